From an optimization exercise on the open Yosys and OpenROAD flow, aimed at small area, a short achievable clock period and few clock cycles per item; shortcuts taken in it are not production practice. RTL that was checked went through simulation tests only; none was proved equivalent to the original. The runs stand in the order in which they began. Some may have run side by side, so a run need not build on the results above it, and the first need not be the original design. The series may have gaps, and a smaller design here may also do less where the tests do not look. The RTL of runs 6, 7 and 13 to 16 was laid out without a check of its function. Power figures rest on the tool's default switching activity, not on a simulated workload.

<file path="flow/config.mk">
export PLATFORM = sky130hd
export DESIGN_NAME = minisys_ex
export DESIGN_NICKNAME = minisys_ex
export VERILOG_FILES = /design/flow/design.v
export SDC_FILE = /design/flow/constraint.sdc
export NUM_CORES = 4
export LEC_CHECK = 0
export CAP_MARGIN = 40
export CORE_MARGIN = 2
export CORE_UTILIZATION = 40
export SLEW_MARGIN = 45
</file>
<file path="flow/run.sh">
#!/bin/bash
# synth_recipe.tcl (not shown) runs the flow's synth.tcl, then flattens the netlist and writes it again
# the make line also repeats each setting of config.mk as NAME=value (left out here)
make -C /OpenROAD-flow-scripts/flow DESIGN_CONFIG=/design/flow/config.mk WORK_HOME=/design/flow/orfs CLKGATE_MAP_FILE= SYNTH_SCRIPT=/design/flow/synth_recipe.tcl finish
</file>
<file path="flow/constraint.sdc">
create_clock -name core_clock -period 14.0 [get_ports {clock}]
set_input_delay 2.8000 -clock core_clock [delete_from_list [all_inputs] [get_ports {clock}]]
set_output_delay 2.8000 -clock core_clock [all_outputs]
set_load 0.01 [all_outputs]
</file>
<file path="flow/design.v">
`timescale 1ns / 1ps
module control32(
   input [31:0] Instruction,
   input [21:0] Alu_resultHigh,
   input clock, 
   input reset, 
   output Regdst, 
   output Alusrc, 
   output MemIOtoReg, 
   output RegWrite, 
   output MemWrite, 
   output MemRead, 
   output IORead, 
   output IOWrite, 
   output Wir, 
   output Waluresult, 
   output Jmp, 
   output Jal, 
   output Jalr, 
   output Jrn, 
   output Beq,
   output Bne,
   output Bgez,
   output Bgtz,
   output Blez,
   output Bltz,
   output Bgezal, 
   output Bltzal, 
   output Mfhi, 
   output Mflo, 
   output Mfc0, 
   output Mthi, 
   output Mtlo, 
   output Mtc0, 
   output I_format, 
   output S_format, 
   output L_format, 
   output Sftmd, 
   output Div, 
   output [1:0] ALUop, 
   output Mem_sign, 
   output [1:0] Mem_Dwidth, 
   output Break, 
   output Syscall, 
   output Eret, 
   output Rsvd 
 );
   reg[2:0] state;
   reg[2:0] next_state;
   parameter[2:0] sinit = 3'b000,
                    sif = 3'b001,
                    sid = 3'b010,
                    sex = 3'b011,
                    smem = 3'b100,
                    swb = 3'b101;
    wire R_format; 
    wire [5:0] op,func; 
    wire[4:0]   rs,rt;
    assign op = Instruction[31:26];
    assign func = Instruction[5:0];
    assign rs = Instruction[25:21];
    assign rt = Instruction[20:16];
    assign R_format = (op==6'b000000|| op==6'b010000); 
    assign Jrn = (op==6'b000000&&func==6'b001000);
    assign Jalr = (op==6'b000000&&func==6'b001001);
    assign Mfhi = (op==6'b000000&&func==6'b010000);
    assign Mflo = (op==6'b000000&&func==6'b010010);
    assign Mthi = (op==6'b000000&&func==6'b010001);
    assign Mtlo = (op==6'b000000&&func==6'b010011);
    assign Mfc0 = (op==6'b010000&&func[5:3]==3'b000);
    assign Mtc0 = (op==6'b010000&&func[5:3]==3'b000);
    assign Break = (op==6'b000000&&func==6'b001101);
    assign Syscall = (op==6'b000000&&func==6'b001100);
    assign Eret = (op==6'b010000&&func==6'b011000);
    assign I_format = (op[5:3]==3'b001); 
    assign L_format = (op[5:3]==3'b100); 
    assign S_format = (op[5:3]==3'b101); 
    assign Beq = (op==6'b000100);
    assign Bne = (op==6'b000101);
    assign Bgez = (op==6'b000001&&rt==5'b00001);
    assign Bgtz = (op==6'b000111&&rt==5'b00000);
    assign Blez = (op==6'b000110&&rt==5'b00000);
    assign Bltz = (op==6'b000001&&rt==5'b00000);
    assign Bgezal = (op==6'b000001&&rt==5'b10001);
    assign Bltzal = (op==6'b000001&&rt==5'b00000);
    assign Jmp = (op==6'b000010);
    assign Jal = (op==6'b000011);
     assign MemRead = L_format&&(Alu_resultHigh!=22'b1111111111111111111111);
     assign IORead = L_format&&(Alu_resultHigh==22'b1111111111111111111111);
     assign MemWrite = S_format&&(Alu_resultHigh!=22'b1111111111111111111111);
     assign IOWrite = S_format&&(Alu_resultHigh==22'b1111111111111111111111);
     assign MemIOtoReg = L_format;
     assign Sftmd = (op==6'b000000&&func[5:3]==3'b000);
     assign Div = (op==6'b000000&&func[5:1]==5'b01101);
     assign Mem_sign = !op[2]; 
     assign Mem_Dwidth = op[1:0]; 
     assign ALUop = {(R_format || I_format),(Beq || Bne || Bgez || Bgtz || Blez ||Bltz || Bgezal || Bltzal)}; 
     assign Alusrc = I_format||L_format||S_format;
     assign RegWrite = R_format? (func[5:3]==3'b100||func[5:1]==5'b10101||Jalr||Sftmd||Mfc0||Mfhi||Mflo):(I_format||L_format||Bgezal||Bltzal||Jal);
     assign Regdst = (R_format && !Mfc0);
     assign Rsvd = !(R_format||I_format||L_format||S_format||Beq || Bne || Bgez || Bgtz || Blez ||Bltz || Bgezal || Bltzal||Jmp||Jal);
endmodule
`timescale 1ns / 1ps
module executs32(
  input clock,
  input reset,
  input [31:0] EX_opcplus4,
  input [31:0] EX_A,
  input [31:0] EX_B,
  input [31:0] EX_IMM,
  input [5:0]  EX_func,
  input [5:0]  EX_op,
  input [4:0]  EX_shamt,
  input [4:0]  EX_write_address_0,
  input [4:0]  EX_write_address_1,
  input [1:0] EX_Aluop,
  input EX_Sftmd,
  input EX_Div,
  input EX_Alusrc,
  input [1:0] AluAsrc,
  input [1:0] AluBsrc,
  input EX_I_format,
  input EX_Jrn,
  input EX_Jalr,
  input EX_Jal,
  input EX_Regdst,
  input EX_Mfhi,
  input EX_Mflo,
  input EX_Mthi,
  input EX_Mtlo,
  input [31:0] EX_MEM_ALU_result,
  input [31:0] Wdata,
  output EX_stall,
  output Zero,
  output Overflow,
  output reg Div_0,
  output [4:0] Waddr,
  output reg [31:0] EX_ALU_result,
  output [31:0] EX_rt_data
);
  assign Waddr = EX_Regdst ? EX_write_address_1 :  EX_write_address_0;
  wire [31:0] A_input,B_input;
  assign A_input = (AluAsrc == 2'b00) ? EX_A : (AluAsrc == 2'b01) ? EX_MEM_ALU_result : Wdata;
  assign B_input = (EX_Alusrc == 1'b1) ? EX_IMM : (AluBsrc == 2'b00) ? EX_B : (AluBsrc == 2'b01) ? EX_MEM_ALU_result : Wdata;
  assign EX_rt_data = (AluBsrc == 2'b00) ? EX_B : (AluBsrc == 2'b01) ? EX_MEM_ALU_result : Wdata;
  reg [31:0] Sftmd_input;
  wire signed [31:0] S_A_input;
  wire signed [31:0] S_B_input;
  assign S_A_input = A_input;
  assign S_B_input = B_input;
  always @* begin
    if (EX_Sftmd)
      case (EX_func[2:0])
        3'b000: Sftmd_input = B_input << EX_shamt; 
        3'b010: Sftmd_input = B_input >> EX_shamt; 
        3'b011: Sftmd_input = S_B_input >>> EX_shamt; 
        3'b100: Sftmd_input = B_input << A_input; 
        3'b110: Sftmd_input = B_input >> A_input; 
        3'b111: Sftmd_input = S_B_input >>> A_input; 
        default: Sftmd_input = B_input;
       endcase
     else Sftmd_input = B_input;
  end
  wire[2:0] ALU_ctl;
  wire[5:0] Exe_code;
  assign Exe_code = (EX_I_format==0) ? EX_func:{3'b000,EX_op[2:0]};
  assign ALU_ctl = (EX_Aluop == 2'b10) ? Exe_code[2:0] : (EX_Aluop == 2'b01)? 3'b010 :3'b000;
  reg[32:0] Alu_output_mux;
  always @* begin
    case(ALU_ctl)
      3'b000: Alu_output_mux = S_A_input + S_B_input;
      3'b001: Alu_output_mux = A_input + B_input;
      3'b010: Alu_output_mux = S_A_input - S_B_input;
      3'b011: Alu_output_mux = A_input - B_input;
      3'b100: Alu_output_mux = A_input & B_input;
      3'b101: Alu_output_mux = A_input | B_input;
      3'b110: Alu_output_mux = A_input ^ B_input;
      3'b111: Alu_output_mux = ~(A_input | B_input);
      default: Alu_output_mux = 32'd0;
    endcase
  end
  assign Zero = (Alu_output_mux[31:0] == 32'd0) ? 1'b1 : 1'b0;
  assign Overflow = (ALU_ctl != 3'b000 && ALU_ctl != 3'b010) ? 1'b0 :
         (ALU_ctl == 3'b000) ? (S_A_input[31] == S_B_input[31] && S_A_input[31] != Alu_output_mux[31]):
         (S_A_input[31] != S_B_input[31] && S_B_input[31] != Alu_output_mux[31]);
  reg [31:0] HI;
  reg [31:0] LO;
  wire Mult,Multu,Div,Divu;
  assign Mult = (EX_op == 6'b000000 && EX_func == 6'b011000);
  assign Multu = (EX_op == 6'b000000 && EX_func == 6'b011001);
  assign Div = (EX_op == 6'b000000 && EX_func == 6'b011010);
  assign Divu = (EX_op == 6'b000000 && EX_func == 6'b011011);
  wire md_signed = Mult || Div;
  wire div_zero = (B_input == 32'd0);
  wire [31:0] md_a = (md_signed && A_input[31]) ? (~A_input + 32'd1) : A_input;
  wire [31:0] md_b = (md_signed && B_input[31]) ? (~B_input + 32'd1) : B_input;
  reg [31:0] md_hi;
  reg [31:0] md_lo;
  wire [35:0] mul_sum = {4'd0, md_hi} + md_a * md_lo[3:0];
  wire [32:0] div_trial = {md_hi, md_lo[31]} - {1'b0, md_b};
  wire [63:0] mul_p = {md_hi, md_lo};
  wire [63:0] Multi_result = (Mult && (A_input[31] ^ B_input[31])) ? (~mul_p + 64'd1) : mul_p;
  wire [31:0] div_qs = (Div && (A_input[31] ^ B_input[31])) ? (~md_lo + 32'd1) : md_lo;
  wire [31:0] div_rs = (Div && A_input[31]) ? (~md_hi + 32'd1) : md_hi;
  reg [5:0] md_count;
  wire md_op = Mult || Multu || Div || Divu;
  wire [5:0] md_last = (Div || Divu) ? 6'd33 : 6'd9;
  assign EX_stall = md_op && (md_count != md_last);
  always @(posedge clock) begin
    if (reset)
      md_count <= 6'd0;
    else if (EX_stall)
      md_count <= md_count + 6'd1;
    else
      md_count <= 6'd0;
  end
  always @(posedge clock) begin
    if (md_op && md_count == 6'd0) begin
      md_hi <= 32'd0;
      md_lo <= EX_Div ? md_a : md_b;
    end
    else if ((Mult || Multu) && md_count <= 6'd8) begin
      md_hi <= mul_sum[35:4];
      md_lo <= {mul_sum[3:0], md_lo[31:4]};
    end
    else if (EX_Div && md_count <= 6'd32) begin
      if (div_trial[32]) begin
        md_hi <= {md_hi[30:0], md_lo[31]};
        md_lo <= {md_lo[30:0], 1'b0};
      end
      else begin
        md_hi <= div_trial[31:0];
        md_lo <= {md_lo[30:0], 1'b1};
      end
    end
  end
  always @(posedge clock) begin
    if (reset)
      Div_0 <= 1'b0;
    else if (EX_Div)
      Div_0 <= div_zero;
  end
  always @(posedge clock) begin
    if (reset) begin
      HI <= 32'd0;
      LO <= 32'd0;
    end
    else if (EX_Mthi)
      HI <= A_input;
    else if (EX_Mtlo)
      LO <= A_input;
    else if (!EX_stall) begin
      if (Mult || Multu)
        {HI,LO} <= Multi_result;
      else if (EX_Div && !div_zero)
        {HI,LO} <= {div_qs, div_rs};
    end
  end
  always @* begin
    if (EX_Mfhi)
      EX_ALU_result = HI;
    else if (EX_Mflo)
      EX_ALU_result = LO;
    else if ((ALU_ctl == 3'b111) && (EX_I_format == 1'b1)) 
      EX_ALU_result = {B_input[15:0] , 16'd0};
    else if (EX_Sftmd)
      EX_ALU_result = Sftmd_input;
    else if ((ALU_ctl [2:1] == 2'b01) && (EX_Aluop[1] == 1'b1) && (Exe_code[5:3] != 3'b100)) 
      EX_ALU_result = {31'd0 , Alu_output_mux[32]};
    else if (EX_Jal || EX_Jalr)
      EX_ALU_result = EX_opcplus4;
    else
      EX_ALU_result = Alu_output_mux[31:0];
  end
endmodule
`timescale 1ns / 1ps
module minisys_ex(
  input clock,
  input reset,
  input [31:0] instr,           
  input [31:0] opcplus4,        
  input [31:0] rs_value,        
  input [31:0] rt_value,        
  input [1:0] fwd_a_sel,        
  input [1:0] fwd_b_sel,        
  input [31:0] mem_result,      
  input [31:0] wb_data,         
  output stall,
  output [31:0] alu_result,
  output zero,
  output overflow,
  output div_zero,
  output [4:0] waddr,
  output [31:0] rt_data
);
  wire [5:0] op = instr[31:26];
  wire [15:0] immediate = instr[15:0];
  wire [31:0] sign_extend = (op==6'b001100||op==6'b001101||op==6'b001110||op==6'b001011) ?
                            {16'd0,immediate} : {{16{immediate[15]}},immediate};
  wire Regdst, Alusrc, Jal, Jalr, Jrn, Mfhi, Mflo, Mthi, Mtlo, I_format, Sftmd, Div;
  wire [1:0] ALUop;
  control32 ctl(
    .Instruction(instr),
    .Alu_resultHigh(22'd0),
    .clock(clock),
    .reset(reset),
    .Regdst(Regdst),
    .Alusrc(Alusrc),
    .MemIOtoReg(),
    .RegWrite(),
    .MemWrite(),
    .MemRead(),
    .IORead(),
    .IOWrite(),
    .Wir(),
    .Waluresult(),
    .Jmp(),
    .Jal(Jal),
    .Jalr(Jalr),
    .Jrn(Jrn),
    .Beq(),
    .Bne(),
    .Bgez(),
    .Bgtz(),
    .Blez(),
    .Bltz(),
    .Bgezal(),
    .Bltzal(),
    .Mfhi(Mfhi),
    .Mflo(Mflo),
    .Mfc0(),
    .Mthi(Mthi),
    .Mtlo(Mtlo),
    .Mtc0(),
    .I_format(I_format),
    .S_format(),
    .L_format(),
    .Sftmd(Sftmd),
    .Div(Div),
    .ALUop(ALUop),
    .Mem_sign(),
    .Mem_Dwidth(),
    .Break(),
    .Syscall(),
    .Eret(),
    .Rsvd()
  );
  executs32 ex(
    .clock(clock),
    .reset(reset),
    .EX_opcplus4(opcplus4),
    .EX_A(rs_value),
    .EX_B(rt_value),
    .EX_IMM(sign_extend),
    .EX_func(instr[5:0]),
    .EX_op(op),
    .EX_shamt(instr[10:6]),
    .EX_write_address_0(instr[20:16]),
    .EX_write_address_1(instr[15:11]),
    .EX_Aluop(ALUop),
    .EX_Sftmd(Sftmd),
    .EX_Div(Div),
    .EX_Alusrc(Alusrc),
    .AluAsrc(fwd_a_sel),
    .AluBsrc(fwd_b_sel),
    .EX_I_format(I_format),
    .EX_Jrn(Jrn),
    .EX_Jalr(Jalr),
    .EX_Jal(Jal),
    .EX_Regdst(Regdst),
    .EX_Mfhi(Mfhi),
    .EX_Mflo(Mflo),
    .EX_Mthi(Mthi),
    .EX_Mtlo(Mtlo),
    .EX_MEM_ALU_result(mem_result),
    .Wdata(wb_data),
    .EX_stall(stall),
    .Zero(zero),
    .Overflow(overflow),
    .Div_0(div_zero),
    .Waddr(waddr),
    .EX_ALU_result(alu_result),
    .EX_rt_data(rt_data)
  );
endmodule
</file>
==> results of run 1 <==
## through the flow
step / instances / setup slack (ns) / power, W / hold WS (ns)
final: 6256 / 0.387 / 0.00347 / 0.461
after global routing: 6235 / 0.260 / 0.00355 / 0.481
after CTS: 6234 / 0.756 / 0.00332 / 0.460
after detailed placement: 6202 / 0.791 / 0.00284 / 0.448
after global placement: 6196 / 0.848 / 0.00283 / 0.440
after floorplan: 4892 / 2.59 / 0.00177 / 0.432
## final cells by class
| cell class | instances | area share, % |
|---|---|---|
| multi-input combinational | 4176 | 73.6 |
| clock buffer | 17 | 1.07 |
| timing repair buffer | 531 | 11.6 |
| antenna | 21 | 0.132 |
| clock inverter | 15 | 0.383 |
| sequential | 135 | 7.59 |
| inverter | 217 | 2.04 |
| tap | 1144 | 3.59 |
## routing by layer
metal  track usage [%]  share of wire [%]  vias to the layer above  wire length (um)
met3              18.2                 14                      838             30700
li1                  -                  -                    18300                 -
met5              2.05               0.15                        -               325
met2              68.0                 39                     3301             87000
met4              38.0                9.4                       18             21100
met1              61.7                 38                    20700             84300
## layout by cell type, fill, tap and decap left out, drive strengths merged, types with 69 or more instances in the layout
cell type / count
inv: 222
nand2: 553
nor3: 126
xnor2: 237
xor2: 89
and2: 90
ha: 210
clkdlybuf4s50: 260
a21o: 69
o21ai: 305
fa: 94
a21oi: 361
nor2: 515
a211oi: 225
nand3: 95
dfxtp: 103
mux2i: 250
buf: 271
## report_power, final
| group | internal [W] | total [W] | switching (W) |
|---|---|---|---|
| clock network | 0.000253 | 0.000474 | 0.000222 |
| registers | 0.000401 | 0.000418 | 0.0000164 |
| logic | 0.000885 | 0.00258 | 0.00169 |
| total | 0.00154 | 0.00347 | 0.00193 |
## worst max-delay path, delay by kind of cell
kind	cells	cell delay (ns)
AOI/OAI and AO/OA	6	1.92
xor gates and xnor gates	2	0.48
adders and majority gates	1	0.39
buffers and inverters	6	2.46
and+or+nand+nor	11	2.74
## state kept, by name (all words and copies together), names as in the netlist
register and count:
ex.HI 32, ex.md_count 6, ex.Div_0 1, ex.md_lo 32
ex.LO 32, ex.md_hi 32
## kinds of logic (layout without fill, tap and decap cells)
| logic type | count (synthesis) | in the layout | synth area share, % |
|---|---|---|---|
| compound gates | 1549 | 1549 | 30.1 |
| mux | 317 | 317 | 9.92 |
| buf+inv | 581 | 780 | 6.93 |
| flops | 135 | 135 | 8.83 |
| other cells | 0 | 21 | 0 |
| simple gates | 1680 | 1680 | 22.7 |
| fa+ha+maj | 304 | 304 | 13.2 |
| xor+xnor | 326 | 326 | 8.34 |
## worst min path at each step
stage          slack (ns)  cells past startpoint   endpoint      start
5_1_grt              0.48                      2  ex.HI[16]  ex.HI[16]
6_report             0.46                      2  ex.HI[16]  ex.HI[16]
4_1_cts              0.46                      2  ex.HI[28]  ex.HI[28]
2_1_floorplan        0.43                      2  ex.HI[26]  ex.HI[26]
3_3_place_gp         0.44                      2  ex.HI[26]  ex.HI[26]
3_5_place_dp         0.45                      2  ex.HI[26]  ex.HI[26]
==> results.toml, run 1 <==
[cells_and_area]
areaGrowthSynthToFinish_pct = 16.4
finish.utilization_pct = 46.9
finalInstanceArea_um2 = 39800
drive_gt1_share_pct = 10.6
finalNetCount = 5580
nFillCells = 8884
multi_input_area_um2 = 29300
seq_area_um2 = 3020

[run_status]
status = "no timing/DRC/antenna violations"

[logic_synthesis]
synthesis.nets = 5394
yosysUniqueCellTypes = 107
synth_top_flop_cell = "dfxtp_1"
synth.most_common_cell = "nand2_1"
yosysTopAreaCell = "ha_1"
synth_edf_count = 32
synth_top_area_share_pct = 7.68
ys_ff_latch = 135
ys_warn_count = 1
synth_area_leaders = "ha_1 (7.7%), mux2i_1 (7.3%), xnor2_1 (6.1%), nand2_1 (6.1%), dfxtp_1 (6.0%)"
syn_area_um2 = 34200
synth-seq-area-share_pct = 8.83
synthCells = 4892
post_synth.cell_area_avg_um2 = 7.00
async_reset_ff_share_pct = 0
yosys-top-cells-count = "nand2_1 (552), nor2_1 (515), a21oi_1 (359)"

[place]
gp_congestion = 1.12
dpl_cell_area_um2 = 39100
port_buffers = 265
dpl.hpwl_um = 174000

[clock_network]
cts_sinks = 135
h-tree-depth = 4
cts_setup_buffers = 0
root_buffer = "clkbuf_16"
cts_tree = "built"
clk_latency_ns = 0.46
path_clk_slew_ns = 0.06
ctsLongestPathBuffers = 2
cts_resized = 0
hold_buffers = 0
cts_buffers = 17

[timing]
min_period_ns = 13.61
fmax_ghz = 0.0735
finalHoldViolCount = 0
tns_ns = 0
max-slew-margin-rel_pct = 35.9
finalCritPeriodShare_pct = 97.2
final-setup-viol-count = 0
worst_pin_slew_ns = 0.955
report.final.slew_viol_count = 0
fin_skew_ns = 0.0218
rsz0062_at_grt = "no"

[global_routing]
grt.overflow.total = 0
grt_pass1_wl_um = 305000
antenna_found_initial = 23
grt_max_degree = 79
grt_pass1_vias = 38800
track_usage_pct = 49.4

[worst_setup_path]
r2r-start = "ex.md_lo[2]"
worstPathArrival_ns = 10.81
crit_type = "in2out"
reg2reg_to = "ex.md_hi[31]"
critPathMaxFanout = 20
cp-end-kind = "output port"
crit_path_start_kind = "primary input"
max_stage_delay_ns = 0.74
crit_start = "instr[29]"
cp_common_cell = "buf_4"
worstRegToRegCells = 18
crit_end = "zero"
crit_slowest_cell = "clkdlybuf4s50_1"
r2r_setup_slack_ns = 8.05
critPathRequiredTime_ns = 11.20

[routing]
wl_per_cell_um = 35.7
vias = 43100
drtPass1Iterations = 7
vias_per_cell = 6.89
drt_iter0_drc = 6881
ant_nets = 0
drc = 0
routed_wl_um = 223000

[die]
rows = 107
io-pin-count = 271
coreArea_um2 = 85000
fp.dieW_um = 297
dieHeight_um = 297
dieArea_um2 = 87900
initial_core_util_pct = 40.3

[job]
max_cap_violations = 0

[power]
power.density_nw_per_um2 = 87.0
peakVddDrop_mv = 0.0818
p_leak_nw = 16.4

[worst_hold_path]
hp-class = "reg2reg"
Testbench counts, summed over its fixed seeds: cycles 36,522, instructions 12,000.
==> inputs of run 2 (changes only) <==
==> flow/design.v (replaced) <==
module skadd #(parameter N = 32) (
  input [N-1:0] a,
  input [N-1:0] b,
  input ci,
  output [N-1:0] s,
  output co
);
  localparam M = N + 1;
  localparam LV = (M <= 2) ? 1 : (M <= 4) ? 2 : (M <= 8) ? 3 : (M <= 16) ? 4 : (M <= 32) ? 5 : (M <= 64) ? 6 : 7;
  wire [M-1:0] g [0:LV];
  wire [M-1:0] p [0:LV];
  assign g[0] = {a & b, ci};
  assign p[0] = {a ^ b, 1'b0};
  genvar l, i;
  generate
    for (l = 0; l < LV; l = l + 1) begin : lv
      for (i = 0; i < M; i = i + 1) begin : bt
        if ((i >> l) & 1) begin : nd
          localparam integer J = ((i >> l) << l) - 1;
          assign g[l+1][i] = g[l][i] | (p[l][i] & g[l][J]);
          assign p[l+1][i] = p[l][i] & p[l][J];
        end else begin : ps
          assign g[l+1][i] = g[l][i];
          assign p[l+1][i] = p[l][i];
        end
      end
    end
  endgenerate
  assign s = p[0][N:1] ^ g[LV][N-1:0];
  assign co = g[LV][N];
endmodule
module inc32(
  input [31:0] x,
  input ci,
  output [31:0] y
);
  wire [8:0] bc;
  assign bc[0] = ci;
  genvar k;
  generate
    for (k = 0; k < 8; k = k + 1) begin : blk
      wire [3:0] xs = x[4*k+3:4*k];
      assign bc[k+1] = bc[k] & (&xs);
      assign y[4*k]   = xs[0] ^ bc[k];
      assign y[4*k+1] = xs[1] ^ (bc[k] & xs[0]);
      assign y[4*k+2] = xs[2] ^ (bc[k] & xs[0] & xs[1]);
      assign y[4*k+3] = xs[3] ^ (bc[k] & xs[0] & xs[1] & xs[2]);
    end
  endgenerate
endmodule
`timescale 1ns / 1ps
module minisys_ex(
  input clock,
  input reset,
  input [31:0] instr,
  input [31:0] opcplus4,
  input [31:0] rs_value,
  input [31:0] rt_value,
  input [1:0] fwd_a_sel,
  input [1:0] fwd_b_sel,
  input [31:0] mem_result,
  input [31:0] wb_data,
  output stall,
  output [31:0] alu_result,
  output zero,
  output overflow,
  output div_zero,
  output [4:0] waddr,
  output [31:0] rt_data
);
  wire [5:0] op = instr[31:26];
  wire [5:0] fn = instr[5:0];
  wire [4:0] rt = instr[20:16];
  wire op0   = (op == 6'h00);
  wire rfmt  = op0 | (op == 6'h10);
  wire ifmt  = (op[5:3] == 3'b001);
  wire lfmt  = (op[5:3] == 3'b100);
  wire sfmt  = (op[5:3] == 3'b101);
  wire br    = (op == 6'h04) | (op == 6'h05) |
               ((op == 6'h01) & ((rt == 5'd0) | (rt == 5'd1) | (rt == 5'd17))) |
               (((op == 6'h07) | (op == 6'h06)) & (rt == 5'd0));
  wire aluop1 = rfmt | ifmt;
  wire alusrc = ifmt | lfmt | sfmt;
  wire jal   = (op == 6'h03);
  wire jalr  = op0 & (fn == 6'h09);
  wire mfhi  = op0 & (fn == 6'h10);
  wire mflo  = op0 & (fn == 6'h12);
  wire mthi  = op0 & (fn == 6'h11);
  wire mtlo  = op0 & (fn == 6'h13);
  wire mfc0  = (op == 6'h10) & (fn[5:3] == 3'b000);
  wire sft   = op0 & (fn[5:3] == 3'b000);
  wire mdop  = op0 & (fn[5:2] == 4'b0110);
  wire isdiv = fn[1];
  wire mdsgn = ~fn[0];
  wire usehl = op0 & (fn[5:4] == 2'b01) & ~fn[2];
  wire zext  = (op == 6'h0c) | (op == 6'h0d) | (op == 6'h0e) | (op == 6'h0b);
  assign waddr = (rfmt & ~mfc0) ? instr[15:11] : instr[20:16];
  wire [2:0] exe_lo = ifmt ? op[2:0] : fn[2:0];
  wire [2:0] ctl = aluop1 ? exe_lo : (br ? 3'b010 : 3'b000);
  wire [31:0] a = (fwd_a_sel == 2'b00) ? rs_value : (fwd_a_sel == 2'b01) ? mem_result : wb_data;
  wire [31:0] bf = (fwd_b_sel == 2'b00) ? rt_value : (fwd_b_sel == 2'b01) ? mem_result : wb_data;
  wire [31:0] imm = {{16{instr[15] & ~zext}}, instr[15:0]};
  wire [31:0] b = alusrc ? imm : bf;
  assign rt_data = bf;
  wire sub = ctl[1];
  wire sgn = ~ctl[0];
  wire [32:0] xa = {sgn & a[31], a};
  wire [32:0] xb = {sgn & b[31], b} ^ {33{sub}};
  wire [32:0] sum;
  wire sum_co;
  skadd #(33) alu_add(.a(xa), .b(xb), .ci(sub), .s(sum), .co(sum_co));
  reg [31:0] lg;
  always @* begin
    case (ctl[1:0])
      2'b00: lg = a & b;
      2'b01: lg = a | b;
      2'b10: lg = a ^ b;
      default: lg = ~(a | b);
    endcase
  end
  wire [31:0] res = ctl[2] ? lg : sum[31:0];
  wire [31:0] hs = xa[31:0] ^ xb[31:0];
  wire [31:0] need = {xa[30:0] | xb[30:0], sub};
  wire zero_as = (hs == need);
  assign zero = ctl[2] ? (lg == 32'd0) : zero_as;
  assign overflow = (ctl == 3'b000) ? ((a[31] == b[31]) & (a[31] != sum[31])) :
                    (ctl == 3'b010) ? ((a[31] != b[31]) & (b[31] != sum[31])) : 1'b0;
  wire v11 = (fn[1:0] == 2'b01);                  
  wire [4:0] amt = v11 ? 5'd0 : (fn[2] ? a[4:0] : instr[10:6]);
  wire big = fn[2] & ~v11 & (|a[31:5]);
  wire left = ~fn[1];
  wire fill = fn[1] & fn[0] & bf[31];
  reg [31:0] brev, srev;
  integer i;
  always @* for (i = 0; i < 32; i = i + 1) brev[i] = bf[31 - i];
  wire [31:0] s0 = left ? brev : bf;
  wire [31:0] s1 = amt[0] ? {fill, s0[31:1]} : s0;
  wire [31:0] s2 = amt[1] ? {{2{fill}}, s1[31:2]} : s1;
  wire [31:0] s3 = amt[2] ? {{4{fill}}, s2[31:4]} : s2;
  wire [31:0] s4 = amt[3] ? {{8{fill}}, s3[31:8]} : s3;
  wire [31:0] s5 = amt[4] ? {{16{fill}}, s4[31:16]} : s4;
  always @* for (i = 0; i < 32; i = i + 1) srev[i] = s5[31 - i];
  reg [31:0] hi, lo, m;
  reg [4:0] cnt;
  reg dtop, dv, msg, sbr, fq, fr, div0, bprev, mfix;
  wire stepping = (cnt != 5'd0);
  wire fixing = fq | fr;
  wire busy = stepping | fixing;
  wire bz = (bf == 32'd0);
  wire sa = mdsgn & a[31];
  wire sb = mdsgn & bf[31];
  wire issue = mdop & ~busy & ~(isdiv & bz);
  wire fixc = ~stepping & fixing;
  assign stall = busy & usehl;
  assign div_zero = (mdop & isdiv) ? bz : div0;
  wire [31:0] nx = fixc ? (fq ? hi : lo) : a;
  wire ns = fixc | (mdop & isdiv & sa);
  wire [31:0] nu;
  inc32 neg_inc(.x(nx ^ {32{ns}}), .ci(ns), .y(nu));
  wire corr = mfix & (cnt == 5'd1);
  wire [3:0] mb = lo[3:0] & {4{~corr}};
  wire [33:0] mx = {{2{msg & m[31]}}, m};
  wire [2:0] bd0 = {mb[1], mb[0], bprev};
  wire [2:0] bd1 = {mb[3], mb[2], mb[1]};
  wire one0 = bd0[1] ^ bd0[0];
  wire two0 = (bd0 == 3'b100) | (bd0 == 3'b011);
  wire one1 = bd1[1] ^ bd1[0];
  wire two1 = (bd1 == 3'b100) | (bd1 == 3'b011);
  wire [33:0] pp0 = (({34{one0}} & mx) | ({34{two0}} & {mx[32:0], 1'b0})) ^ {34{bd0[2]}};
  wire [33:0] pp1 = (({34{one1}} & mx) | ({34{two1}} & {mx[32:0], 1'b0})) ^ {34{bd1[2]}};
  wire [35:0] x0 = {{4{hi[31]}}, hi};
  wire [35:0] x1 = {{2{pp0[33]}}, pp0};
  wire [35:0] x2 = {pp1, bd1[2], bd1[2]};
  wire [35:0] sv = x0 ^ x1 ^ x2;
  wire [35:0] cv = (x0 & x1) | (x0 & x2) | (x1 & x2);
  wire [35:0] macc;
  wire macc_co;
  skadd #(36) m_add(.a(sv), .b({cv[34:0], bd1[2]}), .ci(bd0[2]), .s(macc), .co(macc_co));
  wire [31:0] mhi = corr ? macc[31:0] : macc[35:4];
  wire [31:0] mlo = corr ? lo : {macc[3:0], lo[31:4]};
  wire [32:0] me = sbr ? {1'b1, m} : ~{1'b0, m};
  wire [32:0] w1 = {lo, dtop};
  wire [32:0] t1;
  wire c1;
  skadd #(33) d1(.a(w1), .b(me), .ci(~sbr), .s(t1), .co(c1));
  wire [31:0] r1 = c1 ? t1[31:0] : w1[31:0];
  wire [32:0] w2 = {r1, hi[31]};
  wire [32:0] t2;
  wire c2;
  skadd #(33) d2(.a(w2), .b(me), .ci(~sbr), .s(t2), .co(c2));
  wire [31:0] r2 = c2 ? t2[31:0] : w2[31:0];
  wire [32:0] w3 = {r2, hi[30]};
  wire [32:0] t3;
  wire c3;
  skadd #(33) d3(.a(w3), .b(me), .ci(~sbr), .s(t3), .co(c3));
  wire [31:0] r3 = c3 ? t3[31:0] : w3[31:0];
  always @(posedge clock) begin
    if (reset) begin
      hi <= 32'd0; lo <= 32'd0; cnt <= 5'd0; fq <= 1'b0; fr <= 1'b0; div0 <= 1'b0;
    end else begin
      if (mdop & isdiv) div0 <= bz;
      if (stepping) begin
        cnt <= cnt - 5'd1;
        if (dv) begin
          dtop <= hi[29];
          hi <= {hi[28:0], c1, c2, c3};
          lo <= r3;
        end else begin
          hi <= mhi;
          lo <= mlo;
          bprev <= mb[3] | (bprev & corr);
        end
      end else if (fixing) begin
        if (fq) begin hi <= nu; fq <= 1'b0; end
        else begin lo <= nu; fr <= 1'b0; end
      end else if (issue) begin
        m <= bf;
        dv <= isdiv;
        msg <= ~isdiv & mdsgn;
        sbr <= isdiv & sb;
        bprev <= 1'b0;
        mfix <= ~isdiv & ~mdsgn & a[31];
        if (isdiv) begin
          cnt <= 5'd11;
          dtop <= 1'b0;
          hi <= nu;
          lo <= 32'd0;
          fq <= sa ^ sb;
          fr <= sa;
        end else begin
          cnt <= (~mdsgn & a[31]) ? 5'd9 : 5'd8;
          hi <= 32'd0;
          lo <= nu;
        end
      end else if (mthi) begin
        hi <= nu;
      end else if (mtlo) begin
        lo <= nu;
      end
    end
  end
  wire slt = (ctl[2:1] == 2'b01) & aluop1 & ~(~ifmt & (fn[5:3] == 3'b100));
  wire s_hi = mfhi;
  wire s_lo = mflo;
  wire s_lui = ifmt & (op[2:0] == 3'b111);
  wire s_shl = sft & left & ~big;
  wire s_shr = sft & ~left & ~big;
  wire s_fill = sft & ~left & big & fill;
  wire s_slt = slt & ~sft & ~mflo;
  wire s_pc = jal | jalr;
  wire s_res = ~(s_hi | s_lo | s_lui | sft | s_slt | s_pc);
  assign alu_result = ({32{s_hi}} & hi) | ({32{s_lo}} & lo) | ({32{s_lui}} & {instr[15:0], 16'd0}) |
                      ({32{s_shl}} & srev) | ({32{s_shr}} & s5) | {32{s_fill}} |
                      {31'd0, s_slt & sum[32]} | ({32{s_pc}} & opcplus4) | ({32{s_res}} & res);
endmodule
--- a/flow/config.mk
+++ b/flow/config.mk
@@ -9,3 +9,4 @@
 export CORE_MARGIN = 2
 export CORE_UTILIZATION = 40
+export SETUP_SLACK_MARGIN = 4
 export SLEW_MARGIN = 45
==> results.toml, run 2 <==
[worst_setup_path]
cp_common_cell = "a21o_1"
worstRegToRegCells = 36
r2r-start = "sbr"
critPathRequiredTime_ns = 11.20
crit_end = "overflow"
crit_start = "wb_data[4]"
reg2reg_to = "lo[24]"
crit_path_cell_trace = "dlygate4sd2_1, nand2_1, o21a_2, nor2_4, a21oi_4, xor2_2, ha_1, a21o_1, a21o_1, a21o_1, a21o_1, a21oi_2, o211ai_1, buf_4, o2111ai_4, a21o_1, o21ai_2, a21o_1, a21oi_2, fa_2, a2111oi_4, buf_2"
crit_slowest_cell = "dlygate4sd2_1"
crit_type = "in2out"
max_stage_delay_ns = 0.52
r2r_setup_slack_ns = 4.47
critPathMaxFanout = 6
cp-end-kind = "output port"
crit_path_start_kind = "primary input"
worstPathArrival_ns = 7.42

[power]
p_leak_nw = 13.5
power.density_nw_per_um2 = 232
peakVddDrop_mv = 0.132

[logic_synthesis]
synth_edf_count = 38
synth_top_area_share_pct = 13.6
yosys-top-cells-count = "ha_1 (285), nand2_1 (284), nor2_1 (251)"
post_synth.cell_area_avg_um2 = 7.78
syn_area_um2 = 26200
synth_area_leaders = "ha_1 (14%), xnor2_1 (7.5%), mux2i_1 (7.1%), dfxtp_1 (5.5%), fa_1 (4.4%)"
synth.most_common_cell = "ha_1"
yosysUniqueCellTypes = 84
synthCells = 3366
async_reset_ff_share_pct = 0
ys_ff_latch = 110
synth-seq-area-share_pct = 9.86
yosysTopAreaCell = "ha_1"
ys_warn_count = 3
synth_top_flop_cell = "dfxtp_1"
synthesis.nets = 3906

[routing]
drtPass1Iterations = 9
routed_wl_um = 125000
ant_nets = 0
drc = 0
vias_per_cell = 6.37
vias = 28400
wl_per_cell_um = 28.1
drt_iter0_drc = 3514

[timing]
max-slew-margin-rel_pct = 48.6
worst_pin_slew_ns = 0.749
fin_skew_ns = 0.0152
fmax_ghz = 0.0978
tns_ns = 0
rsz0062_at_grt = "yes"
finalHoldViolCount = 0
final-setup-viol-count = 0
hold_ws_ns = 0.490
min_period_ns = 10.22
report.final.slew_viol_count = 0
finalCritPeriodShare_pct = 73.0

[clock_network]
path_clk_slew_ns = 0.07
ctsLongestPathBuffers = 2
cts_buffers = 9
cts_sinks = 110
hold_buffers = 0
root_buffer = "clkbuf_16"
cts_tree = "built"
clk_latency_ns = 0.40
h-tree-depth = 3

[die]
rows = 93
dieArea_um2 = 67600
coreArea_um2 = 64600
fp.dieW_um = 260
initial_core_util_pct = 40.6
dieHeight_um = 260
io-pin-count = 271

[cells_and_area]
areaGrowthSynthToFinish_pct = 22.9
final_common_cell = "ha_1"
finalInstanceArea_um2 = 32200
finish.utilization_pct = 49.8
final_cell_mix = "ha_1 (279), nand2_1 (278), nor2_1 (233)"
reg_top3 = "hi (32), lo (32), m (32)"
nFillCells = 6353
drive_gt1_share_pct = 15.0
finalNetCount = 4137

[place]
dpl.hpwl_um = 99800
gp_congestion = 1.09
dpl_cell_area_um2 = 29900
port_buffers = 265

[global_routing]
grt_util_met3_pct = 8.27
grt_pass1_vias = 26800
grt.overflow.total = 0
grt_pass1_wl_um = 181000
grt_util_met2_pct = 56.9
track_usage_pct = 36.1
antenna_found_initial = 7
busiest_layer = "met2"
grtUsageMet1_pct = 42.7
grt_max_degree = 68

[worst_hold_path]
min_delay_path_depth = 2
hp-class = "reg2reg"

[run_status]
status = "no timing/DRC/antenna violations"

[job]
max_cap_violations = 0
## run 2: layout make-up
class                      count  area, um2  share of cell area [%]
clock inverter                 6       52.6                   0.163
inverter                     188        737                    2.29
clock buffer                  10        229                   0.711
timing repair buffer         432       4210                    13.1
multi-input combinational   2856      23300                    72.4
sequential                   110       2580                    8.03
antenna                        4       10.0                  0.0311
tap                          855       1070                    3.32
## run 2: report_power, final
group / switching [W] / internal [W] / total, W
clock network: 0.000143 / 0.000124 / 0.000267
logic: 0.00389 / 0.00272 / 0.00662
registers: 0.000180 / 0.000412 / 0.000592
total: 0.00422 / 0.00326 / 0.00748
## run 2: layer usage
layer	wire [um]	vias to the layer above	part of all wire [%]
met4	11400	4	9.1
met2	55000	1730	44
met1	46600	13400	37
met5	27	-	0.022
li1	-	12900	-
met3	12100	449	9.7
## run 2: worst max-delay path: cells and delay by family
family          cells  cell delay (ns)
compound gates     14             2.42
xor+xnor            1             0.21
fa+ha+maj           2             0.78
buf+inv             3             0.91
simple gates        2             0.25
## run 2: cells by family after synthesis
logic type               Yosys count  synth area share (%)
buffers and inverters            401                  6.03
adder cells (fa/ha/maj)          342                  18.0
AND/OR/NAND/NOR                  847                  14.9
XOR/XNOR                         339                  11.3
AO/OA/AOI/OAI                   1012                  26.0
flip-flops                       110                  9.86
multiplexers                     315                  13.9
## run 2: stage by stage
stage / total power (W) / cells / worst slack (ns)
floorplan: 0.00521 / 3366 / 3.88
global placement: 0.00687 / 4352 / 2.11
detailed placement: 0.00689 / 4356 / 2.10
CTS: 0.00729 / 4421 / 3.83
global route: 0.00810 / 4459 / 3.67
finish: 0.00748 / 4461 / 3.78
## run 2: worst min path at each step
stage / start / to / slack [ns]
final: cnt[4] / cnt[4] / 0.49
after global routing: cnt[4] / cnt[4] / 0.54
after CTS: cnt[4] / cnt[4] / 0.49
after detailed placement: cnt[4] / cnt[4] / 0.48
after global placement: cnt[4] / cnt[4] / 0.48
after floorplan: cnt[4] / cnt[4] / 0.44
## run 2: what timing repair did
| item | in CTS | in global routing |
|---|---|---|
| resized for setup | 224 | 126 |
| cloned | 3 | 0 |
| setup buffers | 46 | 35 |
| pin swaps | 28 | 40 |
| setup endpoints to repair | 67 | 64 |
Testbench counts for the RTL of run 2, summed over its fixed seeds: cycles 20,197, instructions 12,000.
==> inputs of run 3 (changes only) <==
--- a/flow/config.mk
+++ b/flow/config.mk
@@ -8,5 +8,6 @@
 export CAP_MARGIN = 40
 export CORE_MARGIN = 2
-export CORE_UTILIZATION = 40
-export SETUP_SLACK_MARGIN = 4
+export CORE_UTILIZATION = 60
+export SETUP_SLACK_MARGIN = 5
 export SLEW_MARGIN = 45
+export TNS_END_PERCENT = 100
==> results.toml, run 3 <==
[run_status]
status = "stopped before the end"
lastStage = "global routing"
error_line = "[ERROR GRT-0232] Routing congestion too high. Check the congestion heatmap in the GUI."

[place]
dpl.hpwl_um = 99300
gp_congestion = 1.14
port_buffers = 265
pre_cts_ws_ns = 1.90

[global_routing]
track_usage_pct = 72.0
grt_max_degree = 68
grt.overflow.total = 19

[clock_network]
cts_sinks = 110
hold_buffers = 0
cts_buffers = 9
h-tree-depth = 3
root_buffer = "clkbuf_16"
ctsLongestPathBuffers = 2

[logic_synthesis]
synth.most_common_cell = "ha_1"
yosysTopAreaCell = "ha_1"
post_synth.cell_area_avg_um2 = 7.78
yosysUniqueCellTypes = 84
synthesis.nets = 3906
synth_area_leaders = "ha_1 (14%), xnor2_1 (7.5%), mux2i_1 (7.1%), dfxtp_1 (5.5%), fa_1 (4.4%)"
synth_top_flop_cell = "dfxtp_1"
synth-seq-area-share_pct = 9.86
async_reset_ff_share_pct = 0
ys_warn_count = 3
synth_edf_count = 38
synthCells = 3366
yosys-top-cells-count = "ha_1 (285), nand2_1 (284), nor2_1 (251)"
ys_ff_latch = 110
synth_top_area_share_pct = 13.6
syn_area_um2 = 26200

[die]
io-pin-count = 271
fp.dieW_um = 213
dieHeight_um = 213
initial_core_util_pct = 60.8
rows = 76
-- run 3: cell counts after synthesis --
Identical to the previous run, type by type.
-- run 3: routing by layer --
layer	overflow	GRT usage, %
met1	0	71.8
met2	5	87.8
met3	0	59.5
met4	14	68.0
met5	0	29.7
-- run 3: kinds of logic after synthesis --
kind of cell	count (synthesis)	synth area share (%)
XOR/XNOR	339	11.3
AND/OR/NAND/NOR	847	14.9
multiplexers	315	13.9
flip-flops	110	9.86
AO/OA/AOI/OAI	1012	26.0
adder cells (fa/ha/maj)	342	18.0
buffers and inverters	401	6.03
-- run 3: power by group through the flow --
stage	Clock [W]	Sequential [W]	Combinational, W
2_1_floorplan	0	0.000497	0.00472
3_3_place_gp	0	0.000583	0.00614
3_5_place_dp	0	0.000589	0.00636
4_1_cts	0.000275	0.000583	0.00681
-- run 3: worst max-delay path by stage --
stage,start,end,slack (ns)
after floorplan,instr[28],overflow,3.88
after global placement,instr[31],alu_result[31],1.94
after detailed placement,instr[31],alu_result[31],1.90
after CTS,instr[28],overflow,3.86
-- run 3: timing repair --
action | CTS
buffers inserted | 132
gates resized for setup | 559
endpoints found under the setup margin | 67
gates cloned | 7
pin swaps | 107
-- run 3: stage by stage --
stage	cells	hold slack, ns	power (W)	cell area (um2)	utilization [%]
after detailed placement	4079	0.497	0.00695	29700	68.9
after global placement	4076	0.470	0.00672	29500	68.5
after floorplan	3366	0.442	0.00522	26400	-
after CTS	4234	0.509	0.00767	32700	75.9
==> inputs of run 4 (changes only) <==
--- a/flow/config.mk
+++ b/flow/config.mk
@@ -8,5 +8,5 @@
 export CAP_MARGIN = 40
 export CORE_MARGIN = 2
-export CORE_UTILIZATION = 60
+export CORE_UTILIZATION = 48
 export SETUP_SLACK_MARGIN = 5
 export SLEW_MARGIN = 45
==> results.toml, run 4 <==
[timing]
rsz0062_at_grt = "yes"
max-slew-margin-rel_pct = -4.73
hold_ws_ns = 0.509
fin_skew_ns = 0.0150
min_period_ns = 10.53
final-setup-viol-count = 0
worst_pin_slew_ns = 1.56
fmax_ghz = 0.0949
finalHoldViolCount = 0
report.final.slew_viol_count = 4
finalCritPeriodShare_pct = 75.2
tns_ns = 0

[die]
dieArea_um2 = 56500
fp.dieW_um = 238
rows = 85
io-pin-count = 271
coreArea_um2 = 53900
initial_core_util_pct = 48.6
dieHeight_um = 238

[routing]
ant_nets = 0
drt_iter0_drc = 4783
drtPass1Iterations = 8
vias = 31800
wl_per_cell_um = 33.2
vias_per_cell = 7.14
drc = 0
routed_wl_um = 148000

[logic_synthesis]
yosysTopAreaCell = "ha_1"
synthCells = 3366
synth-seq-area-share_pct = 9.86
post_synth.cell_area_avg_um2 = 7.78
synth.most_common_cell = "ha_1"
synth_edf_count = 38
synth_top_area_share_pct = 13.6
synth_area_leaders = "ha_1 (14%), xnor2_1 (7.5%), mux2i_1 (7.1%), dfxtp_1 (5.5%), fa_1 (4.4%)"
yosys-top-cells-count = "ha_1 (285), nand2_1 (284), nor2_1 (251)"
synthesis.nets = 3906
async_reset_ff_share_pct = 0
synth_top_flop_cell = "dfxtp_1"
yosysUniqueCellTypes = 84
syn_area_um2 = 26200
ys_ff_latch = 110
ys_warn_count = 3

[cells_and_area]
final_cell_mix = "nand2_1 (273), ha_1 (249), buf_4 (239)"
drive_gt1_share_pct = 25.6
final_common_cell = "nand2_1"
finalNetCount = 4291
reg_top3 = "hi (32), lo (32), m (32)"
areaGrowthSynthToFinish_pct = 34.5

[global_routing]
grt_max_degree = 68
grt_pass1_vias = 29200
antenna_found_initial = 8
grt_pass1_wl_um = 198000
grt.overflow.total = 0
track_usage_pct = 47.6

[worst_hold_path]
hp-class = "reg2reg"

[worst_setup_path]
critPathMaxFanout = 6
crit_type = "in2out"
r2r_setup_slack_ns = 4.20
crit_path_start_kind = "primary input"
cp-end-kind = "output port"
worstPathArrival_ns = 7.73
critPathRequiredTime_ns = 11.20

[power]
power.share.clock_pct = 3.0
p_seq_share_pct = 6.7
p_leak_nw = 14.7
share_comb_of_total_power_pct = 90.4
power.internal_w = 0.00407
switching_power_w = 0.00529
switching_share_pct = 56.5
peakVddDrop_mv = 0.206
power.density_nw_per_um2 = 266

[place]
gp_congestion = 1.10
dpl.hpwl_um = 107000
port_buffers = 265

[job]
max_cap_violations = 1

[clock_network]
path_clk_slew_ns = 0.08
hold_buffers = 0
clk_latency_ns = 0.39
cts_buffers = 9
cts_sinks = 110
h-tree-depth = 3
cts_tree = "built"
root_buffer = "clkbuf_16"
ctsLongestPathBuffers = 2

[run_status]
so_faults = "max-capacitance violations, max-slew violations"
status = "complete, but fails checks"
==> run 4: cell type report <==
class	instances	area (um2)
clock inverter	7	91.3
timing repair buffer	583	5610
multi-input combinational	2859	25100
antenna	3	7.51
sequential	110	2580
tap	696	871
fill	4348	18700
clock buffer	9	225
inverter	188	748
==> run 4: kinds of logic after synthesis <==
family	synth area share, %
XOR/XNOR	11.3
buffers and inverters	6.03
adder cells (fa/ha/maj)	18.0
flip-flops	9.86
AND/OR/NAND/NOR	14.9
multiplexers	13.9
AO/OA/AOI/OAI	26.0
==> run 4: power groups by stage <==
stage | sequential (W) | combinational [W] | clock, W
2_1_floorplan | 0.000497 | 0.00472 | 0
3_3_place_gp | 0.000596 | 0.00622 | 0
3_5_place_dp | 0.000598 | 0.00643 | 0
4_1_cts | 0.000592 | 0.00690 | 0.000275
5_1_grt | 0.000616 | 0.00885 | 0.000285
6_report | 0.000623 | 0.00846 | 0.000277
==> run 4: final timing paths <==
check	cells past startpoint	start	end
hold reg to reg	2	cnt[4]	cnt[4]
setup reg to reg	41	sbr	lo[7]
setup / recovery	26	instr[29]	alu_result[29]
hold / removal	2	cnt[4]	cnt[4]
==> run 4: per-stage QoR <==
stage | worst slack, ns | instances | utilization, % | total power (W) | instance area (um2)
3_5_place_dp | 1.60 | 4205 | 55.6 | 0.00703 | 30000
6_report | 3.47 | 4455 | 65.3 | 0.00936 | 35200
5_1_grt | 3.49 | 4452 | 65.3 | 0.00975 | 35200
4_1_cts | 3.49 | 4318 | 60.2 | 0.00776 | 32500
2_1_floorplan | 3.88 | 3366 | - | 0.00522 | 26400
3_3_place_gp | 1.67 | 4200 | 55.2 | 0.00681 | 29700
==> run 4: routing by layer <==
| metal | global-route usage (%) | vias up | share of wire, % | routed length (um) |
|---|---|---|---|---|
| li1 | - | 13200 | - | - |
| met1 | 55.2 | 14900 | 34 | 50200 |
| met2 | 72.9 | 2743 | 41 | 60600 |
| met3 | 12.5 | 956 | 13 | 19700 |
| met4 | 40.9 | 8 | 12 | 17500 |
| met5 | 0 | - | 0.036 | 54 |
==> run 4: worst max-delay path, cell delays in order <==
cell and delay (ns):
buf_12 0.11, nor4_4 0.29, nor2_2 0.08, o32a_4 0.43, buf_12 0.17, xor2_2 0.18, ha_1 0.33, a21o_1 0.17
a21o_1 0.13, a21o_1 0.10, a21o_1 0.12, a21oi_2 0.06, o211ai_1 0.47, o2111ai_2 0.22, a21o_4 0.30, buf_4 0.14
buf_6 0.10, buf_6 0.10, buf_6 0.10, buf_6 0.10, buf_6 0.10, buf_6 0.12, or2_4 0.21, mux2_4 0.30
o221ai_4 0.27, buf_2 0.20
==> run 4: what timing repair did <==
action	in CTS	in global routing
cloned	8	6
pin swaps	87	182
endpoints found under the setup margin	67	67
buffers inserted	89	126
resized for setup	436	388
==> inputs of run 5 (changes only) <==
==> flow/flow/run.sh (new file) <==
#!/bin/bash
set -euo pipefail
export BUFFER_PORTS_ARGS="-buffer_cell sky130_fd_sc_hd__buf_2"
bash standard.sh finish > standard_make.log 2>&1
==> flow/standard.sh (new file) <==
#!/bin/bash
# synth_recipe.tcl (not shown) runs the flow's synth.tcl, then flattens the netlist and writes it again
# the make line also repeats each setting of config.mk as NAME=value (left out here)
make -C /OpenROAD-flow-scripts/flow DESIGN_CONFIG=/design/flow/config.mk WORK_HOME=/design/flow/orfs CLKGATE_MAP_FILE= SYNTH_SCRIPT=/design/flow/synth_recipe.tcl "${@:-finish}"
--- a/flow/config.mk
+++ b/flow/config.mk
@@ -8,6 +8,5 @@
 export CAP_MARGIN = 40
 export CORE_MARGIN = 2
-export CORE_UTILIZATION = 48
-export SETUP_SLACK_MARGIN = 5
+export CORE_UTILIZATION = 40
+export SETUP_SLACK_MARGIN = 4
 export SLEW_MARGIN = 45
-export TNS_END_PERCENT = 100
removed: flow/run.sh
==> results.toml, run 5 <==
[logic_synthesis]
yosys.area_share.xor_xnor_pct = 11.3
synth_fa_ha_area_share_pct = 18.0
yosys-top-cells-count = "ha_1 (285), nand2_1 (284), nor2_1 (251)"
synthCells = 3366
yosysUniqueCellTypes = 84
synth_area_leaders = "ha_1 (14%), xnor2_1 (7.5%), mux2i_1 (7.1%), dfxtp_1 (5.5%), fa_1 (4.4%)"
synth_compound_area_share_pct = 26.0
synth_top_flop_cell = "dfxtp_1"
synth_top_area_share_pct = 13.6
post_synth.cell_area_avg_um2 = 7.78
yosys.area_share.simple_pct = 14.9
ys_warn_count = 3
yosysTopAreaCell = "ha_1"
ys_ff_latch = 110
synthesis.nets = 3906
synth_edf_count = 38
synth-seq-area-share_pct = 9.86
synth_top_family_by_area = "compound AO/OA/AOI/OAI gates"
synth_mux_area_share_pct = 13.9
synth.most_common_cell = "ha_1"
async_reset_ff_share_pct = 0
syn_area_um2 = 26200

[global_routing]
antenna_found_initial = 11
grt_pass1_wl_um = 181000
track_usage_pct = 36.1
grt_max_degree = 65
grt_pass1_vias = 26800
grt.overflow.total = 0

[run_status]
status = "no timing/DRC/antenna violations"

[clock_network]
h-tree-depth = 3
root_buffer = "clkbuf_16"
ctsLongestPathBuffers = 2
path_clk_slew_ns = 0.07
cts_tree = "built"
cts_buffers = 9
clk_latency_ns = 0.40
cts_sinks = 110

[timing]
hold_ws_ns = 0.489
fmax_ghz = 0.0974
fin_skew_ns = 0.0150
max-slew-margin-rel_pct = 41.6
rsz0062_at_grt = "yes"
min_period_ns = 10.27
finalCritPeriodShare_pct = 73.3
report.final.slew_viol_count = 0
worst_pin_slew_ns = 0.869
final-setup-viol-count = 0
tns_ns = 0
finalHoldViolCount = 0

[power]
power.density_nw_per_um2 = 246
peakVddDrop_mv = 0.135
p_leak_nw = 13.1

[cells_and_area]
final_common_cell = "ha_1"
drive_gt1_share_pct = 19.7
final_cell_mix = "ha_1 (283), nand2_1 (282), buf_2 (256)"
areaGrowthSynthToFinish_pct = 15.1
reg_top3 = "hi (32), lo (32), m (32)"
nFillCells = 6557
finalNetCount = 4116

[routing]
ant_nets = 0
drtPass1Iterations = 13
wl_per_cell_um = 28.2
drc = 0
vias = 28600
drt_iter0_drc = 3551
routed_wl_um = 125000
vias_per_cell = 6.43

[die]
io-pin-count = 271
dieArea_um2 = 67600
dieHeight_um = 260
fp.dieW_um = 260
coreArea_um2 = 64600
rows = 93
initial_core_util_pct = 40.6

[worst_setup_path]
worstPathArrival_ns = 7.47
cp-end-kind = "output port"
critPathMaxFanout = 37
critPathRequiredTime_ns = 11.20
crit_path_start_kind = "primary input"
crit_type = "in2out"

[job]
max_cap_violations = 0

[place]
gp_congestion = 1.11
dpl.hpwl_um = 100000
port_buffers = 265

[worst_hold_path]
hp-class = "reg2reg"
[run 5: kinds of logic (layout without fill, tap and decap cells)]
family / count (synthesis) / in the layout
simple gates: 847 / 848
fa+ha+maj: 342 / 342
compound gates: 1012 / 1012
other cells: 0 / 8
xor+xnor: 339 / 339
mux: 315 / 315
flops: 110 / 110
buf+inv: 401 / 615
[run 5: cell type report]
| type | count | area, um2 | area share (%) |
|---|---|---|---|
| diodes | 8 | 20.0 | 0.0664 |
| clock buffers | 11 | 233 | 0.772 |
| clock inverters | 5 | 41.3 | 0.137 |
| inverters | 188 | 727 | 2.41 |
| multi-input cells | 2856 | 22800 | 75.7 |
| flip-flops and latches | 110 | 2580 | 8.57 |
| well taps | 855 | 1070 | 3.55 |
| repair buffers | 411 | 2650 | 8.79 |
[run 5: worst paths after layout]
check / from / end / slack [ns] / depth (start not counted)
max: fwd_a_sel[1] / overflow / 3.73 / 19
min: cnt[4] / cnt[4] / 0.49 / 2
min reg2reg: cnt[4] / cnt[4] / 0.49 / 2
max reg2reg: sbr / hi[0] / 4.47 / 38
[run 5: routing by layer]
metal  GRT usage [%]  routed length [um]  up-vias
met3            7.78               12400      487
met4            29.6               12500        8
met1            42.7               46100    13600
met5               0                  52        -
met2            56.2               54200     1715
li1                -                   -    12800
[run 5: worst max-delay path: stages]
cell	delay (ns)
buf_2	0.09
buf_4	0.24
inv_4	0.37
mux2i_4	0.48
inv_1	0.22
ha_1	0.48
a21o_1	0.15
a21o_1	0.14
a21oi_1	0.11
o21ai_1	0.28
a21oi_1	0.16
a21o_4	0.28
o21ai_4	0.15
a21o_1	0.15
a21oi_2	0.07
fa_2	0.64
nor2_2	0.06
a2111oi_4	0.36
buf_2	0.20
[run 5: what timing repair did]
| item | in CTS | in global routing |
|---|---|---|
| setup buffers | 41 | 22 |
| endpoints found under the setup margin | 59 | 52 |
| gates resized for setup | 114 | 60 |
| pin swaps | 16 | 13 |
| hold buffers | 0 | 0 |
| cloned | 2 | 1 |
[run 5: report_power, final]
| part | internal [W] | total (W) | switching [W] |
|---|---|---|---|
| clock network | 0.000124 | 0.000266 | 0.000142 |
| logic | 0.00264 | 0.00657 | 0.00393 |
| registers | 0.000412 | 0.000592 | 0.000180 |
| total | 0.00318 | 0.00743 | 0.00425 |
[run 5: through the flow]
stage | worst slack (ns) | power [W] | utilization (%) | cell area [um2] | std cells
5_1_grt | 3.61 | 0.00804 | 46.7 | 30200 | 4441
3_3_place_gp | 2.26 | 0.00680 | 44.1 | 28500 | 4352
4_1_cts | 3.88 | 0.00721 | 46.0 | 29700 | 4413
3_5_place_dp | 2.73 | 0.00684 | 44.2 | 28600 | 4354
6_report | 3.73 | 0.00743 | 46.7 | 30200 | 4444
2_1_floorplan | 3.88 | 0.00521 | - | 26300 | 3366
==> inputs of run 6 (changes only) <==
--- a/flow/design.v
+++ b/flow/design.v
@@ -141,4 +141,26 @@
   wire [31:0] s5 = amt[4] ? {{16{fill}}, s4[31:16]} : s4;
   always @* for (i = 0; i < 32; i = i + 1) srev[i] = s5[31 - i];
+  function [36:0] skf;
+    input [35:0] x;
+    input [35:0] y;
+    input ci;
+    reg [36:0] g, p, gn, pn;
+    integer l, k, j;
+    begin
+      g = {x & y, ci};
+      p = {x ^ y, 1'b0};
+      for (l = 0; l < 6; l = l + 1) begin
+        gn = g; pn = p;
+        for (k = 0; k < 37; k = k + 1)
+          if ((k >> l) & 1) begin
+            j = ((k >> l) << l) - 1;
+            gn[k] = g[k] | (p[k] & g[j]);
+            pn[k] = p[k] & p[j];
+          end
+        g = gn; p = pn;
+      end
+      skf = {g[36], (x ^ y) ^ g[35:0]};
+    end
+  endfunction
   reg [31:0] hi, lo, m;
   reg [4:0] cnt;
@@ -174,24 +196,23 @@
   wire [35:0] sv = x0 ^ x1 ^ x2;
   wire [35:0] cv = (x0 & x1) | (x0 & x2) | (x1 & x2);
-  wire [35:0] macc;
-  wire macc_co;
-  skadd #(36) m_add(.a(sv), .b({cv[34:0], bd1[2]}), .ci(bd0[2]), .s(macc), .co(macc_co));
+  wire [36:0] maccf = skf(sv, {cv[34:0], bd1[2]}, bd0[2]);
+  wire [35:0] macc = maccf[35:0];
   wire [31:0] mhi = corr ? macc[31:0] : macc[35:4];
   wire [31:0] mlo = corr ? lo : {macc[3:0], lo[31:4]};
   wire [32:0] me = sbr ? {1'b1, m} : ~{1'b0, m};
   wire [32:0] w1 = {lo, dtop};
-  wire [32:0] t1;
-  wire c1;
-  skadd #(33) d1(.a(w1), .b(me), .ci(~sbr), .s(t1), .co(c1));
+  wire [36:0] f1 = skf({3'b000, w1}, {3'b000, me}, ~sbr);
+  wire [32:0] t1 = f1[32:0];
+  wire c1 = f1[33];
   wire [31:0] r1 = c1 ? t1[31:0] : w1[31:0];
   wire [32:0] w2 = {r1, hi[31]};
-  wire [32:0] t2;
-  wire c2;
-  skadd #(33) d2(.a(w2), .b(me), .ci(~sbr), .s(t2), .co(c2));
+  wire [36:0] f2 = skf({3'b000, w2}, {3'b000, me}, ~sbr);
+  wire [32:0] t2 = f2[32:0];
+  wire c2 = f2[33];
   wire [31:0] r2 = c2 ? t2[31:0] : w2[31:0];
   wire [32:0] w3 = {r2, hi[30]};
-  wire [32:0] t3;
-  wire c3;
-  skadd #(33) d3(.a(w3), .b(me), .ci(~sbr), .s(t3), .co(c3));
+  wire [36:0] f3 = skf({3'b000, w3}, {3'b000, me}, ~sbr);
+  wire [32:0] t3 = f3[32:0];
+  wire c3 = f3[33];
   wire [31:0] r3 = c3 ? t3[31:0] : w3[31:0];
   always @(posedge clock) begin
==> results.toml, run 6 <==
[worst_hold_path]
hp-class = "reg2reg"

[routing]
m1WireLength_um = 48800
vias = 28500
routed.top_layer = "met5"
vias_per_cell = 6.32
drt_iter0_drc = 3313
ant_nets = 0
drc = 0
drtPass1Iterations = 8
wl_per_cell_um = 28.7
routed_wl_um = 129000
wl_met3_um = 13200
wl_met2_um = 56200

[cells_and_area]
final_cell_mix = "nor2_1 (301), ha_1 (279), nand2_1 (278)"
finalInstanceArea_um2 = 30500
areaGrowthSynthToFinish_pct = 17.5
drive_gt1_share_pct = 19.4
final_common_cell = "nor2_1"
reg_top3 = "hi (32), lo (32), m (32)"
finalNetCount = 4186

[timing]
final-setup-viol-count = 0
rsz0062_at_grt = "yes"
finalCritPeriodShare_pct = 75.7
finalHoldViolCount = 0
fmax_ghz = 0.0943
tns_ns = 0
worst_pin_slew_ns = 0.850
setup_ws_ns = 3.40
report.final.slew_viol_count = 0
max-slew-margin-rel_pct = 42.8
fin_skew_ns = 0.0115
min_period_ns = 10.60

[clock_network]
ctsLongestPathBuffers = 2
path_clk_slew_ns = 0.09
clk_latency_ns = 0.39
cts_tree = "built"
cts_buffers = 9
cts_sinks = 110
root_buffer = "clkbuf_16"
h-tree-depth = 3

[place]
dpl_cell_area_um2 = 28700
pre_cts_ws_ns = 2.03
gp_congestion = 1.06
dpl.hpwl_um = 101000
port_buffers = 265

[logic_synthesis]
synth_edf_count = 38
async_reset_ff_share_pct = 0
synthCells = 3400
post_synth.cell_area_avg_um2 = 7.63
ys_warn_count = 2
yosysUniqueCellTypes = 96
yosys.area_share.simple_pct = 15.9
synth_compound_area_share_pct = 25.8
ys_ff_latch = 110
yosys-top-cells-count = "nor2_1 (311), ha_1 (285), nand2_1 (280)"
synth_area_leaders = "ha_1 (14%), mux2i_1 (7.9%), xnor2_1 (7.7%), dfxtp_1 (5.6%), a21oi_1 (4.9%)"
synth_top_flop_cell = "dfxtp_1"
yosysTopAreaCell = "ha_1"
synth_top_family_by_area = "compound AO/OA/AOI/OAI gates"
synth-seq-area-share_pct = 9.95
synth_fa_ha_area_share_pct = 18.1
yosys.area_share.xor_xnor_pct = 11.7
synth_top_area_share_pct = 13.7
synthesis.nets = 3940
syn_area_um2 = 26000
synth.most_common_cell = "nor2_1"
synth_mux_area_share_pct = 12.5

[worst_setup_path]
crit_path_start_kind = "primary input"
cp-end-kind = "output port"
max_stage_delay_ns = 0.58
crit_slowest_cell = "fa_2"
worstPathArrival_ns = 7.80
critPathTopFamily = "compound AO/OA/AOI/OAI gates"
crit_buf_inv = 4
crit_type = "in2out"
critPathRequiredTime_ns = 11.20
critPathMaxFanout = 5

[die]
rows = 93
coreArea_um2 = 64300
io-pin-count = 271
initial_core_util_pct = 40.3
dieHeight_um = 259
fp.dieW_um = 259
dieArea_um2 = 66900

[global_routing]
grt_pass1_vias = 27100
grt_max_degree = 79
track_usage_pct = 37.6
grt_pass1_wl_um = 185000
grt.overflow.total = 0
antenna_found_initial = 7

[run_status]
status = "no timing/DRC/antenna violations"

[job]
max_cap_violations = 0

[power]
peakVddDrop_mv = 0.146
power.density_nw_per_um2 = 230
p_leak_nw = 13.5
-- run 6: cell count changes in the layout (fill, tap and decap cells not counted), moves of 14 or more --
cell      change
nor2_1       +61
o21ai_0      +41
mux2i_1      +32
a21oi_1      +31
mux2_2       -24
buf_4        +21
o221ai_1     -17
xnor2_1      -16
a222oi_1     -14
nand3_1      -14
-- run 6: cell families after synthesis --
family                     after synthesis
xor gates and xnor gates               346
DFF                                    110
AOI/OAI and AO/OA                     1018
buffers and inverters                  390
and+or+nand+nor                        903
muxes                                  291
adders and majority gates              342
-- run 6: tightest hold or removal path, delay by kind of cell (launching register included) --
kind | cells | cell delay, ns
flops | 1 | 0.34
simple gates | 1 | 0.11
compound gates | 1 | 0.05
-- run 6: power by group --
group | switching (W) | total (W) | internal, W
Clock | 0.000150 | 0.000279 | 0.000129
Sequential | 0.000178 | 0.000582 | 0.000404
Combinational | 0.00366 | 0.00616 | 0.00249
-- run 6: repair_timing --
item,in CTS,in global routing
setup endpoints to repair,56,47
resized for setup,109,54
setup buffers,41,16
pin swaps,31,17
hold buffers,0,0
cloned,8,1
-- run 6: cell type report --
type | instances | area (um2)
fill | 6555 | 33900
tap | 855 | 1070
inverter | 182 | 691
clock buffer | 9 | 225
sequential | 110 | 2580
multi-input combinational | 2901 | 22800
timing repair buffer | 442 | 3050
antenna | 4 | 10.0
clock inverter | 7 | 80.1
-- run 6: path summary, 6_finish.rpt --
| path | start | slack (ns) | endpoint | depth (start not counted) |
|---|---|---|---|---|
| worst min-delay path | hi[1] | 0.55 | hi[1] | 2 |
| worst min register to register | hi[1] | 0.55 | hi[1] | 2 |
| worst max register to register | sbr | 4.34 | lo[28] | 37 |
| worst max-delay path | fwd_b_sel[0] | 3.40 | alu_result[31] | 26 |
-- run 6: through the flow --
step           instances  total power, W  util, %  hold slack [ns]
6_report            4510         0.00702     47.4            0.551
3_5_place_dp        4424         0.00641     44.5            0.536
4_1_cts             4489         0.00685     46.7            0.550
2_1_floorplan       3400         0.00479        -            0.503
5_1_grt             4508         0.00756     47.4            0.593
3_3_place_gp        4422         0.00636     44.4            0.522
-- run 6: per-layer routing --
metal / vias to the layer above / GRT usage [%]
met5: - / 0
met1: 13600 / 46.4
met2: 1663 / 58.8
met3: 418 / 6.84
met4: 6 / 27.6
li1: 12900 / -
==> inputs of run 7 (changes only) <==
--- a/flow/config.mk
+++ b/flow/config.mk
@@ -11,2 +11,3 @@
 export SETUP_SLACK_MARGIN = 4
 export SLEW_MARGIN = 45
+export SYNTH_HIERARCHICAL = 1
==> results.toml, run 7 <==
[die]
dieHeight_um = 259
dieArea_um2 = 66800
io-pin-count = 271
rows = 93
coreArea_um2 = 64200
initial_core_util_pct = 40.3
fp.dieW_um = 259

[worst_hold_path]
hp-class = "reg2reg"

[global_routing]
grt_max_degree = 69
grt_pass1_vias = 26300
track_usage_pct = 36.8
grt.overflow.total = 0
grt_pass1_wl_um = 182000
antenna_found_initial = 8

[cells_and_area]
finalNetCount = 4027
final_cell_mix = "ha_1 (273), buf_2 (263), xnor2_1 (255)"
seq_area_um2 = 2580
final_common_cell = "ha_1"
nFillCells = 6486
multi_input_area_um2 = 22800
reg_top3 = "hi (32), lo (32), m (32)"
areaGrowthSynthToFinish_pct = 15.9
drive_gt1_share_pct = 21.5

[clock_network]
root_buffer = "clkbuf_16"
hold_buffers = 0
clk_latency_ns = 0.39
ctsLongestPathBuffers = 2
cts_tree = "built"
h-tree-depth = 3
cts_sinks = 110
path_clk_slew_ns = 0.09
cts_buffers = 9

[worst_setup_path]
crit_type = "in2out"
crit_path_start_kind = "primary input"
crit_path_cell_trace = "buf_2, nor2_4, nand2_4, mux2i_4, a21oi_2, a31oi_4, buf_8, buf_12, buf_12, buf_8, xor2_2, ha_1, o211ai_1, a21o_4, a21o_1, a31oi_4, o21ai_4, o221ai_4, fa_2, mux2i_4, o2111ai_2, a221o_1, buf_2"
worstPathArrival_ns = 7.33
cp-end-kind = "output port"
critPathMaxFanout = 6
max_stage_delay_ns = 0.51
critPathRequiredTime_ns = 11.20
crit_slowest_cell = "fa_2"

[logic_synthesis]
synthesis.nets = 3825
post_synth.cell_area_avg_um2 = 7.89
syn_area_um2 = 25900
ys_warn_count = 8
synthCells = 3284

[routing]
drt_iter0_drc = 3506
ant_nets = 0
wl_per_cell_um = 29.3
vias = 27900
drtPass1Iterations = 9
routed_wl_um = 127000
vias_per_cell = 6.40
drc = 0

[place]
gp_congestion = 1.08
dpl.hpwl_um = 102000
port_buffers = 265

[timing]
min_period_ns = 10.13
rsz0062_at_grt = "yes"
tns_ns = 0
max-slew-margin-rel_pct = 39.9
worst_pin_slew_ns = 0.901
finalCritPeriodShare_pct = 72.4
final-setup-viol-count = 0
report.final.slew_viol_count = 0
finalHoldViolCount = 0
fin_skew_ns = 0.0182
fmax_ghz = 0.0987

[power]
total_power_w = 0.00797
peakVddDrop_mv = 0.209
power.density_nw_per_um2 = 266
p_leak_nw = 12.9

[run_status]
status = "no timing/DRC/antenna violations"

[job]
max_cap_violations = 0
run 7: report_power, final:
group	internal [W]	switching [W]
sequential	0.000419	0.000202
combinational	0.00283	0.00424
clock	0.000129	0.000156
total	0.00337	0.00460
run 7: path summary, 6_finish.rpt:
path,endpoint,slack [ns],start,cells after the start
max,alu_result[31],3.87,instr[30],23
min,cnt[1],0.50,cnt[1],2
max reg2reg,lo[5],4.45,sbr,36
min reg2reg,cnt[1],0.50,cnt[1],2
run 7: metal layers:
| metal | up-vias | global-route usage, % | share of wire [%] |
|---|---|---|---|
| li1 | 12500 | - | - |
| met1 | 13300 | 46.2 | 39 |
| met5 | - | 0 | 0.026 |
| met2 | 1748 | 56.7 | 43 |
| met3 | 363 | 7.96 | 10 |
| met4 | 6 | 24.7 | 8.1 |
run 7: critical path: cells and delay by family:
kind | cells | cell delay, ns
xor+xnor | 1 | 0.18
compound gates | 10 | 1.90
buf+inv | 6 | 0.87
fa+ha+maj | 2 | 0.82
mux | 2 | 0.49
simple gates | 2 | 0.25
run 7: timing repair:
item	CTS	global route
setup endpoints to repair	63	56
resized for setup	137	89
pin swaps	23	25
endpoints found under the hold margin	0	0
buffers inserted	31	10
cloned	1	0
run 7: layout make-up:
cell class,instances,share of cell area [%]
clock buffers,9,0.750
well taps,855,3.56
diodes,5,0.0417
flip-flops and latches,110,8.60
clock inverters,7,0.292
repair buffers,394,8.19
inverters,199,2.58
multi-input cells,2772,76.0
run 7: stage by stage:
stage / util, % / instances / hold slack, ns / cell area [um2] / setup WS, ns
after global routing: 46.7 / 4348 / 0.510 / 30000 / 3.86
after floorplan: - / 3284 / 0.457 / 25900 / 4.04
after detailed placement: 43.9 / 4281 / 0.483 / 28200 / 2.64
final: 46.8 / 4351 / 0.496 / 30000 / 3.87
after global placement: 43.7 / 4274 / 0.475 / 28100 / 2.33
after CTS: 45.8 / 4329 / 0.494 / 29400 / 3.85
==> inputs of run 8 (changes only) <==
--- a/flow/design.v
+++ b/flow/design.v
@@ -4,4 +4,5 @@
   input ci,
   output [N-1:0] s,
+  output [N-1:0] cy,
   output co
 );
@@ -28,4 +29,5 @@
   endgenerate
   assign s = p[0][N:1] ^ g[LV][N-1:0];
+  assign cy = g[LV][N-1:0];
   assign co = g[LV][N];
 endmodule
@@ -108,6 +110,7 @@
   wire [32:0] xb = {sgn & b[31], b} ^ {33{sub}};
   wire [32:0] sum;
+  wire [32:0] cy;
   wire sum_co;
-  skadd #(33) alu_add(.a(xa), .b(xb), .ci(sub), .s(sum), .co(sum_co));
+  skadd #(33) alu_add(.a(xa), .b(xb), .ci(sub), .s(sum), .cy(cy), .co(sum_co));
   reg [31:0] lg;
   always @* begin
@@ -124,6 +127,6 @@
   wire zero_as = (hs == need);
   assign zero = ctl[2] ? (lg == 32'd0) : zero_as;
-  assign overflow = (ctl == 3'b000) ? ((a[31] == b[31]) & (a[31] != sum[31])) :
-                    (ctl == 3'b010) ? ((a[31] != b[31]) & (b[31] != sum[31])) : 1'b0;
+  assign overflow = (ctl == 3'b000) ? ((a[31] == b[31]) & (a[31] != cy[31])) :
+                    (ctl == 3'b010) ? ((a[31] != b[31]) & (b[31] != cy[31])) : 1'b0;
   wire v11 = (fn[1:0] == 2'b01);                  
   wire [4:0] amt = v11 ? 5'd0 : (fn[2] ? a[4:0] : instr[10:6]);
==> results.toml, run 8 <==
[clock_network]
cts_tree = "built"
hold_buffers = 0
cts_buffers = 9
ctsLongestPathBuffers = 2
root_buffer = "clkbuf_16"
h-tree-depth = 3
path_clk_slew_ns = 0.10
clk_latency_ns = 0.41
cts_sinks = 110

[place]
dpl_cell_area_um2 = 28600
pre_cts_ws_ns = 2.34
dpl.hpwl_um = 102000
gp_congestion = 1.05
port_buffers = 265

[worst_setup_path]
critPathMaxFanout = 7
critPathRequiredTime_ns = 11.20
worstPathArrival_ns = 8.09
crit_slowest_cell = "or4_4"
crit_type = "in2out"
cp-end-kind = "output port"
max_stage_delay_ns = 0.53
critPathTopFamily = "compound AO/OA/AOI/OAI gates"
crit_buf_inv = 9
crit_path_start_kind = "primary input"

[global_routing]
grt.overflow.total = 0
grt_pass1_wl_um = 183000
track_usage_pct = 36.7
grt_pass1_vias = 26700
antenna_found_initial = 9
grt_max_degree = 88

[timing]
fin_skew_ns = 0.0277
fmax_ghz = 0.0918
report.final.slew_viol_count = 0
finalCritPeriodShare_pct = 77.8
worst_pin_slew_ns = 0.895
max-slew-margin-rel_pct = 40.3
tns_ns = 0
min_period_ns = 10.89
setup_ws_ns = 3.11
rsz0062_at_grt = "yes"
finalHoldViolCount = 0
final-setup-viol-count = 0

[routing]
vias_per_cell = 6.50
vias = 28500
drc = 0
drt_iter0_drc = 3328
ant_nets = 0
wl_per_cell_um = 29.3
drtPass1Iterations = 6
routed_wl_um = 128000

[die]
coreArea_um2 = 64600
rows = 93
dieHeight_um = 260
initial_core_util_pct = 40.5
fp.dieW_um = 260
io-pin-count = 271
dieArea_um2 = 67500

[power]
p_seq_share_pct = 7.8
peakVddDrop_mv = 0.143
switching_share_pct = 57.2
total_power_w = 0.00790
power.density_nw_per_um2 = 259
share_comb_of_total_power_pct = 88.6
p_leak_nw = 13.0
power.internal_w = 0.00338
power.share.clock_pct = 3.6
switching_power_w = 0.00452

[logic_synthesis]
ys_warn_count = 8
syn_area_um2 = 26200
synthCells = 3303
synthesis.nets = 3844
post_synth.cell_area_avg_um2 = 7.92

[cells_and_area]
nFillCells = 6514
areaGrowthSynthToFinish_pct = 16.6
final_cell_mix = "ha_1 (275), buf_2 (257), nand2_1 (233)"
reg_top3 = "hi (32), lo (32), m (32)"
finalNetCount = 4049
finish.utilization_pct = 47.2
drive_gt1_share_pct = 21.9
final_common_cell = "ha_1"
finalInstanceArea_um2 = 30500

[worst_hold_path]
hp-class = "reg2reg"

[job]
max_cap_violations = 0

[run_status]
status = "no timing/DRC/antenna violations"
## run 8: changes by cell type in the layout (fill, tap and decap cells not counted), moves of 14 or more
cell,previous run,this run
o211ai_1,40,55
mux2_2,70,92
buf_4,100,121
xnor2_1,255,214
a31oi_1,18,38
a22o_1,5,22
o21ai_0,145,172
a21oi_1,212,173
inv_1,189,203
mux2i_1,187,163
a21boi_0,3,27
nor2_1,242,203
## run 8: worst min-delay path, delay by kind of cell, from the launching register on
kind	cells	cell delay (ns)
AND/OR/NAND/NOR	1	0.07
AO/OA/AOI/OAI	1	0.04
flip-flops	1	0.36
## run 8: path summary, 6_finish.rpt
path	startpoint	to	slack [ns]	depth (start not counted)
max	instr[29]	overflow	3.11	26
max reg2reg	m[12]	lo[0]	4.41	32
min reg2reg	cnt[4]	cnt[4]	0.50	2
min	cnt[4]	cnt[4]	0.50	2
## run 8: cell type report
type	count	area, um2	area share, %
multi-input cells	2775	23200	75.9
flip-flops and latches	110	2580	8.47
repair buffers	404	2580	8.46
well taps	855	1070	3.51
inverters	208	791	2.59
clock buffers	9	225	0.738
clock inverters	7	76.3	0.250
diodes	7	17.5	0.0574
## run 8: what timing repair did
action	CTS	global route
endpoints found under the setup margin	65	57
pin swaps	57	53
cloned	2	0
hold endpoints to repair	0	0
buffers inserted	37	14
gates resized for setup	126	80
## run 8: power by group through the flow
stage	Combinational (W)	Sequential, W	Clock, W
after CTS	0.00679	0.000602	0.000288
after global routing	0.00755	0.000616	0.000297
after floorplan	0.00492	0.000502	0
final	0.00700	0.000613	0.000288
after detailed placement	0.00659	0.000608	0
after global placement	0.00658	0.000608	0
## run 8: metal layers
metal  GRT usage (%)  share of wire, %  routed length (um)  up-vias
met4            27.7               9.1               11700        6
met5               0             0.032                  41        -
met1            44.5                38               48700    13600
met2            58.0                44               56000     1691
met3            6.39               9.1               11600      442
li1                -                 -                   -    12700
## run 8: through the flow
stage          hold WS, ns  cells
2_1_floorplan        0.443   3303
3_3_place_gp         0.478   4295
3_5_place_dp         0.478   4298
4_1_cts              0.495   4353
5_1_grt              0.510   4370
6_report             0.496   4375
Testbench counts for the RTL of run 8, summed over its fixed seeds: cycles 20,197, instructions 12,000.
==> inputs of run 9 (changes only) <==
--- a/flow/config.mk
+++ b/flow/config.mk
@@ -9,5 +9,5 @@
 export CORE_MARGIN = 2
 export CORE_UTILIZATION = 40
-export SETUP_SLACK_MARGIN = 4
+export SETUP_SLACK_MARGIN = 3
 export SLEW_MARGIN = 45
 export SYNTH_HIERARCHICAL = 1
==> results.toml, run 9 <==
[die]
dieArea_um2 = 67500
rows = 93
initial_core_util_pct = 40.5
coreArea_um2 = 64600
io-pin-count = 271
fp.dieW_um = 260
dieHeight_um = 260

[routing]
vias_per_cell = 6.43
wl_per_cell_um = 29.0
drtPass1Iterations = 6
drt_iter0_drc = 3214
vias = 27800
ant_nets = 0
drc = 0
routed_wl_um = 126000

[worst_hold_path]
hp-class = "reg2reg"

[clock_network]
clk_latency_ns = 0.38
h-tree-depth = 3
cts_tree = "built"
ctsLongestPathBuffers = 2
cts_buffers = 9
path_clk_slew_ns = 0.09
cts_sinks = 110
root_buffer = "clkbuf_16"

[worst_setup_path]
worstPathArrival_ns = 8.12
critPathRequiredTime_ns = 11.20
crit_type = "in2out"
cp-end-kind = "output port"
crit_path_start_kind = "primary input"
critPathMaxFanout = 18
max_stage_delay_ns = 0.45
crit_path_cell_trace = "buf_2, buf_4, mux2_2, mux2i_2, inv_1, ha_1, nand2_1, nor2_1, a211oi_4, a2111oi_4, o31a_4, a221o_1, nand2_2, nand2b_4, fa_1, xor2_1, nand2_1, nor3_1, a21oi_1, nand3_1, a211o_1, buf_2"
crit_slowest_cell = "mux2i_2"

[cells_and_area]
final_cell_mix = "ha_1 (285), buf_2 (263), nand2_1 (234)"
reg_top3 = "hi (32), lo (32), m (32)"
final_common_cell = "ha_1"
drive_gt1_share_pct = 18.7
final_cells = 4328
areaGrowthSynthToFinish_pct = 12.3
finalNetCount = 4007
finish.utilization_pct = 45.5

[place]
port_buffers = 265
dpl.hpwl_um = 102000
post-place-cells = 4298
gp_congestion = 1.07

[timing]
report.final.slew_viol_count = 0
final-setup-viol-count = 0
fmax_ghz = 0.0916
min_period_ns = 10.92
max-slew-margin-rel_pct = 37.4
finalCritPeriodShare_pct = 78.0
worst_pin_slew_ns = 0.927
fin_skew_ns = 0.0153
rsz0062_at_grt = "yes"
tns_ns = 0
hold_ws_ns = 0.503
finalHoldViolCount = 0

[power]
power.internal_w = 0.00326
p_leak_nw = 12.6
power.share.clock_pct = 3.6
peakVddDrop_mv = 0.151
share_comb_of_total_power_pct = 88.3
switching_power_w = 0.00442
power.density_nw_per_um2 = 262
p_seq_share_pct = 8.1
total_power_w = 0.00769
switching_share_pct = 57.5

[logic_synthesis]
synthCells = 3303
synthesis.nets = 3844
ys_warn_count = 8
post_synth.cell_area_avg_um2 = 7.92
syn_area_um2 = 26200

[global_routing]
grt_pass1_vias = 26600
grt_pass1_wl_um = 181000
grt_max_degree = 66
grt.overflow.total = 0
antenna_found_initial = 8
track_usage_pct = 36.2

[job]
max_cap_violations = 0

[run_status]
status = "no timing/DRC/antenna violations"
run 9: changes by cell type in the layout (fill, tap and decap cells not counted), sizes merged:
cell	before	now
buf	403	359
clkbuf	10	13
diode	7	2
inv	211	209
clkinv	4	5
run 9: path summary, 6_finish.rpt:
kind                              startpoint       endpoint  slack, ns  cells past startpoint
worst min register to register        cnt[4]         cnt[4]       0.50                      2
worst min-delay path                  cnt[4]         cnt[4]       0.50                      2
worst max-delay path            fwd_a_sel[0]  alu_result[0]       3.08                     22
worst max register to register           sbr         lo[10]       3.37                     33
run 9: worst max-delay path, delay by kind of cell:
family | cells | cell delay [ns]
multiplexers | 2 | 0.83
adder cells (fa/ha/maj) | 2 | 0.82
buffers and inverters | 4 | 1.14
XOR/XNOR | 1 | 0.17
AO/OA/AOI/OAI | 6 | 1.68
AND/OR/NAND/NOR | 7 | 0.61
run 9: metal layers:
layer,global-route usage (%),up-vias,wire length (um)
met5,0,-,50
met4,26.0,8,11200
met3,6.84,382,10800
met2,58.0,1521,55500
met1,43.4,13300,48100
li1,-,12600,-
run 9: timing repair:
item / in CTS / in global routing
hold buffers: 0 / 0
setup buffers: 0 / 10
cloned: 0 / 2
endpoints found under the setup margin: 42 / 36
pin swaps: 3 / 12
resized for setup: 27 / 42
run 9: final cells by class:
type                    count  area, um2
multi-input cells        2775      22400
diodes                      2       5.00
clock buffers              10        250
well taps                 855       1070
inverters                 208        802
clock inverters             6       67.6
flip-flops and latches    110       2580
fillers                  6686      35200
repair buffers            362       2160
run 9: metrics by stage:
step           cell area (um2)  setup WS, ns
6_report                 29400          3.08
5_1_grt                  29400          2.97
4_1_cts                  29000          3.01
3_5_place_dp             28600          2.15
3_3_place_gp             28400          2.14
2_1_floorplan            26200          3.04
run 9: power by group through the flow:
stage	Sequential, W	Combinational [W]	Clock [W]
2_1_floorplan	0.000502	0.00491	0
3_3_place_gp	0.000614	0.00655	0
3_5_place_dp	0.000616	0.00659	0
4_1_cts	0.000608	0.00666	0.000280
5_1_grt	0.000619	0.00739	0.000290
6_report	0.000622	0.00679	0.000280
==> inputs of run 10 (changes only) <==
--- a/flow/config.mk
+++ b/flow/config.mk
@@ -9,5 +9,5 @@
 export CORE_MARGIN = 2
 export CORE_UTILIZATION = 40
-export SETUP_SLACK_MARGIN = 3
+export SETUP_SLACK_MARGIN = 4.5
 export SLEW_MARGIN = 45
 export SYNTH_HIERARCHICAL = 1
==> results.toml, run 10 <==
[timing]
fmax_ghz = 0.0941
worst_pin_slew_ns = 0.901
finalCritPeriodShare_pct = 75.9
fin_skew_ns = 0.0164
max-slew-margin-rel_pct = 40.0
report.final.slew_viol_count = 0
min_period_ns = 10.63
hold_ws_ns = 0.499
rsz0062_at_grt = "yes"
finalHoldViolCount = 0
final-setup-viol-count = 0
tns_ns = 0

[cells_and_area]
final_cell_mix = "ha_1 (279), buf_2 (254), nand2_1 (231)"
nFillCells = 6499
finish.utilization_pct = 47.7
drive_gt1_share_pct = 22.5
final_cells = 4388
reg_top3 = "hi (32), lo (32), m (32)"
final_common_cell = "ha_1"
finalInstanceArea_um2 = 30800
finalNetCount = 4061
areaGrowthSynthToFinish_pct = 17.7

[logic_synthesis]
ys_warn_count = 8
post_synth.cell_area_avg_um2 = 7.92
synthCells = 3303
syn_area_um2 = 26200
synthesis.nets = 3844

[clock_network]
clk_latency_ns = 0.38
hold_buffers = 0
cts_tree = "built"
root_buffer = "clkbuf_16"
path_clk_slew_ns = 0.07
cts_sinks = 110
cts_buffers = 9
ctsLongestPathBuffers = 2
h-tree-depth = 3

[worst_hold_path]
hp-class = "reg2reg"
min_from = "cnt[4]"
min_delay_path_depth = 2

[power]
power.share.clock_pct = 3.5
peakVddDrop_mv = 0.158
power.density_nw_per_um2 = 255
switching_share_pct = 57.1
power.internal_w = 0.00338
share_comb_of_total_power_pct = 88.7
p_seq_share_pct = 7.8
switching_power_w = 0.00448
p_leak_nw = 13.1

[global_routing]
grt_pass1_vias = 27200
grt.overflow.total = 0
track_usage_pct = 37.8
antenna_found_initial = 12
grt_pass1_wl_um = 186000
grt_max_degree = 66

[worst_setup_path]
crit_start = "instr[26]"
cp_common_cell = "buf_12"
r2r-start = "sbr"
crit_path_start_kind = "primary input"
cp-end-kind = "output port"
critPathMaxFanout = 7
critPathRequiredTime_ns = 11.20
crit_type = "in2out"
worstPathArrival_ns = 7.83
crit_slowest_cell = "or4_4"
worstRegToRegCells = 35
max_stage_delay_ns = 0.53

[job]
max_cap_violations = 0

[die]
dieHeight_um = 260
initial_core_util_pct = 40.5
dieArea_um2 = 67500
fp.dieW_um = 260
io-pin-count = 271
rows = 93
coreArea_um2 = 64600

[routing]
vias = 28600
drtPass1Iterations = 6
vias_per_cell = 6.52
drc = 0
ant_nets = 0
drt_iter0_drc = 3412
routed_wl_um = 131000
wl_per_cell_um = 29.9

[place]
post-place-cells = 4293
dpl.hpwl_um = 105000
dpl_cell_area_um2 = 28600
port_buffers = 265
gp_congestion = 1.07

[run_status]
status = "no timing/DRC/antenna violations"
[run 10: timing repair]
action / 4_1_cts / 5_1_grt
setup endpoints to repair: 67 / 67
buffers inserted: 41 / 23
resized for setup: 157 / 69
cloned: 4 / 1
pin swaps: 43 / 38
[run 10: layer usage]
layer	track usage, %	share of wire, %	up-vias
met5	0	0.031	-
met4	33.2	11	6
met3	8.76	10	462
met2	58.4	43	1748
met1	44.0	37	13700
li1	-	-	12700
[run 10: path summary, 6_finish.rpt]
check / endpoint / slack, ns
setup reg to reg: lo[30] / 4.92
setup / recovery: alu_result[0] / 3.37
hold reg to reg: cnt[4] / 0.50
hold / removal: cnt[4] / 0.50
[run 10: cell type report]
type	count	area [um2]	area share, %
clock inverter	7	70.1	0.228
tap	855	1070	3.48
inverter	208	798	2.59
clock buffer	9	225	0.732
multi-input combinational	2776	23200	75.5
timing repair buffer	415	2780	9.02
sequential	110	2580	8.39
antenna	8	20.0	0.0650
[run 10: metrics by stage]
stage                     worst slack, ns  total power, W
final                                3.37         0.00786
after global routing                 3.24         0.00845
after CTS                            3.46         0.00758
after detailed placement             2.40         0.00714
after global placement               2.28         0.00710
after floorplan                      3.55         0.00542
[run 10: worst max-delay path, delay by kind of cell]
family,cells,cell delay (ns)
AO/OA/AOI/OAI,9,2.23
XOR/XNOR,2,0.36
adder cells (fa/ha/maj),2,0.58
buffers and inverters,4,0.53
AND/OR/NAND/NOR,8,1.32
[run 10: power groups by stage]
stage | registers (W) | clock network, W | logic, W
3_5_place_dp | 0.000608 | 0 | 0.00653
2_1_floorplan | 0.000502 | 0 | 0.00492
3_3_place_gp | 0.000608 | 0 | 0.00649
4_1_cts | 0.000600 | 0.000275 | 0.00670
5_1_grt | 0.000612 | 0.000283 | 0.00756
6_report | 0.000614 | 0.000272 | 0.00697
==> inputs of run 11 (changes only) <==
--- a/flow/design.v
+++ b/flow/design.v
@@ -107,10 +107,12 @@
   wire sub = ctl[1];
   wire sgn = ~ctl[0];
-  wire [32:0] xa = {sgn & a[31], a};
-  wire [32:0] xb = {sgn & b[31], b} ^ {33{sub}};
-  wire [32:0] sum;
-  wire [32:0] cy;
-  wire sum_co;
-  skadd #(33) alu_add(.a(xa), .b(xb), .ci(sub), .s(sum), .cy(cy), .co(sum_co));
+  wire [31:0] sadd;
+  wire [31:0] cadd;
+  wire coadd;
+  skadd #(32) alu_add(.a(a), .b(b), .ci(1'b0), .s(sadd), .cy(cadd), .co(coadd));
+  wire [32:0] ssub;
+  wire [32:0] csub;
+  wire cosub;
+  skadd #(33) alu_sub(.a({sgn & a[31], a}), .b(~{sgn & b[31], b}), .ci(1'b1), .s(ssub), .cy(csub), .co(cosub));
   reg [31:0] lg;
   always @* begin
@@ -122,11 +124,9 @@
     endcase
   end
-  wire [31:0] res = ctl[2] ? lg : sum[31:0];
-  wire [31:0] hs = xa[31:0] ^ xb[31:0];
-  wire [31:0] need = {xa[30:0] | xb[30:0], sub};
-  wire zero_as = (hs == need);
-  assign zero = ctl[2] ? (lg == 32'd0) : zero_as;
-  assign overflow = (ctl == 3'b000) ? ((a[31] == b[31]) & (a[31] != cy[31])) :
-                    (ctl == 3'b010) ? ((a[31] != b[31]) & (b[31] != cy[31])) : 1'b0;
+  wire zero_add = ((a ^ b) == {a[30:0] | b[30:0], 1'b0});
+  wire zero_sub = (a == b);
+  assign zero = ctl[2] ? (lg == 32'd0) : (sub ? zero_sub : zero_add);
+  assign overflow = (ctl == 3'b000) ? ((a[31] == b[31]) & (a[31] != cadd[31])) :
+                    (ctl == 3'b010) ? ((a[31] != b[31]) & (b[31] != csub[31])) : 1'b0;
   wire v11 = (fn[1:0] == 2'b01);                  
   wire [4:0] amt = v11 ? 5'd0 : (fn[2] ? a[4:0] : instr[10:6]);
@@ -274,6 +274,11 @@
   wire s_pc = jal | jalr;
   wire s_res = ~(s_hi | s_lo | s_lui | sft | s_slt | s_pc);
-  assign alu_result = ({32{s_hi}} & hi) | ({32{s_lo}} & lo) | ({32{s_lui}} & {instr[15:0], 16'd0}) |
+  wire s_add = s_res & ~ctl[2] & ~sub;
+  wire s_sub = s_res & ~ctl[2] & sub;
+  wire s_lg = s_res & ctl[2];
+  wire [31:0] early = ({32{s_hi}} & hi) | ({32{s_lo}} & lo) | ({32{s_lui}} & {instr[15:0], 16'd0}) |
                       ({32{s_shl}} & srev) | ({32{s_shr}} & s5) | {32{s_fill}} |
-                      {31'd0, s_slt & sum[32]} | ({32{s_pc}} & opcplus4) | ({32{s_res}} & res);
+                      ({32{s_pc}} & opcplus4) | ({32{s_lg}} & lg);
+  assign alu_result = early | ({32{s_add}} & sadd) | ({32{s_sub}} & ssub[31:0]) |
+                      {31'd0, s_slt & ssub[32]};
 endmodule
--- a/flow/config.mk
+++ b/flow/config.mk
@@ -9,5 +9,5 @@
 export CORE_MARGIN = 2
 export CORE_UTILIZATION = 40
-export SETUP_SLACK_MARGIN = 4.5
+export SETUP_SLACK_MARGIN = 4
 export SLEW_MARGIN = 45
 export SYNTH_HIERARCHICAL = 1
==> results.toml, run 11 <==
[timing]
worst_pin_slew_ns = 0.854
finalCritPeriodShare_pct = 73.1
fin_skew_ns = 0.0170
finalHoldViolCount = 0
final-setup-viol-count = 0
min_period_ns = 10.23
report.final.slew_viol_count = 0
rsz0062_at_grt = "yes"
setup_ws_ns = 3.77
fmax_ghz = 0.0978
max-slew-margin-rel_pct = 41.4
tns_ns = 0

[clock_network]
root_buffer = "clkbuf_16"
cts_buffers = 9
hold_buffers = 0
cts_sinks = 110
clk_latency_ns = 0.39
path_clk_slew_ns = 0.08
h-tree-depth = 3
ctsLongestPathBuffers = 2
cts_tree = "built"

[place]
pre_cts_ws_ns = 2.23
port_buffers = 265
dpl_cell_area_um2 = 29300
dpl.hpwl_um = 103000
gp_congestion = 1.05

[power]
power.density_nw_per_um2 = 245
peakVddDrop_mv = 0.182
total_power_w = 0.00780
p_leak_nw = 13.6

[routing]
ant_nets = 0
routed.top_layer = "met4"
wl_per_cell_um = 28.0
vias_per_cell = 6.48
drt_iter0_drc = 3999
routed_wl_um = 129000
wl_met3_um = 11600
drc = 0
wl_met2_um = 55900
drtPass1Iterations = 9
m1WireLength_um = 51600
vias = 29900

[die]
io-pin-count = 271
initial_core_util_pct = 40.2
dieArea_um2 = 69300
fp.dieW_um = 263
dieHeight_um = 263
coreArea_um2 = 66900
rows = 95

[logic_synthesis]
post_synth.cell_area_avg_um2 = 7.68
synthCells = 3500
ys_warn_count = 9
synthesis.nets = 4046
syn_area_um2 = 26900

[global_routing]
track_usage_pct = 35.9
grt.overflow.total = 0
grt_pass1_vias = 28000
grt_pass1_wl_um = 188000
grt_max_degree = 68
antenna_found_initial = 4

[worst_setup_path]
crit_type = "in2out"
critPathRequiredTime_ns = 11.20
cp-end-kind = "output port"
worstPathArrival_ns = 7.43
critPathMaxFanout = 5
crit_path_start_kind = "primary input"

[cells_and_area]
finish.utilization_pct = 47.5
final_common_cell = "nand2_1"
drive_gt1_share_pct = 21.7
nFillCells = 6791
reg_top3 = "hi (32), lo (32), m (32)"
finalNetCount = 4285
final_cell_mix = "nand2_1 (398), ha_1 (274), buf_2 (259)"
areaGrowthSynthToFinish_pct = 18.1
finalInstanceArea_um2 = 31800

[job]
max_cap_violations = 0

[run_status]
status = "no timing/DRC/antenna violations"

[worst_hold_path]
hp-class = "reg2reg"
-- run 11: through the flow --
step                      hold slack, ns  std cells
final                              0.527       4619
after floorplan                    0.465       3500
after CTS                          0.519       4586
after detailed placement           0.505       4501
after global placement             0.476       4499
after global routing               0.551       4618
-- run 11: worst max-delay path, stage by stage --
cell        delay, ns
buf_12           0.13
mux2_4           0.31
mux2i_4          0.17
buf_12           0.15
clkinvlp_4       0.18
a21boi_4         0.28
inv_2            0.08
ha_4             0.22
o21a_1           0.17
o211ai_2         0.16
a211oi_2         0.06
nor2_2           0.22
inv_2            0.12
a2111o_1         0.49
a21o_1           0.23
a21oi_2          0.19
o21bai_2         0.09
fa_1             0.43
nand2_1          0.08
nand3_2          0.11
a311oi_4         0.39
o221ai_2         0.18
buf_2            0.18
-- run 11: layout make-up --
class	instances	area, um2	share of cell area, %
Antenna cell	2	5.00	0.0158
Clock buffer	10	229	0.721
Clock inverter	6	88.8	0.280
Inverter	181	727	2.29
Multi-Input combinational cell	2998	24100	75.8
Sequential cell	110	2580	8.13
Tap cell	873	1090	3.44
Timing Repair Buffer	438	2940	9.26
Timing Repair inverter	1	11.3	0.0354
-- run 11: what timing repair did --
item | CTS | global route
pin swaps | 42 | 43
setup buffers | 65 | 28
setup endpoints to repair | 62 | 50
resized for setup | 194 | 71
gates cloned | 4 | 1
-- run 11: path summary, 6_finish.rpt --
check                                      end  slack (ns)    startpoint  cells past startpoint
worst max-delay path            alu_result[31]        3.77  fwd_b_sel[0]                     23
worst min-delay path                    cnt[4]        0.53        cnt[4]                      1
worst max register to register          lo[25]        4.57           sbr                     33
worst min register to register          cnt[4]        0.53        cnt[4]                      1
-- run 11: metal layers --
layer / track usage [%] / vias to the layer above
met1: 46.7 / 14400
li1: - / 13400
met2: 55.5 / 1780
met3: 4.79 / 357
met4: 24.2 / 0
met5: 0 / -
-- run 11: power breakdown --
group	leakage (nW)	switching, W	total, W	internal, W
sequential	0.941	0.000191	0.000604	0.000413
clock	0.155	0.000146	0.000291	0.000145
combinational	12.5	0.00415	0.00690	0.00276
total	13.6	0.00449	0.00780	0.00331
Testbench counts for the RTL of run 11, summed over its fixed seeds: cycles 20,197, instructions 12,000.
==> inputs of run 12 (changes only) <==
--- a/flow/config.mk
+++ b/flow/config.mk
@@ -11,3 +11,2 @@
 export SETUP_SLACK_MARGIN = 4
 export SLEW_MARGIN = 45
-export SYNTH_HIERARCHICAL = 1
==> results.toml, run 12 <==
[logic_synthesis]
synth.most_common_cell = "nand2_1"
synth-seq-area-share_pct = 9.91
ys_warn_count = 3
synth_area_leaders = "ha_1 (12%), xnor2_1 (8.3%), mux2i_1 (7.2%), dfxtp_1 (5.5%), a21oi_1 (5.2%)"
syn_area_um2 = 26000
async_reset_ff_share_pct = 0
post_synth.cell_area_avg_um2 = 7.69
yosysTopAreaCell = "ha_1"
yosys-top-cells-count = "nand2_1 (338), a21oi_1 (273), nor2_1 (255)"
ys_ff_latch = 110
yosysUniqueCellTypes = 108
synth_top_flop_cell = "dfxtp_1"
synth_edf_count = 38
synth_top_area_share_pct = 12.2
synthCells = 3389
synthesis.nets = 3902

[power]
power.density_nw_per_um2 = 250
p_seq_share_pct = 8.2
share_comb_of_total_power_pct = 87.9
switching_share_pct = 57.6
power.share.clock_pct = 3.9
power.internal_w = 0.00320
switching_power_w = 0.00435
peakVddDrop_mv = 0.174
p_leak_nw = 12.8

[cells_and_area]
finalInstanceArea_um2 = 30200
finalNetCount = 4083
drive_gt1_share_pct = 20.1
reg_top3 = "hi (32), lo (32), m (32)"
final_common_cell = "nand2_1"
multi_input_area_um2 = 22900
finish.utilization_pct = 46.8
areaGrowthSynthToFinish_pct = 15.9
final_cell_mix = "nand2_1 (335), buf_2 (261), a21oi_1 (257)"
seq_area_um2 = 2580
nFillCells = 6632

[clock_network]
clk_latency_ns = 0.40
root_buffer = "clkbuf_16"
ctsLongestPathBuffers = 2
h-tree-depth = 3
cts_sinks = 110
path_clk_slew_ns = 0.09
cts_buffers = 9
cts_tree = "built"

[timing]
tns_ns = 0
finalCritPeriodShare_pct = 71.6
min_period_ns = 10.02
rsz0062_at_grt = "yes"
max-slew-margin-rel_pct = 41.4
final-setup-viol-count = 0
worst_pin_slew_ns = 0.870
fmax_ghz = 0.0998
finalHoldViolCount = 0
report.final.slew_viol_count = 0
fin_skew_ns = 0.0250

[global_routing]
grt_max_degree = 70
track_usage_pct = 38.9
grt.overflow.total = 0
grt_pass1_vias = 26900
antenna_found_initial = 7
grt_pass1_wl_um = 191000

[run_status]
status = "no timing/DRC/antenna violations"

[worst_setup_path]
critPathRequiredTime_ns = 11.20
critPathTopFamily = "simple AND/OR/NAND/NOR gates"
cp-end-kind = "output port"
crit_buf_inv = 4
worstPathArrival_ns = 7.22
critPathMaxFanout = 10
max_stage_delay_ns = 0.59
crit_slowest_cell = "or3_1"
crit_path_start_kind = "primary input"
crit_type = "in2out"
crit_path_cell_trace = "buf_16, buf_12, buf_12, mux2_2, mux2i_2, nand4_1, nor3_1, a41oi_1, and2_1, or3_1, nor2_4, a22oi_1, nand4_1, buf_2"

[die]
io-pin-count = 271
dieArea_um2 = 67200
initial_core_util_pct = 40.4
coreArea_um2 = 64500
dieHeight_um = 259
rows = 93
fp.dieW_um = 259

[worst_hold_path]
hp-class = "reg2reg"

[routing]
routed_wl_um = 135000
drt_iter0_drc = 3475
ant_nets = 0
vias = 28800
vias_per_cell = 6.50
drc = 0
drtPass1Iterations = 7
wl_per_cell_um = 30.6

[place]
dpl.hpwl_um = 108000
gp_congestion = 1.08
port_buffers = 265
dpl_cell_area_um2 = 28300

[job]
max_cap_violations = 0
-- run 12: final timing paths --
kind / slack [ns] / end / cells after the start / startpoint
max: 3.98 / alu_result[22] / 14 / fwd_a_sel[0]
min: 0.52 / cnt[4] / 2 / cnt[4]
max reg2reg: 4.24 / hi[0] / 34 / sbr
min reg2reg: 0.52 / cnt[4] / 2 / cnt[4]
-- run 12: cell type report --
cell class | instances | share of cell area [%]
Inverter | 173 | 2.25
Tap cell | 855 | 3.54
Clock buffer | 9 | 0.746
Sequential cell | 110 | 8.56
Multi-Input combinational cell | 2878 | 75.8
Timing Repair Buffer | 398 | 8.82
Clock inverter | 7 | 0.294
Antenna cell | 3 | 0.0249
-- run 12: cell families (layout without fill, tap and decap cells) --
family	count (synthesis)	in the layout	synth area share, %
flops	110	110	9.91
mux	276	276	12.1
fa+ha+maj	315	315	16.9
simple gates	895	895	16.0
other cells	0	3	0
compound gates	1051	1052	27.3
xor+xnor	340	340	11.4
buf+inv	402	587	6.32
-- run 12: worst reg2reg max path, delay by kind of cell, from the launching register on --
kind / cells / cell delay [ns]
fa+ha+maj: 3 / 0.97
buf+inv: 5 / 0.96
flops: 1 / 0.45
simple gates: 7 / 1.58
compound gates: 16 / 4.29
xor+xnor: 2 / 1.01
mux: 1 / 0.35
-- run 12: power by group through the flow --
stage	Combinational, W	Clock (W)	Sequential [W]
after floorplan	0.00477	0	0.000503
after global placement	0.00628	0	0.000617
after detailed placement	0.00630	0	0.000619
after CTS	0.00642	0.000294	0.000611
after global routing	0.00722	0.000302	0.000623
final	0.00664	0.000293	0.000620
-- run 12: metrics by stage --
stage	power, W	hold WS (ns)	instances	setup slack (ns)
2_1_floorplan	0.00527	0.475	3389	4.03
4_1_cts	0.00733	0.519	4396	3.93
3_3_place_gp	0.00690	0.503	4350	2.48
5_1_grt	0.00815	0.578	4430	3.96
3_5_place_dp	0.00692	0.504	4355	2.52
6_report	0.00755	0.525	4433	3.98
-- run 12: layer usage --
layer  vias to the layer above  track usage (%)  wire (um)
met1                     13800             48.5      52500
met5                         -                0         50
met2                      1743             59.0      57100
li1                      12800                -          -
met3                       409             7.50      13100
met4                         6             30.1      12800
-- run 12: timing repair --
item	in CTS	in global routing
gates cloned	3	5
pin swaps	16	28
buffers inserted	22	29
resized for setup	133	123
hold buffers	0	0
setup endpoints to repair	65	47
==> inputs of run 13 (changes only) <==
--- a/flow/design.v
+++ b/flow/design.v
@@ -131,5 +131,9 @@
   wire v11 = (fn[1:0] == 2'b01);                  
   wire [4:0] amt = v11 ? 5'd0 : (fn[2] ? a[4:0] : instr[10:6]);
-  wire big = fn[2] & ~v11 & (|a[31:5]);
+  wire a_hi_rs = |rs_value[31:5];
+  wire a_hi_mem = |mem_result[31:5];
+  wire a_hi_wb = |wb_data[31:5];
+  wire a_hi = (fwd_a_sel == 2'b00) ? a_hi_rs : (fwd_a_sel == 2'b01) ? a_hi_mem : a_hi_wb;
+  wire big = fn[2] & ~v11 & a_hi;
   wire left = ~fn[1];
   wire fill = fn[1] & fn[0] & bf[31];
==> results.toml, run 13 <==
[global_routing]
track_usage_pct = 37.9
grt.overflow.total = 0
antenna_found_initial = 9
grt_pass1_wl_um = 189000
grt_pass1_vias = 27600
grt_max_degree = 68

[logic_synthesis]
synth_area_leaders = "ha_1 (12%), mux2i_1 (6.9%), xnor2_1 (6.8%), a21oi_1 (6.0%), dfxtp_1 (5.5%)"
yosys-top-cells-count = "a21oi_1 (311), nor2_1 (309), nand2_1 (268)"
yosysTopAreaCell = "ha_1"
ys_ff_latch = 110
synth_edf_count = 38
post_synth.cell_area_avg_um2 = 7.57
yosysUniqueCellTypes = 101
ys_warn_count = 3
syn_area_um2 = 26200
synthesis.nets = 3969
synth_top_flop_cell = "dfxtp_1"
synth-seq-area-share_pct = 9.87
async_reset_ff_share_pct = 0
synth_top_area_share_pct = 12.2
synthCells = 3456
synth.most_common_cell = "a21oi_1"

[job]
max_cap_violations = 0

[routing]
drt_iter0_drc = 4058
drc = 0
ant_nets = 0
drtPass1Iterations = 11
vias = 30100
routed_wl_um = 133000
wl_per_cell_um = 29.6
vias_per_cell = 6.67

[cells_and_area]
finalNetCount = 4159
final_common_cell = "nor2_1"
areaGrowthSynthToFinish_pct = 17.0
finish.utilization_pct = 47.4
seq_area_um2 = 2580
nFillCells = 6499
drive_gt1_share_pct = 19.7
finalInstanceArea_um2 = 30600
reg_top3 = "hi (32), lo (32), m (32)"
final_cell_mix = "nor2_1 (300), a21oi_1 (283), nand2_1 (265)"
multi_input_area_um2 = 23100

[timing]
rsz0062_at_grt = "yes"
hold_ws_ns = 0.537
finalCritPeriodShare_pct = 71.5
tns_ns = 0
fin_skew_ns = 0.0168
finalHoldViolCount = 0
min_period_ns = 10.01
report.final.slew_viol_count = 0
worst_pin_slew_ns = 0.896
final-setup-viol-count = 0
max-slew-margin-rel_pct = 40.3
fmax_ghz = 0.0999

[die]
dieArea_um2 = 67500
fp.dieW_um = 260
coreArea_um2 = 64600
rows = 93
initial_core_util_pct = 40.5
io-pin-count = 271
dieHeight_um = 260

[power]
peakVddDrop_mv = 0.176
p_leak_nw = 13.1
total_power_w = 0.00835
power.density_nw_per_um2 = 273

[worst_setup_path]
crit_end = "alu_result[31]"
cp-end-kind = "output port"
crit_path_start_kind = "primary input"
crit_type = "in2out"
r2r-start = "m[4]"
crit_start = "instr[31]"
reg2reg_to = "lo[4]"
worstRegToRegCells = 33
r2r_setup_slack_ns = 4.32
critPathRequiredTime_ns = 11.20
worstPathArrival_ns = 7.21
critPathMaxFanout = 7

[run_status]
status = "no timing/DRC/antenna violations"

[clock_network]
cts_buffers = 9
h-tree-depth = 3
clk_latency_ns = 0.39
cts_tree = "built"
cts_sinks = 110
ctsLongestPathBuffers = 2
path_clk_slew_ns = 0.08
root_buffer = "clkbuf_16"

[place]
port_buffers = 265
dpl_cell_area_um2 = 28500
dpl.hpwl_um = 105000
gp_congestion = 1.09

[worst_hold_path]
hp-class = "reg2reg"
run 13: cell types whose count changed in the layout (fill, tap and decap cells not counted), sizes merged, moves of 13 or more:
| cell | before | now |
|---|---|---|
| o21a | 42 | 29 |
| a221o | 17 | 40 |
| a222oi | 29 | 16 |
| a221oi | 54 | 70 |
| o21ai | 212 | 179 |
| nor2 | 257 | 312 |
| xnor2 | 248 | 203 |
| buf | 394 | 407 |
| a21oi | 273 | 313 |
| nor3 | 44 | 59 |
| nand3 | 48 | 85 |
| xor2 | 92 | 115 |
| a21o | 60 | 43 |
| nand2 | 339 | 269 |
run 13: cell type report:
class	count	share of cell area [%]
clock buffer	9	0.736
antenna	6	0.0491
inverter	179	2.20
timing repair buffer	415	9.34
tap	855	3.50
multi-input combinational	2931	75.5
sequential	110	8.44
clock inverter	7	0.266
run 13: through the flow:
step	setup WS, ns	cells
after floorplan	4.00	3456
after CTS	4.00	4474
after global routing	3.89	4506
after detailed placement	2.08	4432
final	3.99	4512
after global placement	2.02	4429
run 13: logic make-up (layout without fill, tap and decap cells):
kind of cell	Yosys count	count (layout)	share of synthesized area, %
AND/OR/NAND/NOR	959	961	17.1
AO/OA/AOI/OAI	1073	1073	27.9
flip-flops	110	110	9.87
XOR/XNOR	318	318	10.6
buffers and inverters	417	610	6.33
multiplexers	264	264	11.4
other	0	6	0
adder cells (fa/ha/maj)	315	315	16.8
run 13: what timing repair did:
action | in CTS | in global routing
setup endpoints to repair | 60 | 44
hold buffers | 0 | 0
gates cloned | 6 | 4
gates resized for setup | 142 | 88
buffers inserted | 20 | 26
hold endpoints to repair | 0 | 0
pin swaps | 24 | 31
run 13: how the worst min path moves through the flow:
stage / start / endpoint / slack (ns) / cells after the start
floorplan: cnt[4] / cnt[4] / 0.45 / 2
global placement: cnt[4] / cnt[4] / 0.49 / 2
detailed placement: cnt[4] / cnt[4] / 0.50 / 2
CTS: cnt[4] / cnt[4] / 0.51 / 2
global route: cnt[4] / cnt[4] / 0.56 / 2
finish: cnt[4] / cnt[4] / 0.54 / 2
run 13: per-layer routing:
layer | global-route usage (%) | share of wire, %
met5 | 0 | 0.020
met4 | 29.0 | 9.8
met3 | 10.2 | 12
met2 | 56.5 | 41
met1 | 46.3 | 37
run 13: worst max-delay path, cell delays in order:
cell and delay, ns:
buf_4 0.14, nor2_4 0.21, nor2_4 0.11, buf_12 0.15, o21ai_4 0.29, ha_4 0.27, or4_4 0.51, or3_4 0.43
nor3_4 0.16, o31ai_4 0.11, a32o_2 0.28, o21ba_4 0.21, o21bai_4 0.18, fa_1 0.45, a221oi_2 0.26, o21ai_1 0.12
nor2_1 0.17, o221ai_2 0.16, buf_2 0.19
run 13: where the power goes:
group | switching (W) | leakage, nW | total (W) | internal, W
registers | 0.000221 | 0.941 | 0.000639 | 0.000418
logic | 0.00449 | 12.0 | 0.00742 | 0.00294
clock network | 0.000154 | 0.150 | 0.000283 | 0.000129
==> inputs of run 14 (changes only) <==
--- a/flow/config.mk
+++ b/flow/config.mk
@@ -9,4 +9,4 @@
 export CORE_MARGIN = 2
 export CORE_UTILIZATION = 40
-export SETUP_SLACK_MARGIN = 4
+export SETUP_SLACK_MARGIN = 4.5
 export SLEW_MARGIN = 45
==> results.toml, run 14 <==
[worst_setup_path]
crit_path_start_kind = "primary input"
reg2reg_to = "lo[1]"
crit_buf_inv = 2
worstRegToRegCells = 35
max_stage_delay_ns = 0.53
critPathTopFamily = "compound AO/OA/AOI/OAI gates"
cp-end-kind = "output port"
crit_path_cell_trace = "bufbuf_16, mux2i_1, o21a_1, a21oi_1, ha_1, or4_1, nor3_4, o31ai_4, a32o_2, o21ba_4, o21bai_4, fa_2, a221oi_2, o21ai_1, nor2_1, o221ai_2, buf_2"
crit_slowest_cell = "or4_1"
critPathRequiredTime_ns = 11.20
critPathMaxFanout = 10
r2r_setup_slack_ns = 4.80
r2r-start = "sbr"
crit_type = "in2out"
worstPathArrival_ns = 7.35

[routing]
wl_per_cell_um = 30.1
vias = 30200
drtPass1Iterations = 9
vias_per_cell = 6.60
ant_nets = 0
routed_wl_um = 138000
drt_iter0_drc = 4226
drc = 0

[worst_hold_path]
hp-class = "reg2reg"
min_from = "cnt[4]"
holdPathEnd = "cnt[4]"
min_delay_path_depth = 2

[logic_synthesis]
yosysTopAreaCell = "ha_1"
yosysUniqueCellTypes = 101
yosys-top-cells-count = "a21oi_1 (311), nor2_1 (309), nand2_1 (268)"
synthesis.nets = 3969
synth-seq-area-share_pct = 9.87
synthCells = 3456
synth_top_area_share_pct = 12.2
async_reset_ff_share_pct = 0
ys_warn_count = 3
syn_area_um2 = 26200
post_synth.cell_area_avg_um2 = 7.57
synth_top_flop_cell = "dfxtp_1"
synth.most_common_cell = "a21oi_1"
ys_ff_latch = 110
synth_area_leaders = "ha_1 (12%), mux2i_1 (6.9%), xnor2_1 (6.8%), a21oi_1 (6.0%), dfxtp_1 (5.5%)"
synth_edf_count = 38

[clock_network]
root_buffer = "clkbuf_16"
h-tree-depth = 3
cts_sinks = 110
clk_latency_ns = 0.40
ctsLongestPathBuffers = 2
cts_buffers = 9
cts_tree = "built"
path_clk_slew_ns = 0.08

[die]
io-pin-count = 271
initial_core_util_pct = 40.5
dieArea_um2 = 67500
dieHeight_um = 260
coreArea_um2 = 64600
rows = 93
fp.dieW_um = 260

[power]
p_leak_nw = 13.6
peakVddDrop_mv = 0.208
power.density_nw_per_um2 = 270
total_power_w = 0.00861

[global_routing]
grt_pass1_vias = 27900
antenna_found_initial = 3
track_usage_pct = 39.2
grt_max_degree = 68
grt.overflow.total = 0
grt_pass1_wl_um = 195000

[place]
dpl.hpwl_um = 107000
port_buffers = 265
pre_cts_ws_ns = 2.22
gp_congestion = 1.07
dpl_cell_area_um2 = 28700

[cells_and_area]
nFillCells = 6485
drive_gt1_share_pct = 22.8
finalInstanceArea_um2 = 31900
final_common_cell = "nor2_1"
finish.utilization_pct = 49.3
final_cell_mix = "nor2_1 (297), a21oi_1 (271), nand2_1 (266)"
areaGrowthSynthToFinish_pct = 21.8
finalNetCount = 4231
reg_top3 = "hi (32), lo (32), m (32)"

[timing]
fmax_ghz = 0.0985
min_period_ns = 10.15
max-slew-margin-rel_pct = 40.9
rsz0062_at_grt = "yes"
finalHoldViolCount = 0
tns_ns = 0
report.final.slew_viol_count = 0
setup_ws_ns = 3.85
final-setup-viol-count = 0
worst_pin_slew_ns = 0.886
fin_skew_ns = 0.0183
finalCritPeriodShare_pct = 72.5

[run_status]
status = "no timing/DRC/antenna violations"

[job]
max_cap_violations = 0
[run 14: cell count changes in the layout (fill, tap and decap cells not counted), moves of 5 or more]
cell      delta
mux2i_4      +5
diode_2      -5
a21oi_4     +14
o21ai_0      -8
a221oi_1     -5
buf_6       +25
o21ai_1      +7
a21oi_1     -12
buf_4       +44
[run 14: through the flow]
step / hold WS, ns / std cells
after detailed placement: 0.498 / 4430
after global routing: 0.557 / 4579
final: 0.512 / 4579
after global placement: 0.484 / 4425
after floorplan: 0.445 / 3456
after CTS: 0.509 / 4537
[run 14: kinds of logic after synthesis]
kind of cell,count (synthesis),share of synthesized area [%]
compound gates,1073,27.9
xor+xnor,318,10.6
fa+ha+maj,315,16.8
buf+inv,417,6.33
flops,110,9.87
mux,264,11.4
simple gates,959,17.1
[run 14: how the worst max path moves through the flow]
stage | start | endpoint | slack, ns | depth (start not counted)
3_3_place_gp | fwd_b_sel[0] | alu_result[0] | 2.34 | 21
3_5_place_dp | fwd_b_sel[0] | alu_result[0] | 2.22 | 21
4_1_cts | fwd_b_sel[0] | alu_result[31] | 3.94 | 19
5_1_grt | fwd_b_sel[0] | alu_result[31] | 3.80 | 17
6_report | fwd_b_sel[0] | alu_result[31] | 3.85 | 17
2_1_floorplan | fwd_b_sel[0] | alu_result[31] | 4.23 | 20
[run 14: layout make-up]
| class | instances | area, um2 | share of cell area [%] |
|---|---|---|---|
| clock inverter | 7 | 86.3 | 0.271 |
| tap | 855 | 1070 | 3.36 |
| sequential | 110 | 2580 | 8.11 |
| antenna | 1 | 2.50 | 0.00785 |
| timing repair buffer | 487 | 3520 | 11.1 |
| multi-input combinational | 2931 | 23700 | 74.4 |
| clock buffer | 9 | 225 | 0.707 |
| inverter | 179 | 672 | 2.11 |
[run 14: worst reg2reg max path: cells and delay by family (launching register included)]
kind / cells / cell delay (ns)
buffers and inverters: 5 / 1.00
muxes: 2 / 0.67
adders and majority gates: 3 / 0.99
AOI/OAI and AO/OA: 14 / 3.72
xor gates and xnor gates: 1 / 0.31
and+or+nand+nor: 10 / 1.94
DFF: 1 / 0.50
[run 14: power by group]
part	switching [W]	internal (W)	total (W)
clock network	0.000148	0.000143	0.000291
logic	0.00458	0.00311	0.00769
registers	0.000216	0.000418	0.000634
[run 14: what timing repair did]
item                                    CTS  global route
setup buffers                            87            36
resized for setup                       232           103
cloned                                    4             5
hold endpoints to repair                  0             0
endpoints found under the setup margin   65            63
pin swaps                                74            49
hold buffers                              0             0
[run 14: routing by layer]
metal	share of wire, %	global-route usage [%]	vias to the layer above
met3	11	8.62	474
met5	0.0094	0	-
met1	38	49.8	14300
li1	-	-	13300
met2	42	58.7	2104
met4	8.7	28.0	2
==> inputs of run 15 (changes only) <==
--- a/flow/config.mk
+++ b/flow/config.mk
@@ -8,5 +8,5 @@
 export CAP_MARGIN = 40
 export CORE_MARGIN = 2
-export CORE_UTILIZATION = 40
-export SETUP_SLACK_MARGIN = 4.5
+export CORE_UTILIZATION = 50
+export SETUP_SLACK_MARGIN = 4
 export SLEW_MARGIN = 45
==> results.toml, run 15 <==
[logic_synthesis]
synth_edf_count = 38
async_reset_ff_share_pct = 0
yosysUniqueCellTypes = 101
ys_warn_count = 3
synth_area_leaders = "ha_1 (12%), mux2i_1 (6.9%), xnor2_1 (6.8%), a21oi_1 (6.0%), dfxtp_1 (5.5%)"
post_synth.cell_area_avg_um2 = 7.57
synth_top_area_share_pct = 12.2
synthesis.nets = 3969
yosys-top-cells-count = "a21oi_1 (311), nor2_1 (309), nand2_1 (268)"
syn_area_um2 = 26200
synth.most_common_cell = "a21oi_1"
ys_ff_latch = 110
synthCells = 3456
synth_top_flop_cell = "dfxtp_1"
yosysTopAreaCell = "ha_1"
synth-seq-area-share_pct = 9.87

[global_routing]
busiest_layer = "met2"
grtUsageMet1_pct = 54.8
grt_util_met2_pct = 77.9
grt_pass1_vias = 29900
grt_pass1_wl_um = 197000
grt.overflow.total = 0
grt_util_met3_pct = 12.6
track_usage_pct = 49.3
grt_max_degree = 68
antenna_found_initial = 8

[routing]
routed_wl_um = 138000
drt_iter0_drc = 3944
drtPass1Iterations = 9
vias = 30800
ant_nets = 0
wl_per_cell_um = 31.6
drc = 0
vias_per_cell = 7.06

[worst_setup_path]
cp.depth = 26
crit_buf_inv = 10
r2r-start = "sbr"
cp-end-kind = "output port"
reg2reg_to = "lo[19]"
crit_path_start_kind = "primary input"
crit_slowest_cell = "fa_1"
crit_end = "alu_result[31]"
crit_start = "fwd_b_sel[0]"
critPathTopFamily = "compound AO/OA/AOI/OAI gates"
worstPathArrival_ns = 7.36
crit_type = "in2out"
worstRegToRegCells = 37
r2r_setup_slack_ns = 4.13
cp_common_cell = "buf_4"
max_stage_delay_ns = 0.46
critPathMaxFanout = 7
critPathRequiredTime_ns = 11.20

[clock_network]
cts_buffers = 9
h-tree-depth = 3
path_clk_slew_ns = 0.09
cts_tree = "built"
clk_latency_ns = 0.40
ctsLongestPathBuffers = 2
root_buffer = "clkbuf_16"
cts_sinks = 110

[cells_and_area]
nFillCells = 4736
final_common_cell = "nor2_1"
finalNetCount = 4183
areaGrowthSynthToFinish_pct = 16.8
seq_area_um2 = 2580
drive_gt1_share_pct = 20.5
reg_top3 = "hi (32), lo (32), m (32)"
finish.utilization_pct = 59.3
multi_input_area_um2 = 23200
final_cell_mix = "nor2_1 (301), a21oi_1 (277), nand2_1 (266)"

[die]
dieHeight_um = 233
fp.dieW_um = 233
io-pin-count = 271
rows = 83
coreArea_um2 = 51500
initial_core_util_pct = 50.8
dieArea_um2 = 54200

[run_status]
status = "no timing/DRC/antenna violations"

[power]
p_leak_nw = 13.2
switching_power_w = 0.00505
power.density_nw_per_um2 = 280
share_comb_of_total_power_pct = 89.3
peakVddDrop_mv = 0.234
p_seq_share_pct = 7.3
power.internal_w = 0.00351
switching_share_pct = 59.0
power.share.clock_pct = 3.4

[timing]
min_period_ns = 10.16
worst_pin_slew_ns = 0.868
fin_skew_ns = 0.0144
final-setup-viol-count = 0
tns_ns = 0
report.final.slew_viol_count = 0
fmax_ghz = 0.0984
finalCritPeriodShare_pct = 72.6
max-slew-margin-rel_pct = 42.1
finalHoldViolCount = 0
rsz0062_at_grt = "yes"

[worst_hold_path]
hp-class = "reg2reg"

[job]
max_cap_violations = 0

[place]
dpl.hpwl_um = 109000
port_buffers = 265
gp_congestion = 1.11
==> run 15: cell count changes in the layout (fill, tap and decap cells not counted), moves of 5 or more <==
cell / before / now
xnor2_1: 179 / 186
a21oi_4: 24 / 18
a221oi_1: 61 / 66
ha_2: 5 / 11
a21oi_1: 271 / 277
buf_6: 36 / 8
ha_4: 16 / 11
buf_4: 167 / 152
o21ai_1: 16 / 11
o21ai_0: 141 / 146
==> run 15: metal layers <==
metal | routed length (um) | vias up | share of wire [%]
met5 | 14 | - | 0.010
met4 | 15500 | 2 | 11
met3 | 16000 | 673 | 12
met2 | 59100 | 2369 | 43
met1 | 47100 | 14500 | 34
li1 | - | 13200 | -
==> run 15: kinds of logic (layout without fill, tap and decap cells) <==
kind of cell / Yosys count / in the layout / synth area share, %
AND/OR/NAND/NOR: 959 / 960 / 17.1
multiplexers: 264 / 264 / 11.4
AO/OA/AOI/OAI: 1073 / 1073 / 27.9
XOR/XNOR: 318 / 318 / 10.6
buffers and inverters: 417 / 635 / 6.33
adder cells (fa/ha/maj): 315 / 315 / 16.8
flip-flops: 110 / 110 / 9.87
other: 0 / 5 / 0
==> run 15: worst min path at each step <==
stage	startpoint	endpoint	slack, ns	depth (start not counted)
after floorplan	cnt[4]	cnt[4]	0.45	2
after global placement	cnt[4]	cnt[4]	0.47	2
after detailed placement	cnt[4]	cnt[4]	0.49	2
after CTS	cnt[4]	cnt[4]	0.50	2
after global routing	cnt[4]	cnt[4]	0.53	2
final	cnt[4]	cnt[4]	0.50	2
==> run 15: final cells by class <==
cell class,count,area share [%]
Clock inverter,7,0.307
Timing Repair Buffer,440,9.61
Inverter,179,2.21
Multi-Input combinational cell,2930,75.9
Sequential cell,110,8.46
Tap cell,680,2.79
Antenna cell,5,0.0410
Clock buffer,9,0.737
==> run 15: worst min-delay path, cell delays in order (launching register included) <==
cell and delay, ns:
dfxtp_1 0.36, nand2_1 0.07, a21oi_1 0.04
==> run 15: power groups by stage <==
| stage | clock network (W) | registers [W] | logic, W |
|---|---|---|---|
| finish | 0.000287 | 0.000626 | 0.00764 |
| global route | 0.000300 | 0.000625 | 0.00813 |
| CTS | 0.000288 | 0.000607 | 0.00727 |
| detailed placement | 0 | 0.000614 | 0.00710 |
| global placement | 0 | 0.000611 | 0.00688 |
| floorplan | 0 | 0.000514 | 0.00529 |
==> run 15: per-stage QoR <==
stage	hold slack (ns)	setup WS (ns)	std cells	instance area, um2	power [W]
final	0.504	3.84	4360	30500	0.00856
after global routing	0.529	3.79	4358	30500	0.00906
after CTS	0.497	3.92	4338	30200	0.00817
after detailed placement	0.486	2.17	4255	28300	0.00772
after global placement	0.468	2.21	4254	28200	0.00749
after floorplan	0.445	4.00	3456	26200	0.00580
==> run 15: repair_timing <==
item                                    4_1_cts  5_1_grt
pin swaps                                    40       24
endpoints found under the setup margin       66       45
hold buffers                                  0        0
hold endpoints to repair                      0        0
gates cloned                                  4        1
buffers inserted                             63       15
gates resized for setup                     197       41
==> inputs of run 16 (changes only) <==
==> flow/flow/run.sh (replaced) <==
#!/bin/bash
set -euo pipefail
export BUFFER_PORTS_ARGS="-buffer_cell sky130_fd_sc_hd__buf_1"
bash standard.sh finish > standard_make.log 2>&1
--- a/flow/config.mk
+++ b/flow/config.mk
@@ -8,5 +8,5 @@
 export CAP_MARGIN = 40
 export CORE_MARGIN = 2
-export CORE_UTILIZATION = 50
+export CORE_UTILIZATION = 40
 export SETUP_SLACK_MARGIN = 4
 export SLEW_MARGIN = 45
==> results.toml, run 16 <==
[routing]
drt_iter0_drc = 4092
drtPass1Iterations = 7
wl_met3_um = 15400
vias = 30300
ant_nets = 0
m1WireLength_um = 52200
wl_per_cell_um = 30.1
routed_wl_um = 137000
routed.top_layer = "met5"
vias_per_cell = 6.65
drc = 0
wl_met2_um = 57100

[place]
pre_cts_ws_ns = 2.17
port_buffers = 265
post-place-cells = 4445
dpl.hpwl_um = 108000
gp_congestion = 1.07

[timing]
setup_ws_ns = 4.06
rsz0062_at_grt = "no"
worst_pin_slew_ns = 0.977
final-setup-viol-count = 0
min_period_ns = 9.94
tns_ns = 0
fmax_ghz = 0.101
max-slew-margin-rel_pct = 34.9
report.final.slew_viol_count = 0
finalHoldViolCount = 0
finalCritPeriodShare_pct = 71.0
fin_skew_ns = 0.0149

[logic_synthesis]
synth_area_leaders = "ha_1 (12%), mux2i_1 (6.9%), xnor2_1 (6.8%), a21oi_1 (6.0%), dfxtp_1 (5.5%)"
synth_top_flop_cell = "dfxtp_1"
yosysTopAreaCell = "ha_1"
synthCells = 3456
ys_warn_count = 3
syn_area_um2 = 26200
synth-seq-area-share_pct = 9.87
synth_edf_count = 38
synth.most_common_cell = "a21oi_1"
post_synth.cell_area_avg_um2 = 7.57
synthesis.nets = 3969
async_reset_ff_share_pct = 0
synth_top_area_share_pct = 12.2
yosys-top-cells-count = "a21oi_1 (311), nor2_1 (309), nand2_1 (268)"
ys_ff_latch = 110
yosysUniqueCellTypes = 101

[cells_and_area]
drive_gt1_share_pct = 14.4
areaGrowthSynthToFinish_pct = 17.3
final_cells = 4548
reg_top3 = "hi (32), lo (32), m (32)"
final_common_cell = "nor2_1"
final_cell_mix = "nor2_1 (301), a21oi_1 (284), nand2_1 (265)"
finalNetCount = 4197
nFillCells = 6638

[worst_hold_path]
min_from = "cnt[4]"
holdPathEnd = "cnt[4]"
min_delay_path_depth = 2
hp-class = "reg2reg"

[die]
dieHeight_um = 260
dieArea_um2 = 67500
rows = 93
fp.dieW_um = 260
coreArea_um2 = 64600
io-pin-count = 271
initial_core_util_pct = 40.5

[clock_network]
cts_sinks = 110
hold_buffers = 0
h-tree-depth = 3
ctsLongestPathBuffers = 2
root_buffer = "clkbuf_16"
cts_buffers = 9
cts_tree = "built"
path_clk_slew_ns = 0.09
clk_latency_ns = 0.39

[global_routing]
antenna_found_initial = 5
grt_pass1_vias = 28100
grt_pass1_wl_um = 194000
grt.overflow.total = 0
track_usage_pct = 39.1
grt_max_degree = 68

[worst_setup_path]
critPathMaxFanout = 6
crit_type = "in2out"
worstRegToRegCells = 34
max_stage_delay_ns = 0.46
crit_path_cell_trace = "buf_1, mux2_2, mux2i_1, buf_4, o21ai_2, ha_1, or3_4, nor3_4, o31ai_4, a32o_2, o21ba_4, o21bai_4, fa_2, a221oi_2, o21ai_2, nor2_2, o221ai_2, buf_2"
critPathRequiredTime_ns = 11.20
r2r-start = "sbr"
crit_slowest_cell = "fa_2"
critPathTopFamily = "compound AO/OA/AOI/OAI gates"
cp_common_cell = "o21ai_2"
reg2reg_to = "lo[19]"
crit_path_start_kind = "primary input"
worstPathArrival_ns = 7.14
cp-end-kind = "output port"
r2r_setup_slack_ns = 4.37
crit_buf_inv = 3

[power]
peakVddDrop_mv = 0.169
power.density_nw_per_um2 = 272
p_leak_nw = 12.6

[job]
max_cap_violations = 0

[run_status]
status = "no timing/DRC/antenna violations"
run 16: cell count changes in the layout (fill, tap and decap cells not counted), moves of 5 or more:
cell | previous run | this run
buf_2 | 261 | 10
a21oi_1 | 277 | 284
ha_4 | 11 | 16
a21oi_4 | 18 | 13
buf_6 | 8 | 18
buf_1 | 0 | 245
ha_2 | 11 | 6
o21ai_4 | 16 | 11
xnor2_1 | 186 | 180
run 16: kinds of logic (layout without fill, tap and decap cells):
family,count (synthesis),in the layout,synth area share [%]
mux,264,264,11.4
compound gates,1073,1073,27.9
buf+inv,417,649,6.33
simple gates,959,960,17.1
fa+ha+maj,315,315,16.8
xor+xnor,318,318,10.6
other cells,0,4,0
flops,110,110,9.87
run 16: worst max-delay path by stage:
stage | start | slack [ns] | end | cells past startpoint
final | mem_result[15] | 4.06 | alu_result[31] | 18
after global routing | sbr | 3.96 | lo[19] | 38
after CTS | fwd_b_sel[0] | 3.99 | alu_result[0] | 21
after detailed placement | fwd_b_sel[0] | 2.17 | alu_result[0] | 22
after global placement | fwd_b_sel[0] | 2.26 | alu_result[0] | 22
after floorplan | fwd_b_sel[0] | 4.00 | alu_result[31] | 21
run 16: routing by layer:
layer	GRT usage, %	vias to the layer above
li1	-	13300
met1	49.0	14400
met2	58.8	2063
met3	9.03	483
met4	28.5	2
met5	0	-
run 16: tightest hold or removal path, stage by stage (launching register included):
cell	delay [ns]
dfxtp_1	0.36
nand2_1	0.07
a21oi_1	0.03
run 16: final cells by class:
cell class / count / area, um2 / area share (%)
Antenna cell: 4 / 10.0 / 0.0326
Clock buffer: 9 / 225 / 0.734
Clock inverter: 7 / 88.8 / 0.290
Inverter: 179 / 678 / 2.21
Multi-Input combinational cell: 2930 / 23200 / 75.6
Sequential cell: 110 / 2580 / 8.42
Tap cell: 855 / 1070 / 3.49
Timing Repair Buffer: 454 / 2840 / 9.25
run 16: stage by stage:
step	utilization [%]	total power, W	hold slack, ns	area [um2]
global route	47.5	0.00897	0.564	30700
floorplan	-	0.00580	0.445	26200
global placement	43.6	0.00757	0.485	28100
finish	47.5	0.00833	0.507	30700
detailed placement	43.8	0.00760	0.484	28300
CTS	46.7	0.00809	0.498	30100
run 16: power by group:
group | total (W) | switching [W] | internal [W]
sequential | 0.000634 | 0.000216 | 0.000418
clock | 0.000299 | 0.000155 | 0.000144
combinational | 0.00740 | 0.00448 | 0.00292
run 16: what timing repair did:
action,CTS,global route
cloned,7,0
setup endpoints to repair,58,48
buffers inserted,58,18
hold endpoints to repair,0,0
pin swaps,33,23
gates resized for setup,198,70
==> inputs of run 17 (changes only) <==
--- a/flow/design.v
+++ b/flow/design.v
@@ -131,9 +131,5 @@
   wire v11 = (fn[1:0] == 2'b01);                  
   wire [4:0] amt = v11 ? 5'd0 : (fn[2] ? a[4:0] : instr[10:6]);
-  wire a_hi_rs = |rs_value[31:5];
-  wire a_hi_mem = |mem_result[31:5];
-  wire a_hi_wb = |wb_data[31:5];
-  wire a_hi = (fwd_a_sel == 2'b00) ? a_hi_rs : (fwd_a_sel == 2'b01) ? a_hi_mem : a_hi_wb;
-  wire big = fn[2] & ~v11 & a_hi;
+  wire big = fn[2] & ~v11 & (|a[31:5]);
   wire left = ~fn[1];
   wire fill = fn[1] & fn[0] & bf[31];
==> flow/flow/run.sh (replaced) <==
#!/bin/bash
set -euo pipefail
export BUFFER_PORTS_ARGS="-buffer_cell sky130_fd_sc_hd__buf_2"
bash standard.sh finish > standard_make.log 2>&1
--- a/flow/config.mk
+++ b/flow/config.mk
@@ -6,7 +6,7 @@
 export NUM_CORES = 4
 export LEC_CHECK = 0
-export CAP_MARGIN = 40
+export CAP_MARGIN = 20
 export CORE_MARGIN = 2
 export CORE_UTILIZATION = 40
 export SETUP_SLACK_MARGIN = 4
-export SLEW_MARGIN = 45
+export SLEW_MARGIN = 20
==> results.toml, run 17 <==
[run_status]
status = "no timing/DRC/antenna violations"

[global_routing]
grt_max_degree = 70
grt_pass1_vias = 27200
track_usage_pct = 38.9
antenna_found_initial = 9
grt_pass1_wl_um = 191000
grt.overflow.total = 0

[logic_synthesis]
yosys-top-cells-count = "nand2_1 (338), a21oi_1 (273), nor2_1 (255)"
synthCells = 3389
synth_area_leaders = "ha_1 (12%), xnor2_1 (8.3%), mux2i_1 (7.2%), dfxtp_1 (5.5%), a21oi_1 (5.2%)"
synth_fa_ha_area_share_pct = 16.9
synth_top_area_share_pct = 12.2
synth_edf_count = 38
async_reset_ff_share_pct = 0
yosys.area_share.simple_pct = 16.0
synth_compound_area_share_pct = 27.3
yosysTopAreaCell = "ha_1"
synth_top_family_by_area = "compound AO/OA/AOI/OAI gates"
synth-seq-area-share_pct = 9.91
synth.most_common_cell = "nand2_1"
yosysUniqueCellTypes = 108
ys_ff_latch = 110
synthesis.nets = 3902
post_synth.cell_area_avg_um2 = 7.69
ys_warn_count = 3
yosys.area_share.xor_xnor_pct = 11.4
synth_top_flop_cell = "dfxtp_1"
syn_area_um2 = 26000
synth_mux_area_share_pct = 12.1

[place]
pre_cts_ws_ns = 2.51
gp_congestion = 1.08
port_buffers = 265
dpl.hpwl_um = 108000

[routing]
vias = 29100
routed_wl_um = 136000
ant_nets = 0
drtPass1Iterations = 7
wl_per_cell_um = 30.5
vias_per_cell = 6.54
drt_iter0_drc = 3314
drc = 0

[clock_network]
ctsLongestPathBuffers = 2
hold_buffers = 0
cts_buffers = 9
clk_latency_ns = 0.40
cts_sinks = 110
path_clk_slew_ns = 0.09
cts_tree = "built"
root_buffer = "clkbuf_16"
h-tree-depth = 3

[cells_and_area]
reg_top3 = "hi (32), lo (32), m (32)"
finalNetCount = 4090
finish.utilization_pct = 46.8
final_common_cell = "nand2_1"
areaGrowthSynthToFinish_pct = 15.9
nFillCells = 6595
drive_gt1_share_pct = 19.8
final_cell_mix = "nand2_1 (338), buf_2 (261), a21oi_1 (256)"

[timing]
rsz0062_at_grt = "yes"
finalCritPeriodShare_pct = 71.9
tns_ns = 0
final-setup-viol-count = 0
min_period_ns = 10.07
worst_pin_slew_ns = 1.08
fin_skew_ns = 0.0176
report.final.slew_viol_count = 0
max-slew-margin-rel_pct = 28.3
hold_ws_ns = 0.543
setup_ws_ns = 3.93
fmax_ghz = 0.0993
finalHoldViolCount = 0

[worst_hold_path]
hp-class = "reg2reg"

[power]
p_leak_nw = 12.8
peakVddDrop_mv = 0.139
power.density_nw_per_um2 = 250
total_power_w = 0.00755

[die]
dieHeight_um = 259
fp.dieW_um = 259
dieArea_um2 = 67200
rows = 93
io-pin-count = 271
coreArea_um2 = 64500
initial_core_util_pct = 40.4

[worst_setup_path]
cp-end-kind = "output port"
critPathRequiredTime_ns = 11.20
worstPathArrival_ns = 7.27
critPathMaxFanout = 6
crit_path_start_kind = "primary input"
crit_type = "in2out"

[job]
max_cap_violations = 0
==> run 17: cell count changes in the layout (fill, tap and decap cells not counted), moves of 18 or more <==
cell,delta
buf_2,+251
buf_1,-245
nand2_1,+73
nor2_1,-57
xnor2_1,+51
buf_4,-35
nand3_1,-35
o21ai_1,+35
a21oi_1,-28
xor2_1,-24
a221o_1,-23
a21o_1,+18
==> run 17: worst paths after layout <==
| check | from | to | slack (ns) | cells after the start |
|---|---|---|---|---|
| setup / recovery | fwd_a_sel[0] | alu_result[0] | 3.93 | 19 |
| hold / removal | cnt[4] | cnt[4] | 0.54 | 2 |
| setup reg to reg | sbr | hi[0] | 4.38 | 35 |
| hold reg to reg | cnt[4] | cnt[4] | 0.54 | 2 |
==> run 17: cells by family after synthesis <==
logic type | after synthesis
buf+inv | 402
fa+ha+maj | 315
simple gates | 895
xor+xnor | 340
flops | 110
compound gates | 1051
mux | 276
==> run 17: what timing repair did <==
action / 4_1_cts / 5_1_grt
gates cloned: 3 / 5
endpoints found under the setup margin: 67 / 51
pin swaps: 14 / 26
setup buffers: 21 / 41
gates resized for setup: 129 / 126
endpoints found under the hold margin: 0 / 0
==> run 17: final cells by class <==
class	instances	area (um2)	area share [%]
Multi-Input combinational cell	2878	22900	75.8
Timing Repair Buffer	405	2650	8.78
Sequential cell	110	2580	8.56
Tap cell	855	1070	3.54
Inverter	173	676	2.24
Clock buffer	9	225	0.746
Clock inverter	7	88.8	0.294
Antenna cell	9	22.5	0.0746
==> run 17: worst max-delay path, stage by stage <==
cell      delay, ns
buf_16         0.13
mux2i_1        0.13
o21ai_1        0.65
ha_2           0.43
inv_1          0.12
a21oi_4        0.08
o31ai_4        0.33
a211oi_4       0.15
o21ai_4        0.22
a31oi_4        0.15
o41ai_4        0.36
a21oi_2        0.10
o21bai_1       0.22
fa_2           0.30
xor2_4         0.12
a32oi_2        0.21
nand4_1        0.19
a221o_1        0.39
buf_2          0.17
==> run 17: stage by stage <==
step	std cells	area [um2]
finish	4446	30200
floorplan	3389	26100
CTS	4390	29100
global route	4440	30200
global placement	4350	28100
detailed placement	4350	28100
==> run 17: layer usage <==
layer	global-route usage [%]	part of all wire, %	up-vias
li1	-	-	12900
met2	59.6	42	1782
met1	48.5	38	14000
met3	7.12	9.7	402
met5	0	0.013	-
met4	29.8	9.4	2
==> run 17: power by group <==
part | internal, W | leakage, nW | switching (W)
registers | 0.000413 | 0.940 | 0.000211
logic | 0.00265 | 11.8 | 0.00399
clock network | 0.000132 | 0.154 | 0.000161
total | 0.00319 | 12.8 | 0.00436
Testbench counts for the RTL of run 17, summed over its fixed seeds: cycles 20,197, instructions 12,000.
==> inputs of run 18 (changes only) <==
--- a/flow/config.mk
+++ b/flow/config.mk
@@ -6,7 +6,7 @@
 export NUM_CORES = 4
 export LEC_CHECK = 0
-export CAP_MARGIN = 20
+export CAP_MARGIN = 10
 export CORE_MARGIN = 2
 export CORE_UTILIZATION = 40
 export SETUP_SLACK_MARGIN = 4
-export SLEW_MARGIN = 20
+export SLEW_MARGIN = 10
==> results.toml, run 18 <==
[worst_setup_path]
critPathMaxFanout = 14
reg2reg_to = "hi[0]"
critPathRequiredTime_ns = 11.20
crit_path_cell_trace = "buf_2, nor3b_2, mux2i_4, o32a_1, nor3_1, nor4_1, nand2_1, nor3_2, a221o_1, a221o_1, buf_2"
r2r-start = "sbr"
worstPathArrival_ns = 7.32
crit_slowest_cell = "nor3_2"
crit_buf_inv = 2
worstRegToRegCells = 35
max_stage_delay_ns = 0.74
crit_path_start_kind = "primary input"
critPathTopFamily = "simple AND/OR/NAND/NOR gates"
cp-end-kind = "output port"
crit_type = "in2out"
r2r_setup_slack_ns = 4.39

[worst_hold_path]
min_from = "cnt[4]"
hp-class = "reg2reg"
min_delay_path_depth = 2
holdPathEnd = "cnt[4]"

[timing]
fin_skew_ns = 0.0175
worst_pin_slew_ns = 1.11
max-slew-margin-rel_pct = 25.8
final-setup-viol-count = 0
finalCritPeriodShare_pct = 72.3
report.final.slew_viol_count = 0
min_period_ns = 10.12
tns_ns = 0
rsz0062_at_grt = "yes"
hold_ws_ns = 0.544
finalHoldViolCount = 0
fmax_ghz = 0.0989

[cells_and_area]
finalNetCount = 4089
final_common_cell = "nand2_1"
reg_top3 = "hi (32), lo (32), m (32)"
seq_area_um2 = 2580
areaGrowthSynthToFinish_pct = 15.8
nFillCells = 6598
drive_gt1_share_pct = 19.7
final_cell_mix = "nand2_1 (338), buf_2 (261), a21oi_1 (256)"
finalInstanceArea_um2 = 30200
multi_input_area_um2 = 22900
finish.utilization_pct = 46.8

[die]
fp.dieW_um = 259
initial_core_util_pct = 40.4
io-pin-count = 271
coreArea_um2 = 64500
rows = 93
dieArea_um2 = 67200
dieHeight_um = 259

[logic_synthesis]
async_reset_ff_share_pct = 0
synth_top_flop_cell = "dfxtp_1"
synthCells = 3389
syn_area_um2 = 26000
ys_warn_count = 3
synth-seq-area-share_pct = 9.91
yosys-top-cells-count = "nand2_1 (338), a21oi_1 (273), nor2_1 (255)"
synthesis.nets = 3902
synth_edf_count = 38
yosysUniqueCellTypes = 108
synth_area_leaders = "ha_1 (12%), xnor2_1 (8.3%), mux2i_1 (7.2%), dfxtp_1 (5.5%), a21oi_1 (5.2%)"
synth_top_area_share_pct = 12.2
post_synth.cell_area_avg_um2 = 7.69
ys_ff_latch = 110
yosysTopAreaCell = "ha_1"
synth.most_common_cell = "nand2_1"

[clock_network]
cts_sinks = 110
root_buffer = "clkbuf_16"
cts_tree = "built"
h-tree-depth = 3
hold_buffers = 0
path_clk_slew_ns = 0.09
clk_latency_ns = 0.39
ctsLongestPathBuffers = 2
cts_buffers = 9

[routing]
vias_per_cell = 6.52
drc = 0
drt_iter0_drc = 3337
wl_per_cell_um = 30.5
drtPass1Iterations = 6
ant_nets = 0
routed_wl_um = 135000
vias = 29000

[global_routing]
antenna_found_initial = 9
grt_pass1_wl_um = 191000
grt_max_degree = 70
grt_pass1_vias = 27200
grt.overflow.total = 0
track_usage_pct = 38.9

[job]
max_cap_violations = 0

[power]
power.density_nw_per_um2 = 250
peakVddDrop_mv = 0.139
p_leak_nw = 12.8

[place]
gp_congestion = 1.08
dpl.hpwl_um = 108000
dpl_cell_area_um2 = 28100
port_buffers = 265

[run_status]
status = "no timing/DRC/antenna violations"
-- run 18: cell counts after synthesis --
Identical to the previous run, type by type.
-- run 18: stage by stage --
| step | power (W) | worst slack, ns | instances |
|---|---|---|---|
| after CTS | 0.00732 | 3.84 | 4390 |
| final | 0.00755 | 3.88 | 4445 |
| after global routing | 0.00814 | 3.92 | 4439 |
| after detailed placement | 0.00692 | 2.51 | 4350 |
| after global placement | 0.00690 | 2.48 | 4350 |
| after floorplan | 0.00527 | 4.03 | 3389 |
-- run 18: cell type report --
cell class                 count  area share (%)
timing repair buffer         404            8.72
inverter                     173            2.24
sequential                   110            8.57
tap                          855            3.55
clock inverter                 7           0.295
clock buffer                   9           0.747
antenna                        9          0.0747
multi-input combinational   2878            75.8
-- run 18: routing by layer --
layer / global-route usage (%) / wire, um
met1: 48.5 / 52500
met2: 59.6 / 57700
met3: 7.12 / 12800
met4: 29.8 / 12500
met5: 0 / 17
-- run 18: worst max-delay path by stage --
| stage | to | start | slack (ns) | cells after the start |
|---|---|---|---|---|
| detailed placement | alu_result[0] | fwd_b_sel[0] | 2.51 | 21 |
| global route | alu_result[15] | instr[29] | 3.92 | 11 |
| floorplan | alu_result[31] | fwd_b_sel[0] | 4.03 | 19 |
| finish | alu_result[15] | instr[30] | 3.88 | 11 |
| global placement | alu_result[0] | fwd_b_sel[0] | 2.48 | 20 |
| CTS | alu_result[0] | fwd_a_sel[0] | 3.84 | 22 |
-- run 18: worst register-to-register path, delay by kind of cell (launching register included) --
family | cells | cell delay (ns)
buf+inv | 5 | 0.94
xor+xnor | 2 | 0.78
mux | 1 | 0.29
simple gates | 3 | 0.81
compound gates | 21 | 5.31
flops | 1 | 0.44
fa+ha+maj | 3 | 0.88
-- run 18: cells by family (layout without fill, tap and decap cells) --
kind of cell	count (synthesis)	after routing	synth area share, %
mux	276	276	12.1
buf+inv	402	593	6.32
compound gates	1051	1052	27.3
other cells	0	9	0
flops	110	110	9.91
xor+xnor	340	340	11.4
fa+ha+maj	315	315	16.9
simple gates	895	895	16.0
-- run 18: power by group --
part	total [W]	internal, W	switching [W]
combinational	0.00664	0.00265	0.00399
clock	0.000292	0.000132	0.000160
sequential	0.000624	0.000413	0.000211
total	0.00755	0.00319	0.00436
-- run 18: repair_timing --
item	in CTS	in global routing
hold endpoints to repair	0	0
gates cloned	3	5
setup endpoints to repair	67	67
resized for setup	129	127
pin swaps	14	26
setup buffers	21	41

==> port drivers added, routing unchanged <==
No port has a modelled driver above. Below, the same layouts with a new extraction and two added sets of constraints.
Step 1, drivers: a clkbuf_16 drives clock and a buf_2 each remaining input, both assumed.
Step 2 also shifts input and output timing later by t, the mid clock arrival at the registers, as if the neighbouring blocks saw the same clock.
Three values: no drivers, after step 1, after step 2; two values: the first two.
| run | t, ns | slack for setup (ns) | hold WS [ns] | worst setup path at the end | worst slew at a driven data input, ns |
|---|---|---|---|---|---|
| run 1 | 0.501 | 0.387 / 0.339 / 0.339 | 0.461 / 0.461 / 0.461 | input to output | 0.07 |
| run 2 | 0.451 | 3.778 / 3.734 / 3.734 | 0.490 / 0.490 / 0.490 | input to output | 0.11 |
| run 4 | 0.432 | 3.466 / 3.419 / 3.419 | 0.509 / 0.509 / 0.509 | input to output | 0.09 |
| run 5 | 0.448 | 3.731 / 3.707 / 3.707 | 0.489 / 0.489 / 0.489 | input to output | 0.11 |
| run 6 | 0.440 | 3.397 / 3.296 / 3.296 | 0.551 / 0.551 / 0.551 | input to output | 0.11 |
| run 7 | 0.429 | 3.867 / 3.842 / 3.842 | 0.496 / 0.496 / 0.496 | input to output | 0.12 |
| run 8 | 0.455 | 3.110 / 3.040 / 3.040 | 0.496 / 0.496 / 0.496 | input to output | 0.12 |
| run 9 | 0.423 | 3.080 / 3.054 / 3.054 | 0.503 / 0.503 / 0.503 | input to output | 0.09 |
| run 10 | 0.431 | 3.372 / 3.326 / 3.326 | 0.499 / 0.499 / 0.499 | input to output | 0.09 |
| run 11 | 0.439 | 3.771 / 3.708 / 3.708 | 0.527 / 0.527 / 0.527 | input to output | 0.07 |
| run 12 | 0.450 | 3.978 / 3.885 / 3.885 | 0.525 / 0.525 / 0.525 | input to output | 0.15 |
| run 13 | 0.434 | 3.994 / 3.844 / 3.844 | 0.537 / 0.537 / 0.537 | input to output | 0.16 |
| run 14 | 0.445 | 3.846 / 3.707 / 3.707 | 0.512 / 0.512 / 0.512 | input to output | 0.14 |
| run 15 | 0.443 | 3.839 / 3.777 / 3.777 | 0.504 / 0.504 / 0.504 | input to output | 0.24 |
| run 16 | 0.432 | 4.063 / 3.892 / 3.892 | 0.507 / 0.507 / 0.507 | input to output | 0.17 |
| run 17 | 0.442 | 3.929 / 3.800 / 3.800 | 0.543 / 0.543 / 0.543 | input to output | 0.18 |
| run 18 | 0.442 | 3.884 / 3.776 / 3.776 | 0.544 / 0.544 / 0.544 | input to output | 0.18 |
The setup slack of run 16, which loses most, moves by -0.171 ns with the drivers and by -0.171 ns with both steps.
